Source: an optimization exercise on an open RTL-to-GDS flow (aim: small area). Production flows keep margins and buffers that such runs may drop.
The RTL was checked by simulation tests, not by an equivalence proof against the original design.
Order is by start time. A run may have started before the one above it ended, and the first run may already hold edits.
The series may have gaps, and a smaller design here may also do less where the tests do not look.

File: config.mk
export PLATFORM = sky130hd
export DESIGN_NAME = RGBtoHSV
export DESIGN_NICKNAME = RGBtoHSV
export VERILOG_FILES = /design/flow/design.v
export SDC_FILE = /design/flow/constraint.sdc
export NUM_CORES = 8
export LEC_CHECK = 0
export CAP_MARGIN = 20
export CORE_MARGIN = 2
export CORE_UTILIZATION = 45
export PLACE_DENSITY = 0.6
export SLEW_MARGIN = 20
File: constraint.sdc
create_clock -name core_clock -period 100.0 [get_ports {Clk}]
set_input_delay 20.0000 -clock core_clock [delete_from_list [all_inputs] [get_ports {Clk}]]
set_output_delay 20.0000 -clock core_clock [all_outputs]
set_load 0.01 [all_outputs]
File: design.v
module	Compare_fp(Max,Min, A, B);
	input [31:0]	A, B;
	output reg [31:0] Max,Min;
	wire sign;
	assign sign = A[31] ^ B[31];
	always @ (*) begin
		if (sign) begin
			if (A[31] == 1) begin
				Max = B;
                		Min = A;
            		end
			else begin
               			Min = B;
				Max = A;
            		end
		end else begin
			if (A[31]==1) begin
				if (A[30:0]>B[30:0])begin
                   			Max = B;
                    			Min = A;
               		 	end
				else begin
					Max = A;
                    			Min = B;
                		end
			end else begin
				if (A[30:0]>B[30:0])begin
					Max = A;
                    			Min = B;
                		end
				else begin
					Max = B;
                    			Min = A;
                		end
			end
		end
	end
endmodule
module Select_RGB( 
    output reg[31:0] S1,
    output reg[31:0] S2,
    output reg[31:0] corner,
    input  [31:0] Max,
    input  [31:0] R,
    input  [31:0] G,
    input  [31:0] B
);
    always @(*) begin
        case (Max)
            R : begin
                S1 = G;
                S2 = B;
                corner = 32'b0;
                end
            G : begin
                S1 = B;
                S2 = R;
                corner = 32'h42F00000;
                end
            B : begin
                S1 = R;
                S2 = G;
                corner = 32'h43700000;
                end
            default: begin
                S1 = 32'b0;
                S2 = 32'b0;
                corner = 32'b0;
                end
        endcase  
    end
endmodule
module addSub( o, a, b, s);
	input s;
	input [31:0] a, b;
	output reg[31:0] o;
	reg [23:0] aM, bM, sM;
	reg [23:0]	tM;
	reg [7:0] aE, bE, tE;
	reg aS, bS, tS, x;
	always @ (*) begin
		aM[23:0] = {1'b1,a[22:0]};
		bM[23:0] = {1'b1,b[22:0]};
		aE[7:0] = a[30:23];
		bE[7:0] = b[30:23]; 
		aS = a[31];
		bS = s?~b[31]:b[31];
		if (aE[7:0] > bE[7:0]) begin
			tE = aE - bE;	
			bM = bM >> tE;	
			tE = aE;
		end else if (bE[7:0] > aE[7:0]) begin
			tE = bE - aE;
			aM = aM >> tE;	
			tE = bE;
		end else begin
			tE = aE;
		end
		if ((aS^bS)==1'b1) begin  
			if (aM>=bM) begin
				{x,tM} = aM - bM;
				if (bM==aM) begin
					tS = 0;
				end else begin
					tS = aS;
				end
			end else begin
				{x,tM} = bM - aM;
				tS = bS;
			end
			if(tM[23]==1) begin
					tM = tM;
			end else if (tM[22]==1) begin
					tM = tM << 1;
					tE = tE - 8'd1;
			end else if (tM[21]==1) begin
					tM = tM << 2;
					tE = tE - 8'd2;
			end else if (tM[20]==1) begin
					tM = tM << 3;
					tE = tE - 8'd3;
			end else if (tM[19]==1) begin
					tM = tM << 4;
					tE = tE - 8'd4;
			end else if (tM[18]==1) begin
					tM = tM << 5;
					tE = tE - 8'd5;
			end else if (tM[17]==1) begin
					tM = tM << 6;
					tE = tE - 8'd6;
			end else if (tM[16]==1) begin
					tM = tM << 7;
					tE = tE - 8'd7;
			end else if (tM[15]==1) begin
					tM = tM << 8;
					tE = tE - 8'd8;
			end else if (tM[14]==1) begin
					tM = tM << 9;
					tE = tE - 8'd9;
			end else if (tM[13]==1) begin
					tM = tM << 10;
					tE = tE - 8'd10;
			end else if (tM[12]==1) begin
					tM = tM << 11;
					tE = tE - 8'd11;
			end else if (tM[11]==1) begin
					tM = tM << 12;
					tE = tE - 8'd12;
			end else if (tM[10]==1) begin
					tM = tM << 13;
					tE = tE - 8'd13;
			end else if (tM[9]==1) begin
					tM = tM << 14;
					tE = tE - 8'd14;
			end else if (tM[8]==1) begin
					tM = tM << 15;
					tE = tE - 8'd15;
			end else if (tM[7]==1) begin
					tM = tM << 16;
					tE = tE - 8'd16;
			end else if (tM[6]==1) begin
					tM = tM << 17;
					tE = tE - 8'd17;
			end else if (tM[5]==1) begin
					tM = tM << 18;
					tE = tE - 8'd18;
			end else if (tM[4]==1) begin
					tM = tM << 19;
					tE = tE - 8'd19;
			end else if (tM[3]==1) begin
					tM = tM << 20;
					tE = tE - 8'd20;
			end else if (tM[2]==1) begin
					tM = tM << 21;
					tE = tE - 8'd21;
			end else if (tM[1]==1) begin
					tM = tM << 22;
					tE = tE - 8'd22;
			end else if (tM[0]==1) begin
					tM = tM << 23;
					tE = tE - 8'd23;
			end else begin
					tS = 0;
					tE = 0;
					tM = 0;
			end	
		end else begin  
			{x,tM} = aM + bM;
			if (x==1) begin
				tE = tE + 8'd1;
				tM = tM >> 1;
			end
			tS = aS;
		end
		o[31] = tS;
		o[30:23] = tE[7:0];
		o[22:0] = tM[22:0];
	end
endmodule
module div( o, a, b);
	input [31:0] a,b;
	output reg [31:0] o;
	wire [47:0] o1;
	wire [23:0] n = {1'b1, a[22:0]};
	wire [23:0] d = {1'b1, b[22:0]};
	reg  [24:0] q;
	reg  [24:0] r;
	integer i;
	always @(*) begin
		q[24] = (n >= d);
		r = q[24] ? {1'b0, n - d} : {1'b0, n};
		for (i = 23; i >= 0; i = i - 1) begin
			r = {r[23:0], 1'b0};
			q[i] = (r >= {1'b0, d});
			if (q[i]) r = r - {1'b0, d};
		end
	end
	assign o1 = {23'b0, q};
	always @(*)begin
		o[31] = a[31] ^ b[31];
			if (b[30:0]==0)
				o[31:0] = 32'hffffffff;
			else if(a[31:0]==0)
				o[31:0] = 0; 
			else if(b[22:0] == a[22:0]) begin 
				o[30:23] = a[30:23] + 8'd127 - b[30:23] ;
				o[22:0] = o1[22:0];
			end
			else if (a[22:0] > b[22:0]) begin 
				o[30:23] = a[30:23] + 8'd127 - b[30:23];
				o[22:0] = o1[23:1];
			end
			else begin
				o[30:23] = a[30:23] + 8'd127 - b[30:23]  - 8'd1;
				o[22:0] = o1[22:0];
			end
	end	
endmodule
module mul(Out, InA, InB);
	output [31:0] Out;
	input [31:0] InA, InB;
	reg [31:0] Out;
	reg sign;
	reg [7:0] expA, expB, PhanMu, expTemp;
	reg [47:0] mantise, mantiseB, mantiseA;
	reg [22:0]mantiseTemp;
	always @(*)
	begin
	sign = 1'b0;
	expA = 8'b0; expB = 8'b0; PhanMu = 8'b0; expTemp = 8'b0;
	mantise = 48'b0; mantiseB = 48'b0; mantiseA = 48'b0;
	mantiseTemp = 23'b0;
	if (InA == 32'b0 || InB == 32'b0)
			Out = 32'b0;
	else 
	begin
		sign = InA[31] ^ InB[31];
		expA = InA[30:23];
		expB = InB[30:23];
		mantiseA = {24'b0, 1'b1, InA[22:0]};
		mantiseB = {24'b0, 1'b1, InB[22:0]};
		PhanMu = (expA - 8'd127) + (expB - 8'd127) + 8'd127;
		mantise = mantiseA * mantiseB;
		begin
			if (mantise[47] == 1'b1)
			begin
				mantiseTemp = {mantise[46:24]};
				expTemp = PhanMu + 8'b1;
			end
			else
			begin
				mantiseTemp = {mantise[45:23]};
				expTemp = PhanMu;
			end
		end
		Out = {sign, expTemp, mantiseTemp};
	end
	end
endmodule
module Tier1_HSV(
    output [31:0] S1,
    output [31:0] S2,
    output [31:0] Corner,
    output [31:0] Delta_o,
    output [31:0] Max,
    input  [31:0] InR,
    input  [31:0] InG,
    input  [31:0] InB,
    input  [14:0] control_Tier1,
    input         Clk,
    input         reset
);
    wire [4:0]  Wr          = control_Tier1[4:0];
    wire [2:0]  Com_selA    = control_Tier1[6:5];
    wire        Com_selB    = control_Tier1[7];
    wire        t1_sel      = control_Tier1[8];
    wire        t2_sel      = control_Tier1[9];
    wire [4:0]  ctr_out     = control_Tier1[14:10];
    reg[31:0]   R;
    reg[31:0]   G;
    reg[31:0]   B;
    always @( posedge Clk or negedge reset) begin
        if(reset == 0) begin
            R <= 32'b0;
            G <= 32'b0;
            B <= 32'b0;
        end else if(Wr[0] == 1) begin
            R <= InR;
            G <= InG;
            B <= InB;
        end
    end
    wire[31:0]  compare_max;
    wire[31:0]  compare_min;
    reg[31:0]   t1;
    reg[31:0]   t2;
    wire [31:0] delta;
    wire [31:0] t1_temp;
    wire [31:0] t2_temp; 
    always @(posedge Clk or negedge reset) begin
        if(reset == 0 )begin
            t1 <= 32'b0;
            t2 <= 32'b0;
        end else begin
            if(Wr[1])
                t1 <= t1_temp;
            if(Wr[2])
                t2 <= t2_temp;
        end 
    end
    reg[31:0]   t3;
    always @(posedge Clk or negedge reset) begin
        if(reset == 0 )begin
            t3 <= 32'b0;
        end else if (Wr[3]) begin
            t3 <= compare_max;
        end
    end
    reg [31:0]  t4;
    reg [31:0]  t5;
    reg [31:0]  t6;
    wire [31:0] t4_temp;
    wire [31:0] t5_temp;
    wire [31:0] t6_temp;
    always @(posedge Clk or negedge reset) begin
        if(reset == 0 )begin
            t4  <= 32'b0;
            t5  <= 32'b0;
            t6  <= 32'b0;    
        end else if (Wr[4]) begin
            t4 <= t4_temp;
            t5 <= t5_temp;
            t6 <= t6_temp;
        end
    end
    assign t1_temp = t1_sel ? delta         : compare_min;
    assign t2_temp = t2_sel ? compare_min   : compare_max;
    Select_RGB sel_rgb( 
                        .S1(t4_temp),
                        .S2(t5_temp),
                        .corner(t6_temp),
                        .Max(t3),
                        .R(R),
                        .G(G),
                        .B(B)
    );
    wire [31:0] AA;
    wire [31:0] BB;
    assign AA = Com_selA[1]  ? t1 :   (Com_selA[0] ? t2 : R) ;
    assign BB = Com_selB     ? B  :   G  ;
    Compare_fp compare_fp(
                        .Max(compare_max),
                        .Min(compare_min),
                        .A(AA),
                        .B(BB)
    );
    addSub delta1( 
                .o(delta), 
                .a(t3), 
                .b(t2), 
                .s(1'b1)
    );
    assign S1       = (ctr_out[0]) ? t4 : 32'b0;
    assign S2       = (ctr_out[1]) ? t5 : 32'b0;
    assign Corner   = (ctr_out[2]) ? t6 : 32'b0;
    assign Max      = (ctr_out[3]) ? t3 : 32'b0;
    assign Delta_o  = (ctr_out[4]) ? t1 : 32'b0;
endmodule
module Tier2_HSV(
    output [31:0]   H,
    output [31:0]   S,
    output [31:0]   V,
    input  [31:0]   S1,
    input  [31:0]   S2,
    input  [31:0]   Corner,
    input  [31:0]   Delta,
    input  [31:0]   Max,
    input  [25:0]   Control,
    input           Clk,
    input           reset
);
    wire [5:0]Wr         =  Control[5:0];
    wire [5:0]Sel        =  Control[11:6];
    wire [4:0]Sel_addsub =  Control[16:12];
    wire [3:0]Sel_div    =  Control[20:17];
    wire [1:0]Sel_mul    =  Control[22:21];
    wire [2:0]ctr_out    =  Control[25:23];
    wire [31:0] wire_mul;
    wire [31:0] wire_addsub;
    wire [31:0] wire_div;
    reg[31:0] t1;
    wire[31:0] t1_temp;
    always @(posedge Clk or negedge reset) begin
        if(reset == 0 )
            t1 <= 32'b0;
        else if(Wr[0] == 1)
            t1 <= t1_temp;            
    end
    reg [31:0] t2;
    reg [31:0] t3;
    reg [31:0] t4;
    reg [31:0] t5;
    wire [31:0] t2_temp;
    wire [31:0] t3_temp;
    always @(posedge Clk or negedge reset) begin
        if(reset == 0)begin
            t2 <= 32'b0;
            t3 <= 32'b0;
            t4 <= 32'b0;
            t5 <= 32'b0;
        end else begin
	    if (Wr[1] == 1 ) begin
            	t2 <= t2_temp;
            	t3 <= t3_temp;
            end 
	    if (Wr[2] == 1)
            	t4 <= Corner;
	    if (Wr[3] == 1) 
                t5 <= wire_div;
	end
    end
    reg [31:0] t6;
    reg [31:0] t7;
    wire [31:0] t6_temp;
    wire [31:0] t7_temp;
    always @(posedge Clk or negedge reset) begin
        if(reset == 0 )begin
            t6 <= 32'b0;
            t7 <= 32'b0;
        end else begin
	   if (Wr[4] == 1)
            	t6 <= t6_temp;
           if(Wr[5] == 1)
            	t7 <= t7_temp;
	end 
    end
    assign t1_temp = (Sel[0]) ? wire_mul    : Max;
    assign t2_temp = (Sel[1]) ? wire_mul : S1;
    assign t3_temp = (Sel[2]) ? wire_div : S2;
    assign t6_temp = (Sel[4]) ? wire_addsub :(Sel[3] ? wire_div : wire_addsub);
    assign t7_temp = (Sel[5]) ? wire_addsub : Delta;
    wire [31:0] addsub_a;
    wire [31:0] addsub_b;
    wire addsub_s ;
    assign addsub_a = Sel_addsub[1] ? t7 : (Sel_addsub[0] ? t6 : t2);
    assign addsub_b = Sel_addsub[3] ?  32'h43B40000 : (Sel_addsub[2] ? t4 : t3);
    assign addsub_s = Sel_addsub[4] ?   1'b1 : 1'b0;
    addSub addsub1( .o(wire_addsub), .a(addsub_a), .b(addsub_b), .s(addsub_s));
    wire [31:0] div_a;
    wire [31:0] div_b;
    assign div_a = Sel_div[1] ? t2 : (Sel_div[0] ? t7: t1);
    assign div_b = Sel_div[3] ? t7 : (Sel_div[2] ? t1: 32'h40233333);
    div div1( .o(wire_div), .a(div_a), .b(div_b));
    wire[31:0] mul_a;
    wire[31:0] mul_b;
    assign mul_a = Sel_mul[0] ? t3              : t6;
    assign mul_b = Sel_mul[1] ? 32'h42C80000    : 32'h42700000;
    mul mul1(.Out(wire_mul), .InA(mul_a), .InB(mul_b));
    assign V = ctr_out[0] ? t5 : 32'b0;
    assign S = ctr_out[1] ? t1 : 32'b0;
    assign H = ctr_out[2] ?( (t7 == 32'hffffffff) ? 32'b0 : (t7[31] ? t6 : t7)) : 32'b0;
endmodule
module Controler(
    output reg[14:0]    control_Tier1,
    output reg[25:0]  	control_Tier2,
    output [2:0]	State_o,
    input       	Ready,
    input       	Start,
    input       	reset,
    input       	Clk
);
    reg[2:0] State;
    reg[2:0] NextState;
    always @(posedge Clk or negedge reset) begin
        if(reset == 0 ) 
            State <= 3'b0;
        else
            State <= NextState;
    end
    always @(*) begin
        case (State)
            0: begin
                NextState = 1;
                control_Tier1 = 15'b000000000000000;
                control_Tier2 = 26'b0;
            end
            1: begin
                NextState = 2;
                control_Tier1 = 15'b000000000000001;
                control_Tier2 = 26'b000_00_0101_00000_000110_000010;
            end
            2: begin
                NextState = 3;
                control_Tier1 = 15'b000000000000110;
                control_Tier2 = 26'b000_11_1010_00000_001001_010001;
            end
            3: begin
                NextState = 4;
                control_Tier1 = 15'b000000010101000;
                control_Tier2 = 26'b010_00_0000_00101_100000_100000;
            end
            4: begin
                NextState = 5;
                control_Tier1 = 15'b010001011110100;
		        control_Tier2 = 26'b001_00_0000_01010_010000_010001;
            end
            5: begin
                NextState = 6;
                control_Tier1 = 15'b001110100000010;
                control_Tier2 = 26'b100_00_0000_00000_000000_001110;
            end
	        6: begin
                NextState = 1;
                control_Tier1 = 15'b100000000000000;
                control_Tier2 = 26'b000_00_0000_10000_000000_110000;
            end
            default: begin
                control_Tier1 = 15'b0;
                control_Tier2 = 26'b0;
                NextState = 0;
            end
        endcase
    end
    assign State_o = State;
endmodule
module RGBtoHSV(
    output [31:0] H,
    output [31:0] S,
    output [31:0] V,
    output [31:0] S1,
    output [31:0] S2,
    output [31:0] Corner,
    output [31:0] Delta,
    output [31:0] Max,
    output [2:0]  State,
    input  [31:0] R,
    input  [31:0] G,
    input  [31:0] B,
    input         Clk,
    input         reset
);
   wire[14:0] Control1;
   wire[25:0] Control2;
   wire[31:0] Delta_t;
   wire[31:0] S1_t;
   wire[31:0] S2_t;
   wire[31:0] Corner_t;
   wire[31:0] Max_t;
   Tier1_HSV tier1(
	.S1(S1_t),
     	.S2(S2_t),
     	.Corner(Corner_t),
    	.Delta_o(Delta_t),
    	.Max(Max_t),
    	.InR(R),
   	.InG(G),
    	.InB(B),
	.control_Tier1(Control1),
    	.Clk(Clk),
   	.reset(reset)         
    );
    assign S1     = S1_t;
    assign S2     = S2_t;
    assign Corner = Corner_t;
    assign Delta  = Delta_t;
    assign Max    = Max_t; 
    Tier2_HSV tier2(
      	.H(H),
     	.S(S),
      	.V(V),
  	.S1(S1_t),
   	.S2(S2_t),
   	.Corner(Corner_t),
    	.Delta(Delta_t),
    	.Max(Max_t),
    	.Control(Control2),
    	.Clk(Clk),
    	.reset(reset)
    );
    Controler ctr(
   	.control_Tier1(Control1),
	.control_Tier2(Control2),
	.State_o(State),
   	.Ready(),
    	.Start(Start),
    	.reset(reset),
  	.Clk(Clk)
    );
endmodule
File: run.sh
#!/bin/bash
# synth_recipe.tcl (not shown) runs the flow's synth.tcl, then flattens the netlist and writes it again
# the make line also repeats each setting of config.mk as NAME=value (left out here)
make -C /OpenROAD-flow-scripts/flow DESIGN_CONFIG=/design/flow/config.mk WORK_HOME=/design/flow/orfs CLKGATE_MAP_FILE= SYNTH_SCRIPT=/design/flow/synth_recipe.tcl finish
==> results of run 1 <==
## logic make-up after synthesis
group	Yosys count	share of synthesized area
xor+xnor	899	0.0840
flops	457	0.120
buf+inv	1432	0.0637
other cells	2	0.0000789
compound gates	4768	0.324
fa+ha+maj	1025	0.140
mux	494	0.0564
simple gates	4370	0.212
## worst max-delay path, delay by kind of cell (launching register included)
family	cells	cell delay, ns
adder cells (fa/ha/maj)	28	9.35
multiplexers	9	2.72
buffers and inverters	9	2.85
AO/OA/AOI/OAI	248	51.89
flip-flops	1	0.58
AND/OR/NAND/NOR	137	22.56
XOR/XNOR	1	0.16
## routing by layer
metal,vias up,part of all wire,global-route usage
met4,12,0.095,0.321
met3,1445,0.083,0.0652
met1,50900,0.38,0.503
li1,48300,-,-
met2,5746,0.44,0.648
met5,-,0.00023,0.00134
## layout make-up
class	count	area share
Tap cell	2805	0.0341
Inverter	470	0.0172
Clock inverter	24	0.00275
Multi-Input combinational cell	11600	0.766
Timing Repair Buffer	629	0.0545
Clock buffer	65	0.0136
Sequential cell	457	0.111
Antenna cell	13	0.000316
## how the worst max path moves through the flow
| stage | from | end | slack [ns] | depth (start not counted) |
|---|---|---|---|---|
| after global routing | ctr.State[1] | tier2.t5[0] | 2.52 | 432 |
| final | ctr.State[1] | tier2.t5[0] | 9.55 | 432 |
| after detailed placement | ctr.State[1] | tier2.t5[0] | 11.38 | 430 |
| after global placement | ctr.State[1] | tier2.t5[0] | 12.54 | 431 |
| after CTS | ctr.State[1] | tier2.t5[0] | 10.96 | 431 |
| after floorplan | ctr.State[2] | tier2.t3[0] | 12.39 | 497 |
## metrics by stage
| stage | setup slack (ns) | hold WS [ns] | std cells | instance area (µm²) |
|---|---|---|---|---|
| 3_3_place_gp | 12.54 | 0.450 | 16000 | 101000 |
| 4_1_cts | 10.96 | 0.474 | 16100 | 103000 |
| 6_report | 9.55 | 0.476 | 16100 | 103000 |
| 2_1_floorplan | 12.39 | 0.435 | 13500 | 95400 |
| 5_1_grt | 2.52 | 0.496 | 16100 | 103000 |
| 3_5_place_dp | 11.38 | 0.459 | 16000 | 101000 |
## layout by cell type (no fill, tap or decap), types with 179 or more instances in the layout
cell type,synthesis,final
nand3_1,212,212
o211ai_1,271,271
a211oi_1,180,179
dfrtp_1,457,454
xor2_1,319,311
inv_1,452,450
a21o_1,454,454
nor2_1,1172,1163
o21ai_0,1013,1012
buf_4,41,293
clkdlybuf4s50_1,0,330
mux2i_1,302,300
ha_1,913,911
a21oi_1,1480,1462
nand2_1,1663,1658
nor3_1,236,232
and3_1,243,242
xnor2_1,572,521
==> results.toml, run 1 <==
[setup_path]
cp_max_fo = 170
critPathCaptureType = "register"
reg2reg_to = "tier2.t5[0]"
r2r_slack_ns = 9.55
critPathLaunchType = "register"
rr_worst_depth = 432
reg2reg_from = "ctr.State[1]"
worst_path_most_repeated_cell = "a21o_1"
worstPathArrival_ns = 91.00
crit_required_ns = 100.56
cpPeakStageDelay_ns = 1.00
crit_type = "reg2reg"
cpMaxStageDelayCell = "a31oi_1"

[logic_synthesis]
yosysMostFrequentCell = "nand2_1"
synth_top_cell_area_share = 0.120
avgSynthCellArea_um2 = 7.08
ys_warn_count = 9
synth.area.top_cells = "dfrtp_1 12%, ha_1 12%, a21oi_1 7.8%, nand2_1 6.6%, o21ai_0 5.3%"
ys_seq_elements = 457
ys.flop_type = "dfrtp_1"
synthesis.area_mm2 = 0.0952
ys_types = 197
synthCells = 13400
synth_edf_count = 0
yosysSeqAreaShare = 0.120
ys_top_cells_by_count = "1663 x nand2_1, 1480 x a21oi_1, 1172 x nor2_1, 1013 x o21ai_0, 913 x ha_1"
ys_async_sr_fraction = 1.00
yosys.area.top_type = "dfrtp_1"

[die]
die_h_um = 464
die_w_um = 464
io-pin-count = 357
dieArea_mm2 = 0.215
start_util = 0.453
core_mm2 = 0.210
num_rows = 168

[cts]
ctsResizeCount = 0
cts.htree.levels = 2
cts_hold_buffers = 0
clk_pin_slew_worst_paths_ns = 0.07
cts.sinks = 457
post_cts_buffers = 0
cts_tree = "done"
root_buffer = "clkbuf_16"
clk_latency_ns = 0.68
numCtsBuffers = 50
clockBufferDepth = 3

[status]
status = "complete, no violations"

[grt]
grt_max_degree = 171
grt_antenna_before_repair = 15
grt_use_total = 0.412
grt_pass1_vias = 99500
grt_first_pass_wirelength_um = 676000
grt_overflow = 0

[detailed_routing]
vias_per_cell = 6.62
drt-initial-drc-count = 11100
drtPass1Iterations = 8
drc_errors = 0
ant_nets = 0
drt-total-wl_um = 465000
avgRoutedWirePerCell_um = 29.0
vias = 106000

[placement]
place.gp.congestion = 1.02
numPortBuffers = 331
dp_hpwl_um = 352000

[hold_path]
hold_class = "reg2reg"
min_to = "tier2.t5[29]"
hold_path_depth = 2
holdCritStartpoint = "tier2.t5[29]"

[final_layout]
regArea_mm2 = 0.0114
layout.nets = 14300
multiInputGateArea_mm2 = 0.0788
area_growth_pct = 8.09
fill_cells = 21200
final_util = 0.490
drive_gt1_frac = 0.0737

[timing]
fmax_mhz = 11.1
tightest_slew_ns = 1.30
finalSetupViolations = 0
maxSlewHeadroom = 0.127
setup_tns_ns = 0
skew_ns = 0.0768
final_hold_viol_count = 0
final.period_utilization = 0.904
fin_crit_ns = 90.45
rsz0062_at_grt = "false"
slew_viol_final = 0

[job]
maxCapViolations = 0
Power of run 1 is not shown: default switching activity piles up to over one toggle a cycle in this logic, so the estimate is an artifact.
==> run 2: changes to the inputs <==
==> design.v (replaced) <==
module Compare_fp(
    output ge,
    input [31:0] a,
    input [31:0] b
);
    wire [31:0] c;
    assign c[0] = ~a[31];
    genvar i;
    generate for (i = 0; i < 31; i = i + 1) begin : g
        assign c[i+1] = (a[i] & ~b[i]) | ((a[i] | ~b[i]) & c[i]);
    end endgenerate
    assign ge = (a[31] ^ b[31]) ? ~a[31] : (c[31] ^ a[31]);
endmodule
module addSub(
    output [31:0] o,
    input  [31:0] a,
    input  [31:0] b,
    input         s
);
    wire as_ = a[31];
    wire bs_ = b[31] ^ s;
    wire [31:0] cc;
    assign cc[0] = 1'b0;
    genvar i;
    generate for (i = 0; i < 31; i = i + 1) begin : gc
        assign cc[i+1] = (b[i] & ~a[i]) | ((b[i] | ~a[i]) & cc[i]);
    end endgenerate
    wire swap = cc[31];
    wire [30:0] xm = swap ? b[30:0] : a[30:0];
    wire [30:0] ym = swap ? a[30:0] : b[30:0];
    wire xs = swap ? bs_ : as_;
    wire ys = swap ? as_ : bs_;
    wire [7:0] xe = xm[30:23];
    wire [7:0] ye = ym[30:23];
    wire [7:0] sh;
    wire shc;
    rca #(8) ush(.s(sh), .co(shc), .a(xe), .b(~ye), .ci(1'b1));
    wire far = (sh[7:5] != 3'b0) | (sh[4:3] == 2'b11);
    wire [23:0] y0 = {1'b1, ym[22:0]};
    wire [23:0] y1 = sh[0] ? {1'b0,  y0[23:1]} : y0;
    wire [23:0] y2 = sh[1] ? {2'b0,  y1[23:2]} : y1;
    wire [23:0] y3 = sh[2] ? {4'b0,  y2[23:4]} : y2;
    wire [23:0] y4 = sh[3] ? {8'b0,  y3[23:8]} : y3;
    wire [23:0] y5 = sh[4] ? {16'b0, y4[23:16]} : y4;
    wire [23:0] ya = far ? 24'b0 : y5;
    wire sub = xs ^ ys;
    wire [23:0] t;
    wire tc;
    rca #(24) uad(.s(t), .co(tc), .a({1'b1, xm[22:0]}), .b(ya ^ {24{sub}}), .ci(sub));
    wire [24:0] v0 = {tc & ~sub, t};
    wire z16 = (v0[24:9] == 16'b0);
    wire [24:0] v1 = z16 ? {v0[8:0], 16'b0} : v0;
    wire z8  = (v1[24:17] == 8'b0);
    wire [24:0] v2 = z8 ? {v1[16:0], 8'b0} : v1;
    wire z4  = (v2[24:21] == 4'b0);
    wire [24:0] v3 = z4 ? {v2[20:0], 4'b0} : v2;
    wire z2  = (v3[24:23] == 2'b0);
    wire [24:0] v4 = z2 ? {v3[22:0], 2'b0} : v3;
    wire z1  = ~v4[24];
    wire [24:0] v5 = z1 ? {v4[23:0], 1'b0} : v4;
    wire zero = ~v5[24];
    wire [4:0] lz = {z16, z8, z4, z2, z1};
    wire [7:0] k = 8'd1 - {3'b0, lz};
    wire [7:0] te;
    wire tec;
    rca #(8) uex(.s(te), .co(tec), .a(xe), .b(k), .ci(1'b0));
    assign o = zero ? 32'b0 : {xs, te, v5[23:1]};
endmodule
module srt_row(
    output [26:0] So,
    output [26:0] Co,
    output        qp,
    output        qn,
    input  [26:0] S,
    input  [26:0] C,
    input  [23:0] D
);
    wire [3:0] y;
    wire yc;
    rca #(4) ue(.s(y), .co(yc), .a(S[26:23]), .b(C[26:23]), .ci(1'b0));
    assign qp = ~y[3];
    assign qn = y[3] & ~(y[2] & y[1] & y[0]);
    wire [26:0] A = ({27{qp}} & ~{3'b000, D}) | ({27{qn}} & {3'b000, D});
    wire [26:0] s = S ^ C ^ A;
    wire [26:0] c = (S & C) | (S & A) | (C & A);
    assign So = {s[25:0], 1'b0};
    assign Co = {c[24:0], qp, 1'b0};
endmodule
module div(
    output [24:0] r,
    output [11:0] qp,
    output [11:0] qn,
    input  [26:0] in2r,
    input  [23:0] D
);
    wire [26:0] S [0:12];
    wire [26:0] C [0:12];
    assign S[0] = in2r;
    assign C[0] = 27'b0;
    genvar i;
    generate for (i = 0; i < 12; i = i + 1) begin : g
        srt_row u(.So(S[i+1]), .Co(C[i+1]), .qp(qp[11-i]), .qn(qn[11-i]),
                  .S(S[i]), .C(C[i]), .D(D));
    end endgenerate
    wire co;
    rca #(25) ucpa(.s(r), .co(co), .a(S[12][25:1]), .b(C[12][25:1]), .ci(1'b0));
endmodule
module rca #(parameter N = 8) (
    output [N-1:0] s,
    output         co,
    input  [N-1:0] a,
    input  [N-1:0] b,
    input          ci
);
    wire [N-1:0] p = a ^ b;
    wire [N-1:0] g = a & b;
    wire [N:0] c;
    assign c[0] = ci;
    genvar i;
    generate for (i = 0; i < N; i = i + 1) begin : g_c
        assign c[i+1] = g[i] | (p[i] & c[i]);
    end endgenerate
    assign s = p ^ c[N-1:0];
    assign co = c[N];
endmodule
module mul100(
    output [31:0] o,
    input  [31:0] a
);
    wire [23:0] m = {1'b1, a[22:0]};
    wire [28:0] t;
    wire [27:0] s9;
    wire c9;
    rca #(28) u1(.s(s9), .co(c9), .a({4'b0, m}), .b({1'b0, m, 3'b0}), .ci(1'b0));
    wire c25;
    rca #(29) u2(.s(t), .co(c25), .a({1'b0, s9}), .b({1'b0, m, 4'b0}), .ci(1'b0));
    wire hi = t[28];
    wire [7:0] e = a[30:23] + (hi ? 8'd7 : 8'd6);
    wire [22:0] f = hi ? t[27:5] : t[26:4];
    assign o = (a == 32'b0) ? 32'b0 : {a[31], e, f};
endmodule
module mul60(
    output [31:0] o,
    input  [31:0] a
);
    wire [23:0] m = {1'b1, a[22:0]};
    wire [27:0] t;
    wire co;
    rca #(28) u0(.s(t), .co(co), .a({m, 4'b0}), .b(~{4'b0, m}), .ci(1'b1));
    wire hi = t[27];
    wire [7:0] e = a[30:23] + (hi ? 8'd6 : 8'd5);
    wire [22:0] f = hi ? t[26:4] : t[25:3];
    assign o = (a == 32'b0) ? 32'b0 : {a[31], e, f};
endmodule
module Controler(
    output reg [2:0] State,
    input            reset,
    input            Clk
);
    always @(posedge Clk or negedge reset) begin
        if (reset == 0)
            State <= 3'd0;
        else if (State == 3'd6)
            State <= 3'd1;
        else if (State == 3'd7)
            State <= 3'd0;
        else
            State <= State + 3'd1;
    end
endmodule
module RGBtoHSV(
    output [31:0] H,
    output [31:0] S,
    output [31:0] V,
    output [31:0] S1,
    output [31:0] S2,
    output [31:0] Corner,
    output [31:0] Delta,
    output [31:0] Max,
    output [2:0]  State,
    input  [31:0] R,
    input  [31:0] G,
    input  [31:0] B,
    input         Clk,
    input         reset
);
    wire [2:0] st;
    Controler ctr(.State(st), .reset(reset), .Clk(Clk));
    assign State = st;
    wire s1 = (st == 3'd1);
    wire s2 = (st == 3'd2);
    wire s3 = (st == 3'd3);
    wire s4 = (st == 3'd4);
    wire s5 = (st == 3'd5);
    wire s6 = (st == 3'd6);
    wire s45 = s4 | s5;
    reg [31:0] rR, rG, rB;
    always @(posedge Clk) begin
        if (s1) begin
            rR <= R;
            rG <= G;
            rB <= B;
        end
    end
    wire geRG, geRB, geGB;
    Compare_fp cRG(.ge(geRG), .a(rR), .b(rG));
    Compare_fp cRB(.ge(geRB), .a(rR), .b(rB));
    Compare_fp cGB(.ge(geGB), .a(rG), .b(rB));
    wire mR = geRG & geRB;
    wire mG = ~mR & geGB;
    wire mB = ~mR & ~geGB;
    wire nB = geRB & geGB;
    wire nG = ~nB & geRG;
    wire nR = ~nB & ~geRG;
    wire [31:0] busMax = ({32{mR}} & rR) | ({32{mG}} & rG) | ({32{mB}} & rB);
    wire [31:0] cornerv = ({32{mG}} & 32'h42F00000) | ({32{mB}} & 32'h43700000);
    reg  [31:0] q1, q2, q3;
    wire aR = (s3 & mR) | (s45 & mB);
    wire aG = (s3 & mG) | (s45 & mR);
    wire aB = (s3 & mB) | (s45 & mG);
    wire aQ = s1 | s2;
    wire [31:0] busA = ({32{aR}} & rR) | ({32{aG}} & rG) | ({32{aB}} & rB) | ({32{aQ}} & q1);
    wire bR = (s3 & nR) | (s45 & mG);
    wire bG = (s3 & nG) | (s45 & mB);
    wire bB = (s3 & nB) | (s45 & mR);
    wire [31:0] busB = ({32{bR}} & rR) | ({32{bG}} & rG) | ({32{bB}} & rB)
                     | ({32{s1}} & cornerv) | ({32{s2}} & 32'h43B40000);
    wire [31:0] aso;
    addSub as0(.o(aso), .a(busA), .b(busB), .s(~aQ));
    wire [31:0] P;
    mul60 m60(.o(P), .a(aso));
    reg  [24:0] rem;
    reg  [10:0] exr;
    reg  [10:0] pst, nst;
    wire first = s1 | s3 | s5;
    wire [31:0] dvf = (s1 | s2) ? 32'h40233333 : ((s3 | s4) ? busMax : q3);
    wire [31:0] ddf = s1 ? busMax : (s3 ? aso : {exr[8:0], rem[22:0]});
    wire [23:0] fc;
    assign fc[0] = 1'b1;
    genvar i;
    generate for (i = 0; i < 23; i = i + 1) begin : gfc
        assign fc[i+1] = (ddf[i] & ~dvf[i]) | ((ddf[i] | ~dvf[i]) & fc[i]);
    end endgenerate
    wire ge = fc[23];
    wire [23:0] nm = {1'b1, ddf[22:0]};
    wire [26:0] in2r = first ? (ge ? {3'b000, nm} : {2'b00, nm, 1'b0})
                             : {rem[24], rem, 1'b0};
    wire [24:0] rnew;
    wire [11:0] qp, qn;
    div dv(.r(rnew), .qp(qp), .qn(qn), .in2r(in2r), .D({1'b1, dvf[22:0]}));
    wire isFF = (dvf[30:0] == 31'b0);
    wire isZ  = (ddf == 32'b0);
    wire [7:0] ex = ddf[30:23] + 8'd127 - dvf[30:23] - {7'b0, ~ge};
    always @(posedge Clk) begin
        rem <= s4 ? {2'b01, P[22:0]} : rnew;
        exr <= s4 ? {2'b00, P[31:23]} : {isFF, isZ, ddf[31] ^ dvf[31], ex};
        pst <= qp[10:0];
        nst <= qn[10:0];
    end
    wire [23:0] qv;
    wire qc;
    rca #(24) ucv(.s(qv), .co(qc), .a({1'b1, pst, qp}), .b(~{1'b0, nst, qn}), .ci(~rnew[24]));
    wire [31:0] divres = exr[10] ? 32'hFFFFFFFF : (exr[9] ? 32'b0 : {exr[8:0], qv[22:0]});
    always @(posedge Clk) begin
        if (s6)
            q1 <= divres;
        else if (s1)
            q1 <= aso;
        else if (s2)
            q1 <= (q1 == 32'hFFFFFFFF) ? 32'b0 : (q1[31] ? aso : q1);
        if (s3)
            q2 <= q3;
        else if (s4)
            q2 <= divres;
        if (s2)
            q3 <= divres;
        else if (s3)
            q3 <= aso;
    end
    assign Max    = busMax;
    assign S1     = busA;
    assign S2     = busB;
    assign Corner = cornerv;
    assign Delta  = q3;
    assign V      = q2;
    mul100 m100(.o(S), .a(q2));
    assign H      = q1;
endmodule
==> run 2 against run 1 <==
Against the previous run: critical path depth fell by 132; critical path type unchanged; routed wire length fell by 65%; sequential share of layout area rose by 5.9 points; clock-buffer cell count fell by 28; utilization rose by 3.1 points; still clean on timing, DRC and antenna; global-route usage fell by 1.8 points; design area fell by 60%; non-clock buffer count fell by 170; area after synthesis fell by 62%; die area fell by 62%; synthesized cell count fell by 69%.
==> results.toml, run 2 <==
[detailed_routing]
avgRoutedWirePerCell_um = 29.7
vias = 34500
drt-total-wl_um = 164000
vias_per_cell = 6.25
ant_nets = 0
drc_errors = 0
drt-initial-drc-count = 5060
drtPass1Iterations = 9

[setup_path]
critPathBufInv = 48
reg2reg_to = "q2[22]"
cpMaxStageDelayCell = "a222oi_1"
worst_path_most_repeated_cell = "fa_1"
crit_required_ns = 100.37
cp_max_fo = 69
cpPeakStageDelay_ns = 1.07
worstPathArrival_ns = 83.30
crit_type = "reg2reg"
cpLargestDelayFamily = "adder cells"
reg2reg_from = "rR[20]"
critPathLaunchType = "register"
r2r_slack_ns = 17.07
critPathCaptureType = "register"
rr_worst_depth = 300

[timing]
final.period_utilization = 0.829
rsz0062_at_grt = "false"
setup_tns_ns = 0
tightest_slew_ns = 1.31
slew_viol_final = 0
maxSlewHeadroom = 0.126
final_hold_viol_count = 0
fin_crit_ns = 82.93
skew_ns = 0.0356
finalSetupViolations = 0
fmax_mhz = 12.1

[final_layout]
area_growth_pct = 14.9
layout_common_cells = "491 x nor2_1, 479 x inv_1, 393 x a21oi_1, 384 x fa_1, 367 x nand2_1"
drive_gt1_frac = 0.0709
final_common_cell = "nor2_1"
layout.nets = 5060
fill_cells = 7580

[grt]
grt_pass1_vias = 33000
grt_antenna_before_repair = 4
grt_first_pass_wirelength_um = 235000
grt_use_total = 0.394
grt_max_degree = 74
grt_overflow = 0

[die]
die_w_um = 286
core_mm2 = 0.0789
dieArea_mm2 = 0.0818
die_h_um = 286
start_util = 0.454
num_rows = 103
io-pin-count = 357

[logic_synthesis]
ys.flop_type = "edfxtp_1"
yosysSeqAreaShare = 0.196
ys_warn_count = 3
avgSynthCellArea_um2 = 8.45
synth_top_cell_area_share = 0.215
synth.area.top_cells = "fa_1 21%, edfxtp_1 16%, a21oi_1 5.7%, nor2_1 5.2%, inv_1 5.0%"
synthesis.area_mm2 = 0.0358
synthCells = 4235
ys_top_cells_by_count = "494 x nor2_1, 480 x inv_1, 406 x a21oi_1, 384 x fa_1, 368 x nand2_1"
ys_async_sr_fraction = 0.0119
ys_types = 122
yosysMostFrequentCell = "nor2_1"
yosys.area.top_type = "fa_1"
ys_seq_elements = 253
synth_edf_count = 192

[placement]
dp_hpwl_um = 130000
numPortBuffers = 331
place.gp.congestion = 1.03

[job]
maxCapViolations = 0

[hold_path]
min_to = "ctr.State[0]"
hold_path_depth = 1
hold_class = "reg2reg"
holdCritStartpoint = "ctr.State[0]"

[cts]
root_buffer = "clkbuf_16"
cts_tree = "done"
cts_hold_buffers = 0
clk_pin_slew_worst_paths_ns = 0.06
post_cts_buffers = 0
cts.htree.levels = 1
numCtsBuffers = 30
cts.sinks = 253
clk_latency_ns = 0.63
ctsResizeCount = 0
clockBufferDepth = 3

[status]
status = "complete, no violations"
-- run 2: changes by cell type in the layout (fill, tap and decap cells not counted), sizes merged, moves of 245 or more --
cell / change
nand2: -1303
a21oi: -1084
o21ai: -785
ha: -771
nor2: -684
xnor2: -500
dfrtp: -454
a21o: -438
fa: +305
xor2: -297
o211ai: -257
and3: -245
-- run 2: worst reg2reg max path, delay by kind of cell (launching register included) --
kind,cells,cell delay [ns]
buffers and inverters,48,10.02
xor gates and xnor gates,36,7.18
AOI/OAI and AO/OA,44,11.22
muxes,7,1.74
DFF,1,0.48
and+or+nand+nor,41,10.02
adders and majority gates,124,42.11
-- run 2: area by class of cell --
cell class / count / area [µm²] / share of cell area
Multi-Input combinational cell: 3200 / 25700 / 0.625
Inverter: 492 / 1850 / 0.0450
Clock buffer: 37 / 798 / 0.0194
Clock inverter: 19 / 174 / 0.00423
Antenna cell: 1 / 2.50 / 0.0000609
Sequential cell: 253 / 7000 / 0.170
Timing Repair Buffer: 459 / 4290 / 0.104
Tap cell: 1050 / 1310 / 0.0320
-- run 2: worst max-delay path by stage --
stage | from | endpoint | slack, ns | depth (start not counted)
global route | rR[20] | q2[22] | 11.83 | 301
CTS | rR[20] | q2[22] | 17.75 | 300
floorplan | rG[11] | q2[22] | 22.94 | 318
detailed placement | rR[20] | q2[22] | 17.99 | 300
finish | rR[20] | q2[22] | 17.07 | 300
global placement | rR[20] | q2[22] | 19.42 | 300
-- run 2: per-stage QoR --
| stage | util | instance area (µm²) | worst slack, ns | hold WS, ns | instances |
|---|---|---|---|---|---|
| 4_1_cts | 0.521 | 41100 | 17.75 | 0.598 | 5508 |
| 5_1_grt | 0.521 | 41100 | 11.83 | 0.611 | 5510 |
| 2_1_floorplan | - | 35900 | 22.94 | 0.559 | 4259 |
| 3_3_place_gp | 0.508 | 40100 | 19.42 | 0.588 | 5450 |
| 6_report | 0.521 | 41100 | 17.07 | 0.612 | 5511 |
| 3_5_place_dp | 0.508 | 40100 | 17.99 | 0.592 | 5452 |
-- run 2: kinds of logic after synthesis --
kind of cell               synth area share
AOI/OAI and AO/OA                     0.205
xor gates and xnor gates             0.0240
adders and majority gates             0.273
buffers and inverters                0.0963
DFF                                   0.196
muxes                                0.0581
other                              0.000105
and+or+nand+nor                       0.148
-- run 2: layer usage --
metal	track usage	share of wire	vias to the layer above
met3	0.0931	0.11	423
met4	0.197	0.061	4
met5	0	0.00017	-
li1	-	-	15000
met1	0.540	0.40	16800
met2	0.583	0.42	2235
Power of run 2 is not shown: the default activity estimate is doubtful for this run.
==> run 3: changes to the inputs <==
--- a/config.mk
+++ b/config.mk
@@ -7,2 +7,3 @@
 export LEC_CHECK = 0
+export ABC_AREA = 1
 export CAP_MARGIN = 20
@@ -10,2 +11,4 @@
 export CORE_UTILIZATION = 45
+export CTS_BUF_LIST = sky130_fd_sc_hd__clkbuf_4
+export CTS_CLUSTER_SIZE = 30
 export PLACE_DENSITY = 0.6
==> run 3 against run 2 <==
Against the previous run: register-to-register slack improved by 0.24 ns; via count barely moved; routed wire length shrank 2.5%.
==> results.toml, run 3 <==
[status]
status = "complete, no violations"

[final_layout]
fill_cells = 7577
layout_common_cells = "1157 x nand2_1, 732 x inv_1, 498 x o21ai_0, 384 x fa_1, 331 x clkdlybuf4s50_1"
area_growth_pct = 14.9
layout.nets = 5529
final_common_cell = "nand2_1"
drive_gt1_frac = 0.0733
regArea_mm2 = 0.00700
multiInputGateArea_mm2 = 0.0234
final_util = 0.522
fin_cells = 6007

[grt]
grt_use_total = 0.405
grt_overflow = 0
grt_pass1_vias = 33100
grt_antenna_before_repair = 10
grt_max_degree = 81
grt_first_pass_wirelength_um = 229000

[logic_synthesis]
ys_async_sr_fraction = 0.0119
synth_edf_count = 192
ys_types = 67
synth.area.top_cells = "fa_1 22%, edfxtp_1 17%, nand2_1 13%, inv_1 8.0%, o21ai_0 7.2%"
yosys.area.top_type = "fa_1"
avgSynthCellArea_um2 = 7.42
yosysSeqAreaShare = 0.203
ys_top_cells_by_count = "1157 x nand2_1, 733 x inv_1, 498 x o21ai_0, 384 x fa_1, 261 x nor2_1"
yosysMostFrequentCell = "nand2_1"
ys_seq_elements = 253
ys_warn_count = 3
synthesis.area_mm2 = 0.0345
ys.flop_type = "edfxtp_1"
synth_top_cell_area_share = 0.223
synthCells = 4650

[timing]
fin_crit_ns = 82.68
rsz0062_at_grt = "false"
tightest_slew_ns = 1.23
worst_slack_ns = 17.32
fmax_mhz = 12.1
setup_tns_ns = 0
final_hold_viol_count = 0
final.period_utilization = 0.827
maxSlewHeadroom = 0.172
finalSetupViolations = 0
skew_ns = 0.104
slew_viol_final = 0

[setup_path]
cp_max_fo = 80
crit_type = "reg2reg"
cpMaxStageDelayCell = "a221oi_1"
crit_start = "rR[31]"
worst_path_most_repeated_cell = "fa_1"
worstPathArrival_ns = 83.24
crit_required_ns = 100.55
critPathCaptureType = "register"
cpPeakStageDelay_ns = 0.87
reg2reg_from = "rR[31]"
critPathLaunchType = "register"

[cts]
post_cts_buffers = 0
root_buffer = "clkbuf_4"
cts.sinks = 253
cts_tree = "done"
clk_pin_slew_worst_paths_ns = 0.06
cts_hold_buffers = 0
clockBufferDepth = 3
clk_latency_ns = 0.89
ctsResizeCount = 0
numCtsBuffers = 79
cts.htree.levels = 3

[detailed_routing]
avgRoutedWirePerCell_um = 26.6
wl_met2_um = 70800
drt-initial-drc-count = 4452
drt-total-wl_um = 160000
wl_met3_um = 15200
drc_errors = 0
vias = 34500
top_layer = "met5"
ant_nets = 0
drtPass1Iterations = 8
vias_per_cell = 5.74
met1_length_um = 61700

[die]
dieArea_mm2 = 0.0789
core_mm2 = 0.0759
die_h_um = 281
io-pin-count = 357
die_w_um = 281
num_rows = 101
start_util = 0.454

[job]
maxCapViolations = 0

[hold_path]
holdCritStartpoint = "ctr.State[0]"
hold_class = "reg2reg"

[placement]
place.gp.congestion = 1.05
pre_cts_slack_ns = 18.13
numPortBuffers = 331
dp_hpwl_um = 129000
dp.cells = 5854
## run 3: cell count changes in the layout (fill, tap and decap cells not counted), sizes merged, moves of 48 or more
cell / delta
nor2: -230
o22ai: +67
nand2: +811
inv: +279
nand3: +184
o21ai: +274
nand2b: -48
xnor2: -50
mux2i: -145
clkbuf: +83
a21oi: -310
## run 3: kinds of logic after synthesis
family,share of synthesized area
flops,0.203
mux,0.00609
xor+xnor,0.0203
simple gates,0.225
fa+ha+maj,0.274
other cells,0.000109
compound gates,0.149
buf+inv,0.122
## run 3: through the flow
step	instance area [µm²]	hold WS (ns)
2_1_floorplan	34600	0.559
3_3_place_gp	38600	0.553
3_5_place_dp	38600	0.563
4_1_cts	39600	0.571
5_1_grt	39600	0.603
6_report	39600	0.577
## run 3: routing by layer
layer,global-route usage,vias up
met5,0,-
met4,0.259,8
met3,0.0884,482
met2,0.625,1946
met1,0.514,16600
li1,-,15500
## run 3: worst max-delay path: cells and delay by family (launching register included)
| kind | cells | cell delay [ns] |
|---|---|---|
| buffers and inverters | 53 | 9.51 |
| adders and majority gates | 116 | 41.82 |
| DFF | 1 | 0.49 |
| xor gates and xnor gates | 19 | 2.58 |
| and+or+nand+nor | 157 | 21.92 |
| AOI/OAI and AO/OA | 23 | 5.89 |
## run 3: layout make-up
cell class | instances | share of cell area
Inverter | 780 | 0.0740
Sequential cell | 253 | 0.177
Tap cell | 1030 | 0.0325
Clock inverter | 25 | 0.00249
Timing Repair Buffer | 413 | 0.0992
Antenna cell | 8 | 0.000505
Clock buffer | 120 | 0.0227
Multi-Input combinational cell | 3378 | 0.592
## run 3: worst paths after layout
| path | depth (start not counted) | to | slack, ns |
|---|---|---|---|
| max | 368 | q3[22] | 17.32 |
| min | 1 | ctr.State[0] | 0.58 |
| max reg2reg | 368 | q3[22] | 17.32 |
| min reg2reg | 1 | ctr.State[0] | 0.58 |
| max in group asynchronous | 1 | ctr.State[0] | 80.54 |
| min in group asynchronous | 1 | ctr.State[1] | 19.31 |
Power of run 3 is not shown: the default activity estimate is doubtful for this run.
==> run 4: changes to the inputs <==
--- a/config.mk
+++ b/config.mk
@@ -11,4 +11,3 @@
 export CORE_UTILIZATION = 45
-export CTS_BUF_LIST = sky130_fd_sc_hd__clkbuf_4
-export CTS_CLUSTER_SIZE = 30
+export CTS_BUF_LIST = sky130_fd_sc_hd__clkbuf_2 sky130_fd_sc_hd__clkbuf_4
 export PLACE_DENSITY = 0.6
==> run 4 against run 3 <==
Against the previous run: hold slack did not move; largest cell class unchanged; critical path depth did not move; non-clock buffer count did not move; die area did not move; global-route usage did not move; final cell count did not move; utilization did not move; critical path type unchanged; via count did not move; design area did not move; area after synthesis did not move.
==> results.toml, run 4 <==
[status]
status = "complete, no violations"

[setup_path]
worst_path_most_repeated_cell = "fa_1"
reg2reg_to = "q3[22]"
rr_worst_depth = 368
crit_type = "reg2reg"
critPathCaptureType = "register"
cp_max_fo = 80
critPathLaunchType = "register"
r2r_slack_ns = 17.32
worstPathArrival_ns = 83.24
cpMaxStageDelayCell = "a221oi_1"
reg2reg_from = "rR[31]"
cpPeakStageDelay_ns = 0.87
crit_required_ns = 100.55

[cts]
clk_latency_ns = 0.89
cts_tree = "done"
clk_pin_slew_worst_paths_ns = 0.06
cts.htree.levels = 3
post_cts_buffers = 0
root_buffer = "clkbuf_4"
numCtsBuffers = 79
clockBufferDepth = 3
ctsResizeCount = 0
cts.sinks = 253
cts_hold_buffers = 0

[timing]
skew_ns = 0.104
tightest_slew_ns = 1.23
maxSlewHeadroom = 0.172
worst_slack_ns = 17.32
final_hold_viol_count = 0
finalSetupViolations = 0
final.period_utilization = 0.827
rsz0062_at_grt = "false"
fmax_mhz = 12.1
slew_viol_final = 0
setup_tns_ns = 0
fin_crit_ns = 82.68

[logic_synthesis]
ys_warn_count = 3
synth_edf_count = 192
yosysSeqAreaShare = 0.203
synthCells = 4650
ys_types = 67
synth.area.top_cells = "fa_1 22%, edfxtp_1 17%, nand2_1 13%, inv_1 8.0%, o21ai_0 7.2%"
ys.flop_type = "edfxtp_1"
avgSynthCellArea_um2 = 7.42
ys_top_cells_by_count = "1157 x nand2_1, 733 x inv_1, 498 x o21ai_0, 384 x fa_1, 261 x nor2_1"
yosys.area.top_type = "fa_1"
synth_top_cell_area_share = 0.223
yosysMostFrequentCell = "nand2_1"
synthesis.area_mm2 = 0.0345
ys_async_sr_fraction = 0.0119
ys_seq_elements = 253

[die]
start_util = 0.454
num_rows = 101
die_w_um = 281
die_h_um = 281
core_mm2 = 0.0759
io-pin-count = 357
dieArea_mm2 = 0.0789

[detailed_routing]
ant_nets = 0
drc_errors = 0
drt-initial-drc-count = 4452
vias_per_cell = 5.74
vias = 34500
drtPass1Iterations = 8
avgRoutedWirePerCell_um = 26.6
drt-total-wl_um = 160000

[grt]
grt_use_total = 0.405
grt_overflow = 0
grt_first_pass_wirelength_um = 229000
grt_pass1_vias = 33100
grt_max_degree = 81
grt_antenna_before_repair = 10

[job]
maxCapViolations = 0

[placement]
dp_hpwl_um = 129000
numPortBuffers = 331
pre_cts_slack_ns = 18.13
place.gp.congestion = 1.05

[final_layout]
layout.nets = 5529
drive_gt1_frac = 0.0733
multiInputGateArea_mm2 = 0.0234
area_growth_pct = 14.9
regArea_mm2 = 0.00700
fill_cells = 7577
layout_common_cells = "1157 x nand2_1, 732 x inv_1, 498 x o21ai_0, 384 x fa_1, 331 x clkdlybuf4s50_1"
final_common_cell = "nand2_1"

[hold_path]
holdCritStartpoint = "ctr.State[0]"
min_to = "ctr.State[0]"
hold_path_depth = 1
hold_class = "reg2reg"
==> run 4: metal layers <==
layer | up-vias | global-route usage | part of all wire
li1 | 15500 | - | -
met1 | 16600 | 0.514 | 0.39
met2 | 1946 | 0.625 | 0.44
met3 | 482 | 0.0884 | 0.095
met4 | 8 | 0.259 | 0.075
met5 | - | 0 | 0.00035
==> run 4: logic make-up after synthesis <==
family	synth area share
muxes	0.00609
buffers and inverters	0.122
other	0.000109
AOI/OAI and AO/OA	0.149
xor gates and xnor gates	0.0203
and+or+nand+nor	0.225
adders and majority gates	0.274
DFF	0.203
==> run 4: layout make-up <==
cell class,instances,area share
Tap cell,1030,0.0325
Antenna cell,8,0.000505
Timing Repair Buffer,413,0.0992
Clock buffer,120,0.0227
Multi-Input combinational cell,3378,0.592
Sequential cell,253,0.177
Inverter,780,0.0740
Clock inverter,25,0.00249
==> run 4: worst max-delay path: cells and delay by family (launching register included) <==
kind                     cells  cell delay, ns
buffers and inverters       53            9.51
XOR/XNOR                    19            2.58
adder cells (fa/ha/maj)    116           41.82
flip-flops                   1            0.49
AND/OR/NAND/NOR            157           21.92
AO/OA/AOI/OAI               23            5.89
==> run 4: worst max path at each step <==
stage	startpoint	end	slack [ns]	depth (start not counted)
2_1_floorplan	rB[1]	q3[22]	26.55	387
3_3_place_gp	rR[31]	q1[22]	19.82	377
3_5_place_dp	rR[31]	q1[22]	18.13	370
4_1_cts	rR[31]	q3[22]	18.00	370
5_1_grt	rR[31]	q3[22]	11.34	369
6_report	rR[31]	q3[22]	17.32	368
==> run 4: stage by stage <==
stage               cell area [µm²]  utilization  instances  hold slack [ns]
floorplan                     34600            -       4674            0.559
global placement              38600        0.508       5854            0.553
detailed placement            38600        0.508       5854            0.563
CTS                           39600        0.521       5999            0.571
global route                  39600        0.521       6002            0.603
finish                        39600        0.522       6007            0.577
Power of run 4 is not shown: the default activity estimate is doubtful for this run.
==> run 5: changes to the inputs <==
--- a/config.mk
+++ b/config.mk
@@ -11,3 +11,2 @@
 export CORE_UTILIZATION = 45
-export CTS_BUF_LIST = sky130_fd_sc_hd__clkbuf_2 sky130_fd_sc_hd__clkbuf_4
 export PLACE_DENSITY = 0.6
==> run 5 against run 4 <==
Against the previous run: critical path type unchanged; global-route usage is 0.31 points lower; clock-buffer cell count is 72 lower; fmax hardly changed; final cell count is 1.4% lower; largest cell class unchanged; critical endpoint is now q1[22]; first-iteration DRC count is 4.3% lower; die area stayed put; still clean; sequential cell count stayed put; hold slack worse by 0.0084 ns.
==> results.toml, run 5 <==
[cts]
cts.htree.levels = 2
clk_pin_slew_worst_paths_ns = 0.06
root_buffer = "clkbuf_16"
cts_hold_buffers = 0
clk_latency_ns = 0.58
numCtsBuffers = 36
ctsResizeCount = 0
clockBufferDepth = 3
cts.sinks = 253
post_cts_buffers = 0
cts_tree = "done"

[setup_path]
crit_type = "reg2reg"
reg2reg_from = "rR[31]"
cpPeakStageDelay_ns = 0.89
worst_path_most_repeated_cell = "fa_1"
cp_max_fo = 80
crit_required_ns = 100.31
r2r_slack_ns = 17.26
rr_worst_depth = 366
cpMaxStageDelayCell = "a221oi_1"
worstPathArrival_ns = 83.05
critPathCaptureType = "register"
reg2reg_to = "q1[22]"
critPathLaunchType = "register"

[die]
io-pin-count = 357
num_rows = 101
start_util = 0.454
dieArea_mm2 = 0.0789
die_w_um = 281
core_mm2 = 0.0759
die_h_um = 281

[placement]
dp.cells = 5854
place.gp.congestion = 1.05
numPortBuffers = 331
dp_hpwl_um = 129000

[logic_synthesis]
yosys.area.top_type = "fa_1"
ys_top_cells_by_count = "1157 x nand2_1, 733 x inv_1, 498 x o21ai_0, 384 x fa_1, 261 x nor2_1"
synth_top_cell_area_share = 0.223
ys_async_sr_fraction = 0.0119
synthesis.area_mm2 = 0.0345
ys.flop_type = "edfxtp_1"
synth.area.top_cells = "fa_1 22%, edfxtp_1 17%, nand2_1 13%, inv_1 8.0%, o21ai_0 7.2%"
synth_edf_count = 192
yosysSeqAreaShare = 0.203
yosysMostFrequentCell = "nand2_1"
synthCells = 4650
ys_warn_count = 3
ys_types = 67
avgSynthCellArea_um2 = 7.42
ys_seq_elements = 253

[hold_path]
hold_path_depth = 1
min_to = "ctr.State[0]"
hold_class = "reg2reg"
holdCritStartpoint = "ctr.State[0]"

[timing]
slew_viol_final = 0
setup_tns_ns = 0
final.period_utilization = 0.827
tightest_slew_ns = 1.31
skew_ns = 0.0273
final_hold_viol_count = 0
rsz0062_at_grt = "false"
finalSetupViolations = 0
fin_crit_ns = 82.74
fmax_mhz = 12.1
maxSlewHeadroom = 0.127

[grt]
use_met1 = 0.520
grt_antenna_before_repair = 6
use_met3 = 0.0709
grt_pass1_vias = 32700
grt_overflow = 0
grt_first_pass_wirelength_um = 228000
use_met2 = 0.623
grt_max_degree = 81
grt_most_used_layer = "met2"
grt_use_total = 0.402

[detailed_routing]
drt-initial-drc-count = 4259
ant_nets = 0
drt-total-wl_um = 159000
avgRoutedWirePerCell_um = 26.9
drtPass1Iterations = 8
vias = 34200
drc_errors = 0
vias_per_cell = 5.77

[final_layout]
regArea_mm2 = 0.00700
final_common_cell = "nand2_1"
drive_gt1_frac = 0.0603
area_growth_pct = 15.7
layout.nets = 5486
multiInputGateArea_mm2 = 0.0234
fill_cells = 7515
layout_common_cells = "1157 x nand2_1, 732 x inv_1, 498 x o21ai_0, 384 x fa_1, 331 x clkdlybuf4s50_1"
fin_cells = 5923

[status]
status = "complete, no violations"

[job]
maxCapViolations = 0
[run 5: cell count changes in the layout (fill, tap and decap cells not counted), moves of 5 or more]
cell,delta
diode_2,-5
clkbuf_1,+5
clkbuf_4,-120
clkbuf_16,+37
bufinv_16,+5
clkbuf_8,+6
clkinv_1,-16
clkinvlp_4,+5
[run 5: how the worst max path moves through the flow]
stage | from | to | slack, ns
6_report | rR[31] | q1[22] | 17.26
5_1_grt | rR[31] | q1[22] | 11.37
4_1_cts | rR[31] | q1[22] | 18.05
3_5_place_dp | rR[31] | q1[22] | 18.13
3_3_place_gp | rR[31] | q1[22] | 19.82
2_1_floorplan | rB[1] | q3[22] | 26.55
[run 5: kinds of logic (layout without fill, tap and decap cells)]
family / count (synthesis) / after routing / synth area share
xor+xnor: 80 / 80 / 0.0203
compound gates: 900 / 900 / 0.149
buf+inv: 1043 / 1259 / 0.122
fa+ha+maj: 526 / 526 / 0.274
simple gates: 1826 / 1826 / 0.225
flops: 253 / 253 / 0.203
mux: 21 / 21 / 0.00609
other cells: 1 / 28 / 0.000109
[run 5: routing by layer]
layer / routed length [µm] / vias up / part of all wire
li1: - / 15300 / -
met1: 61700 / 16500 / 0.39
met2: 70500 / 1928 / 0.44
met3: 14900 / 450 / 0.093
met4: 12000 / 8 / 0.075
met5: 57 / - / 0.00036
[run 5: layout make-up]
class                      instances  share of cell area
multi-input combinational       3378               0.587
sequential                       253               0.175
timing repair buffer             413              0.0985
inverter                         780              0.0735
tap                             1030              0.0323
clock buffer                      48              0.0257
clock inverter                    18             0.00696
antenna                            3            0.000188
[run 5: critical path, delay by kind of cell (launching register included)]
kind | cells | cell delay [ns]
adders and majority gates | 116 | 41.82
and+or+nand+nor | 153 | 21.62
buffers and inverters | 53 | 9.53
AOI/OAI and AO/OA | 25 | 6.22
xor gates and xnor gates | 19 | 2.59
DFF | 1 | 0.49
[run 5: metrics by stage]
stage / hold WS (ns) / utilization / area (µm²) / setup slack (ns)
floorplan: 0.559 / - / 34600 / 26.55
global placement: 0.553 / 0.508 / 38600 / 19.82
detailed placement: 0.563 / 0.508 / 38600 / 18.13
CTS: 0.569 / 0.525 / 39900 / 18.05
global route: 0.600 / 0.525 / 39900 / 11.37
finish: 0.569 / 0.525 / 39900 / 17.26
Power of run 5 is not shown: the default activity estimate is doubtful for this run.
==> run 6: changes to the inputs <==
==> flow/run.sh (new file) <==
#!/bin/bash
# Standard layout, except that the port buffers buffer_ports inserts are
# sky130_fd_sc_hd__buf_1 instead of the default delay buffer.
set -euo pipefail
bash standard.sh "BUFFER_PORTS_ARGS=-buffer_cell sky130_fd_sc_hd__buf_1" finish > standard.log 2>&1
==> standard.sh (new file) <==
#!/bin/bash
# synth_recipe.tcl (not shown) runs the flow's synth.tcl, then flattens the netlist and writes it again
# the make line also repeats each setting of config.mk as NAME=value (left out here)
make -C /OpenROAD-flow-scripts/flow DESIGN_CONFIG=/design/flow/config.mk WORK_HOME=/design/flow/orfs CLKGATE_MAP_FILE= SYNTH_SCRIPT=/design/flow/synth_recipe.tcl "${@:-finish}"
removed: run.sh
==> run 6 against run 5 <==
Against the previous run: global-route usage decreased by 1.1 points; final cell count fell by 0.15%; area after synthesis is the same; via count fell by 0.51%; still clean on timing, DRC and antenna; critical endpoint unchanged; routed wire length is 2.8% lower; synthesized cell count is the same; sequential cell count stayed put.
==> results.toml, run 6 <==
[timing]
tightest_slew_ns = 1.23
slew_viol_final = 0
fmax_mhz = 12.0
final_hold_viol_count = 0
maxSlewHeadroom = 0.182
fin_crit_ns = 83.67
worst_slack_ns = 16.33
skew_ns = 0.0284
setup_tns_ns = 0
final.period_utilization = 0.837
rsz0062_at_grt = "false"
finalSetupViolations = 0

[final_layout]
area_growth_pct = 9.20
final_common_cell = "nand2_1"
fill_cells = 7806
layout.nets = 5481
layout_common_cells = "1157 x nand2_1, 732 x inv_1, 498 x o21ai_0, 384 x fa_1, 331 x buf_1"
fin_cells = 5914
final_area_mm2 = 0.0377
drive_gt1_frac = 0.0590

[cts]
root_buffer = "clkbuf_16"
cts_hold_buffers = 0
ctsResizeCount = 0
post_cts_buffers = 0
clockBufferDepth = 3
numCtsBuffers = 35
clk_pin_slew_worst_paths_ns = 0.06
cts.htree.levels = 2
cts_tree = "done"
cts.sinks = 253
clk_latency_ns = 0.58

[logic_synthesis]
avgSynthCellArea_um2 = 7.42
ys_async_sr_fraction = 0.0119
synth.area.top_cells = "fa_1 22%, edfxtp_1 17%, nand2_1 13%, inv_1 8.0%, o21ai_0 7.2%"
yosysSeqAreaShare = 0.203
ys_top_cells_by_count = "1157 x nand2_1, 733 x inv_1, 498 x o21ai_0, 384 x fa_1, 261 x nor2_1"
yosys.area.top_type = "fa_1"
synthesis.area_mm2 = 0.0345
ys_seq_elements = 253
ys.flop_type = "edfxtp_1"
yosysMostFrequentCell = "nand2_1"
synth_edf_count = 192
ys_warn_count = 3
ys_types = 67
synthCells = 4650
synth_top_cell_area_share = 0.223

[grt]
grt_max_degree = 81
grt_use_total = 0.390
grt_antenna_before_repair = 6
grt_first_pass_wirelength_um = 223000
grt_overflow = 0
grt_pass1_vias = 32400

[detailed_routing]
avgRoutedWirePerCell_um = 26.2
drt-initial-drc-count = 4183
vias = 34000
drt-total-wl_um = 155000
drc_errors = 0
ant_nets = 0
drtPass1Iterations = 7
vias_per_cell = 5.75

[setup_path]
r2r_slack_ns = 16.33
worst_path_most_repeated_cell = "fa_1"
crit_required_ns = 100.28
rr_worst_depth = 371
critPathLaunchType = "register"
worstPathArrival_ns = 83.95
critPathCaptureType = "register"
cpMaxStageDelayCell = "nor2_1"
reg2reg_to = "q1[22]"
reg2reg_from = "rR[31]"
cp_max_fo = 80
crit_type = "reg2reg"
cpPeakStageDelay_ns = 0.90

[placement]
dp.cells = 5849
place.gp.congestion = 1.04
dp_hpwl_um = 125000
placed_cell_area_mm2 = 0.0365
numPortBuffers = 331
pre_cts_slack_ns = 16.57

[die]
die_w_um = 281
start_util = 0.454
die_h_um = 281
core_mm2 = 0.0759
num_rows = 101
io-pin-count = 357
dieArea_mm2 = 0.0789

[hold_path]
hold_class = "reg2reg"
holdCritStartpoint = "ctr.State[0]"
hold_path_depth = 1
min_to = "ctr.State[0]"

[job]
maxCapViolations = 0

[status]
status = "complete, no violations"
[run 6: final cells by class]
type                    instances  area [µm²]  share of cell area
multi-input cells            3378       23500               0.623
well taps                    1030        1290              0.0342
diodes                          2        5.00            0.000133
repair buffers                409        1830              0.0485
clock inverters                24         224             0.00595
clock buffers                  38         918              0.0244
inverters                     780        2930              0.0778
flip-flops and latches        253        7000               0.186
[run 6: stage by stage]
| step | hold slack [ns] | utilization |
|---|---|---|
| floorplan | 0.559 | - |
| global placement | 0.555 | 0.480 |
| detailed placement | 0.571 | 0.480 |
| CTS | 0.576 | 0.496 |
| global route | 0.624 | 0.496 |
| finish | 0.587 | 0.496 |
[run 6: logic make-up (layout without fill, tap and decap cells)]
kind of cell / after synthesis / after routing / synth area share
muxes: 21 / 21 / 0.00609
DFF: 253 / 253 / 0.203
xor gates and xnor gates: 80 / 80 / 0.0203
other: 1 / 27 / 0.000109
and+or+nand+nor: 1826 / 1826 / 0.225
adders and majority gates: 526 / 526 / 0.274
AOI/OAI and AO/OA: 900 / 900 / 0.149
buffers and inverters: 1043 / 1251 / 0.122
[run 6: per-layer routing]
metal / global-route usage / share of wire
met1: 0.497 / 0.38
met2: 0.617 / 0.45
met3: 0.0760 / 0.092
met4: 0.232 / 0.073
met5: 0 / 0.00028
[run 6: how the worst max path moves through the flow]
stage               endpoint    from  depth (start not counted)  slack [ns]
finish                q1[22]  rR[31]                        371       16.33
global route          q3[22]  rR[31]                        369       10.33
CTS                   q1[22]  rR[31]                        377       16.45
detailed placement    q1[22]  rR[31]                        377       16.57
global placement      q1[22]  rR[31]                        377       17.91
floorplan             q3[22]   rB[1]                        387       26.55
[run 6: worst max-delay path, delay by kind of cell, from the launching register on]
family | cells | cell delay (ns)
adder cells (fa/ha/maj) | 116 | 41.95
AND/OR/NAND/NOR | 158 | 22.75
buffers and inverters | 53 | 9.41
AO/OA/AOI/OAI | 25 | 5.92
XOR/XNOR | 19 | 2.61
flip-flops | 1 | 0.50
Power of run 6 is not shown: the default activity estimate is doubtful for this run.
==> run 7: changes to the inputs <==
--- a/config.mk
+++ b/config.mk
@@ -11,2 +11,3 @@
 export CORE_UTILIZATION = 45
+export CTS_BUF_LIST = sky130_fd_sc_hd__clkbuf_8
 export PLACE_DENSITY = 0.6
==> run 7 against run 6 <==
Against the previous run: critical endpoint unchanged; clock skew is 0.0095 ns higher; via count is 0.15% higher; global-route usage hardly changed; register-to-register slack worse by 0.04 ns; die area stayed put; clock-buffer cell count is 15 higher; fmax hardly changed; sequential share of layout area is 0.076 points higher; highest routed layer unchanged; sequential cell count stayed put.
==> results.toml, run 7 <==
[die]
num_rows = 101
io-pin-count = 357
start_util = 0.454
die_h_um = 281
die_w_um = 281
dieArea_mm2 = 0.0789
core_mm2 = 0.0759

[placement]
numPortBuffers = 331
dp_hpwl_um = 125000
place.gp.congestion = 1.04

[grt]
grt_use_total = 0.390
grt_max_degree = 81
grt_overflow = 0
grt_pass1_vias = 32600
grt_antenna_before_repair = 8
grt_first_pass_wirelength_um = 223000

[detailed_routing]
drt-initial-drc-count = 3908
drt-total-wl_um = 155000
drc_errors = 0
avgRoutedWirePerCell_um = 26.0
vias = 34100
ant_nets = 0
drtPass1Iterations = 8
vias_per_cell = 5.72

[setup_path]
worst_path_most_repeated_cell = "fa_1"
crit_type = "reg2reg"
worstPathArrival_ns = 84.09
cpPeakStageDelay_ns = 0.91
crit_required_ns = 100.39
cpMaxStageDelayCell = "nor2_1"
critPathBufInv = 53
critPathLaunchType = "register"
cp_max_fo = 80
cpLargestDelayFamily = "adder cells"
critPathCaptureType = "register"

[logic_synthesis]
synth_edf_count = 192
ys_top_cells_by_count = "1157 x nand2_1, 733 x inv_1, 498 x o21ai_0, 384 x fa_1, 261 x nor2_1"
synth_compound_area_frac = 0.149
yosysMostFrequentCell = "nand2_1"
yosys.area_share.simple = 0.225
synth_top_family_by_area = "adder cells"
ys.flop_type = "edfxtp_1"
synthCells = 4650
yosys.area.top_type = "fa_1"
ys_types = 67
synth.area.top_cells = "fa_1 22%, edfxtp_1 17%, nand2_1 13%, inv_1 8.0%, o21ai_0 7.2%"
yosysSeqAreaShare = 0.203
synth_top_cell_area_share = 0.223
synthXorXnorAreaFrac = 0.0203
ys_warn_count = 3
synthesis.area_mm2 = 0.0345
avgSynthCellArea_um2 = 7.42
synth_fa_ha_area_frac = 0.274
ys_async_sr_fraction = 0.0119
ys_seq_elements = 253
synth.area.mux_share = 0.00609

[cts]
clockBufferDepth = 3
clk_latency_ns = 0.69
root_buffer = "clkbuf_8"
ctsResizeCount = 0
cts_hold_buffers = 0
post_cts_buffers = 0
numCtsBuffers = 50
cts_tree = "done"
cts.sinks = 253
clk_pin_slew_worst_paths_ns = 0.06
cts.htree.levels = 2

[job]
maxCapViolations = 0

[final_layout]
regArea_mm2 = 0.00700
area_growth_pct = 8.75
fill_cells = 7857
layout_common_cells = "1157 x nand2_1, 740 x inv_1, 498 x o21ai_0, 384 x fa_1, 331 x buf_1"
multiInputGateArea_mm2 = 0.0235
final_common_cell = "nand2_1"
layout.nets = 5497
drive_gt1_frac = 0.0629

[timing]
rsz0062_at_grt = "false"
tightest_slew_ns = 1.24
slew_viol_final = 0
setup_tns_ns = 0
fmax_mhz = 11.9
final.period_utilization = 0.837
final_hold_viol_count = 0
skew_ns = 0.0380
finalSetupViolations = 0
maxSlewHeadroom = 0.177
fin_crit_ns = 83.70

[status]
status = "complete, no violations"

[hold_path]
hold_class = "reg2reg"
==> run 7: cell counts after synthesis <==
Identical to the previous run, type by type.
==> run 7: worst paths after layout <==
check                             start  cells after the start            to  slack, ns
max in group asynchronous         reset                      1  ctr.State[2]      80.69
min in group asynchronous         reset                      1  ctr.State[0]      19.15
min                        ctr.State[0]                      1  ctr.State[0]       0.58
min reg2reg                ctr.State[0]                      1  ctr.State[0]       0.58
max                              rR[31]                    371        q1[22]      16.30
max reg2reg                      rR[31]                    371        q1[22]      16.30
==> run 7: cells by family after synthesis <==
family                     Yosys count
AOI/OAI and AO/OA                  900
xor gates and xnor gates            80
adders and majority gates          526
buffers and inverters             1043
DFF                                253
muxes                               21
other                                1
and+or+nand+nor                   1826
==> run 7: layout make-up <==
cell class / instances / area share
tap: 1030 / 0.0344
sequential: 253 / 0.187
antenna: 4 / 0.000267
multi-input combinational: 3378 / 0.626
timing repair buffer: 410 / 0.0491
inverter: 780 / 0.0782
clock inverter: 41 / 0.00647
clock buffer: 53 / 0.0194
==> run 7: metrics by stage <==
stage | area, µm² | worst slack, ns | cells | hold WS, ns | util
after detailed placement | 36500 | 16.57 | 5849 | 0.571 | 0.480
after CTS | 37500 | 16.44 | 5943 | 0.577 | 0.493
final | 37500 | 16.30 | 5949 | 0.582 | 0.494
after global placement | 36500 | 17.91 | 5849 | 0.555 | 0.480
after floorplan | 34600 | 26.55 | 4674 | 0.559 | -
after global routing | 37500 | 10.33 | 5947 | 0.625 | 0.494
==> run 7: metal layers <==
| layer | share of wire | global-route usage | up-vias |
|---|---|---|---|
| met5 | 0.00014 | 0 | - |
| met4 | 0.074 | 0.241 | 4 |
| met3 | 0.090 | 0.0771 | 456 |
| met2 | 0.45 | 0.612 | 1907 |
| met1 | 0.39 | 0.495 | 16300 |
| li1 | - | - | 15400 |
Power of run 7 is not shown: the default activity estimate is doubtful for this run.
==> run 8: changes to the inputs <==
==> flow/run.sh (replaced) <==
#!/bin/bash
# Standard synthesis, then the combinational logic between the standard
# synthesis's registers, adders and tie cells is mapped again by ABC for
# area (registers keep their names and cells), then the standard layout
# with sky130_fd_sc_hd__buf_1 as the port buffer.
set -euo pipefail
R=orfs/results/${FLOW_PLATFORM}/RGBtoHSV/base
LIB=${FLOW_HOME}/platforms/${FLOW_PLATFORM}/lib/sky130_fd_sc_hd__tt_025C_1v80.lib
bash standard.sh synth > synth.log 2>&1
cp $R/1_2_yosys.v $R/1_2_yosys.std.v
DU=$(sed -n '/^export DONT_USE_CELLS/,/^$/p' ${FLOW_HOME}/platforms/${FLOW_PLATFORM}/config.mk | grep -o 'sky130_fd_sc_hd__[a-z0-9_]*' | sed 's/^/-dont_use /' | tr '\n' ' ')
sed -e "s#@LIB@#${LIB}#g" -e "s#@IN@#$R/1_2_yosys.std.v#g" -e "s#@OUT@#$R/1_2_yosys.v#g" -e "s#@DU@#${DU}#g" \
    flow/resyn.ys.in > resyn.ys
yosys -s resyn.ys > resyn.log 2>&1
bash standard.sh "BUFFER_PORTS_ARGS=-buffer_cell sky130_fd_sc_hd__buf_1" finish > standard.log 2>&1
==> flow/resyn.ys.in (new file) <==
read_liberty -ignore_miss_func @LIB@
read_verilog @IN@
hierarchy -top RGBtoHSV
blackbox sky130_fd_sc_hd__fa_1 sky130_fd_sc_hd__ha_1 sky130_fd_sc_hd__edfxtp_1 sky130_fd_sc_hd__dfxtp_1 sky130_fd_sc_hd__dfrtp_1 sky130_fd_sc_hd__conb_1
flatten
opt_clean
abc -liberty @LIB@ @DU@ -script +strash;dch;map,-B,0.9;topo;dnsize
opt_clean -purge
stat -liberty @LIB@
write_verilog -noattr -noexpr -nohex -nodec @OUT@
==> run 8 against run 7 <==
Against the previous run: still clean; register-to-register slack got worse by 7.6 ns; largest cell class unchanged; first-iteration DRC count increased by 20%; clock skew about the same; synthesized cell count decreased by 6.0%.
==> results.toml, run 8 <==
[detailed_routing]
ant_nets = 0
drt-initial-drc-count = 4680
vias_per_cell = 5.83
avgRoutedWirePerCell_um = 25.8
drtPass1Iterations = 6
vias = 34300
drt-total-wl_um = 152000
drc_errors = 0

[die]
io-pin-count = 357
start_util = 0.457
die_h_um = 274
die_w_um = 274
core_mm2 = 0.0717
num_rows = 98
dieArea_mm2 = 0.0750

[final_layout]
fill_cells = 7326
area_growth_pct = 13.7
drive_gt1_frac = 0.0478
layout_common_cells = "1191 x nand2_1, 796 x clkinv_1, 530 x o21ai_0, 384 x fa_1, 331 x buf_1"
final_common_cell = "nand2_1"
final_util = 0.519
regArea_mm2 = 0.00700
multiInputGateArea_mm2 = 0.0230
layout.nets = 5503

[setup_path]
worst-path-stages = 382
reg2reg_to = "q3[22]"
critPathCaptureType = "register"
cp-endpoint = "q3[22]"
worst_path_most_repeated_cell = "nand2_1"
worstPathArrival_ns = 91.71
crit_required_ns = 100.37
critPathBufInv = 52
crit_start = "rR[31]"
cpMaxStageDelayCell = "nor2_1"
crit_type = "reg2reg"
critPathLaunchType = "register"
cpPeakStageDelay_ns = 0.95
r2r_slack_ns = 8.66
cpLargestDelayFamily = "adder cells"
reg2reg_from = "rR[31]"
rr_worst_depth = 382
cp_max_fo = 75

[timing]
maxSlewHeadroom = 0.0652
tightest_slew_ns = 1.40
finalSetupViolations = 0
fin_crit_ns = 91.34
final_hold_viol_count = 0
setup_tns_ns = 0
slew_viol_final = 0
skew_ns = 0.0381
rsz0062_at_grt = "false"
hold_slack_ns = 0.597
fmax_mhz = 10.9
final.period_utilization = 0.913

[placement]
place.gp.congestion = 1.06
numPortBuffers = 331
dp_hpwl_um = 121000

[logic_synthesis]
synthesis.area_mm2 = 0.0328
ys_warn_count = 3
synthCells = 4373
avgSynthCellArea_um2 = 7.49

[grt]
grt_pass1_vias = 32300
grt_first_pass_wirelength_um = 219000
grt_use_total = 0.401
grt_antenna_before_repair = 11
grt_max_degree = 76
grt_overflow = 0

[cts]
root_buffer = "clkbuf_8"
cts.sinks = 253
cts_hold_buffers = 0
ctsResizeCount = 0
clk_pin_slew_worst_paths_ns = 0.07
cts_tree = "done"
cts.htree.levels = 2
clockBufferDepth = 3
post_cts_buffers = 0
clk_latency_ns = 0.69
numCtsBuffers = 49

[job]
maxCapViolations = 0

[hold_path]
hold_class = "reg2reg"

[status]
status = "complete, no violations"
-- run 8: per-stage QoR --
stage / setup slack (ns) / cells / instance area [µm²]
3_5_place_dp: 9.78 / 5777 / 36200
5_1_grt: 2.00 / 5872 / 37200
4_1_cts: 9.58 / 5868 / 37200
3_3_place_gp: 11.91 / 5777 / 36200
6_report: 8.66 / 5876 / 37200
2_1_floorplan: 11.91 / 4397 / 32800
-- run 8: area by class of cell --
cell class	instances	share of cell area
multi-input combinational	3355	0.618
sequential	253	0.188
inverter	789	0.0795
timing repair buffer	431	0.0535
tap	950	0.0319
clock buffer	50	0.0185
clock inverter	41	0.00961
antenna	7	0.000470
-- run 8: per-layer routing --
layer	global-route usage	wire length [µm]	up-vias
li1	-	-	15500
met1	0.559	61500	16200
met2	0.582	62800	2197
met3	0.0995	19000	421
met4	0.193	8510	8
met5	0	57	-
-- run 8: how the worst min path moves through the flow --
stage | from | cells after the start | endpoint
after global placement | ctr.State[0] | 1 | ctr.State[0]
final | q3[25] | 2 | q2[25]
after global routing | q3[30] | 2 | q2[30]
after detailed placement | q3[9] | 2 | q2[9]
after floorplan | ctr.State[0] | 1 | ctr.State[0]
after CTS | q3[9] | 2 | q2[9]
-- run 8: tightest hold or removal path, stage by stage, from the launching register on --
cell and delay, ns:
edfxtp_1 0.38, nand2_1 0.06, o21ai_0 0.06
Power of run 8 is not shown: the default activity estimate is doubtful for this run.
==> run 9: changes to the inputs <==
--- a/flow/resyn.ys.in
+++ b/flow/resyn.ys.in
@@ -6,3 +6,3 @@
 opt_clean
-abc -liberty @LIB@ @DU@ -script +strash;dch;map,-B,0.9;topo;dnsize
+abc -liberty @LIB@ @DU@ -script +&get,-n;&st;&dch;&nf,-R,1000;&put;topo;dnsize
 opt_clean -purge
==> run 9 against run 8 <==
Against the previous run: still clean; hold slack lost 0.019 ns; register-to-register slack gained 1.8 ns; area after synthesis shrank 4.9%; sequential share of layout area grew 0.80 points; synthesized cell count shrank 16%; clock-buffer cell count is the same; setup slack gained 1.8 ns; via count shrank 9.4%; fmax grew 2.0%; final cell count shrank 12%; clock skew grew 0.0043 ns.
==> results.toml, run 9 <==
[cts]
clk_pin_slew_worst_paths_ns = 0.06
root_buffer = "clkbuf_8"
ctsResizeCount = 0
cts.sinks = 253
numCtsBuffers = 50
clk_latency_ns = 0.70
cts_tree = "done"
cts.htree.levels = 2
cts_hold_buffers = 0
post_cts_buffers = 0
clockBufferDepth = 3

[timing]
setup_tns_ns = 0
tightest_slew_ns = 1.27
finalSetupViolations = 0
final_hold_viol_count = 0
skew_ns = 0.0424
fmax_mhz = 11.2
final.period_utilization = 0.895
rsz0062_at_grt = "false"
fin_crit_ns = 89.54
maxSlewHeadroom = 0.146
slew_viol_final = 0
worst_slack_ns = 10.46
hold_slack_ns = 0.578

[final_layout]
multiInputGateArea_mm2 = 0.0227
area_growth_pct = 14.7
drive_gt1_frac = 0.0515
layout.nets = 4820
regArea_mm2 = 0.00700
final_common_cell = "nand2_1"
fill_cells = 6713
final_area_mm2 = 0.0357
layout_common_cells = "547 x nand2_1, 497 x clkinv_1, 434 x o21ai_0, 384 x fa_1, 381 x a21oi_1"

[die]
num_rows = 96
die_h_um = 267
start_util = 0.454
dieArea_mm2 = 0.0713
io-pin-count = 357
core_mm2 = 0.0686
die_w_um = 267

[placement]
dp_hpwl_um = 104000
place.gp.congestion = 1.05
placed_cell_area_mm2 = 0.0346
pre_cts_slack_ns = 11.14
numPortBuffers = 331

[detailed_routing]
drt-initial-drc-count = 4357
vias_per_cell = 6.00
drt-total-wl_um = 131000
avgRoutedWirePerCell_um = 25.4
vias = 31000
drc_errors = 0
drtPass1Iterations = 6
ant_nets = 0

[setup_path]
critPathLaunchType = "register"
critPathBufInv = 44
critPathCaptureType = "register"
crit_required_ns = 100.37
cpMaxStageDelayCell = "nand2b_1"
worstPathArrival_ns = 89.91
crit_type = "reg2reg"
cpPeakStageDelay_ns = 0.78
cp_max_fo = 104
worst_path_most_repeated_cell = "fa_1"
cpLargestDelayFamily = "adder cells"

[job]
maxCapViolations = 0

[logic_synthesis]
synthCells = 3693
synthesis.area_mm2 = 0.0311
avgSynthCellArea_um2 = 8.43
ys_warn_count = 3

[grt]
grt_use_total = 0.367
grt_first_pass_wirelength_um = 193000
grt_max_degree = 105
grt_antenna_before_repair = 3
grt_pass1_vias = 29500
grt_overflow = 0

[hold_path]
hold_class = "reg2reg"

[status]
status = "complete, no violations"
run 9: changes by cell type in the layout (fill, tap and decap cells not counted), moves of 31 or more:
cell      delta
mux2i_1     +55
nand2_1    -644
or2_2       -31
a21oi_1    +288
a22oi_1     +37
a222oi_1    +38
nand3_1    -168
nor2_1      +79
clkinv_1   -299
o21ai_0     -96
run 9: final timing paths:
kind	from	end	slack [ns]	cells past startpoint
setup reg to reg	rR[31]	q2[22]	10.46	372
hold reg to reg	ctr.State[0]	ctr.State[0]	0.58	1
max in group asynchronous	reset	ctr.State[1]	80.71	1
setup / recovery	rR[31]	q2[22]	10.46	372
min in group asynchronous	reset	ctr.State[0]	19.13	1
hold / removal	ctr.State[0]	ctr.State[0]	0.58	1
run 9: metrics by stage:
step                instances   util
floorplan                3717      -
global placement         5073  0.505
detailed placement       5075  0.505
CTS                      5168  0.521
global route             5169  0.521
finish                   5170  0.521
run 9: worst register-to-register path: cells and delay by family, from the launching register on:
| family | cells | cell delay [ns] |
|---|---|---|
| mux | 1 | 0.11 |
| compound gates | 96 | 15.82 |
| buf+inv | 44 | 8.53 |
| flops | 1 | 0.60 |
| simple gates | 79 | 17.73 |
| xor+xnor | 33 | 5.92 |
| fa+ha+maj | 119 | 40.56 |
run 9: final cells by class:
cell class	instances	share of cell area
multi-input cells	2974	0.634
flip-flops and latches	253	0.196
repair buffers	427	0.0554
inverters	490	0.0516
well taps	931	0.0326
clock buffers	50	0.0193
clock inverters	43	0.0109
diodes	2	0.000140
run 9: routing by layer:
metal | up-vias | routed length (µm) | global-route usage
met5 | - | 14 | 0
met4 | 2 | 8440 | 0.201
met3 | 393 | 13600 | 0.0784
met2 | 1840 | 58900 | 0.574
met1 | 14900 | 50600 | 0.476
li1 | 13900 | - | -
Power of run 9 is not shown: the default activity estimate is doubtful for this run.
==> run 10: changes to the inputs <==
--- a/flow/run.sh
+++ b/flow/run.sh
@@ -2,3 +2,3 @@
 # Standard synthesis, then the combinational logic between the standard
-# synthesis's registers, adders and tie cells is mapped again by ABC for
+# synthesis's registers, full adders and tie cells is mapped again by ABC for
 # area (registers keep their names and cells), then the standard layout
--- a/flow/resyn.ys.in
+++ b/flow/resyn.ys.in
@@ -3,3 +3,3 @@
 hierarchy -top RGBtoHSV
-blackbox sky130_fd_sc_hd__fa_1 sky130_fd_sc_hd__ha_1 sky130_fd_sc_hd__edfxtp_1 sky130_fd_sc_hd__dfxtp_1 sky130_fd_sc_hd__dfrtp_1 sky130_fd_sc_hd__conb_1
+blackbox sky130_fd_sc_hd__fa_1 sky130_fd_sc_hd__edfxtp_1 sky130_fd_sc_hd__dfxtp_1 sky130_fd_sc_hd__dfrtp_1 sky130_fd_sc_hd__conb_1
 flatten
==> run 10 against run 9 <==
Against the previous run: still clean on timing, DRC and antenna; final cell count fell by 2.3%; critical path depth fell by 24; hold slack improved by 0.034 ns; register-to-register slack improved by 5.1 ns; design area fell by 2.3%; die area fell by 3.1%; first-iteration DRC count rose by 2.2%; clock skew rose by 0.039 ns; fmax rose by 6.0%; non-clock buffer count rose by 18; highest routed layer unchanged.
==> results.toml, run 10 <==
[timing]
fmax_mhz = 11.8
final_hold_viol_count = 0
skew_ns = 0.0813
maxSlewHeadroom = 0.229
fin_crit_ns = 84.46
setup_tns_ns = 0
slew_viol_final = 0
final.period_utilization = 0.845
tightest_slew_ns = 1.16
rsz0062_at_grt = "false"
finalSetupViolations = 0

[grt]
grt_pass1_vias = 29600
grt_overflow = 0
grt_use_total = 0.383
use_met3 = 0.0836
use_met2 = 0.605
grt_max_degree = 95
grt_most_used_layer = "met2"
use_met1 = 0.482
grt_antenna_before_repair = 9
grt_first_pass_wirelength_um = 197000

[setup_path]
crit_type = "reg2reg"
worstPathArrival_ns = 84.86
critPathBufInv = 44
critPathLaunchType = "register"
cp_max_fo = 94
reg2reg_from = "rR[31]"
cpMaxStageDelayCell = "nand2b_1"
rr_worst_depth = 348
cpLargestDelayFamily = "adder cells"
r2r_slack_ns = 15.54
worst_path_most_repeated_cell = "fa_1"
crit_required_ns = 100.40
reg2reg_to = "q1[21]"
critPathCaptureType = "register"
cpPeakStageDelay_ns = 0.75

[die]
core_mm2 = 0.0660
start_util = 0.457
io-pin-count = 357
die_h_um = 263
dieArea_mm2 = 0.0691
num_rows = 94
die_w_um = 263

[final_layout]
regArea_mm2 = 0.00700
drive_gt1_frac = 0.0581
final_area_mm2 = 0.0349
multiInputGateArea_mm2 = 0.0221
layout.nets = 4622
area_growth_pct = 15.8
final_common_cell = "nand2_1"
fill_cells = 6472
layout_common_cells = "583 x nand2_1, 414 x nor2_1, 393 x clkinv_1, 387 x o21ai_0, 384 x fa_1"

[cts]
numCtsBuffers = 50
cts.htree.levels = 2
cts_tree = "done"
clk_latency_ns = 0.74
root_buffer = "clkbuf_8"
clk_pin_slew_worst_paths_ns = 0.07
cts_hold_buffers = 0
clockBufferDepth = 3
cts.sinks = 253
ctsResizeCount = 0
post_cts_buffers = 0

[detailed_routing]
drc_errors = 0
vias_per_cell = 6.13
avgRoutedWirePerCell_um = 26.7
vias = 31000
drtPass1Iterations = 10
drt-initial-drc-count = 4455
ant_nets = 0
drt-total-wl_um = 135000

[placement]
numPortBuffers = 331
place.gp.congestion = 1.04
placed_cell_area_mm2 = 0.0337
dp_hpwl_um = 105000

[hold_path]
min_to = "q2[26]"
holdCritStartpoint = "q3[26]"
hold_class = "reg2reg"
hold_path_depth = 2

[logic_synthesis]
synthesis.area_mm2 = 0.0301
avgSynthCellArea_um2 = 8.33
ys_warn_count = 3
synthCells = 3619

[status]
status = "complete, no violations"

[job]
maxCapViolations = 0
## run 10: changes by cell type in the layout (fill, tap and decap cells not counted), moves of 22 or more
cell / previous run / this run
clkinv_1: 497 / 393
nand2_1: 547 / 583
a21oi_1: 381 / 322
o21ai_0: 434 / 387
nand3_1: 16 / 38
ha_1: 141 / 0
nor2_1: 345 / 414
xor2_1: 19 / 59
## run 10: cell type report
type / instances / share of cell area
multi-input cells: 3002 / 0.632
flip-flops and latches: 253 / 0.201
repair buffers: 445 / 0.0601
inverters: 388 / 0.0418
well taps: 864 / 0.0310
clock buffers: 52 / 0.0205
clock inverters: 42 / 0.0136
diodes: 3 / 0.000215
## run 10: tightest hold or removal path: stages (launching register included)
cell and delay (ns):
edfxtp_1 0.38, nand2_1 0.05, o21ai_0 0.07
## run 10: worst max-delay path by stage
| stage | start | endpoint | cells past startpoint |
|---|---|---|---|
| after floorplan | rR[31] | q3[22] | 317 |
| after global placement | rR[31] | q1[21] | 348 |
| after detailed placement | rR[31] | q1[21] | 348 |
| after CTS | rR[31] | q1[21] | 348 |
| after global routing | rR[31] | q3[21] | 348 |
| final | rR[31] | q1[21] | 348 |
## run 10: metal layers
layer  vias to the layer above  routed length, µm
met3                       440              13900
met5                         -                 68
li1                      13800                  -
met1                     14900              50400
met2                      1869              61100
met4                        10               9520
## run 10: metrics by stage
step                utilization  setup WS [ns]  instances  hold WS (ns)
global placement          0.511          17.59       4952         0.581
CTS                       0.529          15.80       5046         0.593
detailed placement        0.511          16.19       4952         0.594
finish                    0.529          15.54       5049         0.612
global route              0.529           9.15       5049         0.637
floorplan                     -           6.48       3643         0.558
Power of run 10 is not shown: the default activity estimate is doubtful for this run.
==> run 11: changes to the inputs <==
--- a/design.v
+++ b/design.v
@@ -263,17 +263,13 @@
     wire [31:0] divres = exr[10] ? 32'hFFFFFFFF : (exr[9] ? 32'b0 : {exr[8:0], qv[22:0]});
+    wire [31:0] hsel = (q1 == 32'hFFFFFFFF) ? 32'b0 : (q1[31] ? aso : q1);
+    wire h1 = ~(s6 | s1 | s2);
+    wire h2 = ~(s3 | s4);
+    wire h3 = ~(s2 | s3);
+    wire [31:0] q1n = ({32{s6}} & divres) | ({32{s1}} & aso) | ({32{s2}} & hsel) | ({32{h1}} & q1);
+    wire [31:0] q2n = ({32{s3}} & q3) | ({32{s4}} & divres) | ({32{h2}} & q2);
+    wire [31:0] q3n = ({32{s2}} & divres) | ({32{s3}} & aso) | ({32{h3}} & q3);
     always @(posedge Clk) begin
-        if (s6)
-            q1 <= divres;
-        else if (s1)
-            q1 <= aso;
-        else if (s2)
-            q1 <= (q1 == 32'hFFFFFFFF) ? 32'b0 : (q1[31] ? aso : q1);
-        if (s3)
-            q2 <= q3;
-        else if (s4)
-            q2 <= divres;
-        if (s2)
-            q3 <= divres;
-        else if (s3)
-            q3 <= aso;
+        q1 <= q1n;
+        q2 <= q2n;
+        q3 <= q3n;
     end
==> run 11 against run 10 <==
Against the previous run: sequential cell count is the same; critical path type unchanged; design area shrank 0.98%; non-clock buffer count is the same; routed wire length shrank 1.3%; still clean.
==> results.toml, run 11 <==
[status]
status = "complete, no violations"

[die]
start_util = 0.456
die_w_um = 262
core_mm2 = 0.0660
dieArea_mm2 = 0.0689
io-pin-count = 357
num_rows = 94
die_h_um = 262

[grt]
grt_max_degree = 95
grt_pass1_vias = 30000
grt_antenna_before_repair = 6
grt_first_pass_wirelength_um = 197000
grt_overflow = 0
grt_use_total = 0.379

[timing]
finalSetupViolations = 0
skew_ns = 0.0536
rsz0062_at_grt = "false"
final_hold_viol_count = 0
maxSlewHeadroom = 0.256
tightest_slew_ns = 1.11
setup_tns_ns = 0
final.period_utilization = 0.825
worst_slack_ns = 17.49
slew_viol_final = 0
fin_crit_ns = 82.51
fmax_mhz = 12.1

[final_layout]
fill_cells = 6616
layout_common_cells = "666 x nand2_1, 497 x o21ai_0, 406 x clkinv_1, 384 x fa_1, 368 x nor2_1"
drive_gt1_frac = 0.0521
final_util = 0.524
regArea_mm2 = 0.00604
final_common_cell = "nand2_1"
layout.nets = 4780
area_growth_pct = 14.9
multiInputGateArea_mm2 = 0.0229

[cts]
cts_tree = "done"
cts.sinks = 253
clockBufferDepth = 3
ctsResizeCount = 0
cts.htree.levels = 2
post_cts_buffers = 0
root_buffer = "clkbuf_8"
cts_hold_buffers = 0
clk_latency_ns = 0.71
numCtsBuffers = 49
clk_pin_slew_worst_paths_ns = 0.06

[detailed_routing]
drt-total-wl_um = 133000
drtPass1Iterations = 10
vias_per_cell = 6.19
drt-initial-drc-count = 4240
avgRoutedWirePerCell_um = 25.6
ant_nets = 0
drc_errors = 0
vias = 32200

[setup_path]
crit_required_ns = 100.56
critPathLaunchType = "register"
cpMaxStageDelayCell = "buf_4"
crit_type = "reg2reg"
cpPeakStageDelay_ns = 0.67
critPathCaptureType = "register"
worstPathArrival_ns = 83.08
cp_max_fo = 94
worst_path_most_repeated_cell = "fa_1"

[logic_synthesis]
ys_warn_count = 3
synthCells = 3778
avgSynthCellArea_um2 = 7.96
synthesis.area_mm2 = 0.0301

[placement]
numPortBuffers = 331
pre_cts_slack_ns = 18.22
dp_hpwl_um = 105000
place.gp.congestion = 1.05

[hold_path]
hold_class = "reg2reg"

[job]
maxCapViolations = 0
==> run 11: layout make-up <==
class                      count  area share
antenna                        5    0.000362
clock buffer                  52      0.0207
clock inverter                35     0.00721
inverter                     399      0.0435
multi-input combinational   3150       0.661
sequential                   253       0.175
tap                          864      0.0313
timing repair buffer         445      0.0607
==> run 11: worst max-delay path, delay by kind of cell, from the launching register on <==
family / cells / cell delay (ns)
mux: 1 / 0.40
buf+inv: 43 / 9.33
simple gates: 78 / 11.44
xor+xnor: 35 / 5.94
fa+ha+maj: 86 / 35.77
flops: 1 / 0.40
compound gates: 108 / 18.94
==> run 11: worst paths after layout <==
path | from | endpoint | slack [ns] | depth (start not counted)
min in group asynchronous | reset | ctr.State[0] | 19.15 | 1
max reg2reg | rR[31] | q3[22] | 17.49 | 351
max | rR[31] | q3[22] | 17.49 | 351
min | q3[10] | q2[10] | 0.51 | 2
max in group asynchronous | reset | ctr.State[0] | 80.66 | 1
min reg2reg | q3[10] | q2[10] | 0.51 | 2
==> run 11: per-layer routing <==
metal / vias up / global-route usage / wire length, µm
met5: - / 0 / 13
li1: 14300 / - / -
met4: 2 / 0.135 / 5630
met1: 15400 / 0.537 / 55100
met3: 333 / 0.126 / 18400
met2: 2155 / 0.539 / 54300
==> run 11: per-stage QoR <==
stage                     hold slack [ns]  area [µm²]  std cells
final                               0.506       34600       5203
after global routing                0.517       34500       5198
after CTS                           0.499       34500       5198
after detailed placement            0.490       33600       5111
after global placement              0.490       33600       5111
after floorplan                     0.484       30200       3802
Power of run 11 is not shown: the default activity estimate is doubtful for this run.
==> run 12: changes to the inputs <==
--- a/config.mk
+++ b/config.mk
@@ -8,7 +8,7 @@
 export ABC_AREA = 1
-export CAP_MARGIN = 20
+export CAP_MARGIN = 0
 export CORE_MARGIN = 2
-export CORE_UTILIZATION = 45
+export CORE_UTILIZATION = 60
 export CTS_BUF_LIST = sky130_fd_sc_hd__clkbuf_8
-export PLACE_DENSITY = 0.6
-export SLEW_MARGIN = 20
+export PLACE_DENSITY = 0.7
+export SLEW_MARGIN = 0
==> run 12 against run 11 <==
Against the previous run: the layout now fails its checks (capacitance limit, slew limit); fmax is 3.0% lower; routed wire length shrank 0.14%; utilization increased by 16 points; hold slack worse by 0.015 ns; sequential cell count unchanged; die area is 25% lower; critical path type unchanged.
==> results.toml, run 12 <==
[timing]
setup_tns_ns = 0
fin_crit_ns = 85.09
skew_ns = 0.0665
tightest_slew_ns = 1.49
rsz0062_at_grt = "false"
finalSetupViolations = 0
final_hold_viol_count = 0
maxSlewHeadroom = -0.00578
final.period_utilization = 0.851
slew_viol_final = 1
fmax_mhz = 11.8

[grt]
grt_antenna_before_repair = 5
grt_pass1_vias = 30800
grt_max_degree = 95
grt_first_pass_wirelength_um = 195000
grt_overflow = 0
grt_use_total = 0.501

[setup_path]
reg2reg_from = "rR[31]"
worstPathArrival_ns = 85.62
reg2reg_to = "q2[21]"
cpPeakStageDelay_ns = 0.80
cpMaxStageDelayCell = "clkinv_1"
critPathLaunchType = "register"
crit_required_ns = 100.53
rr_worst_depth = 355
crit_type = "reg2reg"
worst_path_most_repeated_cell = "fa_1"
crit_start = "rR[31]"
cp_max_fo = 94
critPathCaptureType = "register"
r2r_slack_ns = 14.91
cp-endpoint = "q2[21]"

[detailed_routing]
drt-total-wl_um = 133000
wl_met3_um = 23800
vias = 33600
met1_length_um = 49500
ant_nets = 0
avgRoutedWirePerCell_um = 26.6
drc_errors = 0
top_layer = "met5"
vias_per_cell = 6.73
drt-initial-drc-count = 6162
wl_met2_um = 51900
drtPass1Iterations = 12

[logic_synthesis]
synthesis.area_mm2 = 0.0301
avgSynthCellArea_um2 = 7.96
ys_warn_count = 3
synthCells = 3778

[status]
status = "finished with violations"
violations = "capacitance limit, slew limit"

[final_layout]
drive_gt1_frac = 0.0500
fin_cells = 4996
layout.nets = 4770
layout_common_cells = "664 x nand2_1, 502 x o21ai_0, 401 x clkinv_1, 384 x fa_1, 371 x nor2_1"
final_common_cell = "nand2_1"
area_growth_pct = 13.7
fill_cells = 4313

[cts]
cts_tree = "done"
cts.htree.levels = 2
clk_pin_slew_worst_paths_ns = 0.06
root_buffer = "clkbuf_8"
ctsResizeCount = 0
clk_latency_ns = 0.73
post_cts_buffers = 0
numCtsBuffers = 46
cts_hold_buffers = 0
cts.sinks = 253
clockBufferDepth = 3

[placement]
dp.cells = 4912
numPortBuffers = 331
place.gp.congestion = 1.05
dp_hpwl_um = 103000

[job]
maxCapViolations = 2

[die]
io-pin-count = 357
start_util = 0.603
dieArea_mm2 = 0.0519
die_h_um = 228
die_w_um = 228
num_rows = 82
core_mm2 = 0.0499

[hold_path]
hold_class = "reg2reg"
==> run 12: final cells by class <==
| type | instances | area [µm²] | area share |
|---|---|---|---|
| Antenna cell | 5 | 12.5 | 0.000366 |
| Clock buffer | 53 | 729 | 0.0213 |
| Clock inverter | 26 | 169 | 0.00494 |
| Inverter | 399 | 1500 | 0.0440 |
| Multi-Input combinational cell | 3150 | 22800 | 0.668 |
| Sequential cell | 253 | 6040 | 0.177 |
| Tap cell | 672 | 841 | 0.0246 |
| Timing Repair Buffer | 438 | 2050 | 0.0598 |
==> run 12: worst min path at each step <==
| stage | startpoint | to | slack (ns) | cells past startpoint |
|---|---|---|---|---|
| 2_1_floorplan | q3[10] | q2[10] | 0.48 | 2 |
| 4_1_cts | q3[11] | q3[11] | 0.49 | 2 |
| 3_5_place_dp | q3[11] | q3[11] | 0.48 | 2 |
| 6_report | q3[11] | q3[11] | 0.49 | 2 |
| 5_1_grt | q3[11] | q3[11] | 0.53 | 2 |
| 3_3_place_gp | q3[11] | q3[11] | 0.47 | 2 |
==> run 12: metrics by stage <==
| step | utilization | setup slack (ns) | instance area (µm²) | hold WS, ns |
|---|---|---|---|---|
| 4_1_cts | 0.685 | 16.41 | 34200 | 0.487 |
| 2_1_floorplan | - | 4.61 | 30200 | 0.484 |
| 6_report | 0.686 | 14.91 | 34200 | 0.491 |
| 3_5_place_dp | 0.667 | 16.75 | 33300 | 0.479 |
| 3_3_place_gp | 0.667 | 18.32 | 33300 | 0.472 |
| 5_1_grt | 0.685 | 9.29 | 34200 | 0.533 |
==> run 12: critical path: cells and delay by family, from the launching register on <==
family	cells	cell delay, ns
adders and majority gates	86	35.75
muxes	1	0.40
AOI/OAI and AO/OA	110	19.56
and+or+nand+nor	80	12.73
DFF	1	0.39
buffers and inverters	45	9.97
xor gates and xnor gates	33	5.90
==> run 12: routing by layer <==
layer / track usage / vias to the layer above
li1: - / 14300
met1: 0.683 / 15700
met2: 0.675 / 2991
met3: 0.229 / 579
met4: 0.236 / 4
met5: 0 / -
Power of run 12 is not shown: the default activity estimate is doubtful for this run.
==> run 13: changes to the inputs <==
--- a/flow/run.sh
+++ b/flow/run.sh
@@ -4,3 +4,4 @@
 # area (registers keep their names and cells), then the standard layout
-# with sky130_fd_sc_hd__buf_1 as the port buffer.
+# with sky130_fd_sc_hd__buf_1 as the port buffer and a clock tree
+# without dummy loads.
 set -euo pipefail
@@ -14,2 +15,3 @@
 yosys -s resyn.ys > resyn.log 2>&1
-bash standard.sh "BUFFER_PORTS_ARGS=-buffer_cell sky130_fd_sc_hd__buf_1" finish > standard.log 2>&1
+bash standard.sh "BUFFER_PORTS_ARGS=-buffer_cell sky130_fd_sc_hd__buf_1" \
+    "CTS_ARGS=-sink_clustering_enable -repair_clock_nets -dont_use_dummy_load -buf_list sky130_fd_sc_hd__clkbuf_8" finish > standard.log 2>&1
--- a/config.mk
+++ b/config.mk
@@ -8,7 +8,7 @@
 export ABC_AREA = 1
-export CAP_MARGIN = 0
+export CAP_MARGIN = 20
 export CORE_MARGIN = 2
-export CORE_UTILIZATION = 60
+export CORE_UTILIZATION = 45
 export CTS_BUF_LIST = sky130_fd_sc_hd__clkbuf_8
-export PLACE_DENSITY = 0.7
-export SLEW_MARGIN = 0
+export PLACE_DENSITY = 0.6
+export SLEW_MARGIN = 20
==> run 13 against run 12 <==
Against the previous run: now clean on timing, DRC and antenna; critical path depth decreased by 4; sequential cell count is the same; utilization down 17 points; sequential share of layout area about the same; critical endpoint is now q3[22].
==> results.toml, run 13 <==
[detailed_routing]
vias_per_cell = 6.20
avgRoutedWirePerCell_um = 25.7
ant_nets = 0
drt-total-wl_um = 133000
drt-initial-drc-count = 4242
drtPass1Iterations = 10
vias = 32000
drc_errors = 0

[final_layout]
final_common_cell = "nand2_1"
drive_gt1_frac = 0.0480
layout.nets = 4780
final_area_mm2 = 0.0343
layout_common_cells = "666 x nand2_1, 497 x o21ai_0, 398 x clkinv_1, 384 x fa_1, 368 x nor2_1"
final_util = 0.519
area_growth_pct = 14.0
fill_cells = 6638

[cts]
cts.htree.levels = 2
clk_pin_slew_worst_paths_ns = 0.06
post_cts_buffers = 0
numCtsBuffers = 49
clk_latency_ns = 0.69
cts_tree = "done"
clockBufferDepth = 3
root_buffer = "clkbuf_8"
cts_hold_buffers = 0
ctsResizeCount = 0
cts.sinks = 253

[grt]
grt_first_pass_wirelength_um = 196000
grt_antenna_before_repair = 6
grt_max_degree = 95
grt_overflow = 0
grt_pass1_vias = 29900
grt_use_total = 0.379

[timing]
final_hold_viol_count = 0
final.period_utilization = 0.826
maxSlewHeadroom = 0.232
rsz0062_at_grt = "false"
worst_slack_ns = 17.45
fmax_mhz = 12.1
fin_crit_ns = 82.55
slew_viol_final = 0
setup_tns_ns = 0
skew_ns = 0.0896
finalSetupViolations = 0
tightest_slew_ns = 1.14

[setup_path]
cpPeakStageDelay_ns = 0.69
worstPathArrival_ns = 83.10
cpMaxStageDelayCell = "clkinv_1"
crit_type = "reg2reg"
cp_max_fo = 94
crit_required_ns = 100.55
critPathLaunchType = "register"
critPathCaptureType = "register"
worst_path_most_repeated_cell = "fa_1"

[logic_synthesis]
ys_warn_count = 3
synthCells = 3778
avgSynthCellArea_um2 = 7.96
synthesis.area_mm2 = 0.0301

[placement]
dp_hpwl_um = 105000
place.gp.congestion = 1.05
placed_cell_area_mm2 = 0.0336
numPortBuffers = 331
pre_cts_slack_ns = 18.22

[die]
core_mm2 = 0.0660
die_h_um = 262
start_util = 0.456
die_w_um = 262
dieArea_mm2 = 0.0689
num_rows = 94
io-pin-count = 357

[job]
maxCapViolations = 0

[hold_path]
hold_class = "reg2reg"

[status]
status = "complete, no violations"
[run 13: cell type report]
class | instances | area (µm²) | area share
multi-input cells | 3150 | 22900 | 0.667
clock buffers | 49 | 674 | 0.0197
diodes | 4 | 10.0 | 0.000292
repair buffers | 445 | 2100 | 0.0612
inverters | 399 | 1500 | 0.0439
flip-flops and latches | 253 | 6040 | 0.176
well taps | 864 | 1080 | 0.0315
[run 13: layer usage]
metal	vias to the layer above	global-route usage	routed length (µm)
met1	15200	0.533	54500
met3	351	0.131	18800
li1	14300	-	-
met5	-	0	45
met4	6	0.134	5640
met2	2153	0.540	54000
[run 13: per-stage QoR]
step / hold WS (ns) / cells
after floorplan: 0.484 / 3802
after global placement: 0.490 / 5111
after detailed placement: 0.490 / 5111
after CTS: 0.498 / 5160
after global routing: 0.517 / 5160
final: 0.506 / 5164
[run 13: worst max-delay path, delay by kind of cell (launching register included)]
kind	cells	cell delay, ns
simple gates	78	11.41
flops	1	0.39
compound gates	108	18.99
buf+inv	43	9.30
mux	1	0.40
xor+xnor	35	5.93
fa+ha+maj	86	35.82
[run 13: path summary, 6_finish.rpt]
check	from	endpoint	slack, ns	cells past startpoint
hold reg to reg	q3[11]	q3[11]	0.51	2
setup / recovery	rR[31]	q3[22]	17.45	351
setup reg to reg	rR[31]	q3[22]	17.45	351
max in group asynchronous	reset	ctr.State[2]	80.64	1
hold / removal	q3[11]	q3[11]	0.51	2
min in group asynchronous	reset	ctr.State[0]	19.16	1
Power of run 13 is not shown: the default activity estimate is doubtful for this run.
==> run 14: changes to the inputs <==
--- a/flow/run.sh
+++ b/flow/run.sh
@@ -4,4 +4,3 @@
 # area (registers keep their names and cells), then the standard layout
-# with sky130_fd_sc_hd__buf_1 as the port buffer and a clock tree
-# without dummy loads.
+# with sky130_fd_sc_hd__buf_1 as the port buffer.
 set -euo pipefail
@@ -15,3 +14,2 @@
 yosys -s resyn.ys > resyn.log 2>&1
-bash standard.sh "BUFFER_PORTS_ARGS=-buffer_cell sky130_fd_sc_hd__buf_1" \
-    "CTS_ARGS=-sink_clustering_enable -repair_clock_nets -dont_use_dummy_load -buf_list sky130_fd_sc_hd__clkbuf_8" finish > standard.log 2>&1
+bash standard.sh "BUFFER_PORTS_ARGS=-buffer_cell sky130_fd_sc_hd__buf_1" finish > standard.log 2>&1
--- a/config.mk
+++ b/config.mk
@@ -8,7 +8,7 @@
 export ABC_AREA = 1
-export CAP_MARGIN = 20
+export CAP_MARGIN = 10
 export CORE_MARGIN = 2
-export CORE_UTILIZATION = 45
+export CORE_UTILIZATION = 60
 export CTS_BUF_LIST = sky130_fd_sc_hd__clkbuf_8
-export PLACE_DENSITY = 0.6
-export SLEW_MARGIN = 20
+export PLACE_DENSITY = 0.7
+export SLEW_MARGIN = 10
==> run 14 against run 13 <==
Against the previous run: non-clock buffer count down 7; clock skew down 0.025 ns; design area down 0.24%; still clean; critical path type unchanged.
==> results.toml, run 14 <==
[cts]
cts_hold_buffers = 0
post_cts_buffers = 0
cts.sinks = 253
numCtsBuffers = 46
cts.htree.levels = 2
clockBufferDepth = 3
clk_latency_ns = 0.72
cts_tree = "done"
clk_pin_slew_worst_paths_ns = 0.06
ctsResizeCount = 0
root_buffer = "clkbuf_8"

[timing]
fin_crit_ns = 85.11
finalSetupViolations = 0
final_hold_viol_count = 0
setup_tns_ns = 0
skew_ns = 0.0644
fmax_mhz = 11.7
final.period_utilization = 0.851
maxSlewHeadroom = 0.0533
rsz0062_at_grt = "false"
tightest_slew_ns = 1.41
slew_viol_final = 0

[grt]
grt_max_degree = 95
grt_use_total = 0.501
grt_overflow = 0
grt_antenna_before_repair = 5
grt_pass1_vias = 30800
grt_first_pass_wirelength_um = 195000

[die]
die_h_um = 228
io-pin-count = 357
die_w_um = 228
core_mm2 = 0.0499
num_rows = 82
dieArea_mm2 = 0.0519
start_util = 0.603

[final_layout]
final_common_cell = "nand2_1"
multiInputGateArea_mm2 = 0.0228
fill_cells = 4314
layout.nets = 4770
drive_gt1_frac = 0.0500
regArea_mm2 = 0.00604
area_growth_pct = 13.7
layout_common_cells = "664 x nand2_1, 501 x o21ai_0, 401 x clkinv_1, 384 x fa_1, 371 x nor2_1"

[detailed_routing]
vias_per_cell = 6.73
drt-initial-drc-count = 6162
drc_errors = 0
drtPass1Iterations = 13
avgRoutedWirePerCell_um = 26.6
vias = 33600
ant_nets = 0
drt-total-wl_um = 133000

[job]
maxCapViolations = 0

[hold_path]
hold_path_depth = 2
hold_class = "reg2reg"

[setup_path]
critPathLaunchType = "register"
critPathCaptureType = "register"
worstPathArrival_ns = 85.65
cp_max_fo = 94
crit_type = "reg2reg"
worst_path_most_repeated_cell = "fa_1"
crit_required_ns = 100.54
rr_worst_depth = 355
cpPeakStageDelay_ns = 0.79
cpMaxStageDelayCell = "clkinv_1"

[logic_synthesis]
avgSynthCellArea_um2 = 7.96
synthCells = 3778
synthesis.area_mm2 = 0.0301
ys_warn_count = 3

[status]
status = "complete, no violations"

[placement]
numPortBuffers = 331
place.gp.congestion = 1.05
dp_hpwl_um = 103000
run 14: final cells by class:
cell class / count / share of cell area
Multi-Input combinational cell: 3150 / 0.668
Inverter: 399 / 0.0440
Tap cell: 672 / 0.0246
Sequential cell: 253 / 0.177
Clock buffer: 53 / 0.0213
Antenna cell: 6 / 0.000439
Clock inverter: 26 / 0.00494
Timing Repair Buffer: 438 / 0.0598
run 14: critical path: cells and delay by family, from the launching register on:
kind	cells	cell delay, ns
simple gates	80	12.71
flops	1	0.39
fa+ha+maj	86	35.82
buf+inv	45	9.96
xor+xnor	33	5.88
compound gates	110	19.61
mux	1	0.40
run 14: worst paths after layout:
| path | startpoint | end | slack (ns) |
|---|---|---|---|
| setup reg to reg | rR[31] | q2[21] | 14.89 |
| min in group asynchronous | reset | ctr.State[2] | 19.10 |
| hold / removal | q3[11] | q3[11] | 0.49 |
| max in group asynchronous | reset | ctr.State[0] | 80.73 |
| hold reg to reg | q3[11] | q3[11] | 0.49 |
| setup / recovery | rR[31] | q2[21] | 14.89 |
run 14: metrics by stage:
step | utilization | std cells | area [µm²] | hold WS [ns] | setup slack (ns)
finish | 0.686 | 4997 | 34200 | 0.491 | 14.89
global route | 0.685 | 4992 | 34200 | 0.533 | 9.30
CTS | 0.685 | 4991 | 34200 | 0.487 | 16.41
detailed placement | 0.667 | 4912 | 33300 | 0.479 | 16.75
global placement | 0.667 | 4912 | 33300 | 0.472 | 18.32
floorplan | - | 3802 | 30200 | 0.484 | 4.61
run 14: layer usage:
layer,up-vias,global-route usage,part of all wire
met3,565,0.229,0.18
li1,14300,-,-
met5,-,0,0.00020
met2,2969,0.675,0.39
met1,15800,0.683,0.37
met4,4,0.236,0.059
Power of run 14 is not shown: the default activity estimate is doubtful for this run.
==> run 15: changes to the inputs <==
--- a/flow/run.sh
+++ b/flow/run.sh
@@ -4,3 +4,4 @@
 # area (registers keep their names and cells), then the standard layout
-# with sky130_fd_sc_hd__buf_1 as the port buffer.
+# with sky130_fd_sc_hd__buf_1 as the port buffer and a clock tree
+# without dummy loads.
 set -euo pipefail
@@ -14,2 +15,3 @@
 yosys -s resyn.ys > resyn.log 2>&1
-bash standard.sh "BUFFER_PORTS_ARGS=-buffer_cell sky130_fd_sc_hd__buf_1" finish > standard.log 2>&1
+bash standard.sh "BUFFER_PORTS_ARGS=-buffer_cell sky130_fd_sc_hd__buf_1" \
+    "CTS_ARGS=-sink_clustering_enable -repair_clock_nets -dont_use_dummy_load -buf_list sky130_fd_sc_hd__clkbuf_4 -sink_clustering_size 10" finish > standard.log 2>&1
--- a/config.mk
+++ b/config.mk
@@ -8,7 +8,7 @@
 export ABC_AREA = 1
-export CAP_MARGIN = 10
+export CAP_MARGIN = 20
 export CORE_MARGIN = 2
-export CORE_UTILIZATION = 60
+export CORE_UTILIZATION = 45
 export CTS_BUF_LIST = sky130_fd_sc_hd__clkbuf_8
-export PLACE_DENSITY = 0.7
-export SLEW_MARGIN = 10
+export PLACE_DENSITY = 0.6
+export SLEW_MARGIN = 20
==> run 15 against run 14 <==
Against the previous run: hold slack better by 0.0018 ns; routed wire length hardly changed; utilization is 17 points lower; fmax is 3.1% higher; clock skew is 0.073 ns higher; via count is 4.2% lower; sequential share of layout area hardly changed; sequential cell count stayed put; register-to-register slack better by 2.6 ns; setup slack better by 2.6 ns; first-iteration DRC count is 32% lower; critical path type unchanged.
==> results.toml, run 15 <==
[setup_path]
cpMaxStageDelayCell = "clkinv_1"
rr_worst_depth = 351
reg2reg_to = "q3[22]"
crit_type = "reg2reg"
worst_path_most_repeated_cell = "fa_1"
crit_start = "rR[31]"
worstPathArrival_ns = 83.32
r2r_slack_ns = 17.44
cp-endpoint = "q3[22]"
reg2reg_from = "rR[31]"
crit_required_ns = 100.76
cpPeakStageDelay_ns = 0.69
critPathCaptureType = "register"
cp_max_fo = 94
critPathLaunchType = "register"

[detailed_routing]
drc_errors = 0
drtPass1Iterations = 8
avgRoutedWirePerCell_um = 25.6
drt-initial-drc-count = 4194
drt-total-wl_um = 133000
ant_nets = 0
vias = 32200
vias_per_cell = 6.20

[cts]
cts.htree.levels = 3
numCtsBuffers = 76
clk_pin_slew_worst_paths_ns = 0.06
ctsResizeCount = 0
post_cts_buffers = 0
root_buffer = "clkbuf_4"
cts_hold_buffers = 0
clockBufferDepth = 3
clk_latency_ns = 0.87
cts.sinks = 253
cts_tree = "done"

[die]
die_w_um = 262
start_util = 0.456
dieArea_mm2 = 0.0689
die_h_um = 262
core_mm2 = 0.0660
io-pin-count = 357
num_rows = 94

[final_layout]
layout_common_cells = "666 x nand2_1, 497 x o21ai_0, 398 x clkinv_1, 384 x fa_1, 368 x nor2_1"
fill_cells = 6661
final_common_cell = "nand2_1"
drive_gt1_frac = 0.0537
layout.nets = 4807
area_growth_pct = 13.6

[logic_synthesis]
avgSynthCellArea_um2 = 7.96
synthesis.area_mm2 = 0.0301
synthCells = 3778
ys_warn_count = 3

[timing]
skew_ns = 0.137
rsz0062_at_grt = "false"
fin_crit_ns = 82.56
fmax_mhz = 12.1
slew_viol_final = 0
final_hold_viol_count = 0
final.period_utilization = 0.826
setup_tns_ns = 0
maxSlewHeadroom = 0.113
finalSetupViolations = 0
tightest_slew_ns = 1.32

[status]
status = "complete, no violations"

[placement]
place.gp.congestion = 1.05
numPortBuffers = 331
dp_hpwl_um = 105000

[grt]
grt_use_total = 0.380
grt_antenna_before_repair = 5
grt_overflow = 0
grt_max_degree = 95
grt_pass1_vias = 30200
grt_first_pass_wirelength_um = 197000

[hold_path]
hold_class = "reg2reg"

[job]
maxCapViolations = 0
-- run 15: cell count changes in the layout (fill, tap and decap cells not counted), moves of 2 or more --
cell,change
o21ai_1,+4
nand2_1,+2
nand2_2,-2
clkbuf_8,-53
clkbuf_4,+76
o21ai_0,-4
clkinv_1,-3
inv_1,-8
diode_2,+2
nor2_2,+3
clkinv_2,-10
buf_4,+7
nor2_1,-3
-- run 15: area by class of cell --
| cell class | instances | area (µm²) | area share |
|---|---|---|---|
| clock buffer | 76 | 571 | 0.0167 |
| sequential | 253 | 6040 | 0.177 |
| timing repair buffer | 445 | 2100 | 0.0614 |
| antenna | 8 | 20.0 | 0.000586 |
| multi-input combinational | 3150 | 22900 | 0.669 |
| tap | 864 | 1080 | 0.0316 |
| inverter | 399 | 1500 | 0.0440 |
-- run 15: worst min-delay path by stage --
stage	startpoint	to	slack [ns]	cells past startpoint
after floorplan	q3[10]	q2[10]	0.48	2
after global placement	q3[11]	q3[11]	0.49	2
after detailed placement	q3[11]	q3[11]	0.49	2
after CTS	q3[15]	q2[15]	0.47	2
after global routing	q3[15]	q2[15]	0.51	2
final	q3[10]	q2[10]	0.49	2
-- run 15: routing by layer --
metal  vias up  part of all wire  global-route usage
met5         -          0.000098                   0
met4         2             0.043               0.134
met3       362              0.14               0.134
met2      2146              0.41               0.541
met1     15300              0.41               0.533
li1      14400                 -                   -
-- run 15: worst max-delay path, delay by kind of cell, from the launching register on --
| kind | cells | cell delay, ns |
|---|---|---|
| adders and majority gates | 86 | 35.82 |
| AOI/OAI and AO/OA | 108 | 19.07 |
| and+or+nand+nor | 78 | 11.40 |
| buffers and inverters | 43 | 9.30 |
| xor gates and xnor gates | 35 | 5.92 |
| muxes | 1 | 0.40 |
| DFF | 1 | 0.39 |
-- run 15: metrics by stage --
step / hold WS, ns / cells / worst slack [ns] / util / instance area, µm²
floorplan: 0.484 / 3802 / 4.61 / - / 30200
global placement: 0.490 / 5111 / 19.50 / 0.509 / 33600
CTS: 0.474 / 5187 / 18.03 / 0.518 / 34100
detailed placement: 0.490 / 5111 / 18.22 / 0.509 / 33600
global route: 0.509 / 5190 / 10.93 / 0.518 / 34200
finish: 0.493 / 5195 / 17.44 / 0.518 / 34200
Power of run 15 is not shown: the default activity estimate is doubtful for this run.
==> run 16: changes to the inputs <==
--- a/design.v
+++ b/design.v
@@ -131,7 +131,9 @@
     wire [28:0] t;
-    wire [27:0] s9;
-    wire c9;
-    rca #(28) u1(.s(s9), .co(c9), .a({4'b0, m}), .b({1'b0, m, 3'b0}), .ci(1'b0));
+    wire [28:0] x0 = {5'b0, m};
+    wire [28:0] x1 = {2'b0, m, 3'b0};
+    wire [28:0] x2 = {1'b0, m, 4'b0};
+    wire [28:0] cs = x0 ^ x1 ^ x2;
+    wire [28:0] cc = (x0 & x1) | (x0 & x2) | (x1 & x2);
     wire c25;
-    rca #(29) u2(.s(t), .co(c25), .a({1'b0, s9}), .b({1'b0, m, 4'b0}), .ci(1'b0));
+    rca #(29) u2(.s(t), .co(c25), .a(cs), .b({cc[27:0], 1'b0}), .ci(1'b0));
     wire hi = t[28];
@@ -252,3 +254,6 @@
     wire isZ  = (ddf == 32'b0);
-    wire [7:0] ex = ddf[30:23] + 8'd127 - dvf[30:23] - {7'b0, ~ge};
+    wire [7:0] ex0, ex;
+    wire exc0, exc1;
+    rca #(8) uex0(.s(ex0), .co(exc0), .a(ddf[30:23]), .b(~dvf[30:23]), .ci(ge));
+    rca #(8) uex1(.s(ex), .co(exc1), .a(ex0), .b(8'h7F), .ci(1'b0));
     always @(posedge Clk) begin
@@ -259,5 +264,10 @@
     end
-    wire [23:0] qv;
-    wire qc;
-    rca #(24) ucv(.s(qv), .co(qc), .a({1'b1, pst, qp}), .b(~{1'b0, nst, qn}), .ci(~rnew[24]));
+    wire [23:0] dp = {1'b1, pst, qp};
+    wire [23:0] dn = {1'b0, nst, qn};
+    wire [24:0] bw;
+    assign bw[0] = rnew[24];
+    generate for (i = 0; i < 24; i = i + 1) begin : gcv
+        assign bw[i+1] = dn[i] | (~dp[i] & bw[i]);
+    end endgenerate
+    wire [23:0] qv = (dp | dn) ^ bw[23:0];
     wire [31:0] divres = exr[10] ? 32'hFFFFFFFF : (exr[9] ? 32'b0 : {exr[8:0], qv[22:0]});
--- a/config.mk
+++ b/config.mk
@@ -8,7 +8,6 @@
 export ABC_AREA = 1
-export CAP_MARGIN = 20
+export CAP_MARGIN = 10
 export CORE_MARGIN = 2
 export CORE_UTILIZATION = 45
-export CTS_BUF_LIST = sky130_fd_sc_hd__clkbuf_8
 export PLACE_DENSITY = 0.6
-export SLEW_MARGIN = 20
+export SLEW_MARGIN = 10
==> run 16 against run 15 <==
Against the previous run: sequential cell count stayed put; die area is 1.1% lower; via count is 0.74% lower; final cell count is 1.8% lower; synthesized cell count is 2.2% lower; largest cell class unchanged.
==> results.toml, run 16 <==
[status]
status = "complete, no violations"

[setup_path]
critPathLaunchType = "register"
worstPathArrival_ns = 85.41
cpPeakStageDelay_ns = 0.88
worst_path_most_repeated_cell = "fa_1"
cpLargestDelayFamily = "adder cells"
rr_worst_depth = 331
crit_required_ns = 100.67
critPathCaptureType = "register"
cpMaxStageDelayCell = "clkinv_1"
worst-path-stages = 331
r2r_slack_ns = 15.27
critPathBufInv = 44
crit_type = "reg2reg"
cp_max_fo = 106

[timing]
skew_ns = 0.0762
final.period_utilization = 0.847
finalSetupViolations = 0
tightest_slew_ns = 1.19
rsz0062_at_grt = "false"
fmax_mhz = 11.8
fin_crit_ns = 84.73
final_hold_viol_count = 0
setup_tns_ns = 0
slew_viol_final = 0
maxSlewHeadroom = 0.207

[grt]
grt_antenna_before_repair = 6
grt_overflow = 0
grt_max_degree = 107
grt_use_total = 0.400
grt_most_used_layer = "met2"
use_met1 = 0.564
grt_pass1_vias = 29800
grt_first_pass_wirelength_um = 201000
use_met3 = 0.116
use_met2 = 0.575

[detailed_routing]
drt-total-wl_um = 138000
ant_nets = 0
drtPass1Iterations = 13
avgRoutedWirePerCell_um = 27.1
drc_errors = 0
vias = 32000
drt-initial-drc-count = 4832
vias_per_cell = 6.27

[cts]
cts.htree.levels = 3
numCtsBuffers = 77
post_cts_buffers = 0
ctsResizeCount = 0
clockBufferDepth = 3
cts_tree = "done"
cts_hold_buffers = 0
root_buffer = "clkbuf_4"
clk_latency_ns = 0.85
cts.sinks = 253
clk_pin_slew_worst_paths_ns = 0.06

[die]
core_mm2 = 0.0656
die_h_um = 261
die_w_um = 261
start_util = 0.453
io-pin-count = 357
num_rows = 94
dieArea_mm2 = 0.0682

[final_layout]
layout_common_cells = "659 x nand2_1, 384 x o21ai_0, 374 x fa_1, 362 x clkinv_1, 355 x a21oi_1"
final_common_cell = "nand2_1"
drive_gt1_frac = 0.0536
area_growth_pct = 13.8
layout.nets = 4707

[hold_path]
hold_path_depth = 2
hold_class = "reg2reg"

[logic_synthesis]
synthCells = 3695
ys_warn_count = 3
synthesis.area_mm2 = 0.0297
avgSynthCellArea_um2 = 8.05

[job]
maxCapViolations = 0

[placement]
dp_hpwl_um = 107000
place.gp.congestion = 1.00
numPortBuffers = 331
## run 16: worst paths after layout
check / endpoint / start
worst max-delay path: q1[22] / rR[31]
worst min-delay path: q3[26] / q3[26]
worst max register to register: q1[22] / rR[31]
worst min register to register: q3[26] / q3[26]
max in group asynchronous: ctr.State[0] / reset
min in group asynchronous: ctr.State[1] / reset
## run 16: tightest hold or removal path: cells and delay by family (launching register included)
kind / cells / cell delay (ns)
simple gates: 1 / 0.06
flops: 1 / 0.33
compound gates: 1 / 0.07
## run 16: metal layers
layer	vias up	wire, µm
li1	14100	-
met1	15300	56400
met2	2191	57700
met3	369	17500
met4	6	6670
met5	-	41
## run 16: layout make-up
| cell class | instances | area, µm² |
|---|---|---|
| diodes | 2 | 5.00 |
| multi-input cells | 3103 | 22700 |
| well taps | 864 | 1080 |
| flip-flops and latches | 253 | 6040 |
| fillers | 6535 | 31800 |
| repair buffers | 437 | 2040 |
| inverters | 363 | 1370 |
| clock buffers | 77 | 578 |
## run 16: through the flow
stage / cells / util / hold WS, ns / area, µm² / worst slack [ns]
2_1_floorplan: 3719 / - / 0.484 / 29800 / 6.14
3_3_place_gp: 5020 / 0.507 / 0.508 / 33300 / 18.08
3_5_place_dp: 5020 / 0.507 / 0.515 / 33300 / 16.58
4_1_cts: 5097 / 0.516 / 0.523 / 33800 / 16.33
5_1_grt: 5098 / 0.516 / 0.540 / 33800 / 8.78
6_report: 5099 / 0.516 / 0.521 / 33800 / 15.27
Power of run 16 is not shown: the default activity estimate is doubtful for this run.
==> run 17: changes to the inputs <==
--- a/config.mk
+++ b/config.mk
@@ -11,2 +11,3 @@
 export CORE_UTILIZATION = 45
+export GPL_TIMING_DRIVEN = 0
 export PLACE_DENSITY = 0.6
==> run 17 against run 16 <==
Against the previous run: still clean; sequential share of layout area down 0.095 points; clock skew shrank 0.020 ns; register-to-register slack got worse by 8.4 ns; fmax fell by 9.0%; critical endpoint unchanged.
==> results.toml, run 17 <==
[final_layout]
layout.nets = 4654
area_growth_pct = 14.5
layout_common_cells = "656 x nand2_1, 383 x o21ai_0, 374 x fa_1, 360 x clkinv_1, 354 x a21oi_1"
drive_gt1_frac = 0.0469
final_common_cell = "nand2_1"

[setup_path]
critPathCaptureType = "register"
critPathBufInv = 34
worst_path_most_repeated_cell = "fa_1"
critPathLaunchType = "register"
cp_max_fo = 40
crit_type = "reg2reg"
crit_required_ns = 100.69
cpPeakStageDelay_ns = 1.02
cpLargestDelayFamily = "adder cells"
cpMaxStageDelayCell = "a211oi_1"
worstPathArrival_ns = 93.80

[timing]
hold_slack_ns = 0.501
finalSetupViolations = 0
setup_tns_ns = 0
final.period_utilization = 0.931
fin_crit_ns = 93.11
rsz0062_at_grt = "false"
fmax_mhz = 10.7
skew_ns = 0.0566
final_hold_viol_count = 0
maxSlewHeadroom = 0.0881
slew_viol_final = 0
tightest_slew_ns = 1.35

[placement]
dp_hpwl_um = 99600
numPortBuffers = 331
place.gp.congestion = 0.969

[detailed_routing]
drt-total-wl_um = 125000
drt-initial-drc-count = 4051
drtPass1Iterations = 7
vias_per_cell = 6.18
ant_nets = 0
vias = 31200
avgRoutedWirePerCell_um = 24.7
drc_errors = 0

[grt]
grt_first_pass_wirelength_um = 184000
grt_use_total = 0.360
grt_max_degree = 76
grt_pass1_vias = 28600
grt_overflow = 0
grt_antenna_before_repair = 9

[die]
dieArea_mm2 = 0.0682
io-pin-count = 357
start_util = 0.453
core_mm2 = 0.0656
die_w_um = 261
num_rows = 94
die_h_um = 261

[hold_path]
hold_class = "reg2reg"

[cts]
cts_tree = "done"
cts.htree.levels = 3
cts_hold_buffers = 0
numCtsBuffers = 73
post_cts_buffers = 0
clk_pin_slew_worst_paths_ns = 0.06
clockBufferDepth = 3
root_buffer = "clkbuf_4"
clk_latency_ns = 0.86
ctsResizeCount = 0
cts.sinks = 253

[logic_synthesis]
avgSynthCellArea_um2 = 8.05
ys_warn_count = 3
synthesis.area_mm2 = 0.0297
synthCells = 3695

[job]
maxCapViolations = 0

[status]
status = "complete, no violations"
[run 17: final cells by class]
class,instances,area (µm²)
Tap cell,864,1080
Sequential cell,253,6040
Antenna cell,8,20.0
Timing Repair Buffer,388,2160
Fill cell,6535,31600
Multi-Input combinational cell,3103,22800
Clock buffer,73,548
Inverter,363,1380
[run 17: worst reg2reg max path: cells and delay by family, from the launching register on]
| family | cells | cell delay [ns] |
|---|---|---|
| AOI/OAI and AO/OA | 110 | 23.93 |
| xor gates and xnor gates | 27 | 8.30 |
| adders and majority gates | 81 | 33.94 |
| muxes | 3 | 1.28 |
| and+or+nand+nor | 58 | 16.65 |
| DFF | 1 | 0.62 |
| buffers and inverters | 34 | 8.18 |
[run 17: stage by stage]
| step | util | instance area (µm²) | setup slack, ns | cells |
|---|---|---|---|---|
| 3_5_place_dp | 0.510 | 33400 | 6.76 | 4971 |
| 4_1_cts | 0.518 | 34000 | 6.44 | 5044 |
| 5_1_grt | 0.519 | 34000 | 0.214 | 5051 |
| 6_report | 0.519 | 34000 | 6.89 | 5052 |
| 3_3_place_gp | 0.490 | 32200 | -30.42 | 4914 |
| 2_1_floorplan | - | 29800 | 6.14 | 3719 |
[run 17: routing by layer]
layer | GRT usage | wire length (µm)
met1 | 0.521 | 51900
met2 | 0.534 | 53900
met3 | 0.0779 | 14100
met4 | 0.122 | 4660
met5 | 0 | 0
[run 17: worst paths after layout]
path,slack [ns],start,to,cells after the start
worst max-delay path,6.89,rG[3],q1[22],313
worst max register to register,6.89,rG[3],q1[22],313
min in group asynchronous,18.94,reset,ctr.State[1],1
worst min-delay path,0.50,q3[18],q2[18],2
max in group asynchronous,80.83,reset,ctr.State[0],1
worst min register to register,0.50,q3[18],q2[18],2
Power of run 17 is not shown: the default activity estimate is doubtful for this run.
==> run 18: changes to the inputs <==
--- a/flow/run.sh
+++ b/flow/run.sh
@@ -16,2 +16,2 @@
 bash standard.sh "BUFFER_PORTS_ARGS=-buffer_cell sky130_fd_sc_hd__buf_1" \
-    "CTS_ARGS=-sink_clustering_enable -repair_clock_nets -dont_use_dummy_load -buf_list sky130_fd_sc_hd__clkbuf_4 -sink_clustering_size 10" finish > standard.log 2>&1
+    "CTS_ARGS=-sink_clustering_enable -repair_clock_nets -dont_use_dummy_load -buf_list {sky130_fd_sc_hd__clkbuf_2 sky130_fd_sc_hd__clkbuf_4} -sink_clustering_size 8" finish > standard.log 2>&1
--- a/config.mk
+++ b/config.mk
@@ -11,3 +11,2 @@
 export CORE_UTILIZATION = 45
-export GPL_TIMING_DRIVEN = 0
 export PLACE_DENSITY = 0.6
==> run 18 against run 17 <==
Against the previous run: die area unchanged; critical endpoint unchanged; critical path depth increased by 18; setup slack improved by 8.4 ns.
==> results.toml, run 18 <==
[die]
start_util = 0.453
io-pin-count = 357
die_w_um = 261
dieArea_mm2 = 0.0682
die_h_um = 261
core_mm2 = 0.0656
num_rows = 94

[final_layout]
area_growth_pct = 13.8
drive_gt1_frac = 0.0536
layout_common_cells = "659 x nand2_1, 384 x o21ai_0, 374 x fa_1, 362 x clkinv_1, 355 x a21oi_1"
final_util = 0.516
final_area_mm2 = 0.0338
regArea_mm2 = 0.00604
multiInputGateArea_mm2 = 0.0227
fill_cells = 6535
final_common_cell = "nand2_1"
layout.nets = 4707

[cts]
clockBufferDepth = 3
numCtsBuffers = 77
ctsResizeCount = 0
cts.htree.levels = 3
post_cts_buffers = 0
root_buffer = "clkbuf_4"
clk_pin_slew_worst_paths_ns = 0.06
cts_tree = "done"
clk_latency_ns = 0.85
cts.sinks = 253
cts_hold_buffers = 0

[setup_path]
crit_start = "rR[31]"
reg2reg_from = "rR[31]"
worstPathArrival_ns = 85.41
cp_max_fo = 106
worst_path_most_repeated_cell = "fa_1"
cpPeakStageDelay_ns = 0.88
crit_type = "reg2reg"
critPathCaptureType = "register"
critPathLaunchType = "register"
cpMaxStageDelayCell = "clkinv_1"
crit_required_ns = 100.67

[grt]
use_met3 = 0.116
grt_antenna_before_repair = 6
grt_use_total = 0.400
grt_pass1_vias = 29800
use_met1 = 0.564
grt_overflow = 0
use_met2 = 0.575
grt_max_degree = 107
grt_most_used_layer = "met2"
grt_first_pass_wirelength_um = 201000

[detailed_routing]
drt-total-wl_um = 138000
avgRoutedWirePerCell_um = 27.1
drc_errors = 0
drt-initial-drc-count = 4832
vias = 32000
drtPass1Iterations = 13
vias_per_cell = 6.27
ant_nets = 0

[hold_path]
hold_class = "reg2reg"
holdCritStartpoint = "q3[26]"

[logic_synthesis]
synthCells = 3695
avgSynthCellArea_um2 = 8.05
synthesis.area_mm2 = 0.0297
ys_warn_count = 3

[timing]
final_hold_viol_count = 0
slew_viol_final = 0
finalSetupViolations = 0
maxSlewHeadroom = 0.207
final.period_utilization = 0.847
skew_ns = 0.0762
rsz0062_at_grt = "false"
setup_tns_ns = 0
worst_slack_ns = 15.27
tightest_slew_ns = 1.19
fin_crit_ns = 84.73
fmax_mhz = 11.8

[placement]
place.gp.congestion = 1.00
placed_cell_area_mm2 = 0.0333
dp_hpwl_um = 107000
pre_cts_slack_ns = 16.58
numPortBuffers = 331

[status]
status = "complete, no violations"

[job]
maxCapViolations = 0
run 18: cell type report:
cell class	count	area share
Clock buffer	77	0.0171
Inverter	363	0.0403
Antenna cell	2	0.000148
Tap cell	864	0.0319
Timing Repair Buffer	437	0.0602
Multi-Input combinational cell	3103	0.672
Sequential cell	253	0.178
run 18: metal layers:
| layer | up-vias | routed length (µm) |
|---|---|---|
| met2 | 2191 | 57700 |
| met5 | - | 41 |
| met4 | 6 | 6670 |
| met1 | 15300 | 56400 |
| li1 | 14100 | - |
| met3 | 369 | 17500 |
run 18: worst max-delay path, delay by kind of cell, from the launching register on:
kind,cells,cell delay [ns]
buffers and inverters,44,9.86
AND/OR/NAND/NOR,62,14.19
multiplexers,4,1.43
AO/OA/AOI/OAI,108,19.43
adder cells (fa/ha/maj),81,33.19
XOR/XNOR,32,5.74
flip-flops,1,0.52
run 18: worst paths after layout:
check                                to  slack, ns  cells past startpoint
setup reg to reg                 q1[22]      15.27                    331
hold reg to reg                  q3[26]       0.52                      2
min in group asynchronous  ctr.State[1]      18.97                      1
hold / removal                   q3[26]       0.52                      2
setup / recovery                 q1[22]      15.27                    331
max in group asynchronous  ctr.State[0]      80.87                      1
run 18: stage by stage:
| step | hold WS (ns) | std cells |
|---|---|---|
| floorplan | 0.484 | 3719 |
| global placement | 0.508 | 5020 |
| detailed placement | 0.515 | 5020 |
| CTS | 0.523 | 5097 |
| global route | 0.540 | 5098 |
| finish | 0.521 | 5099 |
Power of run 18 is not shown: the default activity estimate is doubtful for this run.
==> run 19: changes to the inputs <==
--- a/design.v
+++ b/design.v
@@ -197,3 +197,2 @@
     wire s6 = (st == 3'd6);
-    wire s45 = s4 | s5;
     reg [31:0] rR, rG, rB;
@@ -219,14 +218,20 @@
     reg  [31:0] q1, q2, q3;
-    wire aR = (s3 & mR) | (s45 & mB);
-    wire aG = (s3 & mG) | (s45 & mR);
-    wire aB = (s3 & mB) | (s45 & mG);
-    wire aQ = s1 | s2;
-    wire [31:0] busA = ({32{aR}} & rR) | ({32{aG}} & rG) | ({32{aB}} & rB) | ({32{aQ}} & q1);
-    wire bR = (s3 & nR) | (s45 & mG);
-    wire bG = (s3 & nG) | (s45 & mB);
-    wire bB = (s3 & nB) | (s45 & mR);
+    reg  [1:0] cc;
+    always @(posedge Clk) begin
+        if (s1)
+            cc <= {mG, mB};
+    end
+    wire [31:0] cornerp = ({32{cc[1]}} & 32'h42F00000) | ({32{cc[0]}} & 32'h43700000);
+    wire s24 = s2 | s4;
+    wire aR = (s3 & mR) | (s5 & mB);
+    wire aG = (s3 & mG) | (s5 & mR);
+    wire aB = (s3 & mB) | (s5 & mG);
+    wire [31:0] busA = ({32{aR}} & rR) | ({32{aG}} & rG) | ({32{aB}} & rB) | ({32{s24}} & q1);
+    wire bR = (s3 & nR) | (s5 & mG);
+    wire bG = (s3 & nG) | (s5 & mB);
+    wire bB = (s3 & nB) | (s5 & mR);
     wire [31:0] busB = ({32{bR}} & rR) | ({32{bG}} & rG) | ({32{bB}} & rB)
-                     | ({32{s1}} & cornerv) | ({32{s2}} & 32'h43B40000);
+                     | ({32{s2}} & cornerp) | ({32{s4}} & 32'h43B40000);
     wire [31:0] aso;
-    addSub as0(.o(aso), .a(busA), .b(busB), .s(~aQ));
+    addSub as0(.o(aso), .a(busA), .b(busB), .s(~s24));
     wire [31:0] P;
@@ -236,5 +241,5 @@
     reg  [10:0] pst, nst;
-    wire first = s1 | s3 | s5;
-    wire [31:0] dvf = (s1 | s2) ? 32'h40233333 : ((s3 | s4) ? busMax : q3);
-    wire [31:0] ddf = s1 ? busMax : (s3 ? aso : {exr[8:0], rem[22:0]});
+    wire first = s2 | s4 | s6;
+    wire [31:0] dvf = (s2 | s3) ? 32'h40233333 : ((s4 | s5) ? busMax : q3);
+    wire [31:0] ddf = s4 ? q3 : {exr[8:0], rem[22:0]};
     wire [23:0] fc;
@@ -258,5 +263,11 @@
     rca #(8) uex1(.s(ex), .co(exc1), .a(ex0), .b(8'h7F), .ci(1'b0));
+    wire [31:0] pre = s1 ? busMax : P;
     always @(posedge Clk) begin
-        rem <= s4 ? {2'b01, P[22:0]} : rnew;
-        exr <= s4 ? {2'b00, P[31:23]} : {isFF, isZ, ddf[31] ^ dvf[31], ex};
+        if (s1 | s5) begin
+            rem <= {2'b01, pre[22:0]};
+            exr <= {2'b00, pre[31:23]};
+        end else begin
+            rem <= rnew;
+            exr <= {isFF, isZ, ddf[31] ^ dvf[31], ex};
+        end
         pst <= qp[10:0];
@@ -274,8 +285,7 @@
     wire [31:0] hsel = (q1 == 32'hFFFFFFFF) ? 32'b0 : (q1[31] ? aso : q1);
-    wire h1 = ~(s6 | s1 | s2);
-    wire h2 = ~(s3 | s4);
-    wire h3 = ~(s2 | s3);
-    wire [31:0] q1n = ({32{s6}} & divres) | ({32{s1}} & aso) | ({32{s2}} & hsel) | ({32{h1}} & q1);
-    wire [31:0] q2n = ({32{s3}} & q3) | ({32{s4}} & divres) | ({32{h2}} & q2);
-    wire [31:0] q3n = ({32{s2}} & divres) | ({32{s3}} & aso) | ({32{h3}} & q3);
+    wire h1 = ~(s1 | s2 | s4);
+    wire h2 = ~(s3 | s5);
+    wire [31:0] q1n = ({32{s1}} & divres) | ({32{s2}} & aso) | ({32{s4}} & hsel) | ({32{h1}} & q1);
+    wire [31:0] q2n = ({32{~h2}} & divres) | ({32{h2}} & q2);
+    wire [31:0] q3n = ({32{s3}} & aso) | ({32{~s3}} & q3);
     always @(posedge Clk) begin
--- a/flow/run.sh
+++ b/flow/run.sh
@@ -16,2 +16,2 @@
 bash standard.sh "BUFFER_PORTS_ARGS=-buffer_cell sky130_fd_sc_hd__buf_1" \
-    "CTS_ARGS=-sink_clustering_enable -repair_clock_nets -dont_use_dummy_load -buf_list {sky130_fd_sc_hd__clkbuf_2 sky130_fd_sc_hd__clkbuf_4} -sink_clustering_size 8" finish > standard.log 2>&1
+    "CTS_ARGS=-sink_clustering_enable -repair_clock_nets -dont_use_dummy_load -buf_list sky130_fd_sc_hd__clkbuf_4 -sink_clustering_size 10" finish > standard.log 2>&1
--- a/flow/resyn.ys.in
+++ b/flow/resyn.ys.in
@@ -6,3 +6,3 @@
 opt_clean
-abc -liberty @LIB@ @DU@ -script +&get,-n;&st;&dch;&nf,-R,1000;&put;topo;dnsize
+abc -liberty @LIB@ @DU@ -script +strash;dch;amap;topo
 opt_clean -purge
==> run 19 against run 18 <==
Against the previous run: non-clock buffer count rose by 2; critical path depth fell by 43; first-iteration DRC count fell by 25%; setup slack improved by 16 ns; via count fell by 4.7%; area after synthesis fell by 4.2%; fmax rose by 23%; utilization barely moved; highest routed layer unchanged.
==> results.toml, run 19 <==
[cts]
cts.htree.levels = 3
post_cts_buffers = 0
cts_tree = "done"
ctsResizeCount = 0
root_buffer = "clkbuf_4"
clk_pin_slew_worst_paths_ns = 0.06
numCtsBuffers = 76
clk_latency_ns = 0.85
cts_hold_buffers = 0
clockBufferDepth = 3
cts.sinks = 255

[placement]
place.gp.congestion = 1.01
dp_hpwl_um = 102000
placed_cell_area_mm2 = 0.0318
numPortBuffers = 331

[final_layout]
final_common_cell = "clkinv_1"
final_area_mm2 = 0.0324
drive_gt1_frac = 0.0550
layout_common_cells = "588 x clkinv_1, 481 x o22ai_1, 381 x fa_1, 360 x nor2_1, 331 x buf_1"
layout.nets = 4314
area_growth_pct = 13.8

[die]
io-pin-count = 357
num_rows = 92
die_w_um = 256
die_h_um = 256
start_util = 0.453
core_mm2 = 0.0629
dieArea_mm2 = 0.0654

[logic_synthesis]
avgSynthCellArea_um2 = 8.65
synthesis.area_mm2 = 0.0285
synthCells = 3294
ys_warn_count = 3

[timing]
final_hold_viol_count = 0
rsz0062_at_grt = "false"
final.period_utilization = 0.687
finalSetupViolations = 0
skew_ns = 0.0887
setup_tns_ns = 0
maxSlewHeadroom = 0.0815
fmax_mhz = 14.5
tightest_slew_ns = 1.37
hold_slack_ns = 0.594
fin_crit_ns = 68.74
slew_viol_final = 0

[setup_path]
crit_start = "rR[31]"
rr_worst_depth = 288
reg2reg_from = "rR[31]"
critPathLaunchType = "register"
cp_max_fo = 35
critPathCaptureType = "register"
worstPathArrival_ns = 69.36
crit_type = "reg2reg"
crit_required_ns = 100.62
r2r_slack_ns = 31.26
cpPeakStageDelay_ns = 0.94
worst_path_most_repeated_cell = "fa_1"
reg2reg_to = "q1[22]"
cpMaxStageDelayCell = "a21oi_2"

[hold_path]
hold_path_depth = 1
min_to = "ctr.State[0]"
hold_class = "reg2reg"
holdCritStartpoint = "ctr.State[0]"

[detailed_routing]
vias = 30500
drt-initial-drc-count = 3609
vias_per_cell = 6.51
drc_errors = 0
avgRoutedWirePerCell_um = 28.4
ant_nets = 0
drtPass1Iterations = 8
drt-total-wl_um = 133000

[status]
status = "complete, no violations"

[grt]
grt_use_total = 0.399
grt_overflow = 0
grt_antenna_before_repair = 4
grt_max_degree = 64
grt_pass1_vias = 29200
grt_first_pass_wirelength_um = 193000

[job]
maxCapViolations = 0
==> run 19: worst max path at each step <==
stage / endpoint / slack, ns / cells past startpoint
4_1_cts: q1[22] / 32.43 / 288
3_3_place_gp: q1[22] / 34.08 / 291
5_1_grt: q1[22] / 25.63 / 291
6_report: q1[22] / 31.26 / 288
3_5_place_dp: q1[22] / 32.56 / 288
2_1_floorplan: q1[22] / 28.34 / 281
==> run 19: area by class of cell <==
type | count | area (µm²)
Antenna cell | 5 | 12.5
Clock buffer | 76 | 571
Fill cell | 6210 | 30400
Inverter | 588 | 2210
Multi-Input combinational cell | 2475 | 19800
Sequential cell | 255 | 6740
Tap cell | 846 | 1060
Timing Repair Buffer | 439 | 2050
==> run 19: worst max-delay path, delay by kind of cell (launching register included) <==
kind                       cells  cell delay [ns]
AOI/OAI and AO/OA            123            22.15
xor gates and xnor gates       1             0.19
adders and majority gates     54            22.15
buffers and inverters         42            12.01
DFF                            1             0.52
and+or+nand+nor               68            11.36
==> run 19: routing by layer <==
metal	wire [µm]	global-route usage	vias up
met2	59900	0.626	1982
met5	15	0	-
met3	14300	0.111	473
li1	-	-	13400
met4	9750	0.253	2
met1	48900	0.486	14600
==> run 19: stage by stage <==
step / util / setup WS [ns] / std cells
2_1_floorplan: - / 28.34 / 3318
3_3_place_gp: 0.507 / 34.08 / 4603
3_5_place_dp: 0.507 / 32.56 / 4603
4_1_cts: 0.516 / 32.43 / 4679
5_1_grt: 0.516 / 25.63 / 4681
6_report: 0.516 / 31.26 / 4684
Power of run 19 is not shown: the default activity estimate is doubtful for this run.
==> run 20: changes to the inputs <==
--- a/config.mk
+++ b/config.mk
@@ -11,2 +11,4 @@
 export CORE_UTILIZATION = 45
+export GPL_ROUTABILITY_DRIVEN = 0
+export GPL_TIMING_DRIVEN = 0
 export PLACE_DENSITY = 0.6
==> run 20 against run 19 <==
Against the previous run: synthesized cell count did not move; register-to-register slack lost 9.1 ns; global-route usage down 4.7 points; clock skew up 0.047 ns; sequential share of layout area fell by 0.25 points; final cell count fell by 1.0%; utilization rose by 0.62 points; die area is the same; hold slack got worse by 0.025 ns; routed wire length decreased by 12%; fmax down 12%; setup slack lost 9.1 ns; critical path type unchanged.
==> results.toml, run 20 <==
[status]
status = "complete, no violations"

[detailed_routing]
drt-initial-drc-count = 3048
avgRoutedWirePerCell_um = 25.3
drtPass1Iterations = 9
ant_nets = 0
vias = 29900
drc_errors = 0
vias_per_cell = 6.45
drt-total-wl_um = 117000

[setup_path]
rr_worst_depth = 278
cpPeakStageDelay_ns = 1.12
crit_required_ns = 100.66
critPathBufInv = 33
reg2reg_from = "rR[31]"
crit_start = "rR[31]"
critPathLaunchType = "register"
worst_path_most_repeated_cell = "fa_1"
worstPathArrival_ns = 78.50
crit_type = "reg2reg"
cpLargestDelayFamily = "compound AO/OA/AOI/OAI gates"
cpMaxStageDelayCell = "clkinv_1"
reg2reg_to = "q1[22]"
critPathCaptureType = "register"
cp_max_fo = 31
r2r_slack_ns = 22.16

[die]
num_rows = 92
core_mm2 = 0.0629
die_h_um = 256
start_util = 0.453
io-pin-count = 357
dieArea_mm2 = 0.0654
die_w_um = 256

[grt]
grt_use_total = 0.352
grt_overflow = 0
grt_antenna_before_repair = 3
grt_max_degree = 57
grt_pass1_vias = 29200
grt_first_pass_wirelength_um = 176000

[hold_path]
hold_class = "reg2reg"
min_to = "ctr.State[0]"
holdCritStartpoint = "ctr.State[0]"
hold_path_depth = 1

[logic_synthesis]
ys_warn_count = 3
synthesis.area_mm2 = 0.0285
avgSynthCellArea_um2 = 8.65
synthCells = 3294

[final_layout]
layout.nets = 4265
final_util = 0.522
drive_gt1_frac = 0.0547
fill_cells = 6181
final_common_cell = "clkinv_1"
layout_common_cells = "585 x clkinv_1, 480 x o22ai_1, 381 x fa_1, 349 x nor2_1, 331 x buf_1"
area_growth_pct = 15.1
final_area_mm2 = 0.0328
fin_cells = 4636

[timing]
slew_viol_final = 0
finalSetupViolations = 0
tightest_slew_ns = 1.24
rsz0062_at_grt = "false"
fin_crit_ns = 77.84
maxSlewHeadroom = 0.173
skew_ns = 0.136
final.period_utilization = 0.778
fmax_mhz = 12.8
final_hold_viol_count = 0
setup_tns_ns = 0

[cts]
clk_pin_slew_worst_paths_ns = 0.06
root_buffer = "clkbuf_4"
cts_tree = "done"
numCtsBuffers = 70
cts.htree.levels = 3
cts_hold_buffers = 0
clockBufferDepth = 3
clk_latency_ns = 0.82
post_cts_buffers = 0
ctsResizeCount = 0
cts.sinks = 255

[job]
maxCapViolations = 0

[placement]
numPortBuffers = 331
placed_cell_area_mm2 = 0.0323
dp_hpwl_um = 93600
dp.cells = 4560
-- run 20: worst register-to-register path, delay by kind of cell, from the launching register on --
kind	cells	cell delay, ns
AOI/OAI and AO/OA	127	27.01
xor gates and xnor gates	1	0.19
adders and majority gates	54	22.74
buffers and inverters	33	13.40
DFF	1	0.54
and+or+nand+nor	63	13.83
-- run 20: cell type report --
class / count / area (µm²) / share of cell area
inverters: 588 / 2210 / 0.0673
repair buffers: 396 / 2200 / 0.0670
well taps: 846 / 1060 / 0.0323
diodes: 6 / 15.0 / 0.000458
clock buffers: 70 / 526 / 0.0160
multi-input cells: 2475 / 20100 / 0.611
flip-flops and latches: 255 / 6740 / 0.205
-- run 20: how the worst max path moves through the flow --
stage	end	depth (start not counted)
floorplan	q1[22]	281
global placement	q1[22]	282
detailed placement	q1[22]	278
CTS	q1[22]	278
global route	q1[22]	279
finish	q1[22]	278
-- run 20: per-layer routing --
metal / track usage / vias to the layer above / wire length [µm]
met3: 0.0678 / 379 / 10700
met5: 0 / - / 7
met2: 0.580 / 1697 / 54500
met1: 0.442 / 14500 / 45400
met4: 0.182 / 2 / 6800
li1: - / 13300 / -
-- run 20: metrics by stage --
step / setup WS [ns] / hold WS (ns)
2_1_floorplan: 28.34 / 0.520
3_3_place_gp: -7.53 / 0.511
3_5_place_dp: 24.34 / 0.553
4_1_cts: 24.04 / 0.568
5_1_grt: 17.48 / 0.604
6_report: 22.16 / 0.569
Power of run 20 is not shown: the default activity estimate is doubtful for this run.
==> run 21: changes to the inputs <==
--- a/flow/resyn.ys.in
+++ b/flow/resyn.ys.in
@@ -6,3 +6,3 @@
 opt_clean
-abc -liberty @LIB@ @DU@ -script +strash;dch;amap;topo
+abc -liberty @LIB@ @DU@ -script +strash;dch;amap,-m,-F,2,-A,8,-C,1000;topo
 opt_clean -purge
--- a/config.mk
+++ b/config.mk
@@ -11,4 +11,2 @@
 export CORE_UTILIZATION = 45
-export GPL_ROUTABILITY_DRIVEN = 0
-export GPL_TIMING_DRIVEN = 0
 export PLACE_DENSITY = 0.6
==> run 21 against run 20 <==
Against the previous run: global-route usage is 5.1 points higher; utilization is 0.43 points lower; sequential share of layout area grew 0.51 points; critical path type unchanged; largest cell class unchanged.
==> results.toml, run 21 <==
[timing]
fin_crit_ns = 64.69
fmax_mhz = 15.5
final.period_utilization = 0.647
final_hold_viol_count = 0
rsz0062_at_grt = "false"
setup_tns_ns = 0
skew_ns = 0.0994
tightest_slew_ns = 1.26
slew_viol_final = 0
finalSetupViolations = 0
maxSlewHeadroom = 0.151

[detailed_routing]
ant_nets = 0
drtPass1Iterations = 11
avgRoutedWirePerCell_um = 28.7
drt-initial-drc-count = 4104
vias = 30700
drc_errors = 0
drt-total-wl_um = 132000
vias_per_cell = 6.67

[placement]
place.gp.congestion = 1.05
dp_hpwl_um = 104000
placed_cell_area_mm2 = 0.0314
numPortBuffers = 331

[die]
dieArea_mm2 = 0.0647
num_rows = 91
die_w_um = 254
core_mm2 = 0.0618
die_h_um = 254
start_util = 0.456
io-pin-count = 357

[cts]
clk_pin_slew_worst_paths_ns = 0.06
root_buffer = "clkbuf_4"
post_cts_buffers = 0
clk_latency_ns = 0.85
numCtsBuffers = 75
clockBufferDepth = 3
ctsResizeCount = 0
cts_tree = "done"
cts.sinks = 255
cts_hold_buffers = 0
cts.htree.levels = 3

[grt]
grt_max_degree = 74
grt_use_total = 0.403
grt_overflow = 0
grt_antenna_before_repair = 6
grt_pass1_vias = 29900
grt_first_pass_wirelength_um = 193000

[setup_path]
critPathBufInv = 47
critPathLaunchType = "register"
cpLargestDelayFamily = "adder cells"
crit_type = "reg2reg"
worstPathArrival_ns = 65.42
critPathCaptureType = "register"
crit_required_ns = 100.73
cp_max_fo = 32
cpMaxStageDelayCell = "a2111oi_0"
cpPeakStageDelay_ns = 0.88

[final_layout]
layout_common_cells = "574 x clkinv_1, 464 x o22ai_1, 381 x fa_1, 331 x buf_1, 312 x o21ai_0"
regArea_mm2 = 0.00674
multiInputGateArea_mm2 = 0.0195
layout.nets = 4238
final_util = 0.518
drive_gt1_frac = 0.0514
fill_cells = 6016
final_common_cell = "clkinv_1"
area_growth_pct = 13.4
final_area_mm2 = 0.0320

[job]
maxCapViolations = 0

[logic_synthesis]
synthesis.area_mm2 = 0.0282
synthCells = 3231
ys_warn_count = 3
avgSynthCellArea_um2 = 8.73

[hold_path]
hold_class = "reg2reg"

[status]
status = "complete, no violations"
-- run 21: worst paths after layout --
kind                                    from            to  slack (ns)  cells past startpoint
worst max-delay path                  rR[31]        q1[22]       35.31                    295
worst min register to register  ctr.State[1]  ctr.State[1]        0.56                      1
min in group asynchronous              reset  ctr.State[1]       18.98                      1
worst min-delay path            ctr.State[1]  ctr.State[1]        0.56                      1
max in group asynchronous              reset  ctr.State[0]       80.86                      1
worst max register to register        rR[31]        q1[22]       35.31                    295
-- run 21: final cells by class --
| class | instances | area share |
|---|---|---|
| antenna | 7 | 0.000547 |
| clock buffer | 75 | 0.0176 |
| inverter | 574 | 0.0673 |
| multi-input combinational | 2426 | 0.610 |
| sequential | 255 | 0.211 |
| tap | 837 | 0.0327 |
| timing repair buffer | 427 | 0.0613 |
-- run 21: worst register-to-register path: cells and delay by family (launching register included) --
| kind | cells | cell delay (ns) |
|---|---|---|
| adder cells (fa/ha/maj) | 54 | 22.61 |
| flip-flops | 1 | 0.40 |
| AND/OR/NAND/NOR | 71 | 10.00 |
| AO/OA/AOI/OAI | 122 | 21.80 |
| XOR/XNOR | 1 | 0.23 |
| buffers and inverters | 47 | 9.63 |
-- run 21: per-layer routing --
metal	share of wire	global-route usage
met4	0.076	0.257
met1	0.36	0.497
met5	0.000083	0
met2	0.45	0.639
met3	0.11	0.0945
-- run 21: metrics by stage --
stage	worst slack, ns	instances	hold slack [ns]
floorplan	29.18	3255	0.532
global placement	38.09	4518	0.543
detailed placement	36.08	4518	0.558
CTS	35.97	4593	0.566
global route	30.54	4597	0.598
finish	35.31	4601	0.564
Power of run 21 is not shown: the default activity estimate is doubtful for this run.
==> run 22: changes to the inputs <==
--- a/design.v
+++ b/design.v
@@ -125,31 +125,19 @@
 endmodule
-module mul100(
+module mulc(
     output [31:0] o,
-    input  [31:0] a
+    input  [31:0] a,
+    input         h
 );
     wire [23:0] m = {1'b1, a[22:0]};
-    wire [28:0] t;
-    wire [28:0] x0 = {5'b0, m};
-    wire [28:0] x1 = {2'b0, m, 3'b0};
-    wire [28:0] x2 = {1'b0, m, 4'b0};
-    wire [28:0] cs = x0 ^ x1 ^ x2;
-    wire [28:0] cc = (x0 & x1) | (x0 & x2) | (x1 & x2);
-    wire c25;
-    rca #(29) u2(.s(t), .co(c25), .a(cs), .b({cc[27:0], 1'b0}), .ci(1'b0));
+    wire [29:0] t;
+    wire [29:0] x0 = h ? {2'b0, m, 4'b0} : {1'b0, m, 5'b0};
+    wire [29:0] x1 = h ? {3'b0, m, 3'b0} : 30'b0;
+    wire [29:0] x2 = h ? {6'b0, m} : ~{5'b0, m, 1'b0};
+    wire [29:0] cs = x0 ^ x1 ^ x2;
+    wire [29:0] cc = (x0 & x1) | (x0 & x2) | (x1 & x2);
+    wire c30;
+    rca #(30) u2(.s(t), .co(c30), .a(cs), .b({cc[28:0], 1'b0}), .ci(~h));
     wire hi = t[28];
-    wire [7:0] e = a[30:23] + (hi ? 8'd7 : 8'd6);
+    wire [7:0] e = a[30:23] + {5'b0, 1'b1, h, ~h} + {7'b0, hi};
     wire [22:0] f = hi ? t[27:5] : t[26:4];
-    assign o = (a == 32'b0) ? 32'b0 : {a[31], e, f};
-endmodule
-module mul60(
-    output [31:0] o,
-    input  [31:0] a
-);
-    wire [23:0] m = {1'b1, a[22:0]};
-    wire [27:0] t;
-    wire co;
-    rca #(28) u0(.s(t), .co(co), .a({m, 4'b0}), .b(~{4'b0, m}), .ci(1'b1));
-    wire hi = t[27];
-    wire [7:0] e = a[30:23] + (hi ? 8'd6 : 8'd5);
-    wire [22:0] f = hi ? t[26:4] : t[25:3];
     assign o = (a == 32'b0) ? 32'b0 : {a[31], e, f};
@@ -237,3 +225,5 @@
     wire [31:0] P;
-    mul60 m60(.o(P), .a(aso));
+    wire [31:0] mco;
+    mulc mc(.o(mco), .a(s3 ? q2 : aso), .h(s3));
+    assign P = mco;
     reg  [24:0] rem;
@@ -301,3 +291,3 @@
     assign V      = q2;
-    mul100 m100(.o(S), .a(q2));
+    assign S      = mco;
     assign H      = q1;
==> run 22 against run 21 <==
Against the previous run: setup slack worse by 8.2 ns; non-clock buffer count up 14; die area down 0.20%; clock skew up 0.020 ns; highest routed layer unchanged; register-to-register slack worse by 8.2 ns; first-iteration DRC count up 2.7%; sequential share of layout area about the same; critical path type unchanged; synthesized cell count up 1.2%.
==> results.toml, run 22 <==
[die]
die_w_um = 254
io-pin-count = 357
num_rows = 91
start_util = 0.455
dieArea_mm2 = 0.0646
die_h_um = 254
core_mm2 = 0.0618

[cts]
cts_hold_buffers = 0
clk_pin_slew_worst_paths_ns = 0.06
cts.htree.levels = 3
cts.sinks = 255
cts_tree = "done"
ctsResizeCount = 0
numCtsBuffers = 71
post_cts_buffers = 0
root_buffer = "clkbuf_4"
clockBufferDepth = 3
clk_latency_ns = 0.84

[timing]
maxSlewHeadroom = 0.0654
finalSetupViolations = 0
setup_tns_ns = 0
fmax_mhz = 13.7
worst_slack_ns = 27.10
final.period_utilization = 0.729
rsz0062_at_grt = "false"
tightest_slew_ns = 1.40
final_hold_viol_count = 0
fin_crit_ns = 72.90
slew_viol_final = 0
skew_ns = 0.119

[setup_path]
cpMaxStageDelayCell = "clkinv_1"
worst_path_most_repeated_cell = "fa_1"
cpPeakStageDelay_ns = 1.06
cp_max_fo = 31
worstPathArrival_ns = 73.61
crit_type = "reg2reg"
critPathLaunchType = "register"
crit_required_ns = 100.71
critPathCaptureType = "register"

[detailed_routing]
drtPass1Iterations = 12
drt-total-wl_um = 139000
vias_per_cell = 6.74
vias = 31300
ant_nets = 0
drt-initial-drc-count = 4214
avgRoutedWirePerCell_um = 29.9
drc_errors = 0

[job]
maxCapViolations = 0

[grt]
grt_overflow = 0
grt_max_degree = 77
grt_first_pass_wirelength_um = 201000
grt_use_total = 0.427
grt_antenna_before_repair = 6
grt_pass1_vias = 30200

[final_layout]
layout_common_cells = "608 x clkinv_1, 476 x o22ai_1, 365 x fa_1, 331 x buf_1, 315 x o21ai_0"
layout.nets = 4271
final_common_cell = "clkinv_1"
area_growth_pct = 13.7
drive_gt1_frac = 0.0533
fill_cells = 6036

[logic_synthesis]
avgSynthCellArea_um2 = 8.61
synthesis.area_mm2 = 0.0282
ys_warn_count = 3
synthCells = 3270

[hold_path]
hold_class = "reg2reg"

[placement]
dp_hpwl_um = 107000
pre_cts_slack_ns = 29.34
place.gp.congestion = 1.07
numPortBuffers = 331

[status]
status = "complete, no violations"
[run 22: cell types whose count changed in the layout (fill, tap and decap cells not counted), moves of 7 or more]
cell / delta
a21oi_1: -17
a221oi_1: -10
a31oi_1: +14
buf_4: +15
clkinv_1: +34
fa_1: -16
nand2_1: -9
nor2_1: +17
nor2b_1: +7
nor4_1: -12
o221ai_1: +13
o22ai_1: +12
[run 22: layer usage]
layer | vias up | track usage | part of all wire
met5 | - | 0 | 0.00025
met4 | 6 | 0.318 | 0.089
met3 | 620 | 0.126 | 0.11
met2 | 2279 | 0.672 | 0.45
met1 | 15100 | 0.494 | 0.35
li1 | 13400 | - | -
[run 22: through the flow]
stage	utilization	cells	hold WS, ns	area, µm²
floorplan	-	3294	0.527	28300
global placement	0.509	4572	0.527	31500
detailed placement	0.509	4572	0.549	31500
CTS	0.518	4643	0.557	32000
global route	0.518	4644	0.604	32000
finish	0.518	4645	0.569	32000
[run 22: path summary, 6_finish.rpt]
check	slack [ns]	to	depth (start not counted)	startpoint
setup / recovery	27.10	q1[22]	282	rR[31]
hold / removal	0.57	ctr.State[1]	1	ctr.State[1]
setup reg to reg	27.10	q1[22]	282	rR[31]
hold reg to reg	0.57	ctr.State[1]	1	ctr.State[1]
max in group asynchronous	80.86	ctr.State[2]	1	reset
min in group asynchronous	18.96	ctr.State[1]	1	reset
[run 22: cell type report]
class	count	area [µm²]	share of cell area
inverter	608	2280	0.0713
tap	837	1050	0.0327
multi-input combinational	2431	19300	0.604
timing repair buffer	441	2070	0.0646
antenna	2	5.00	0.000156
sequential	255	6740	0.211
clock buffer	71	533	0.0166
[run 22: critical path, delay by kind of cell, from the launching register on]
family	cells	cell delay, ns
fa+ha+maj	54	22.80
compound gates	116	21.87
buf+inv	45	14.53
simple gates	65	12.41
flops	1	0.63
xor+xnor	2	0.37
Power of run 22 is not shown: the default activity estimate is doubtful for this run.
==> run 23: changes to the inputs <==
--- a/design.v
+++ b/design.v
@@ -233,3 +233,3 @@
     wire [31:0] dvf = (s2 | s3) ? 32'h40233333 : ((s4 | s5) ? busMax : q3);
-    wire [31:0] ddf = s4 ? q3 : {exr[8:0], rem[22:0]};
+    wire [31:0] ddf = {exr[8:0], rem[22:0]};
     wire [23:0] fc;
@@ -253,5 +253,5 @@
     rca #(8) uex1(.s(ex), .co(exc1), .a(ex0), .b(8'h7F), .ci(1'b0));
-    wire [31:0] pre = s1 ? busMax : P;
-    always @(posedge Clk) begin
-        if (s1 | s5) begin
+    wire [31:0] pre = s1 ? busMax : (s3 ? aso : P);
+    always @(posedge Clk) begin
+        if (s1 | s3 | s5) begin
             rem <= {2'b01, pre[22:0]};
==> run 23 against run 22 <==
Against the previous run: still clean; design area shrank 1.9%; synthesized cell count shrank 3.9%; routed wire length shrank 9.8%; highest routed layer is now met4.
==> results.toml, run 23 <==
[die]
die_w_um = 252
num_rows = 90
core_mm2 = 0.0605
start_util = 0.457
dieArea_mm2 = 0.0634
io-pin-count = 357
die_h_um = 252

[final_layout]
layout_common_cells = "560 x clkinv_1, 447 x o22ai_1, 365 x fa_1, 332 x buf_1, 304 x o21ai_0"
final_common_cell = "clkinv_1"
layout.nets = 4141
area_growth_pct = 13.8
final_util = 0.520
fill_cells = 5957
multiInputGateArea_mm2 = 0.0190
drive_gt1_frac = 0.0555
regArea_mm2 = 0.00674

[timing]
rsz0062_at_grt = "false"
fmax_mhz = 14.4
worst_slack_ns = 30.55
tightest_slew_ns = 1.29
finalSetupViolations = 0
setup_tns_ns = 0
skew_ns = 0.0811
slew_viol_final = 0
fin_crit_ns = 69.45
final.period_utilization = 0.695
final_hold_viol_count = 0
maxSlewHeadroom = 0.133

[setup_path]
critPathBufInv = 28
crit_type = "reg2out"
critPathLaunchType = "register"
worstPathArrival_ns = 49.45
r2r_slack_ns = 33.76
worst_path_most_repeated_cell = "fa_1"
cpPeakStageDelay_ns = 0.86
cp_max_fo = 55
crit_required_ns = 80.00
reg2reg_from = "rR[31]"
reg2reg_to = "q1[22]"
critPathCaptureType = "output port"
rr_worst_depth = 276
cpMaxStageDelayCell = "clkinv_1"
cpLargestDelayFamily = "adder cells"

[detailed_routing]
vias_per_cell = 6.74
drc_errors = 0
drt-initial-drc-count = 4262
drt-total-wl_um = 125000
avgRoutedWirePerCell_um = 28.1
drtPass1Iterations = 11
ant_nets = 0
vias = 30100

[placement]
dp_hpwl_um = 98800
numPortBuffers = 331
place.gp.congestion = 1.01
pre_cts_slack_ns = 32.12

[logic_synthesis]
avgSynthCellArea_um2 = 8.79
ys_warn_count = 3
synthCells = 3142
synthesis.area_mm2 = 0.0276

[grt]
grt_pass1_vias = 28900
grt_first_pass_wirelength_um = 187000
grt_max_degree = 103
grt_antenna_before_repair = 3
grt_overflow = 0
grt_use_total = 0.395

[cts]
ctsResizeCount = 0
numCtsBuffers = 74
root_buffer = "clkbuf_4"
cts.htree.levels = 3
cts.sinks = 255
post_cts_buffers = 0
cts_hold_buffers = 0
clockBufferDepth = 3
cts_tree = "done"
clk_latency_ns = 0.84
clk_pin_slew_worst_paths_ns = 0.07

[hold_path]
min_to = "q1[30]"
hold_class = "reg2reg"
holdCritStartpoint = "q1[30]"
hold_path_depth = 2

[status]
status = "complete, no violations"

[job]
maxCapViolations = 0
==> run 23: worst max path at each step <==
stage	slack (ns)	endpoint	start	depth (start not counted)
2_1_floorplan	28.31	S[30]	ctr.State[0]	154
3_3_place_gp	33.38	S[30]	rR[31]	211
3_5_place_dp	32.12	S[30]	rR[31]	211
4_1_cts	31.26	S[30]	rR[31]	211
5_1_grt	26.53	S[30]	rR[31]	211
6_report	30.55	S[29]	rR[31]	212
==> run 23: worst reg2reg max path: cells and delay by family (launching register included) <==
kind | cells | cell delay, ns
compound gates | 114 | 23.71
fa+ha+maj | 54 | 22.83
buf+inv | 44 | 10.71
simple gates | 63 | 8.29
flops | 1 | 0.39
xor+xnor | 1 | 0.21
==> run 23: cell type report <==
type	instances	share of cell area
Timing Repair Buffer	436	0.0649
Sequential cell	255	0.215
Antenna cell	3	0.000239
Multi-Input combinational cell	2350	0.604
Inverter	561	0.0670
Clock buffer	74	0.0177
Tap cell	782	0.0311
==> run 23: layer usage <==
layer  GRT usage  vias to the layer above  part of all wire  wire (µm)
met5           0                        -                 0          0
met4       0.123                        0             0.035       4420
met3       0.133                      236              0.14      17000
met2       0.552                     2052              0.41      51300
met1       0.573                    14800              0.42      52600
li1            -                    13000                 -          -
==> run 23: through the flow <==
stage                     area, µm²  hold slack, ns  std cells
after floorplan               27700           0.495       3166
final                         31400           0.558       4461
after CTS                     31400           0.558       4458
after detailed placement      30900           0.542       4384
after global placement        30800           0.550       4383
after global routing          31400           0.599       4461
Power of run 23 is not shown: the default activity estimate is doubtful for this run.
==> run 24: changes to the inputs <==
--- a/flow/run.sh
+++ b/flow/run.sh
@@ -16,2 +16,2 @@
 bash standard.sh "BUFFER_PORTS_ARGS=-buffer_cell sky130_fd_sc_hd__buf_1" \
-    "CTS_ARGS=-sink_clustering_enable -repair_clock_nets -dont_use_dummy_load -buf_list sky130_fd_sc_hd__clkbuf_4 -sink_clustering_size 10" finish > standard.log 2>&1
+    "CTS_ARGS=-sink_clustering_enable -repair_clock_nets -dont_use_dummy_load -buf_list sky130_fd_sc_hd__clkbuf_4 -sink_clustering_size 16" finish > standard.log 2>&1
==> run 24 against run 23 <==
Against the previous run: still clean on timing, DRC and antenna; synthesized cell count unchanged; clock skew grew 0.0071 ns; first-iteration DRC count down 0.49%; utilization stayed put; sequential cell count unchanged; via count is essentially flat; area after synthesis unchanged; die area unchanged; critical path depth is 1 lower; largest cell class unchanged.
==> results.toml, run 24 <==
[grt]
grt_use_total = 0.395
use_met3 = 0.133
grt_antenna_before_repair = 3
use_met2 = 0.552
grt_pass1_vias = 28900
use_met1 = 0.573
grt_first_pass_wirelength_um = 187000
grt_max_degree = 103
grt_overflow = 0
grt_most_used_layer = "met1"

[die]
start_util = 0.457
die_h_um = 252
core_mm2 = 0.0605
dieArea_mm2 = 0.0634
die_w_um = 252
num_rows = 90
io-pin-count = 357

[timing]
skew_ns = 0.0882
fin_crit_ns = 69.43
finalSetupViolations = 0
fmax_mhz = 14.4
rsz0062_at_grt = "false"
slew_viol_final = 0
final.period_utilization = 0.694
maxSlewHeadroom = 0.128
tightest_slew_ns = 1.30
hold_slack_ns = 0.561
setup_tns_ns = 0
final_hold_viol_count = 0

[cts]
ctsResizeCount = 0
cts_tree = "done"
cts.sinks = 255
numCtsBuffers = 74
cts_hold_buffers = 0
root_buffer = "clkbuf_4"
cts.htree.levels = 3
clockBufferDepth = 3
clk_latency_ns = 0.83
post_cts_buffers = 0
clk_pin_slew_worst_paths_ns = 0.07

[setup_path]
worst_path_most_repeated_cell = "fa_1"
critPathLaunchType = "register"
r2r_slack_ns = 33.95
cpMaxStageDelayCell = "clkinv_1"
cp-endpoint = "S[30]"
rr_worst_depth = 276
crit_required_ns = 80.00
crit_type = "reg2out"
reg2reg_to = "q1[22]"
critPathCaptureType = "output port"
reg2reg_from = "rR[31]"
worstPathArrival_ns = 49.43
cpPeakStageDelay_ns = 0.83
crit_start = "rR[31]"
cp_max_fo = 55

[detailed_routing]
drtPass1Iterations = 15
vias_per_cell = 6.74
ant_nets = 0
avgRoutedWirePerCell_um = 28.1
drc_errors = 0
vias = 30100
drt-initial-drc-count = 4241
drt-total-wl_um = 125000

[logic_synthesis]
synthesis.area_mm2 = 0.0276
avgSynthCellArea_um2 = 8.79
ys_warn_count = 3
synthCells = 3142

[placement]
numPortBuffers = 331
place.gp.congestion = 1.01
dp.cells = 4384
dp_hpwl_um = 98800

[final_layout]
layout_common_cells = "560 x clkinv_1, 447 x o22ai_1, 365 x fa_1, 332 x buf_1, 304 x o21ai_0"
final_util = 0.520
layout.nets = 4141
final_common_cell = "clkinv_1"
fill_cells = 5957
fin_cells = 4461
area_growth_pct = 13.8
drive_gt1_frac = 0.0555

[status]
status = "complete, no violations"

[job]
maxCapViolations = 0

[hold_path]
hold_class = "reg2reg"
==> run 24: how the worst min path moves through the flow <==
stage / endpoint / cells after the start / start
2_1_floorplan: register / 2 / exr[10]
3_3_place_gp: q1[30] / 2 / q1[30]
3_5_place_dp: q1[30] / 2 / q1[30]
4_1_cts: q1[30] / 2 / q1[30]
5_1_grt: q1[30] / 2 / q1[30]
6_report: q1[30] / 2 / q1[30]
==> run 24: per-stage QoR <==
stage          area (µm²)  setup slack [ns]
2_1_floorplan       27700             28.31
3_3_place_gp        30800             33.38
3_5_place_dp        30900             32.12
4_1_cts             31400             31.26
5_1_grt             31400             26.53
6_report            31400             30.57
==> run 24: final cells by class <==
type | count | area, µm² | share of cell area
multi-input combinational | 2350 | 19000 | 0.604
inverter | 561 | 2110 | 0.0670
clock buffer | 74 | 556 | 0.0177
antenna | 3 | 7.51 | 0.000239
tap | 782 | 978 | 0.0311
sequential | 255 | 6740 | 0.215
timing repair buffer | 436 | 2040 | 0.0649
==> run 24: routing by layer <==
layer	wire, µm	vias up
met5	0	-
met4	4410	0
met3	17500	238
met2	51400	2099
met1	52200	14800
li1	-	13000
==> run 24: worst max-delay path, delay by kind of cell (launching register included) <==
| kind | cells | cell delay (ns) |
|---|---|---|
| AND/OR/NAND/NOR | 36 | 5.93 |
| buffers and inverters | 27 | 7.27 |
| flip-flops | 1 | 0.39 |
| adder cells (fa/ha/maj) | 47 | 19.21 |
| AO/OA/AOI/OAI | 101 | 15.72 |
Power of run 24 is not shown: the default activity estimate is doubtful for this run.
==> run 25: changes to the inputs <==
--- a/flow/run.sh
+++ b/flow/run.sh
@@ -16,2 +16,2 @@
 bash standard.sh "BUFFER_PORTS_ARGS=-buffer_cell sky130_fd_sc_hd__buf_1" \
-    "CTS_ARGS=-sink_clustering_enable -repair_clock_nets -dont_use_dummy_load -buf_list sky130_fd_sc_hd__clkbuf_4 -sink_clustering_size 16" finish > standard.log 2>&1
+    "CTS_ARGS=-sink_clustering_enable -repair_clock_nets -dont_use_dummy_load -buf_list sky130_fd_sc_hd__clkbuf_4 -sink_clustering_size 10 -sink_clustering_max_diameter 40" finish > standard.log 2>&1
==> run 25 against run 24 <==
Against the previous run: die area did not move; clock-buffer cell count fell by 27; sequential share of layout area grew 0.14 points; register-to-register slack about the same; highest routed layer unchanged.
==> results.toml, run 25 <==
[hold_path]
hold_path_depth = 2
holdCritStartpoint = "q1[30]"
min_to = "q1[30]"
hold_class = "reg2reg"

[placement]
dp_hpwl_um = 98800
place.gp.congestion = 1.01
numPortBuffers = 331

[setup_path]
critPathBufInv = 27
cpLargestDelayFamily = "adder cells"
rr_worst_depth = 278
cpPeakStageDelay_ns = 0.85
critPathLaunchType = "register"
critPathCaptureType = "output port"
worstPathArrival_ns = 49.50
worst_path_most_repeated_cell = "fa_1"
crit_start = "rR[31]"
cpMaxStageDelayCell = "clkinv_1"
reg2reg_to = "q1[22]"
cp_max_fo = 55
crit_type = "reg2out"
r2r_slack_ns = 33.95
reg2reg_from = "rR[31]"
crit_required_ns = 80.00

[die]
num_rows = 90
start_util = 0.457
die_w_um = 252
io-pin-count = 357
core_mm2 = 0.0605
dieArea_mm2 = 0.0634
die_h_um = 252

[cts]
post_cts_buffers = 0
clk_pin_slew_worst_paths_ns = 0.10
clockBufferDepth = 3
numCtsBuffers = 47
cts_hold_buffers = 0
root_buffer = "clkbuf_4"
cts.htree.levels = 2
ctsResizeCount = 0
cts.sinks = 255
cts_tree = "done"
clk_latency_ns = 0.84

[timing]
tightest_slew_ns = 1.34
final_hold_viol_count = 0
slew_viol_final = 0
setup_tns_ns = 0
maxSlewHeadroom = 0.0994
fin_crit_ns = 69.50
fmax_mhz = 14.4
final.period_utilization = 0.695
finalSetupViolations = 0
rsz0062_at_grt = "false"
skew_ns = 0.135

[final_layout]
layout_common_cells = "560 x clkinv_1, 447 x o22ai_1, 365 x fa_1, 332 x buf_1, 304 x o21ai_0"
fill_cells = 5968
drive_gt1_frac = 0.0485
area_growth_pct = 13.0
final_common_cell = "clkinv_1"
layout.nets = 4114

[grt]
grt_max_degree = 103
grt_pass1_vias = 28700
grt_first_pass_wirelength_um = 186000
grt_antenna_before_repair = 2
grt_use_total = 0.392
grt_overflow = 0

[logic_synthesis]
ys_warn_count = 3
synthesis.area_mm2 = 0.0276
synthCells = 3142
avgSynthCellArea_um2 = 8.79

[detailed_routing]
avgRoutedWirePerCell_um = 28.2
vias_per_cell = 6.73
ant_nets = 0
vias = 29800
drc_errors = 0
drt-initial-drc-count = 4369
drtPass1Iterations = 11
drt-total-wl_um = 125000

[status]
status = "complete, no violations"

[job]
maxCapViolations = 0
-- run 25: worst reg2reg max path: cells and delay by family, from the launching register on --
| kind | cells | cell delay, ns |
|---|---|---|
| DFF | 1 | 0.38 |
| and+or+nand+nor | 63 | 8.37 |
| AOI/OAI and AO/OA | 115 | 23.49 |
| buffers and inverters | 45 | 11.03 |
| xor gates and xnor gates | 1 | 0.21 |
| adders and majority gates | 54 | 22.54 |
-- run 25: through the flow --
stage / std cells / setup slack [ns] / area, µm² / hold slack [ns] / utilization
5_1_grt: 4432 / 26.60 / 31200 / 0.611 / 0.516
3_5_place_dp: 4384 / 32.12 / 30900 / 0.542 / 0.510
4_1_cts: 4431 / 31.32 / 31200 / 0.567 / 0.516
6_report: 4432 / 30.50 / 31200 / 0.570 / 0.516
2_1_floorplan: 3166 / 28.31 / 27700 / 0.495 / -
3_3_place_gp: 4383 / 33.38 / 30800 / 0.550 / 0.510
-- run 25: per-layer routing --
metal / vias up / routed length (µm) / global-route usage / part of all wire
li1: 12900 / - / - / -
met1: 14600 / 52500 / 0.576 / 0.42
met2: 2042 / 51100 / 0.552 / 0.41
met3: 247 / 16700 / 0.120 / 0.13
met4: 0 / 4460 / 0.118 / 0.036
met5: - / 0 / 0 / 0
-- run 25: worst max-delay path by stage --
stage          cells past startpoint  slack, ns     to
6_report                         211      30.50  S[30]
4_1_cts                          211      31.32  S[30]
3_3_place_gp                     211      33.38  S[30]
2_1_floorplan                    154      28.31  S[30]
5_1_grt                          211      26.60  S[30]
3_5_place_dp                     211      32.12  S[30]
-- run 25: cell type report --
class / count / area (µm²) / area share
tap: 782 / 978 / 0.0313
sequential: 255 / 6740 / 0.216
antenna: 1 / 2.50 / 0.0000802
clock buffer: 47 / 353 / 0.0113
timing repair buffer: 436 / 2040 / 0.0653
inverter: 561 / 2110 / 0.0675
multi-input combinational: 2350 / 19000 / 0.609
Power of run 25 is not shown: the default activity estimate is doubtful for this run.
==> run 26: changes to the inputs <==
--- a/flow/run.sh
+++ b/flow/run.sh
@@ -16,2 +16,2 @@
 bash standard.sh "BUFFER_PORTS_ARGS=-buffer_cell sky130_fd_sc_hd__buf_1" \
-    "CTS_ARGS=-sink_clustering_enable -repair_clock_nets -dont_use_dummy_load -buf_list sky130_fd_sc_hd__clkbuf_4 -sink_clustering_size 10 -sink_clustering_max_diameter 40" finish > standard.log 2>&1
+    "CTS_ARGS=-sink_clustering_enable -repair_clock_nets -dont_use_dummy_load -buf_list sky130_fd_sc_hd__clkbuf_4 -sink_clustering_size 10 -sink_clustering_max_diameter 33" finish > standard.log 2>&1
==> run 26 against run 25 <==
Against the previous run: still clean on timing, DRC and antenna; setup slack worse by 0.018 ns; non-clock buffer count unchanged; clock skew up 0.019 ns; area after synthesis unchanged; die area unchanged; clock-buffer cell count up 11; global-route usage about the same; highest routed layer unchanged.
==> results.toml, run 26 <==
[timing]
setup_tns_ns = 0
final.period_utilization = 0.695
maxSlewHeadroom = 0.0916
final_hold_viol_count = 0
fmax_mhz = 14.4
rsz0062_at_grt = "false"
fin_crit_ns = 69.52
tightest_slew_ns = 1.35
skew_ns = 0.153
finalSetupViolations = 0
hold_slack_ns = 0.557
slew_viol_final = 0

[setup_path]
worstPathArrival_ns = 49.52
worst_path_most_repeated_cell = "fa_1"
crit_required_ns = 80.00
critPathCaptureType = "output port"
cpPeakStageDelay_ns = 0.86
cp_max_fo = 55
crit_type = "reg2out"
cpMaxStageDelayCell = "clkinv_1"
critPathLaunchType = "register"

[final_layout]
final_area_mm2 = 0.0313
area_growth_pct = 13.3
layout.nets = 4125
layout_common_cells = "560 x clkinv_1, 447 x o22ai_1, 365 x fa_1, 332 x buf_1, 304 x o21ai_0"
final_common_cell = "clkinv_1"
drive_gt1_frac = 0.0514

[detailed_routing]
drt-initial-drc-count = 4377
avgRoutedWirePerCell_um = 28.1
vias = 29900
drt-total-wl_um = 125000
drc_errors = 0
drtPass1Iterations = 11
ant_nets = 0
vias_per_cell = 6.72

[die]
dieArea_mm2 = 0.0634
num_rows = 90
io-pin-count = 357
core_mm2 = 0.0605
start_util = 0.457
die_h_um = 252
die_w_um = 252

[grt]
grt_use_total = 0.392
grt_overflow = 0
grt_pass1_vias = 28800
grt_antenna_before_repair = 3
grt_first_pass_wirelength_um = 186000
grt_max_degree = 103

[logic_synthesis]
ys_warn_count = 3
synthCells = 3142
synthesis.area_mm2 = 0.0276
avgSynthCellArea_um2 = 8.79

[cts]
cts.sinks = 255
root_buffer = "clkbuf_4"
ctsResizeCount = 0
cts_tree = "done"
post_cts_buffers = 0
numCtsBuffers = 58
clockBufferDepth = 3
cts_hold_buffers = 0
clk_latency_ns = 0.87
cts.htree.levels = 2
clk_pin_slew_worst_paths_ns = 0.09

[status]
status = "complete, no violations"

[placement]
dp_hpwl_um = 98800
numPortBuffers = 331
place.gp.congestion = 1.01
placed_cell_area_mm2 = 0.0309

[job]
maxCapViolations = 0

[hold_path]
hold_class = "reg2reg"
==> run 26: changes by cell type in the layout (fill, tap and decap cells not counted) <==
cell / previous run / this run
clkbuf_4: 47 / 58
diode_2: 1 / 2
==> run 26: final timing paths <==
check	start	to	slack, ns	cells past startpoint
hold / removal	q1[30]	q1[30]	0.56	2
min in group asynchronous	reset	ctr.State[0]	18.95	1
setup reg to reg	rR[31]	register	33.86	274
max in group asynchronous	reset	ctr.State[0]	80.89	1
setup / recovery	rR[31]	S[30]	30.48	211
hold reg to reg	q1[30]	q1[30]	0.56	2
==> run 26: worst max-delay path, delay by kind of cell, from the launching register on <==
kind,cells,cell delay [ns]
AO/OA/AOI/OAI,101,15.72
flip-flops,1,0.39
adder cells (fa/ha/maj),47,19.22
buffers and inverters,27,7.34
AND/OR/NAND/NOR,36,5.91
==> run 26: per-layer routing <==
metal / vias up / global-route usage / wire length [µm]
li1: 12900 / - / -
met1: 14700 / 0.573 / 52000
met2: 2047 / 0.548 / 50800
met3: 246 / 0.124 / 17200
met4: 0 / 0.127 / 4670
met5: - / 0 / 0
==> run 26: stage by stage <==
stage	utilization	cells	setup WS (ns)
5_1_grt	0.518	4443	26.53
3_3_place_gp	0.510	4383	33.38
3_5_place_dp	0.510	4384	32.12
2_1_floorplan	-	3166	28.31
6_report	0.518	4444	30.48
4_1_cts	0.517	4442	31.26
==> run 26: area by class of cell <==
type                       instances  area (µm²)
antenna                            2        5.00
clock buffer                      58         435
fill                            5973       29200
inverter                         561        2110
multi-input combinational       2350       19000
sequential                       255        6740
tap                              782         978
timing repair buffer             436        2040
Power of run 26 is not shown: the default activity estimate is doubtful for this run.
==> run 27: changes to the inputs <==
--- a/flow/run.sh
+++ b/flow/run.sh
@@ -16,2 +16,2 @@
 bash standard.sh "BUFFER_PORTS_ARGS=-buffer_cell sky130_fd_sc_hd__buf_1" \
-    "CTS_ARGS=-sink_clustering_enable -repair_clock_nets -dont_use_dummy_load -buf_list sky130_fd_sc_hd__clkbuf_4 -sink_clustering_size 10 -sink_clustering_max_diameter 33" finish > standard.log 2>&1
+    "CTS_ARGS=-sink_clustering_enable -repair_clock_nets -dont_use_dummy_load -buf_list sky130_fd_sc_hd__clkbuf_4 -sink_clustering_size 10 -sink_clustering_max_diameter 40" finish > standard.log 2>&1
--- a/config.mk
+++ b/config.mk
@@ -10,4 +10,4 @@
 export CORE_MARGIN = 2
-export CORE_UTILIZATION = 45
-export PLACE_DENSITY = 0.6
+export CORE_UTILIZATION = 55
+export PLACE_DENSITY = 0.7
 export SLEW_MARGIN = 10
==> run 27 against run 26 <==
Against the previous run: still clean on timing, DRC and antenna; routed wire length down 4.5%; via count up 2.1%; register-to-register slack worse by 1.1 ns; design area down 1.1%; non-clock buffer count down 5; critical path type unchanged; largest cell class unchanged; highest routed layer is now met5.
==> results.toml, run 27 <==
[logic_synthesis]
ys_warn_count = 3
avgSynthCellArea_um2 = 8.79
synthCells = 3142
synthesis.area_mm2 = 0.0276

[grt]
grt_overflow = 0
grt_pass1_vias = 28900
grt_use_total = 0.450
grt_antenna_before_repair = 4
grt_max_degree = 72
grt_first_pass_wirelength_um = 180000

[setup_path]
critPathLaunchType = "register"
cp_max_fo = 54
rr_worst_depth = 295
cp-endpoint = "S[30]"
reg2reg_to = "q1[22]"
crit_required_ns = 80.00
reg2reg_from = "rR[31]"
worstPathArrival_ns = 49.31
cpPeakStageDelay_ns = 0.95
worst_path_most_repeated_cell = "fa_1"
cpMaxStageDelayCell = "clkinv_1"
crit_start = "rR[31]"
r2r_slack_ns = 32.72
crit_type = "reg2out"
critPathCaptureType = "output port"

[detailed_routing]
drt-total-wl_um = 119000
vias = 30500
drtPass1Iterations = 12
avgRoutedWirePerCell_um = 27.6
vias_per_cell = 7.07
ant_nets = 0
drc_errors = 0
drt-initial-drc-count = 5354

[placement]
numPortBuffers = 331
dp.cells = 4269
place.gp.congestion = 1.05
dp_hpwl_um = 93100

[cts]
cts.sinks = 255
clockBufferDepth = 3
clk_latency_ns = 0.83
numCtsBuffers = 41
cts.htree.levels = 2
post_cts_buffers = 0
cts_tree = "done"
cts_hold_buffers = 0
clk_pin_slew_worst_paths_ns = 0.09
ctsResizeCount = 0
root_buffer = "clkbuf_4"

[hold_path]
hold_class = "reg2reg"
holdCritStartpoint = "exr[7]"

[timing]
skew_ns = 0.166
finalSetupViolations = 0
fmax_mhz = 14.4
final.period_utilization = 0.693
tightest_slew_ns = 1.21
setup_tns_ns = 0
fin_crit_ns = 69.31
slew_viol_final = 0
rsz0062_at_grt = "false"
maxSlewHeadroom = 0.190
final_hold_viol_count = 0

[final_layout]
layout_common_cells = "560 x clkinv_1, 447 x o22ai_1, 365 x fa_1, 331 x buf_1, 304 x o21ai_0"
area_growth_pct = 12.1
layout.nets = 4103
final_common_cell = "clkinv_1"
fin_cells = 4312
drive_gt1_frac = 0.0445
final_util = 0.621

[die]
start_util = 0.554
die_h_um = 228
core_mm2 = 0.0499
die_w_um = 228
dieArea_mm2 = 0.0520
num_rows = 82
io-pin-count = 357

[status]
status = "complete, no violations"

[job]
maxCapViolations = 0
run 27: layout make-up:
| type | instances | area [µm²] |
|---|---|---|
| clock buffer | 41 | 308 |
| tap | 672 | 841 |
| multi-input combinational | 2350 | 19000 |
| fill | 4497 | 18900 |
| antenna | 2 | 5.00 |
| inverter | 561 | 2110 |
| sequential | 255 | 6740 |
| timing repair buffer | 431 | 1990 |
run 27: worst max-delay path: cells and delay by family, from the launching register on:
kind	cells	cell delay (ns)
fa+ha+maj	47	19.28
compound gates	96	16.55
buf+inv	26	7.02
simple gates	35	5.19
flops	1	0.40
run 27: stage by stage:
stage	instance area [µm²]	hold WS, ns	setup slack, ns
global placement	30600	0.549	34.12
CTS	30900	0.514	31.75
floorplan	27700	0.495	28.31
detailed placement	30600	0.553	32.67
global route	31000	0.560	27.14
finish	31000	0.515	30.69
run 27: metal layers:
| metal | part of all wire | GRT usage | wire length [µm] |
|---|---|---|---|
| met2 | 0.40 | 0.615 | 47200 |
| met5 | 0.00015 | 0 | 18 |
| met1 | 0.37 | 0.629 | 44600 |
| met4 | 0.053 | 0.180 | 6300 |
| met3 | 0.18 | 0.190 | 20900 |
run 27: worst min path at each step:
stage	to	cells after the start
global route	exr[9]	3
global placement	exr[9]	3
CTS	exr[9]	3
finish	exr[9]	3
detailed placement	exr[9]	3
floorplan	register	2
Power of run 27 is not shown: the default activity estimate is doubtful for this run.
==> run 28: changes to the inputs <==
--- a/config.mk
+++ b/config.mk
@@ -10,4 +10,5 @@
 export CORE_MARGIN = 2
-export CORE_UTILIZATION = 55
-export PLACE_DENSITY = 0.7
+export CORE_UTILIZATION = 45
+export GPL_ROUTABILITY_DRIVEN = 0
+export PLACE_DENSITY = 0.6
 export SLEW_MARGIN = 10
==> run 28 against run 27 <==
Against the previous run: area after synthesis unchanged; design area increased by 0.61%; via count decreased by 1.4%; routed wire length increased by 0.80%; first-iteration DRC count decreased by 13%; utilization decreased by 11 points; die area increased by 22%; clock skew decreased by 0.032 ns; hold slack improved by 0.068 ns; synthesized cell count unchanged; sequential cell count unchanged; sequential share of layout area decreased by 0.13 points; critical path type unchanged; highest routed layer is now met4.
==> results.toml, run 28 <==
[status]
status = "complete, no violations"

[logic_synthesis]
avgSynthCellArea_um2 = 8.79
synthesis.area_mm2 = 0.0276
synthCells = 3142
ys_warn_count = 3

[grt]
grt_antenna_before_repair = 3
grt_most_used_layer = "met1"
grt_use_total = 0.374
grt_pass1_vias = 28300
grt_first_pass_wirelength_um = 180000
use_met1 = 0.539
grt_max_degree = 73
use_met3 = 0.116
use_met2 = 0.507
grt_overflow = 0

[job]
maxCapViolations = 0

[setup_path]
cp_max_fo = 55
worstPathArrival_ns = 49.02
crit_start = "rR[31]"
reg2reg_from = "rR[31]"
critPathLaunchType = "register"
crit_required_ns = 80.00
critPathCaptureType = "output port"
worst_path_most_repeated_cell = "fa_1"
cpMaxStageDelayCell = "nor2_1"
crit_type = "reg2out"
cpPeakStageDelay_ns = 0.74

[die]
die_w_um = 252
io-pin-count = 357
num_rows = 90
die_h_um = 252
dieArea_mm2 = 0.0634
core_mm2 = 0.0605
start_util = 0.457

[detailed_routing]
vias_per_cell = 6.80
drc_errors = 0
drt-total-wl_um = 120000
drtPass1Iterations = 11
drt-initial-drc-count = 4656
ant_nets = 0
avgRoutedWirePerCell_um = 27.1
vias = 30100

[hold_path]
holdCritStartpoint = "exr[0]"
hold_class = "reg2reg"

[cts]
cts.sinks = 255
post_cts_buffers = 0
ctsResizeCount = 0
clockBufferDepth = 3
numCtsBuffers = 41
cts_hold_buffers = 0
clk_pin_slew_worst_paths_ns = 0.10
clk_latency_ns = 0.81
root_buffer = "clkbuf_4"
cts.htree.levels = 2
cts_tree = "done"

[timing]
final.period_utilization = 0.690
maxSlewHeadroom = 0.269
setup_tns_ns = 0
finalSetupViolations = 0
slew_viol_final = 0
skew_ns = 0.135
hold_slack_ns = 0.583
fin_crit_ns = 69.02
rsz0062_at_grt = "false"
tightest_slew_ns = 1.09
final_hold_viol_count = 0
fmax_mhz = 14.5

[placement]
placed_cell_area_mm2 = 0.0308
numPortBuffers = 331
dp_hpwl_um = 94000

[final_layout]
drive_gt1_frac = 0.0464
final_common_cell = "clkinv_1"
layout.nets = 4108
layout_common_cells = "560 x clkinv_1, 447 x o22ai_1, 365 x fa_1, 331 x buf_1, 304 x o21ai_0"
final_area_mm2 = 0.0311
area_growth_pct = 12.8
[run 28: cell count changes in the layout (fill, tap and decap cells not counted), moves of 2 or more]
cell	delta
a21oi_2	+2
a2111oi_1	+2
buf_4	+5
a21oi_1	-2
[run 28: metrics by stage]
stage,setup WS (ns),instances,util
floorplan,28.31,3166,-
global placement,34.62,4384,0.510
detailed placement,33.00,4384,0.510
CTS,32.07,4425,0.515
global route,27.29,4426,0.515
finish,30.98,4427,0.515
[run 28: path summary, 6_finish.rpt]
kind                                endpoint  slack (ns)  depth (start not counted)
worst max-delay path                   S[30]       30.98                        207
worst min-delay path                  exr[9]        0.58                          3
worst max register to register        q1[22]       33.79                        295
worst min register to register        exr[9]        0.58                          3
max in group asynchronous       ctr.State[2]       80.86                          1
min in group asynchronous       ctr.State[1]       18.99                          1
[run 28: per-layer routing]
layer	routed length, µm	vias up
li1	-	12900
met1	48000	14500
met2	47300	2381
met3	17900	358
met4	6770	0
met5	0	-
[run 28: area by class of cell]
cell class / count / area (µm²)
fillers: 5921 / 29300
multi-input cells: 2350 / 19000
diodes: 2 / 5.00
inverters: 561 / 2110
well taps: 782 / 978
flip-flops and latches: 255 / 6740
repair buffers: 436 / 2030
clock buffers: 41 / 308
[run 28: worst max-delay path: cells and delay by family, from the launching register on]
kind / cells / cell delay [ns]
buf+inv: 28 / 7.06
simple gates: 36 / 6.37
flops: 1 / 0.41
fa+ha+maj: 47 / 19.31
compound gates: 96 / 14.97
Power of run 28 is not shown: the default activity estimate is doubtful for this run.
==> run 29: changes to the inputs <==
--- a/flow/run.sh
+++ b/flow/run.sh
@@ -16,2 +16,2 @@
 bash standard.sh "BUFFER_PORTS_ARGS=-buffer_cell sky130_fd_sc_hd__buf_1" \
-    "CTS_ARGS=-sink_clustering_enable -repair_clock_nets -dont_use_dummy_load -buf_list sky130_fd_sc_hd__clkbuf_4 -sink_clustering_size 10 -sink_clustering_max_diameter 40" finish > standard.log 2>&1
+    "CTS_ARGS=-sink_clustering_enable -repair_clock_nets -dont_use_dummy_load -buf_list sky130_fd_sc_hd__clkbuf_4 -sink_clustering_size 10 -sink_clustering_max_diameter 33" finish > standard.log 2>&1
--- a/config.mk
+++ b/config.mk
@@ -10,5 +10,5 @@
 export CORE_MARGIN = 2
-export CORE_UTILIZATION = 45
+export CORE_UTILIZATION = 55
 export GPL_ROUTABILITY_DRIVEN = 0
-export PLACE_DENSITY = 0.6
+export PLACE_DENSITY = 0.7
 export SLEW_MARGIN = 10
==> run 29 against run 28 <==
Against the previous run: register-to-register slack lost 1.0 ns; via count grew 1.6%; still clean on timing, DRC and antenna; critical path type unchanged; first-iteration DRC count grew 26%; design area shrank 0.63%; fmax shrank 1.9%; area after synthesis is the same; hold slack lost 0.083 ns; clock skew grew 0.023 ns; routed wire length shrank 3.8%.
==> results.toml, run 29 <==
[cts]
cts_hold_buffers = 0
clk_pin_slew_worst_paths_ns = 0.11
cts_tree = "done"
clockBufferDepth = 3
post_cts_buffers = 0
cts.htree.levels = 2
ctsResizeCount = 0
numCtsBuffers = 46
clk_latency_ns = 0.81
cts.sinks = 255
root_buffer = "clkbuf_4"

[detailed_routing]
drtPass1Iterations = 10
wl_met2_um = 45400
drt-total-wl_um = 115000
vias_per_cell = 7.09
avgRoutedWirePerCell_um = 26.8
drc_errors = 0
ant_nets = 0
met1_length_um = 42100
vias = 30600
top_layer = "met5"
wl_met3_um = 20900
drt-initial-drc-count = 5875

[timing]
final_hold_viol_count = 0
skew_ns = 0.157
maxSlewHeadroom = 0.140
tightest_slew_ns = 1.28
fmax_mhz = 14.2
finalSetupViolations = 0
setup_tns_ns = 0
final.period_utilization = 0.704
slew_viol_final = 0
rsz0062_at_grt = "false"
fin_crit_ns = 70.38

[hold_path]
hold_class = "reg2reg"

[setup_path]
cp-endpoint = "S[30]"
crit_required_ns = 80.00
critPathLaunchType = "register"
cpMaxStageDelayCell = "clkinv_1"
rr_worst_depth = 293
reg2reg_to = "q1[22]"
critPathCaptureType = "output port"
worst_path_most_repeated_cell = "fa_1"
crit_start = "rR[31]"
reg2reg_from = "rR[31]"
crit_type = "reg2out"
worstPathArrival_ns = 50.38
r2r_slack_ns = 32.75
cpPeakStageDelay_ns = 0.94
cp_max_fo = 55

[die]
dieArea_mm2 = 0.0520
core_mm2 = 0.0499
start_util = 0.554
die_w_um = 228
die_h_um = 228
io-pin-count = 357
num_rows = 82

[placement]
dp_hpwl_um = 89200
numPortBuffers = 331

[final_layout]
layout.nets = 4103
area_growth_pct = 12.1
fill_cells = 4514
layout_common_cells = "560 x clkinv_1, 447 x o22ai_1, 365 x fa_1, 331 x buf_1, 304 x o21ai_0"
final_common_cell = "clkinv_1"
drive_gt1_frac = 0.0440

[logic_synthesis]
ys_warn_count = 3
synthesis.area_mm2 = 0.0276
synthCells = 3142
avgSynthCellArea_um2 = 8.79

[grt]
grt_pass1_vias = 29100
grt_use_total = 0.436
grt_max_degree = 63
grt_antenna_before_repair = 2
grt_overflow = 0
grt_first_pass_wirelength_um = 176000

[status]
status = "complete, no violations"

[job]
maxCapViolations = 0
run 29: final cells by class:
cell class | count | area, µm² | share of cell area
Multi-Input combinational cell | 2350 | 19000 | 0.613
Sequential cell | 255 | 6740 | 0.218
Inverter | 561 | 2110 | 0.0680
Timing Repair Buffer | 426 | 1960 | 0.0632
Tap cell | 672 | 841 | 0.0272
Clock buffer | 46 | 345 | 0.0112
Antenna cell | 1 | 2.50 | 0.0000808
run 29: worst min path at each step:
stage | start | to | slack, ns | cells after the start
floorplan | exr[10] | register | 0.49 | 2
global placement | ctr.State[0] | ctr.State[1] | 0.55 | 1
detailed placement | exr[7] | exr[9] | 0.55 | 3
CTS | ctr.State[0] | ctr.State[1] | 0.52 | 1
global route | ctr.State[0] | ctr.State[1] | 0.54 | 1
finish | ctr.State[0] | ctr.State[1] | 0.50 | 1
run 29: per-layer routing:
| metal | vias to the layer above | GRT usage |
|---|---|---|
| met4 | 2 | 0.204 |
| met1 | 14300 | 0.605 |
| met2 | 2887 | 0.593 |
| met5 | - | 0 |
| li1 | 12800 | - |
| met3 | 566 | 0.178 |
run 29: worst max-delay path, delay by kind of cell, from the launching register on:
kind | cells | cell delay, ns
compound gates | 101 | 16.74
fa+ha+maj | 47 | 19.30
buf+inv | 25 | 6.15
flops | 1 | 0.42
simple gates | 38 | 6.95
run 29: metrics by stage:
step	utilization	hold slack, ns	cell area [µm²]	setup slack (ns)	instances
after floorplan	-	0.495	27700	28.31	3166
after global placement	0.614	0.550	30600	33.86	4264
after detailed placement	0.614	0.551	30600	31.69	4264
after CTS	0.621	0.515	30900	31.00	4310
after global routing	0.621	0.537	31000	26.07	4311
final	0.621	0.501	31000	29.62	4311
Power of run 29 is not shown: the default activity estimate is doubtful for this run.

[port drivers added, routing unchanged]
The results above use ideal ports. As a check the final layouts listed here were re-extracted and re-timed, cells and wires unchanged.
Step 1: set_driving_cell puts a clkbuf_16 on Clk and a buf_2 on each other input, an assumption about the parent block.
Step 2 moves the port delays by t, midway between the first and last clock arrival at a register: inputs arrive t later, outputs are due t later. That takes back most of the time a late clock gives input paths.
a / b / c = ideal ports / drivers / drivers and shift; a / b = the first two.
| run | t (ns) | setup WS [ns] | hold slack, ns | latest minus earliest clock arrival (ns) |
|---|---|---|---|---|
| run 1 | 0.715 | 9.554 / 9.554 / 9.554 | 0.476 / 0.476 / 0.476 | 0.078 / 0.077 |
| run 2 | 0.670 | 17.074 / 17.074 / 17.074 | 0.612 / 0.612 / 0.612 | 0.036 / 0.035 |
| run 3 | 0.904 | 17.316 / 17.316 / 17.316 | 0.577 / 0.577 / 0.577 | 0.104 / 0.104 |
| run 4 | 0.904 | 17.316 / 17.316 / 17.316 | 0.577 / 0.577 / 0.577 | 0.104 / 0.104 |
| run 5 | 0.637 | 17.257 / 17.257 / 17.257 | 0.569 / 0.569 / 0.569 | 0.028 / 0.027 |
| run 6 | 0.631 | 16.334 / 16.334 / 16.334 | 0.587 / 0.587 / 0.587 | 0.029 / 0.029 |
| run 7 | 0.731 | 16.297 / 16.297 / 16.297 | 0.582 / 0.582 / 0.582 | 0.038 / 0.038 |
| run 8 | 0.732 | 8.659 / 8.659 / 8.659 | 0.597 / 0.597 / 0.597 | 0.038 / 0.038 |
| run 9 | 0.734 | 10.462 / 10.462 / 10.462 | 0.578 / 0.578 / 0.578 | 0.043 / 0.043 |
| run 10 | 0.756 | 15.539 / 15.539 / 15.539 | 0.612 / 0.612 / 0.612 | 0.082 / 0.081 |
| run 11 | 0.744 | 17.486 / 17.486 / 17.486 | 0.506 / 0.506 / 0.506 | 0.053 / 0.053 |
| run 12 | 0.754 | 14.910 / 14.910 / 14.910 | 0.491 / 0.491 / 0.491 | 0.066 / 0.067 |
| run 13 | 0.706 | 17.450 / 17.450 / 17.450 | 0.506 / 0.506 / 0.506 | 0.090 / 0.089 |
| run 14 | 0.752 | 14.889 / 14.889 / 14.889 | 0.491 / 0.491 / 0.491 | 0.064 / 0.065 |
| run 15 | 0.867 | 17.440 / 17.440 / 17.440 | 0.493 / 0.493 / 0.493 | 0.138 / 0.138 |
| run 16 | 0.879 | 15.268 / 15.268 / 15.268 | 0.521 / 0.521 / 0.521 | 0.076 / 0.076 |
| run 17 | 0.889 | 6.888 / 6.888 / 6.888 | 0.501 / 0.501 / 0.501 | 0.056 / 0.057 |
| run 18 | 0.879 | 15.268 / 15.268 / 15.268 | 0.521 / 0.521 / 0.521 | 0.076 / 0.076 |
| run 19 | 0.871 | 31.262 / 31.262 / 31.262 | 0.594 / 0.594 / 0.594 | 0.088 / 0.089 |
| run 20 | 0.809 | 22.162 / 22.162 / 22.162 | 0.569 / 0.569 / 0.569 | 0.138 / 0.138 |
| run 21 | 0.856 | 35.308 / 35.308 / 35.308 | 0.564 / 0.564 / 0.564 | 0.100 / 0.099 |
| run 22 | 0.838 | 27.096 / 27.096 / 27.096 | 0.569 / 0.569 / 0.569 | 0.120 / 0.119 |
| run 23 | 0.853 | 30.546 / 30.491 / 31.344 | 0.558 / 0.558 / 0.558 | 0.081 / 0.081 |
| run 24 | 0.847 | 30.572 / 30.517 / 31.363 | 0.561 / 0.561 / 0.561 | 0.091 / 0.091 |
| run 25 | 0.825 | 30.501 / 30.448 / 31.272 | 0.570 / 0.570 / 0.570 | 0.134 / 0.135 |
| run 26 | 0.850 | 30.483 / 30.430 / 31.279 | 0.557 / 0.557 / 0.557 | 0.154 / 0.153 |
| run 27 | 0.800 | 30.686 / 30.633 / 31.433 | 0.515 / 0.515 / 0.515 | 0.166 / 0.166 |
| run 28 | 0.802 | 30.978 / 30.924 / 31.726 | 0.583 / 0.583 / 0.583 | 0.139 / 0.139 |
| run 29 | 0.791 | 29.619 / 29.562 / 30.353 | 0.501 / 0.501 / 0.501 | 0.157 / 0.157 |
